Background: an optimization exercise with open tools, aiming at small area. Do not read the settings as production practice. Only simulation tests tie the RTL to the original design; equivalence was not proved. Runs are listed by start time; runs that overlapped did not see each other's results, and the first one shown may already differ from the original design. Some runs may be left out. An edit can pass the tests and still lose a function that they never use.

<file path="flow/design.v">
`timescale 1ns/1ps
module set_time (clk, rst, button_mid, button_r, button_l, button_up, button_down,  mode, 
set_string, count, year_d, month_d, week, day_d, hour_d, min_d, sec_d);
input clk;
input rst;
input button_mid;
input button_l;
input button_r;
input button_down;
input button_up;
input [3:0]mode;
reg[15:0]year;
reg[7:0]month;
reg[7:0]day;
reg[7:0]hour;
reg[7:0]minute;
reg[7:0]sec;
output reg [3:0]week;
reg start_set;
localparam HOLD = 10;
output reg [83:0] set_string;
output reg[4:0] count;
reg[31:0] timer;
reg[31:0] timer2;
reg [3:0]year_th;
reg [3:0]year_h;
reg [3:0]year_t;
reg [3:0]year_u;
reg [3:0]month_t;
reg [3:0]month_u;
reg [3:0]day_t;
reg [3:0]day_u;
reg [3:0]hour_t;
reg [3:0]hour_u;
reg [3:0]min_t;
reg [3:0]min_u;
reg [3:0]sec_t;
reg [3:0]sec_u;
output reg [14:0]year_d;
output reg [3:0]month_d;
output reg [4:0]day_d;
output reg [5:0]hour_d;
output reg [5:0]min_d;
output reg [5:0]sec_d;
reg [14:0]year_f;
reg [3:0]month_f;
reg [8:0]week_f;
always @(*) begin
   set_string <= {year , 4'hb , month , 4'hb , day , 4'hb , week , 4'hb , hour , 4'hb , minute , 4'hb , sec};
end
always @(posedge clk) begin
if(rst)begin
    year <= 16'h2023;
    month <= 8'h01;
    day <= 8'h01;
    hour <= 8'h00;
    minute <= 8'h00;
    sec <= 8'h00;
    year_d <= 15'd2023;
    month_d <= 4'd1;
    day_d <= 5'd1;
    hour_d <= 6'd0;
    min_d <= 6'd0;
    sec_d <= 6'd0;
    year_f <= 15'd2022;
    month_f <= 4'd13;
    week = 4'd0;
    timer2 <= 32'd0;
    year_th <= 4'd2;
    year_h <= 4'd0;
    year_t <= 4'd2;
    year_u <= 4'd3;
    month_t <= 4'd0;
    month_u <= 4'd1;
    day_t <= 4'd0;
    day_u <= 4'd1;
    hour_t <= 4'd0;
    hour_u <= 4'd0;
    min_t <= 4'd0;
    min_u <= 4'd0;
    sec_t <= 4'd0;
    sec_u <= 4'd0;
end
else begin
    year <= {year_th , year_h , year_t , year_u};
    month <= {month_t , month_u};
    day <= {day_t , day_u};
    hour <= {hour_t , hour_u};
    minute <= {min_t , min_u};
    sec <= {sec_t , sec_u};
    year_d <= year_th*1000 + year_h*100 + year_t*10 + year_u;
    month_d <= month_t*10 + month_u;
    day_d <= day_t*10 + day_u;
    hour_d <= hour_t*10 + hour_u;
    min_d <= min_t*10 + min_u;
    sec_d <= sec_t*10 + sec_u;
    if(month_d == 1 || month_d == 2)begin
        month_f <= month_d + 12;
        year_f <= year_d - 1;
    end
    else begin
        month_f <= month_d ;
        year_f <= year_d ;
    end
    if(year_d > 1582)
        week = (day_d + 2*month_f + 3*(month_f + 1)/5 + year_f + year_f / 4 - year_f / 100 + year_f / 400 + 1) % 7;
    else begin
        if(year_d == 1582)begin
            if(month_d > 10)
                week = (day_d + 2*month_f + 3*(month_f + 1)/5 + year_f + year_f / 4 - year_f / 100 + year_f / 400 + 1) % 7;
            else if(month_d == 10)begin
                if(day_d >= 1 && day_d <= 4)begin  
                    week_f = year_f%100 + (year_f%100)/4 - year_f/100 + 2*month_f + (3*(month_f + 1)/5) + day_d - 1;
                    if(week_f[8] == 1)
                        week_f = ~ week_f + 1;
                    week = week_f % 7; 
                end
                else if(day_d >= 5 && day_d <= 14)begin 
                    day_t <= 1;
                    day_u <= 5;
                end 
                else begin  
                    week = (day_d + 2*month_f + 3*(month_f + 1)/5 + year_f + year_f / 4 - year_f / 100 + year_f / 400 + 1) % 7;
                end
            end
            else begin
                week_f = year_f%100 + (year_f%100)/4 - year_f/100 + 2*month_f + (3*(month_f + 1)/5) + day_d - 1;
                    if(week_f[8] == 1)
                        week_f = ~ week_f + 1;
                    week = week_f % 7; 
            end
        end
        else begin
            week_f = year_f%100 + (year_f%100)/4 - year_f/100 + 2*month_f + (3*(month_f + 1)/5) + day_d - 1;
            if(week_f[8] == 1)
                week_f = ~ week_f + 1;
            week = week_f % 7; 
        end
    end
    if(week == 0)
        week = 7;
    if(start_set == 1)begin
        if(button_up == 1 || button_down == 1)
        timer2 <= timer2 + 1;
        else
            timer2 <= 0;
    end
    else
        timer2 <= 0;
    if(timer2 == HOLD)begin  
        if(button_up == 1) begin  
            case (count)
            20: 
                begin
                    if(year_th >= 9)
                        year_th <= 0;
                    else
                        year_th <= year_th + 1; 
                end
            19:
                begin
                    if(year_h >= 9)
                        year_h <= 0;
                    else
                        year_h <= year_h + 1; 
                end
            18:
                begin
                    if(year_t >= 9)
                        year_t <= 0;
                    else
                        year_t <= year_t + 1; 
                end
            17:
                begin
                    if(year_th == 0 && year_h == 0 && year_t == 0 )begin
                        if(year_u >= 9)
                            year_u <= 1;
                        else
                            year_u <= year_u + 1; 
                    end
                    else begin
                        if(year_u >= 9)
                            year_u <= 0;
                        else
                            year_u <= year_u + 1; 
                    end
                end
            15:
                begin
                    if(month_t >= 1)
                        month_t <= 0;
                    else
                        month_t <= month_t + 1; 
                end
            14:
                begin
                    if(month_t != 1)begin
                        if(month_u >= 9)
                        month_u <= 1;
                    else
                        month_u <= month_u + 1; 
                    end
                    else begin
                        if(month_u >= 2)
                            month_u <= 0;
                        else
                            month_u <= month_u + 1; 
                    end
                end
            12:
                begin
                    if(month_d != 2)begin
                        if(day_t >= 3)
                        day_t <= 0;
                    else
                        day_t <=day_t + 1; 
                    end
                    else begin
                        if(day_t >= 2)
                            day_t <= 0;
                        else if(day_t == 3)
                            day_t <= 2;
                        else
                            day_t <=day_t + 1; 
                    end
                end
            11:
                begin
                    if(month_d == 2)begin  
                        if(day_t == 2)begin
                            if(year_d % 400 == 0 || (year_d % 4 == 0 && year_d%100!=0))begin  
                                if(day_u >= 9)
                                    day_u <= 0;  
                                else
                                    day_u <= day_u + 1;   
                            end
                            else begin
                                if(day_u >= 8)
                                    day_u <= 0;  
                                else
                                    day_u <= day_u + 1;
                            end
                        end
                        else begin
                            if(day_t == 0)begin
                                if(day_u >= 9)
                                    day_u <= 1;
                                else
                                    day_u <= day_u + 1; 
                            end
                            else begin
                                if(day_u >= 9)
                                    day_u <= 0;
                                else
                                    day_u <= day_u + 1;
                            end
                        end
                    end
                    else if(month_d == 1 || month_d == 3 || month_d == 5 || month_d == 7 || month_d == 8 || month_d == 10 || month_d == 12 )begin  
                        if(day_t == 3)begin
                            if(day_u >= 1)
                                day_u <= 0;
                            else
                                day_u <= day_u + 1;
                        end
                        else begin
                            if(day_t == 0)begin
                                if(day_u >= 9)
                                    day_u <= 1;
                                else
                                    day_u <=day_u + 1;
                            end
                            else begin
                                if(day_u >= 9)
                                    day_u <= 0;
                                else
                                    day_u <=day_u + 1;
                            end
                        end
                    end
                    else begin  
                        if(day_t == 3)begin
                            day_u <= 0;
                        end
                        else begin
                            if(day_t == 0)begin
                                if(day_u >= 9)
                                    day_u <= 1;
                                else
                                    day_u <=day_u + 1;
                            end
                            else begin
                                if(day_u >= 9)
                                    day_u <= 0;
                                else
                                    day_u <=day_u + 1; 
                            end
                        end
                    end
                end
            7:
                begin
                    if(hour_t >= 2)
                        hour_t <= 0;
                    else
                        hour_t <=hour_t + 1; 
                end
            6:
                begin
                    if(hour_t == 2)begin
                        if(hour_u >= 3)
                            hour_u <= 0;
                        else
                            hour_u <=hour_u + 1;
                    end
                    else begin
                        if(hour_u >= 9)
                            hour_u <= 0;
                        else
                            hour_u <=hour_u + 1; 
                end
                    end
            4:
                begin
                    if(min_t >= 5)
                        min_t <= 0;
                    else
                        min_t <=min_t + 1; 
                end
            3:
                begin
                    if(min_u >= 9)
                        min_u <= 0;
                    else
                        min_u <=min_u + 1; 
                end
            1:
                begin
                    if(sec_t >= 5)
                        sec_t <= 0;
                    else
                        sec_t <=sec_t + 1; 
                end
            0:
                begin
                    if(sec_u >= 9)
                        sec_u <= 0;
                    else
                        sec_u <= sec_u + 1; 
                end
            endcase
        end
        else if(button_down == 1)begin
            case (count)
            20: 
                begin
                    if(year_th <= 0)
                        year_th <= 9;
                    else
                        year_th <= year_th - 1; 
                end
            19:
                begin
                    if(year_h <= 0)
                        year_h <= 9;
                    else
                        year_h <= year_h - 1; 
                end
            18:
                begin
                    if(year_t <= 0)
                        year_t <= 9;
                    else
                        year_t <= year_t - 1; 
                end
            17:
                begin
                    if(year_th == 0 && year_h == 0 && year_t == 0)begin
                        if(year_u <= 1)
                            year_u <= 9;
                        else
                            year_u <= year_u - 1; 
                    end
                    else begin
                        if(year_u <= 0)
                            year_u <= 9;
                        else
                            year_u <= year_u - 1; 
                    end
                end
            15:
                begin
                    if(month_t <= 0)
                        month_t <= 1;
                    else
                        month_t <= month_t - 1; 
                end
            14:
                begin
                    if(month_t != 1)begin
                        if(month_u <= 1)
                        month_u <= 9;
                    else
                        month_u <= month_u - 1; 
                    end
                    else begin
                        if(month_u <= 0)
                            month_u <= 2;
                        else
                            month_u <= month_u - 1; 
                    end 
                end
            12:
                begin
                     if(month_d != 2)begin
                        if(day_t <= 0)
                        day_t <= 3;
                    else
                        day_t <=day_t - 1; 
                    end
                    else begin
                        if(day_t <= 0)
                            day_t <= 2;
                        else if(day_t == 3)
                            day_t <= 2;
                        else
                            day_t <=day_t - 1; 
                    end 
                end
            11:
                begin
                    if(month_d == 2)begin  
                        if(day_t == 2)begin
                            if(year_d % 400 == 0 || (year_d % 4 == 0 && year_d%100!=0))begin  
                                if(day_u <= 0)
                                    day_u <= 9;  
                                else
                                    day_u <= day_u - 1;   
                            end
                            else begin
                                if(day_u <= 0)
                                    day_u <= 8;  
                                else
                                    day_u <= day_u - 1;
                            end
                        end
                        else begin
                            if(day_t == 0)begin
                                if(day_u <= 1)
                                    day_u <= 9;
                                else
                                    day_u <= day_u - 1; 
                            end
                            else begin
                                if(day_u <= 0)
                                    day_u <= 9;
                                else
                                    day_u <= day_u - 1;
                            end
                        end
                    end
                    else if(month_d == 1 || month_d == 3 || month_d == 5 || month_d == 7 || month_d == 8 || month_d == 10 || month_d == 12 )begin  
                        if(day_t == 3)begin
                            if(day_u <= 0)
                                day_u <= 1;
                            else
                                day_u <= day_u - 1;
                        end
                        else begin
                            if(day_t == 0)begin
                                if(day_u <= 1)
                                    day_u <= 9;
                                else
                                    day_u <=day_u - 1;
                            end
                            else begin
                                if(day_u <= 0)
                                    day_u <= 9;
                                else
                                    day_u <=day_u - 1;
                            end
                        end
                    end
                    else begin  
                        if(day_t >= 3)begin
                            day_u <= 0;
                        end
                        else begin
                            if(day_t == 0)begin
                                if(day_u <= 1)
                                    day_u <= 9;
                                else
                                    day_u <=day_u - 1;
                            end
                            else begin
                                if(day_u <= 0)
                                    day_u <= 9;
                                else
                                    day_u <=day_u - 1;
                            end
                        end
                    end
                end
            7:
                begin
                    if(hour_t <= 0)
                        hour_t <= 2;
                    else
                        hour_t <=hour_t - 1; 
                end
            6:
                begin
                    if(hour_t == 2)begin
                        if(hour_u <= 0)
                            hour_u <= 3;
                        else
                            hour_u <=hour_u - 1;
                    end
                    else begin
                        if(hour_u <= 0)
                            hour_u <= 9;
                        else
                            hour_u <=hour_u - 1;
                    end
                end
            4:
                begin
                    if(min_t <= 0)
                        min_t <= 5;
                    else
                        min_t <=min_t - 1; 
                end
            3:
                begin
                    if(min_u <= 0)
                        min_u <= 9;
                    else
                        min_u <=min_u - 1; 
                end
            1:
                begin
                    if(sec_t <= 0)
                        sec_t <= 5;
                    else
                        sec_t <=sec_t - 1; 
                end
            0:
                begin
                    if(sec_u <= 0)
                        sec_u <= 9;
                    else
                        sec_u <= sec_u - 1; 
                end
            endcase
        end
    end
if(month_t == 1 && month_u > 2)begin
    month_t <=1;
    month_u <= 2;
end
if(month_t == 0 && month_u == 0)begin
    month_t <=0;
    month_u <= 1;
end
if(month_d == 2)begin
    if(year_d % 400 == 0 || (year_d % 4 == 0 && year_d%100!=0))begin
        if((day_t == 2 && day_u > 9) || day_t == 3)begin
            day_t <= 2;
            day_u <= 9;
        end
    end
    else begin
        if((day_t == 2 && day_u > 8) || day_t == 3)begin
            day_t <= 2;
            day_u <= 8;
        end
    end
end
else if(month_d == 1 || month_d == 3 || month_d == 5 || month_d == 7 || month_d == 8 || month_d == 10 || month_d == 12)begin
    if(day_t == 3 && day_u > 1)begin
        day_t <= 3;
        day_u <= 1; 
    end
end
else begin
    if(day_t == 3 && day_u > 0)begin
        day_t <= 3;
        day_u <= 0;
    end
end
if(day_t == 0 && day_u == 0)begin
    day_t <= 0;
    day_u <= 1;
end
if(hour_t == 2 && hour_u > 3)begin
    hour_t <= 2;
    hour_u <= 3;
end
if(year_th == 0 && year_h == 0 && year_t == 0 && year_u == 0)begin
    year_th <= 0;
    year_h <= 0;
    year_t <= 0;
    year_u <= 1;
end
if(year_d == 1582 && month_d == 10)begin
    if(day_d >4 && day_d < 15)begin
        day_t <= 1;
        day_u <= 5;
    end
end
end
end
always @(*) begin
    if(mode == 0)
        start_set <= 1;
    else
        start_set <= 0;
end
always @(posedge clk) begin
    if(rst)begin
        timer <= 32'd0;
        count <= 5'd20;
    end
    else if(start_set == 1)begin
    if(button_l == 1 || button_r == 1)
        timer <= timer + 1;
        else
            timer <= 0;
    if(timer == HOLD)begin     
        if(button_l == 1) begin
            if(count >= 20)
                count <= 0;
            else if(count == 1)
                count <= 3;
            else if(count == 4 )
                count <= 6;
            else if(count == 7)
                count <= 9;
            else if(count == 9)
                count <= 11;
            else if(count == 12)
                count <= 14;
            else if(count == 15)
                count <= 17;
            else
                count <= count + 1;
        end
        else if(button_r == 1)begin
            if(count <= 0)
                count <= 20;
            else if(count == 3)
                count <= 1;
            else if(count == 6 )
                count <= 4;
            else if(count == 9)
                count <= 7;
            else if(count == 11)
                count <= 9;
            else if(count == 14)
                count <= 12;
            else if(count == 17)
                count <= 15;
            else
                count <= count - 1;
        end
    end
    end
end
endmodule  
</file>
<file path="flow/run.sh">
#!/bin/bash
# synth_recipe.tcl (not shown) runs the flow's synth.tcl, then flattens the netlist and writes it again
# the make line also repeats each setting of config.mk as NAME=value (left out here)
make -C /OpenROAD-flow-scripts/flow DESIGN_CONFIG=/design/flow/config.mk WORK_HOME=/design/flow/orfs CLKGATE_MAP_FILE= SYNTH_SCRIPT=/design/flow/synth_recipe.tcl finish
</file>
<file path="flow/config.mk">
export PLATFORM = sky130hd
export DESIGN_NAME = set_time
export DESIGN_NICKNAME = set_time
export VERILOG_FILES = /design/flow/design.v
export SDC_FILE = /design/flow/constraint.sdc
export NUM_CORES = 4
export LEC_CHECK = 0
export CAP_MARGIN = 20
export CORE_MARGIN = 2
export CORE_UTILIZATION = 40
export PLACE_DENSITY = 0.6
export SLEW_MARGIN = 20
</file>
<file path="flow/constraint.sdc">
create_clock -name core_clock -period 40.0 [get_ports {clk}]
set_input_delay 8.0000 -clock core_clock [delete_from_list [all_inputs] [get_ports {clk}]]
set_output_delay 8.0000 -clock core_clock [all_outputs]
set_load 0.01 [all_outputs]
</file>
==> run summary, run 1 <==
* Setup TNS at 0 ns
* Layout net count at 3723
* DP Area at 27300 um^2
* Core box area at 63300 um^2
* H-tree levels at 1
* Initial antenna violation count at 0
* Ys flop type: dfxtp_1
* Setup crit end kind: register
* Startpoint Class: register
* Crit path largest cell delay at 0.70 ns
* Post-DP HPWL at 50.9 mm
* Vias/cell at 5.58
* Mapped cell area at 25700 um^2
* DR iter-0 viols at 1290
* Largest net degree at the start of global routing at 63
* Number of nets with antenna violations after routing at 0
* FF-to-FF setup slack at 19.39 ns
* Final Wtd Congestion at 0.891
* Clock skew at 0.0371 ns
* Layout area overhead at 10.2%
* Gr ovfl total at 0
* First-pass GRT wire length at 112 mm
* Fmax at 0.0485 GHz
* Largest buffer count on any clock path at 3
* Final wirelength at 67.1 mm
* MaxCap Viol Count at 0
* Avg Inst Size Synth at 7.56 um^2
* CTS tree: done
* # rows at 92
* Crit Path Class: reg -> reg
* Ports at 146
* Setup slack at placement at 19.22 ns
* Distinct cells, synth at 121
* # setup viols final at 0
* Worst Tran Pin Value at 0.996 ns
* CTS sink cnt at 240
* Cell taking the most area after synthesis: dfxtp_1
* Hold WC Path Type: reg -> reg
* Vias at 23900
* Share of async-settable or async-resettable flops after synthesis at 0%
* Fin. max-slew vios at 0
* Fill cell count at 6542
* Die Ht at 257 um
* YS warnings at 1
* Largest cells by area after synthesis: dfxtp_1 19%, ha_1 11%, fa_1 5.7%, nor2_1 5.6%, xnor2_1 4.3%
* Slack of the critical path at 19.39 ns
* Period utilisation layout at 51.5%
* Fin. Hold Viols at 0
* Post-CTS Hold Buffers at 0
* Critical Path Fanout Max at 13
* Status: complete, no violations
* Area share of the largest cell type after synthesis at 18.7%
* Clock tree root buffer cell: clkbuf_16
* Number of flops mapped to enable cells by yosys at 0
* Minimum clock period at 20.61 ns
* Finished Cell Area at 28300 um^2
* Crit-path slowest cell: a221oi_1
* Synth Instances at 3396
* 1st-pass router iterations at 6
* Gr usage total at 19.7%
* Die Area at 66300 um^2
* WL/cell at 15.7 um
* Initial Utilization at 40.6%
* RSZ-0062 raised after global routing: no
* I/O Buffers at 120
* Layout cells sized above 1 at 4.75%
* Most common cell on crit path: inv_1
* Gates resized, CTS repair at 0
* Clock slew at reported path FFs at 0.06 ns
* Total CTS buffers at 29
* # diodes at 0
* Required @ worst endpoint at 40.49 ns
* DRC Markers at 0
* Vias in the first global route at 22385
* Final core utilization at 44.7%
* Data arrival time of the worst path at 21.10 ns
* Die Span X at 257 um
* Sequential element share of the synthesized area at 18.7%
* Relative slew slack at 33.1%
* Worst skew pair latency at 0.60 ns
* Postcts setup bufs at 0
* #FFs+latches synth at 240
==> cells by family after synthesis <==
logic type	synth area share (%)
xor+xnor	7.16
compound gates	23.9
fa+ha+maj	17.3
other cells	0.0292
flops	18.7
simple gates	24.4
buf+inv	6.64
mux	1.84
==> registers in the layout (all words and copies together), names as in the netlist, 5 cells and up <==
signal	flops
sec_d	6
sec	7
day	8
year_d	14
month	8
timer	32
min_d	6
hour	7
year	16
hour_d	6
count	5
timer2	32
year_f	15
minute	7
==> synthesized netlist by cell type (all sizes together) (21+ instances only) <==
| master | count |
|---|---|
| fa | 73 |
| o31ai | 21 |
| nand4 | 41 |
| dfxtp | 240 |
| mux2i | 30 |
| and2 | 35 |
| ha | 228 |
| buf | 66 |
| o21ai | 192 |
| inv | 228 |
| xor2 | 83 |
| xnor2 | 126 |
| nor4 | 38 |
| o21a | 25 |
| nand3 | 122 |
| nand2b | 28 |
| or2 | 31 |
| a31oi | 43 |
| nor2b | 62 |
| or3 | 41 |
| and3 | 54 |
| a211oi | 62 |
| clkbuf | 109 |
| o211ai | 41 |
| nor3 | 124 |
| nor2 | 388 |
| a21oi | 209 |
| nand2 | 262 |
| a21o | 35 |
==> routing by layer <==
metal  routed length [um]  global-route usage (%)  vias to the layer above  part of all wire, %
met1                31600                    26.8                    11116                   47
met2                31100                    33.5                      520                   46
met3                 3090                    2.32                       71                  4.6
li1                     -                       -                    12193                    -
met5                    0                       0                        -                    0
met4                 1230                    4.32                        0                  1.8
==> worst max-delay path: cells and delay by family, from the launching register on <==
kind | cells | cell delay, ns
mux | 2 | 0.53
flops | 1 | 0.69
fa+ha+maj | 9 | 3.11
buf+inv | 8 | 0.84
simple gates | 19 | 4.86
compound gates | 30 | 9.84
xor+xnor | 4 | 0.66
==> final timing paths <==
check | startpoint | endpoint | cells past startpoint
setup / recovery | year_f[13] | week[1] | 72
hold / removal | timer2[0] | timer2[0] | 1
setup reg to reg | year_f[13] | week[1] | 72
hold reg to reg | timer2[0] | timer2[0] | 1
==> placed cells by master (no fill, tap or decap), drive strengths merged, types with 24 or more instances in the layout <==
cell type and n:
nor2 388, nand2 262, dfxtp 240, inv 232, ha 228, a21oi 209
o21ai 192, xnor2 126, nor3 124, nand3 122, clkdlybuf4s50 118, xor2 83
fa 73, nor2b 62, a211oi 62, and3 54, a31oi 43, nand4 41
or3 41, o211ai 41, nor4 38, a21o 35, and2 35, clkbuf 35
or2 31, mux2i 30, nand2b 28, o21a 25, conb 24
==> area by class of cell <==
cell class / instances / area (um^2) / share of cell area [%]
Multi-Input combinational cell: 2770 / 19300 / 68.1
Sequential cell: 240 / 4800 / 17.0
Timing Repair Buffer: 137 / 1320 / 4.66
Tap cell: 846 / 1060 / 3.74
Inverter: 233 / 877 / 3.10
Clock buffer: 35 / 778 / 2.75
Clock inverter: 19 / 181 / 0.641
==> metrics by stage <==
stage / hold WS [ns] / std cells
2_1_floorplan: 0.448 / 3418
3_3_place_gp: 0.477 / 4225
3_5_place_dp: 0.490 / 4225
4_1_cts: 0.503 / 4279
5_1_grt: 0.544 / 4280
6_report: 0.497 / 4280
Power of run 1 is not shown: the default activity estimate is doubtful for this run.
==> inputs of run 2 (changes only) <==
==> flow/design.v (replaced) <==
`timescale 1ns/1ps
module set_time (clk, rst, button_mid, button_r, button_l, button_up, button_down,  mode,
set_string, count, year_d, month_d, week, day_d, hour_d, min_d, sec_d);
input clk;
input rst;
input button_mid;
input button_l;
input button_r;
input button_down;
input button_up;
input [3:0]mode;
output [83:0] set_string;
output reg [4:0] count;
output [14:0] year_d;
output [3:0] month_d;
output reg [3:0] week;
output [4:0] day_d;
output [5:0] hour_d;
output [5:0] min_d;
output [5:0] sec_d;
localparam HOLD = 10;
reg [3:0] y3, y2, y1, y0;      
reg       mt;                  
reg [3:0] mu;
reg [1:0] dt;                  
reg [3:0] du;
reg [1:0] ht;                  
reg [3:0] hu;
reg [2:0] nt;                  
reg [3:0] nu;
reg [2:0] st;                  
reg [3:0] su;
reg [3:0] oy3, oy2, oy1, oy0;
reg       omt;
reg [3:0] omu;
reg [1:0] odt;
reg [3:0] odu;
reg [1:0] oht;
reg [3:0] ohu;
reg [2:0] ont;
reg [3:0] onu;
reg [2:0] ost;
reg [3:0] osu;
reg [2:0] gq;     
reg [2:0] kq;     
reg [5:0] kn;     
reg [3:0] timer;    
reg [3:0] timer2;   
assign set_string = {oy3, oy2, oy1, oy0, 4'hb, 3'b000, omt, omu, 4'hb, 2'b00, odt, odu, 4'hb,
                     week, 4'hb, 2'b00, oht, ohu, 4'hb, 1'b0, ont, onu, 4'hb, 1'b0, ost, osu};
wire [13:0] ybin = oy3 * 10'd1000 + oy2 * 7'd100 + oy1 * 4'd10 + oy0;
assign year_d  = {1'b0, ybin};
wire [4:0] mbin = omt * 4'd10 + omu;
assign month_d = mbin[3:0];
wire [5:0] dbin = odt * 4'd10 + odu;
assign day_d   = dbin[4:0];
assign hour_d  = oht * 4'd10 + ohu;
assign min_d   = ont * 4'd10 + onu;
assign sec_d   = ost * 4'd10 + osu;
wire [3:0] md = month_d;
wire [4:0] dd = day_d;
wire y_mod100 = (oy1 == 4'd0) && (oy0 == 4'd0);
wire y_mod4   = !oy0[0] && (oy0[1] == oy1[0]);
wire c_mod4   = !oy2[0] && (oy2[1] == oy3[0]);
wire leap     = (y_mod100 && c_mod4) || (y_mod4 && !y_mod100);
wire y_eq1582 = (oy3 == 4'd1) && (oy2 == 4'd5) && (oy1 == 4'd8) && (oy0 == 4'd2);
wire y_gt1582 = (oy3 > 4'd1) ||
                ((oy3 == 4'd1) && ((oy2 > 4'd5) ||
                 ((oy2 == 4'd5) && ((oy1 > 4'd8) || ((oy1 == 4'd8) && (oy0 > 4'd2))))));
wire m_feb = (md == 4'd2);
wire m_31  = (md == 4'd1) || (md == 4'd3) || (md == 4'd5) || (md == 4'd7) ||
             (md == 4'd8) || (md == 4'd10) || (md == 4'd12);
wire m_oct = (md == 4'd10);
wire d_gap = (dd > 5'd4) && (dd < 5'd15);
wire       jm = (md == 4'd1) || (md == 4'd2);
wire       fsp = jm && (oy3 == 4'd0) && (oy2 == 4'd0) && (oy1 == 4'd0) && (oy0 == 4'd0);
wire       c0 = (oy1 == 4'd0) && (oy0 == 4'd0);
wire       c4 = y_mod4;
reg [5:0] m2;
always @(*) begin
    case (md)
    4'd0: m2 = 6'd0;   4'd1: m2 = 6'd34;  4'd2: m2 = 6'd37;  4'd3: m2 = 6'd8;
    4'd4: m2 = 6'd11;  4'd5: m2 = 6'd13;  4'd6: m2 = 6'd16;  4'd7: m2 = 6'd18;
    4'd8: m2 = 6'd21;  4'd9: m2 = 6'd24;  4'd10: m2 = 6'd26; 4'd11: m2 = 6'd29;
    4'd12: m2 = 6'd31; 4'd13: m2 = 6'd34; 4'd14: m2 = 6'd37; default: m2 = 6'd39;
    endcase
end
function [2:0] mod7add;
    input [2:0] x, y;
    reg [3:0] s;
    begin
        s = x + y;
        mod7add = (s >= 4'd7) ? s - 4'd7 : s[2:0];
    end
endfunction
function [2:0] mod7;
    input [6:0] x;
    reg [3:0] s;
    begin
        s = x[6] + x[5:3] + x[2:0];
        case (s)
        4'd7, 4'd14: mod7 = 3'd0;
        4'd8, 4'd15: mod7 = 3'd1;
        4'd9:        mod7 = 3'd2;
        4'd10:       mod7 = 3'd3;
        4'd11:       mod7 = 3'd4;
        4'd12:       mod7 = 3'd5;
        4'd13:       mod7 = 3'd6;
        default:     mod7 = s[2:0];
        endcase
    end
endfunction
wire [4:0] qtu = ({oy1, 1'b0} + oy0);     
wire [4:0] qab = ({oy3, 1'b0} + oy2);     
wire [2:0] p_r  = mod7(oy1 * 7'd5 + oy0 + qtu[4:2]);
wire [2:0] m2_r = mod7({1'b0, m2});
wire [2:0] pm_r = mod7add(p_r, m2_r);
wire [2:0] g_r  = mod7(oy3 * 7'd3 + oy2 * 7'd5 + qab[4:2]);
wire [2:0] k_r  = mod7(oy3 * 7'd4 + oy2 * 7'd6);
wire [2:0] g_c = fsp ? 3'd1 : !jm ? 3'd1 : leap ? 3'd6 : 3'd0;
wire [2:0] k_c = fsp ? 3'd0 : !jm ? 3'd6 : c4 ? 3'd4 : 3'd5;
wire [2:0] gq_n = mod7add(mod7add(pm_r, g_r), g_c);
wire [2:0] kq_n = mod7add(mod7add(pm_r, k_r), k_c);
wire [6:0] cC = oy3 * 4'd10 + oy2;
wire [6:0] tT = oy1 * 4'd12 + oy0 + qtu[4:2];
wire [8:0] sS = cC + 1 + jm + (jm & c4) - tT - m2;
wire [5:0] kn_n = fsp ? 6'd32 : (jm && c0) ? 6'd0 : sS[8] ? 6'd0 : (sS[7:5] != 3'd0) ? 6'd32 : {1'b0, sS[4:0]};
wire [2:0] dd7 = mod7({2'b0, dd});
wire [2:0] greg = mod7add(dd7, gq);
wire [2:0] jr = mod7add(dd7, kq);
wire       jneg = dd < kn;
wire [2:0] jul = (jneg && jr != 3'd0) ? 3'd7 - jr : jr;
reg [3:0] wsel;
always @(*) begin
    if (y_gt1582)
        wsel = {1'b0, greg};
    else if (y_eq1582) begin
        if (md > 4'd10)
            wsel = {1'b0, greg};
        else if (m_oct) begin
            if (dd >= 5'd1 && dd <= 5'd4)
                wsel = {1'b0, jul};
            else if (d_gap)
                wsel = week;
            else
                wsel = {1'b0, greg};
        end
        else
            wsel = {1'b0, jul};
    end
    else
        wsel = {1'b0, jul};
end
wire start_set = (mode == 4'd0);
wire act_ud = (timer2 == HOLD);
wire act_lr = (timer == HOLD);
wire [3:0] timer2_inc = (timer2 == 4'd11) ? timer2 : timer2 + 4'd1;
wire [3:0] timer_inc  = (timer == 4'd11) ? timer : timer + 4'd1;
reg [3:0] sx, slo, shi;
always @(*) begin
    sx = 4'd0; slo = 4'd0; shi = 4'd9;
    case (count)
    5'd20: sx = y3;
    5'd19: sx = y2;
    5'd18: sx = y1;
    5'd17: begin sx = y0; slo = (y3 == 0 && y2 == 0 && y1 == 0) ? 4'd1 : 4'd0; end
    5'd15: begin sx = {3'd0, mt}; shi = 4'd1; end
    5'd14: begin sx = mu; slo = mt ? 4'd0 : 4'd1; shi = mt ? 4'd2 : 4'd9; end
    5'd12: begin sx = {2'd0, dt}; shi = m_feb ? 4'd2 : 4'd3; end
    5'd11: begin
        sx = du;
        slo = (dt == 2'd0) ? 4'd1 : 4'd0;
        shi = (dt == 2'd3) ? (m_feb ? 4'd9 : m_31 ? 4'd1 : 4'd0) :
              (dt == 2'd2 && m_feb) ? (leap ? 4'd9 : 4'd8) : 4'd9;
    end
    5'd7:  begin sx = {2'd0, ht}; shi = 4'd2; end
    5'd6:  begin sx = hu; shi = (ht == 2'd2) ? 4'd3 : 4'd9; end
    5'd4:  begin sx = {1'b0, nt}; shi = 4'd5; end
    5'd3:  sx = nu;
    5'd1:  begin sx = {1'b0, st}; shi = 4'd5; end
    5'd0:  sx = su;
    default: ;
    endcase
end
wire [3:0] nx = button_up ? ((sx >= shi) ? slo : sx + 4'd1)
                          : ((sx <= slo) ? shi : sx - 4'd1);
reg [3:0] n_y3, n_y2, n_y1, n_y0, n_mu, n_du, n_hu, n_nu, n_su;
reg       n_mt;
reg [1:0] n_dt, n_ht;
reg [2:0] n_nt, n_st;
always @(*) begin
    n_y3 = y3; n_y2 = y2; n_y1 = y1; n_y0 = y0;
    n_mt = mt; n_mu = mu; n_dt = dt; n_du = du;
    n_ht = ht; n_hu = hu; n_nt = nt; n_nu = nu; n_st = st; n_su = su;
    if (act_ud && (button_up || button_down)) begin
        case (count)
        5'd20: n_y3 = nx;
        5'd19: n_y2 = nx;
        5'd18: n_y1 = nx;
        5'd17: n_y0 = nx;
        5'd15: n_mt = nx[0];
        5'd14: n_mu = nx;
        5'd12: n_dt = nx[1:0];
        5'd11: n_du = nx;
        5'd7:  n_ht = nx[1:0];
        5'd6:  n_hu = nx;
        5'd4:  n_nt = nx[2:0];
        5'd3:  n_nu = nx;
        5'd1:  n_st = nx[2:0];
        5'd0:  n_su = nx;
        default: ;
        endcase
    end
    if (mt && mu > 2) begin
        n_mt = 1'b1; n_mu = 4'd2;
    end
    if (!mt && mu == 0) begin
        n_mt = 1'b0; n_mu = 4'd1;
    end
    if (m_feb) begin
        if (leap) begin
            if (dt == 3) begin
                n_dt = 2'd2; n_du = 4'd9;
            end
        end
        else begin
            if ((dt == 2 && du > 8) || dt == 3) begin
                n_dt = 2'd2; n_du = 4'd8;
            end
        end
    end
    else if (m_31) begin
        if (dt == 3 && du > 1) begin
            n_dt = 2'd3; n_du = 4'd1;
        end
    end
    else begin
        if (dt == 3 && du > 0) begin
            n_dt = 2'd3; n_du = 4'd0;
        end
    end
    if (dt == 0 && du == 0) begin
        n_dt = 2'd0; n_du = 4'd1;
    end
    if (ht == 2 && hu > 3) begin
        n_ht = 2'd2; n_hu = 4'd3;
    end
    if (y3 == 0 && y2 == 0 && y1 == 0 && y0 == 0)
        n_y0 = 4'd1;
    if (y_eq1582 && m_oct && d_gap) begin
        n_dt = 2'd1; n_du = 4'd5;
    end
end
reg [4:0] n_count;
always @(*) begin
    n_count = count;
    if (button_l) begin
        if (count >= 20)      n_count = 5'd0;
        else if (count == 1)  n_count = 5'd3;
        else if (count == 4)  n_count = 5'd6;
        else if (count == 7)  n_count = 5'd9;
        else if (count == 9)  n_count = 5'd11;
        else if (count == 12) n_count = 5'd14;
        else if (count == 15) n_count = 5'd17;
        else                  n_count = count + 5'd1;
    end
    else if (button_r) begin
        if (count == 0)       n_count = 5'd20;
        else if (count == 3)  n_count = 5'd1;
        else if (count == 6)  n_count = 5'd4;
        else if (count == 9)  n_count = 5'd7;
        else if (count == 11) n_count = 5'd9;
        else if (count == 14) n_count = 5'd12;
        else if (count == 17) n_count = 5'd15;
        else                  n_count = count - 5'd1;
    end
end
always @(posedge clk) begin
    if (rst) begin
        y3 <= 4'd2; y2 <= 4'd0; y1 <= 4'd2; y0 <= 4'd3;
        mt <= 1'b0; mu <= 4'd1; dt <= 2'd0; du <= 4'd1;
        ht <= 2'd0; hu <= 4'd0; nt <= 3'd0; nu <= 4'd0; st <= 3'd0; su <= 4'd0;
        oy3 <= 4'd2; oy2 <= 4'd0; oy1 <= 4'd2; oy0 <= 4'd3;
        omt <= 1'b0; omu <= 4'd1; odt <= 2'd0; odu <= 4'd1;
        oht <= 2'd0; ohu <= 4'd0; ont <= 3'd0; onu <= 4'd0; ost <= 3'd0; osu <= 4'd0;
        gq <= 3'd6; kq <= 3'd5; kn <= 6'd0;
        week <= 4'd0;
        timer2 <= 4'd0;
    end
    else begin
        y3 <= n_y3; y2 <= n_y2; y1 <= n_y1; y0 <= n_y0;
        mt <= n_mt; mu <= n_mu; dt <= n_dt; du <= n_du;
        ht <= n_ht; hu <= n_hu; nt <= n_nt; nu <= n_nu; st <= n_st; su <= n_su;
        oy3 <= y3; oy2 <= y2; oy1 <= y1; oy0 <= y0;
        omt <= mt; omu <= mu; odt <= dt; odu <= du;
        oht <= ht; ohu <= hu; ont <= nt; onu <= nu; ost <= st; osu <= su;
        gq <= gq_n; kq <= kq_n; kn <= kn_n;
        week <= (wsel == 4'd0) ? 4'd7 : wsel;
        timer2 <= (start_set && (button_up || button_down)) ? timer2_inc : 4'd0;
    end
end
always @(posedge clk) begin
    if (rst) begin
        timer <= 4'd0;
        count <= 5'd20;
    end
    else if (start_set) begin
        timer <= (button_l || button_r) ? timer_inc : 4'd0;
        if (act_lr)
            count <= n_count;
    end
end
endmodule
==> run summary, run 2 <==
* Status: complete, no violations
* Number of nets with antenna violations after routing at 0 (unchanged)
* Worst Tran Pin Value at 1.02 ns (+0.0237 ns)
* Area share of the largest cell type after synthesis at 19.7% (+0.96 points)
* Vias at 10741 (-55%)
* Startpoint Class: register
* Period utilisation layout at 33.7% (-18 points)
* Gr usage total at 18.7% (-1.0 points)
* Data arrival time of the worst path at 5.47 ns (-15.63 ns)
* Required @ worst endpoint at 32.00 ns (-8.49 ns)
* DRC Markers at 0 (unchanged)
* Commonest cells post-synth: 206 x ha_1, 174 x inv_1, 123 x dfxtp_1, 118 x nor2_1, 82 x a21oi_1
* Core box area at 32400 um^2 (-49%)
* Mapped cell area at 13100 um^2 (-49%)
* Share of async-settable or async-resettable flops after synthesis at 0% (unchanged)
* Avg Inst Size Synth at 8.63 um^2 (+14%)
* Gates resized, CTS repair at 0 (unchanged)
* R2R Path End: gq[1]
* Die Span X at 185 um (-28%)
* Biggest regs: kn: 6 flops, count: 5 flops
* Ports at 146 (unchanged)
* Largest buffer count on any clock path at 2 (-1)
* # setup viols final at 0 (unchanged)
* Final wirelength at 31.0 mm (-54%)
* Fin. max-slew vios at 0 (unchanged)
* Layout area overhead at 14.7%
* # rows at 66 (-28%)
* FF-to-FF setup slack at 30.67 ns (+11.28 ns)
* Sequential element share of the synthesized area at 18.8% (+0.083 points)
* Crit Path Class: reg -> out
* Final Wtd Congestion at 0.913 (+2.4%)
* Minimum clock period at 13.47 ns (-7.14 ns)
* Finished Cell Area at 15000 um^2 (-47%)
* Number of flops mapped to enable cells by yosys at 0 (unchanged)
* Largest net degree at the start of global routing at 59 (-6.3%)
* DR iter-0 viols at 591 (-54%)
* Cell taking the most area after synthesis: ha_1
* Largest cells by area after synthesis: ha_1 20%, dfxtp_1 19%, fa_1 9.5%, inv_1 5.0%, xnor2_1 3.7%
* MaxCap Viol Count at 0 (unchanged)
* Most numerous cell in the Yosys netlist: ha_1
* Worst R2R Path Depth at 35 (-51%)
* Fmax at 0.0743 GHz (+53%)
* Post-CTS Hold Buffers at 0 (unchanged)
* Layout cells sized above 1 at 6.12% (+1.4 points)
* YS warnings at 1 (unchanged)
* Setup TNS at 0 ns (unchanged)
* DP Area at 14400 um^2 (-47%)
* Hold path cells at 1 (unchanged)
* Vias/cell at 5.22 (-6.6%)
* Worst skew pair latency at 0.42 ns (-0.18 ns)
* H-tree levels at 4 (+3)
* Reg with most FFs: kn
* CTS sink cnt at 123 (-49%)
* Gr ovfl total at 0 (unchanged)
* Die Ht at 185 um (-28%)
* Clock slew at reported path FFs at 0.06 ns (about the same)
* CTS tree: done
* WL/cell at 15.1 um (-3.8%)
* Layout net count at 1883 (-49%)
* Most frequent cells in the layout: 206 x ha_1, 174 x inv_1, 123 x dfxtp_1, 118 x nor2_1, 109 x clkdlybuf4s50_1
* I/O Buffers at 110 (-8.3%)
* Postcts setup bufs at 0 (unchanged)
* # diodes at 0 (unchanged)
* Fin. Hold Viols at 0 (unchanged)
* Ys flop type: dfxtp_1
* Hold endpoint: osu[2]
* Clock skew at 0.0160 ns (-0.0211 ns)
* Initial antenna violation count at 0 (unchanged)
* Commonest non-fill, non-tap cell in the layout: ha_1
* Distinct cells, synth at 101 (-17%)
* Vias in the first global route at 10471 (-53%)
* First-pass GRT wire length at 51.8 mm (-54%)
* Synth Instances at 1519 (-55%)
* Die Area at 34200 um^2 (-48%)
* HP Start: su[2]
* #FFs+latches synth at 123 (-49%)
* Relative slew slack at 31.9% (-1.2 points)
* Total CTS buffers at 17 (-41%)
* Clock tree root buffer cell: clkbuf_16
* RSZ-0062 raised after global routing: no
* Crit Reg-Reg Startpoint: oy1[1]
* Setup crit end kind: output port
* Initial Utilization at 40.5% (-0.085 points)
* Max reg flops at 6
* Critical Path Fanout Max at 11 (-2)
* 1st-pass router iterations at 6 (unchanged)
* Hold WC Path Type: reg -> reg
* Post-DP HPWL at 24.8 mm (-51%)
-- run 2: cell count changes after synthesis, sizes merged, moves of 48 or more --
cell and delta:
a21oi -126, nand3 -96, nand2 -181, o21ai -128, xnor2 -70, dfxtp -117, clkbuf -90, nor2 -268
inv -51, xor2 -48, nor3 -98
-- run 2: cell type report --
class	instances	area [um^2]
clock inverter	12	188
tap	442	553
sequential	123	2460
fill	3150	17300
inverter	177	664
timing repair buffer	118	1160
clock buffer	20	457
multi-input combinational	1167	9540
-- run 2: worst max-delay path by stage --
stage                       from    endpoint  slack, ns
after global placement    oy3[2]  year_d[13]      26.96
after CTS                 oy3[2]  year_d[13]      26.45
final                     oy3[2]  year_d[13]      26.53
after floorplan           oy3[1]  year_d[13]      27.83
after global routing      oy3[2]  year_d[13]      26.19
after detailed placement  oy3[2]  year_d[13]      26.93
-- run 2: cells by family after synthesis --
logic type	count (synthesis)	share of synthesized area, %
and+or+nand+nor	421	17.0
DFF	123	18.8
muxes	24	1.95
buffers and inverters	261	9.31
xor gates and xnor gates	92	6.25
other	2	0.0573
AOI/OAI and AO/OA	324	17.2
adders and majority gates	272	29.4
-- run 2: worst max-delay path, stage by stage, from the launching register on --
cell and delay [ns]:
dfxtp_1 0.77, fa_1 0.61, inv_1 0.11, fa_1 0.42
inv_1 0.07, ha_1 0.25, nor2b_1 0.14, o21ai_0 0.21
and3_1 0.18, nor2_1 0.04, ha_1 0.27, ha_1 0.29
ha_1 0.35, a21o_1 0.19, a31oi_1 0.26, o21ai_0 0.18
xnor2_1 0.15, clkdlybuf4s50_1 0.55
-- run 2: routing by layer --
| layer | routed length [um] | GRT usage, % | up-vias |
|---|---|---|---|
| met5 | 0 | 0 | - |
| met4 | 796 | 5.97 | 0 |
| met3 | 1190 | 2.87 | 50 |
| met2 | 14900 | 32.1 | 241 |
| met1 | 14200 | 24.2 | 5112 |
| li1 | - | - | 5338 |
-- run 2: through the flow --
stage	worst slack (ns)	std cells	util, %	hold WS (ns)
floorplan	27.83	1551	-	0.453
global placement	26.96	2027	44.4	0.477
detailed placement	26.93	2027	44.4	0.477
CTS	26.45	2059	46.4	0.488
global route	26.19	2059	46.4	0.506
finish	26.53	2059	46.4	0.485
Power of run 2 is not shown: the default activity estimate is doubtful for this run.
==> inputs of run 3 (changes only) <==
==> flow/design.v (replaced) <==
`timescale 1ns/1ps
module set_time (clk, rst, button_mid, button_r, button_l, button_up, button_down,  mode,
set_string, count, year_d, month_d, week, day_d, hour_d, min_d, sec_d);
input clk;
input rst;
input button_mid;
input button_l;
input button_r;
input button_down;
input button_up;
input [3:0]mode;
output [83:0] set_string;
output reg [4:0] count;
output [14:0] year_d;
output [3:0] month_d;
output reg [3:0] week;
output [4:0] day_d;
output [5:0] hour_d;
output [5:0] min_d;
output [5:0] sec_d;
localparam HOLD = 10;
function [8:0] add8;    
    input [7:0] x, y;
    input ci;
    integer i;
    reg c;
    begin
        c = ci;
        for (i = 0; i < 8; i = i + 1) begin
            add8[i] = x[i] ^ y[i] ^ c;
            c = (x[i] & y[i]) | (x[i] & c) | (y[i] & c);
        end
        add8[8] = c;
    end
endfunction
function [15:0] add15;   
    input [14:0] x, y;
    integer i;
    reg c;
    begin
        c = 1'b0;
        for (i = 0; i < 15; i = i + 1) begin
            add15[i] = x[i] ^ y[i] ^ c;
            c = (x[i] & y[i]) | (x[i] & c) | (y[i] & c);
        end
        add15[15] = c;
    end
endfunction
function [3:0] inc4;
    input [3:0] x;
    inc4 = {x[3] ^ (x[2] & x[1] & x[0]), x[2] ^ (x[1] & x[0]), x[1] ^ x[0], ~x[0]};
endfunction
function [3:0] dec4;
    input [3:0] x;
    dec4 = {x[3] ^ ~(x[2] | x[1] | x[0]), x[2] ^ ~(x[1] | x[0]), x[1] ^ ~x[0], ~x[0]};
endfunction
function ge4;           
    input [3:0] x, y;
    reg [8:0] s;
    begin
        s = add8({4'd0, x}, {4'h0, ~y}, 1'b1);
        ge4 = s[4];
    end
endfunction
function [5:0] csa7;
    input [2:0] x, y, z;
    reg [2:0] s, c;
    begin
        s = x ^ y ^ z;
        c = (x & y) | (x & z) | (y & z);
        csa7 = {c[1:0], c[2], s};
    end
endfunction
function [2:0] fin7;
    input [5:0] v;
    reg [8:0] s;
    reg [8:0] r;
    begin
        s = add8({5'd0, v[2:0]}, {5'd0, v[5:3]}, 1'b0);
        r = add8({5'd0, s[2:0]}, 8'd0, s[3]);
        fin7 = (r[2:0] == 3'd7) ? 3'd0 : r[2:0];
    end
endfunction
function [15:0] tenx;
    input [14:0] x;
    input [3:0] y;
    reg [15:0] s;
    begin
        s = add15(x, {12'd0, y[3:1]});                        
        tenx = add15({x[11:0], 3'd0}, {s[13:0], y[0]});       
    end
endfunction
reg [3:0] y3, y2, y1, y0;      
reg       mt;                  
reg [3:0] mu;
reg [1:0] dt;                  
reg [3:0] du;
reg [1:0] ht;                  
reg [3:0] hu;
reg [2:0] nt;                  
reg [3:0] nu;
reg [2:0] st;                  
reg [3:0] su;
reg [3:0] oy3, oy2, oy1, oy0;
reg       omt;
reg [3:0] omu;
reg [1:0] odt;
reg [3:0] odu;
reg [1:0] oht;
reg [3:0] ohu;
reg [2:0] ont;
reg [3:0] onu;
reg [2:0] ost;
reg [3:0] osu;
reg [2:0] gq;     
reg [2:0] kq;     
reg [5:0] kn;     
reg [3:0] timer;    
reg [3:0] timer2;   
assign set_string = {oy3, oy2, oy1, oy0, 4'hb, 3'b000, omt, omu, 4'hb, 2'b00, odt, odu, 4'hb,
                     week, 4'hb, 2'b00, oht, ohu, 4'hb, 1'b0, ont, onu, 4'hb, 1'b0, ost, osu};
wire [15:0] yb1 = tenx({11'd0, oy3}, oy2);
wire [15:0] yb2 = tenx({8'd0, yb1[6:0]}, oy1);
wire [15:0] yb3 = tenx({5'd0, yb2[9:0]}, oy0);
assign year_d  = {1'b0, yb3[13:0]};
wire [15:0] mb = tenx({14'd0, omt}, omu);
assign month_d = mb[3:0];
wire [15:0] db = tenx({13'd0, odt}, odu);
assign day_d   = db[4:0];
wire [15:0] hb = tenx({13'd0, oht}, ohu);
assign hour_d  = hb[5:0];
wire [15:0] nb = tenx({12'd0, ont}, onu);
assign min_d   = nb[5:0];
wire [15:0] sb = tenx({12'd0, ost}, osu);
assign sec_d   = sb[5:0];
wire [3:0] md = month_d;
wire [4:0] dd = day_d;
wire c0   = (oy1 == 4'd0) && (oy0 == 4'd0);           
wire c4   = !oy0[0] && (oy0[1] == oy1[0]);            
wire C4   = !oy2[0] && (oy2[1] == oy3[0]);            
wire leap = (c0 && C4) || (c4 && !c0);
wire y_eq1582 = (oy3 == 4'd1) && (oy2 == 4'd5) && (oy1 == 4'd8) && (oy0 == 4'd2);
wire y_gt1582 = (|oy3[3:1]) ||
                ((oy3 == 4'd1) && ((oy2[3] | (oy2[2] & oy2[1])) ||
                 ((oy2 == 4'd5) && ((oy1[3] & (|oy1[2:0])) ||
                  ((oy1 == 4'd8) && (oy0[3] | oy0[2] | (oy0[1] & oy0[0])))))));
wire m_feb = (md == 4'd2);
wire m_31  = (md == 4'd1) || (md == 4'd3) || (md == 4'd5) || (md == 4'd7) ||
             (md == 4'd8) || (md == 4'd10) || (md == 4'd12);
wire m_oct = (md == 4'd10);
wire m_gt10 = md[3] & (md[2] | (md[1] & md[0]));
wire d_le4  = !dd[4] && !dd[3] && (!dd[2] || (!dd[1] && !dd[0]));
wire d_lt15 = !dd[4] && !(dd[3] & dd[2] & dd[1] & dd[0]);
wire d_gap  = !d_le4 && d_lt15;                       
wire d_1to4 = d_le4 && (|dd);
wire jm  = (md == 4'd1) || (md == 4'd2);
wire fsp = jm && c0 && (oy3 == 4'd0) && (oy2 == 4'd0);
wire [1:0] cm4 = {oy0[1] ^ oy1[0], oy0[0]};
wire [1:0] Cm4 = {oy2[1] ^ oy3[0], oy2[0]};
wire [3:0] nu_ = ~oy0;
wire [3:0] nb_ = ~oy2;
wire [3:0] vb_a = {cm4, Cm4};
wire [2:0] vb = {
    (vb_a == 4'd1) | (vb_a == 4'd4) | (vb_a == 4'd7) | (vb_a == 4'd10) | (vb_a == 4'd11) | (vb_a == 4'd13) | (vb_a == 4'd14),
    (vb_a == 4'd2) | (vb_a == 4'd5) | (vb_a == 4'd7) | (vb_a == 4'd8) | (vb_a == 4'd10) | (vb_a == 4'd13) | (vb_a == 4'd15),
    (vb_a == 4'd1) | (vb_a == 4'd2) | (vb_a == 4'd3) | (vb_a == 4'd4) | (vb_a == 4'd5) | (vb_a == 4'd6) | (vb_a == 4'd8) | (vb_a == 4'd9) | (vb_a == 4'd12)};
wire [1:0] vbk_a = cm4;
wire [2:0] vbk = {
    (vbk_a == 2'd1),
    (vbk_a == 2'd2),
    (vbk_a == 2'd1) | (vbk_a == 2'd2) | (vbk_a == 2'd3)};
wire [5:0] vdg_a = {md, leap, fsp};
wire [2:0] vdg = {
    (vdg_a == 6'd0) | (vdg_a == 6'd1) | (vdg_a == 6'd2) | (vdg_a == 6'd3) | (vdg_a == 6'd8) | (vdg_a == 6'd9) | (vdg_a == 6'd10) | (vdg_a == 6'd11) | (vdg_a == 6'd12) | (vdg_a == 6'd13) | (vdg_a == 6'd14) | (vdg_a == 6'd15) | (vdg_a == 6'd21) | (vdg_a == 6'd23) | (vdg_a == 6'd24) | (vdg_a == 6'd26) | (vdg_a == 6'd32) | (vdg_a == 6'd33) | (vdg_a == 6'd34) | (vdg_a == 6'd35) | (vdg_a == 6'd44) | (vdg_a == 6'd45) | (vdg_a == 6'd46) | (vdg_a == 6'd47) | (vdg_a == 6'd53) | (vdg_a == 6'd55) | (vdg_a == 6'd56) | (vdg_a == 6'd58),
    (vdg_a == 6'd4) | (vdg_a == 6'd5) | (vdg_a == 6'd7) | (vdg_a == 6'd9) | (vdg_a == 6'd11) | (vdg_a == 6'd13) | (vdg_a == 6'd15) | (vdg_a == 6'd17) | (vdg_a == 6'd19) | (vdg_a == 6'd20) | (vdg_a == 6'd22) | (vdg_a == 6'd24) | (vdg_a == 6'd26) | (vdg_a == 6'd29) | (vdg_a == 6'd31) | (vdg_a == 6'd40) | (vdg_a == 6'd41) | (vdg_a == 6'd42) | (vdg_a == 6'd43) | (vdg_a == 6'd45) | (vdg_a == 6'd47) | (vdg_a == 6'd52) | (vdg_a == 6'd54) | (vdg_a == 6'd56) | (vdg_a == 6'd58) | (vdg_a == 6'd61) | (vdg_a == 6'd63),
    (vdg_a == 6'd1) | (vdg_a == 6'd3) | (vdg_a == 6'd5) | (vdg_a == 6'd6) | (vdg_a == 6'd7) | (vdg_a == 6'd8) | (vdg_a == 6'd12) | (vdg_a == 6'd14) | (vdg_a == 6'd16) | (vdg_a == 6'd18) | (vdg_a == 6'd20) | (vdg_a == 6'd22) | (vdg_a == 6'd28) | (vdg_a == 6'd30) | (vdg_a == 6'd33) | (vdg_a == 6'd35) | (vdg_a == 6'd37) | (vdg_a == 6'd39) | (vdg_a == 6'd41) | (vdg_a == 6'd43) | (vdg_a == 6'd44) | (vdg_a == 6'd46) | (vdg_a == 6'd49) | (vdg_a == 6'd51) | (vdg_a == 6'd52) | (vdg_a == 6'd54) | (vdg_a == 6'd60) | (vdg_a == 6'd62)};
wire [5:0] vdk_a = {md, c4, fsp};
wire [2:0] vdk = {
    (vdk_a == 6'd4) | (vdk_a == 6'd6) | (vdk_a == 6'd9) | (vdk_a == 6'd11) | (vdk_a == 6'd13) | (vdk_a == 6'd15) | (vdk_a == 6'd16) | (vdk_a == 6'd18) | (vdk_a == 6'd25) | (vdk_a == 6'd27) | (vdk_a == 6'd28) | (vdk_a == 6'd30) | (vdk_a == 6'd36) | (vdk_a == 6'd37) | (vdk_a == 6'd38) | (vdk_a == 6'd39) | (vdk_a == 6'd40) | (vdk_a == 6'd42) | (vdk_a == 6'd45) | (vdk_a == 6'd47) | (vdk_a == 6'd48) | (vdk_a == 6'd49) | (vdk_a == 6'd50) | (vdk_a == 6'd51) | (vdk_a == 6'd57) | (vdk_a == 6'd59) | (vdk_a == 6'd60) | (vdk_a == 6'd62),
    (vdk_a == 6'd1) | (vdk_a == 6'd3) | (vdk_a == 6'd4) | (vdk_a == 6'd8) | (vdk_a == 6'd12) | (vdk_a == 6'd14) | (vdk_a == 6'd21) | (vdk_a == 6'd23) | (vdk_a == 6'd24) | (vdk_a == 6'd26) | (vdk_a == 6'd33) | (vdk_a == 6'd35) | (vdk_a == 6'd37) | (vdk_a == 6'd39) | (vdk_a == 6'd40) | (vdk_a == 6'd42) | (vdk_a == 6'd44) | (vdk_a == 6'd46) | (vdk_a == 6'd49) | (vdk_a == 6'd51) | (vdk_a == 6'd53) | (vdk_a == 6'd55) | (vdk_a == 6'd56) | (vdk_a == 6'd58),
    (vdk_a == 6'd0) | (vdk_a == 6'd1) | (vdk_a == 6'd2) | (vdk_a == 6'd3) | (vdk_a == 6'd5) | (vdk_a == 6'd6) | (vdk_a == 6'd7) | (vdk_a == 6'd10) | (vdk_a == 6'd16) | (vdk_a == 6'd18) | (vdk_a == 6'd24) | (vdk_a == 6'd25) | (vdk_a == 6'd26) | (vdk_a == 6'd27) | (vdk_a == 6'd28) | (vdk_a == 6'd30) | (vdk_a == 6'd32) | (vdk_a == 6'd33) | (vdk_a == 6'd34) | (vdk_a == 6'd35) | (vdk_a == 6'd41) | (vdk_a == 6'd43) | (vdk_a == 6'd56) | (vdk_a == 6'd57) | (vdk_a == 6'd58) | (vdk_a == 6'd59) | (vdk_a == 6'd60) | (vdk_a == 6'd62)};
wire [3:0] m2v_a = md;
wire [5:0] m2v = {
    (m2v_a == 4'd1) | (m2v_a == 4'd2) | (m2v_a == 4'd13) | (m2v_a == 4'd14) | (m2v_a == 4'd15),
    (m2v_a == 4'd6) | (m2v_a == 4'd7) | (m2v_a == 4'd8) | (m2v_a == 4'd9) | (m2v_a == 4'd10) | (m2v_a == 4'd11) | (m2v_a == 4'd12),
    (m2v_a == 4'd3) | (m2v_a == 4'd4) | (m2v_a == 4'd5) | (m2v_a == 4'd9) | (m2v_a == 4'd10) | (m2v_a == 4'd11) | (m2v_a == 4'd12),
    (m2v_a == 4'd2) | (m2v_a == 4'd5) | (m2v_a == 4'd8) | (m2v_a == 4'd11) | (m2v_a == 4'd12) | (m2v_a == 4'd14) | (m2v_a == 4'd15),
    (m2v_a == 4'd1) | (m2v_a == 4'd4) | (m2v_a == 4'd7) | (m2v_a == 4'd10) | (m2v_a == 4'd12) | (m2v_a == 4'd13) | (m2v_a == 4'd15),
    (m2v_a == 4'd2) | (m2v_a == 4'd4) | (m2v_a == 4'd5) | (m2v_a == 4'd8) | (m2v_a == 4'd11) | (m2v_a == 4'd12) | (m2v_a == 4'd14) | (m2v_a == 4'd15)};
wire [5:0] p1 = csa7({oy1[1], oy1[0], oy1[2]}, {nu_[3], oy1[3], 1'b0}, {nu_[0], nu_[2], nu_[1]});
wire [5:0] g1 = csa7(p1[2:0], p1[5:3], vb);
wire [5:0] g2 = csa7(g1[2:0], g1[5:3], vdg);
wire [2:0] gq_n = fin7(g2);
wire [5:0] k1 = csa7(p1[2:0], p1[5:3], vbk);
wire [5:0] k2 = csa7(k1[2:0], k1[5:3], vdk);
wire [5:0] k3 = csa7(k2[2:0], k2[5:3], {oy3[0], oy3[2], oy3[1]});
wire [5:0] k4 = csa7(k3[2:0], k3[5:3], {oy3[3], 1'b0, nb_[3]});
wire [5:0] k5 = csa7(k4[2:0], k4[5:3], {nb_[2], nb_[1], nb_[0]});
wire [2:0] kq_n = fin7(k5);
wire [15:0] cB = tenx({11'd0, oy1}, oy0);
wire [8:0] tS = add8({1'b0, cB[6:0]}, {3'd0, cB[6:2]}, 1'b0);
wire [15:0] CB = yb1;
wire [8:0] nS = add8(tS[7:0], {2'd0, m2v}, 1'b0);
wire [1:0] e = {jm, ~jm | c4};
wire [8:0] pS = add8({1'b0, CB[6:0]}, {6'd0, e}, 1'b0);
wire [8:0] sS = add8(pS[7:0], ~nS[7:0], 1'b1);         
wire spos = sS[8] && (|sS[7:0]);
wire [5:0] kn_n = fsp ? 6'd32 : (jm && c0) ? 6'd0 : !spos ? 6'd0 :
                  (|sS[7:5]) ? 6'd32 : {1'b0, sS[4:0]};
wire [5:0] gw = csa7({dd[2], dd[1], dd[0]}, {1'b0, dd[4], dd[3]}, gq);
wire [2:0] greg = fin7(gw);
wire [5:0] jw = csa7({dd[2], dd[1], dd[0]}, {1'b0, dd[4], dd[3]}, kq);
wire [2:0] jr = fin7(jw);
wire [8:0] kc = add8({3'd0, dd}, {2'b00, ~kn}, 1'b1);   
wire       jneg = !kc[6];
wire [2:0] jul = (jneg && (|jr)) ? ~jr : jr;
reg [3:0] wsel;
always @(*) begin
    if (y_gt1582)
        wsel = {1'b0, greg};
    else if (y_eq1582) begin
        if (m_gt10)
            wsel = {1'b0, greg};
        else if (m_oct) begin
            if (d_1to4)
                wsel = {1'b0, jul};
            else if (d_gap)
                wsel = week;
            else
                wsel = {1'b0, greg};
        end
        else
            wsel = {1'b0, jul};
    end
    else
        wsel = {1'b0, jul};
end
wire start_set = (mode == 4'd0);
wire act_ud = (timer2 == HOLD);
wire act_lr = (timer == HOLD);
wire [3:0] timer2_inc = (timer2 == 4'd11) ? timer2 : inc4(timer2);
wire [3:0] timer_inc  = (timer == 4'd11) ? timer : inc4(timer);
reg [3:0] sx, shi;
reg       slo;
always @(*) begin
    sx = 4'd0; slo = 1'b0; shi = 4'd9;
    case (count)
    5'd20: sx = y3;
    5'd19: sx = y2;
    5'd18: sx = y1;
    5'd17: begin sx = y0; slo = (y3 == 0 && y2 == 0 && y1 == 0); end
    5'd15: begin sx = {3'd0, mt}; shi = 4'd1; end
    5'd14: begin sx = mu; slo = !mt; shi = mt ? 4'd2 : 4'd9; end
    5'd12: begin sx = {2'd0, dt}; shi = m_feb ? 4'd2 : 4'd3; end
    5'd11: begin
        sx = du;
        slo = (dt == 2'd0);
        shi = (dt == 2'd3) ? (m_feb ? 4'd9 : m_31 ? 4'd1 : 4'd0) :
              (dt == 2'd2 && m_feb) ? (leap ? 4'd9 : 4'd8) : 4'd9;
    end
    5'd7:  begin sx = {2'd0, ht}; shi = 4'd2; end
    5'd6:  begin sx = hu; shi = (ht == 2'd2) ? 4'd3 : 4'd9; end
    5'd4:  begin sx = {1'b0, nt}; shi = 4'd5; end
    5'd3:  sx = nu;
    5'd1:  begin sx = {1'b0, st}; shi = 4'd5; end
    5'd0:  sx = su;
    default: ;
    endcase
end
wire sx_le_lo = (sx[3:1] == 3'd0) && (!sx[0] || slo);
wire [3:0] nx = button_up ? (ge4(sx, shi) ? {3'd0, slo} : inc4(sx))
                          : (sx_le_lo ? shi : dec4(sx));
wire step = act_ud && (button_up || button_down);
reg [3:0] n_y3, n_y2, n_y1, n_y0, n_mu, n_du, n_hu, n_nu, n_su;
reg       n_mt;
reg [1:0] n_dt, n_ht;
reg [2:0] n_nt, n_st;
always @(*) begin
    n_y3 = y3; n_y2 = y2; n_y1 = y1; n_y0 = y0;
    n_mt = mt; n_mu = mu; n_dt = dt; n_du = du;
    n_ht = ht; n_hu = hu; n_nt = nt; n_nu = nu; n_st = st; n_su = su;
    if (step) begin
        case (count)
        5'd20: n_y3 = nx;
        5'd19: n_y2 = nx;
        5'd18: n_y1 = nx;
        5'd17: n_y0 = nx;
        5'd15: n_mt = nx[0];
        5'd14: n_mu = nx;
        5'd12: n_dt = nx[1:0];
        5'd11: n_du = nx;
        5'd7:  n_ht = nx[1:0];
        5'd6:  n_hu = nx;
        5'd4:  n_nt = nx[2:0];
        5'd3:  n_nu = nx;
        5'd1:  n_st = nx[2:0];
        5'd0:  n_su = nx;
        default: ;
        endcase
    end
    if (mt && (mu[3] | mu[2] | (mu[1] & mu[0]))) begin    
        n_mt = 1'b1; n_mu = 4'd2;
    end
    if (!mt && mu == 4'd0) begin
        n_mt = 1'b0; n_mu = 4'd1;
    end
    if (m_feb) begin
        if (leap) begin
            if (dt == 2'd3) begin
                n_dt = 2'd2; n_du = 4'd9;
            end
        end
        else begin
            if ((dt == 2'd2 && (du[3] & (|du[2:0]))) || dt == 2'd3) begin
                n_dt = 2'd2; n_du = 4'd8;
            end
        end
    end
    else if (m_31) begin
        if (dt == 2'd3 && (|du[3:1])) begin
            n_dt = 2'd3; n_du = 4'd1;
        end
    end
    else begin
        if (dt == 2'd3 && (|du)) begin
            n_dt = 2'd3; n_du = 4'd0;
        end
    end
    if (dt == 2'd0 && du == 4'd0) begin
        n_dt = 2'd0; n_du = 4'd1;
    end
    if (ht == 2'd2 && (|hu[3:2])) begin
        n_ht = 2'd2; n_hu = 4'd3;
    end
    if (y3 == 4'd0 && y2 == 4'd0 && y1 == 4'd0 && y0 == 4'd0)
        n_y0 = 4'd1;
    if (y_eq1582 && m_oct && d_gap) begin
        n_dt = 2'd1; n_du = 4'd5;
    end
end
wire [4:0] cl_a = count;
wire [4:0] cl = {
    (cl_a == 5'd15) | (cl_a == 5'd17) | (cl_a == 5'd18) | (cl_a == 5'd19),
    (cl_a == 5'd7) | (cl_a == 5'd9) | (cl_a == 5'd11) | (cl_a == 5'd12) | (cl_a == 5'd14),
    (cl_a == 5'd3) | (cl_a == 5'd4) | (cl_a == 5'd6) | (cl_a == 5'd11) | (cl_a == 5'd12) | (cl_a == 5'd14) | (cl_a == 5'd19),
    (cl_a == 5'd1) | (cl_a == 5'd4) | (cl_a == 5'd6) | (cl_a == 5'd9) | (cl_a == 5'd12) | (cl_a == 5'd14) | (cl_a == 5'd17) | (cl_a == 5'd18),
    (cl_a == 5'd0) | (cl_a == 5'd1) | (cl_a == 5'd6) | (cl_a == 5'd7) | (cl_a == 5'd9) | (cl_a == 5'd14) | (cl_a == 5'd15) | (cl_a == 5'd18)};
wire [4:0] cr_a = count;
wire [4:0] cr = {
    (cr_a == 5'd0) | (cr_a == 5'd2) | (cr_a == 5'd5) | (cr_a == 5'd8) | (cr_a == 5'd10) | (cr_a == 5'd13) | (cr_a == 5'd16) | (cr_a == 5'd18) | (cr_a == 5'd19) | (cr_a == 5'd20) | (cr_a == 5'd21) | (cr_a == 5'd22) | (cr_a == 5'd23) | (cr_a == 5'd24) | (cr_a == 5'd25) | (cr_a == 5'd26) | (cr_a == 5'd27) | (cr_a == 5'd28) | (cr_a == 5'd29) | (cr_a == 5'd30) | (cr_a == 5'd31),
    (cr_a == 5'd11) | (cr_a == 5'd12) | (cr_a == 5'd14) | (cr_a == 5'd15) | (cr_a == 5'd17),
    (cr_a == 5'd0) | (cr_a == 5'd6) | (cr_a == 5'd7) | (cr_a == 5'd9) | (cr_a == 5'd14) | (cr_a == 5'd15) | (cr_a == 5'd17),
    (cr_a == 5'd2) | (cr_a == 5'd4) | (cr_a == 5'd5) | (cr_a == 5'd7) | (cr_a == 5'd8) | (cr_a == 5'd9) | (cr_a == 5'd10) | (cr_a == 5'd12) | (cr_a == 5'd13) | (cr_a == 5'd15) | (cr_a == 5'd16) | (cr_a == 5'd17) | (cr_a == 5'd19) | (cr_a == 5'd20) | (cr_a == 5'd21) | (cr_a == 5'd22) | (cr_a == 5'd23) | (cr_a == 5'd24) | (cr_a == 5'd25) | (cr_a == 5'd26) | (cr_a == 5'd27) | (cr_a == 5'd28) | (cr_a == 5'd29) | (cr_a == 5'd30) | (cr_a == 5'd31),
    (cr_a == 5'd2) | (cr_a == 5'd3) | (cr_a == 5'd4) | (cr_a == 5'd5) | (cr_a == 5'd8) | (cr_a == 5'd9) | (cr_a == 5'd10) | (cr_a == 5'd11) | (cr_a == 5'd12) | (cr_a == 5'd13) | (cr_a == 5'd16) | (cr_a == 5'd17) | (cr_a == 5'd18) | (cr_a == 5'd20) | (cr_a == 5'd21) | (cr_a == 5'd22) | (cr_a == 5'd23) | (cr_a == 5'd24) | (cr_a == 5'd25) | (cr_a == 5'd26) | (cr_a == 5'd27) | (cr_a == 5'd28) | (cr_a == 5'd29) | (cr_a == 5'd30) | (cr_a == 5'd31)};
wire [4:0] n_count = button_l ? cl : button_r ? cr : count;
always @(posedge clk) begin
    if (rst) begin
        y3 <= 4'd2; y2 <= 4'd0; y1 <= 4'd2; y0 <= 4'd3;
        mt <= 1'b0; mu <= 4'd1; dt <= 2'd0; du <= 4'd1;
        ht <= 2'd0; hu <= 4'd0; nt <= 3'd0; nu <= 4'd0; st <= 3'd0; su <= 4'd0;
        oy3 <= 4'd2; oy2 <= 4'd0; oy1 <= 4'd2; oy0 <= 4'd3;
        omt <= 1'b0; omu <= 4'd1; odt <= 2'd0; odu <= 4'd1;
        oht <= 2'd0; ohu <= 4'd0; ont <= 3'd0; onu <= 4'd0; ost <= 3'd0; osu <= 4'd0;
        gq <= 3'd6; kq <= 3'd5; kn <= 6'd0;
        week <= 4'd0;
        timer2 <= 4'd0;
    end
    else begin
        y3 <= n_y3; y2 <= n_y2; y1 <= n_y1; y0 <= n_y0;
        mt <= n_mt; mu <= n_mu; dt <= n_dt; du <= n_du;
        ht <= n_ht; hu <= n_hu; nt <= n_nt; nu <= n_nu; st <= n_st; su <= n_su;
        oy3 <= y3; oy2 <= y2; oy1 <= y1; oy0 <= y0;
        omt <= mt; omu <= mu; odt <= dt; odu <= du;
        oht <= ht; ohu <= hu; ont <= nt; onu <= nu; ost <= st; osu <= su;
        gq <= gq_n; kq <= kq_n; kn <= kn_n;
        week <= (wsel == 4'd0) ? 4'd7 : wsel;
        timer2 <= (start_set && (button_up || button_down)) ? timer2_inc : 4'd0;
    end
end
always @(posedge clk) begin
    if (rst) begin
        timer <= 4'd0;
        count <= 5'd20;
    end
    else if (start_set) begin
        timer <= (button_l || button_r) ? timer_inc : 4'd0;
        if (act_lr)
            count <= n_count;
    end
end
endmodule
==> run summary, run 3 <==
* Total CTS buffers at 17 (unchanged)
* Startpoint Class: register
* Biggest regs: kn: 6 flops, count: 5 flops
* Synth Instances at 1168 (-23%)
* Setup slack at placement at 25.35 ns (-1.59 ns)
* Mapped cell area at 10100 um^2 (-23%)
* Vias at 8278 (-23%)
* Largest net degree at the start of global routing at 73 (+24%)
* Area share of the largest cell type after synthesis at 24.4% (+4.8 points)
* Clock tree root buffer cell: clkbuf_16
* Vias/cell at 5.22 (about the same)
* Crit-path cells: ha_1 -> fa_1 -> inv_1 -> fa_1 -> inv_1 -> ha_1 -> inv_1 -> fa_1 -> inv_1 -> ha_1 -> inv_1 -> fa_1 -> inv_1 -> ha_1 -> fa_1 -> fa_1 -> fa_1 -> fa_1 -> fa_1 -> inv_1 -> fa_1 -> inv_1 -> clkdlybuf4s50_1
* First-pass GRT wire length at 41.5 mm (-20%)
* # rows at 58 (-12%)
* Reg with most FFs: kn
* #FFs+latches synth at 123 (unchanged)
* Die Span X at 163 um (-12%)
* Share of async-settable or async-resettable flops after synthesis at 0% (unchanged)
* Most frequent cells in the layout: 148 x inv_1, 123 x dfxtp_1, 109 x clkdlybuf4s50_1, 100 x nor2_1, 86 x fa_1
* Ports at 146 (unchanged)
* Required @ worst endpoint at 32.00 ns (about the same)
* Ys flop type: dfxtp_1
* Core box area at 25000 um^2 (-23%)
* RSZ-0062 raised after global routing: no
* CP startpoint: oy3[0]
* Largest cells by area after synthesis: dfxtp_1 24%, fa_1 17%, ha_1 8.1%, inv_1 5.5%, nor2_1 3.7%
* # setup viols final at 0 (unchanged)
* Period utilisation layout at 37.6% (+3.9 points)
* Post-DP HPWL at 19.9 mm (-19%)
* Max reg flops at 6 (unchanged)
* Layout net count at 1405 (-25%)
* Largest buffer count on any clock path at 2 (unchanged)
* DR iter-0 viols at 593 (+0.34%)
* # diodes at 0 (unchanged)
* Layout area overhead at 16.6%
* Setup TNS at 0 ns (unchanged)
* H-tree levels at 4 (unchanged)
* CTS sink cnt at 123 (unchanged)
* Worst skew pair latency at 0.42 ns (about the same)
* Clock skew at 0.0132 ns (-0.00280 ns)
* Number of flops mapped to enable cells by yosys at 0 (unchanged)
* Initial antenna violation count at 0 (unchanged)
* Crit path largest cell delay at 0.54 ns (-0.23 ns)
* Crit-path slowest cell: fa_1
* Crit Path Class: reg -> out
* Setup crit end kind: output port
* I/O Buffers at 110 (unchanged)
* 1st-pass router iterations at 5 (-1)
* Crit Reg-Reg Startpoint: omu[1]
* Data arrival time of the worst path at 7.05 ns (+1.58 ns)
* Die Ht at 163 um (-12%)
* Slack of the critical path at 24.95 ns (-1.58 ns)
* Postcts setup bufs at 0 (unchanged)
* Worst R2R Path Depth at 24 (-31%)
* Hold WC Path Type: reg -> reg
* Fin. Hold Viols at 0 (unchanged)
* Finished Cell Area at 11800 um^2 (-22%)
* Final wirelength at 25.7 mm (-17%)
* Gates resized, CTS repair at 0 (unchanged)
* MaxCap Viol Count at 0 (unchanged)
* Relative slew slack at 45.4% (+13 points)
* R2R Path End: kq[0]
* WL/cell at 16.2 um (+7.6%)
* Layout cells sized above 1 at 6.21% (+0.088 points)
* Post-CTS Hold Buffers at 0 (unchanged)
* YS warnings at 1 (unchanged)
* DP Area at 11200 um^2 (-22%)
* Cell taking the most area after synthesis: dfxtp_1
* Critical Path Fanout Max at 7 (-4)
* Die Area at 26500 um^2 (-23%)
* Distinct cells, synth at 82 (-19%)
* Worst Tran Pin Value at 0.812 ns (-0.208 ns)
* DRC Markers at 0 (unchanged)
* Minimum clock period at 15.05 ns (+1.58 ns)
* Fill cell count at 2446 (-22%)
* Commonest cells post-synth: 148 x inv_1, 123 x dfxtp_1, 100 x nor2_1, 86 x fa_1, 77 x nand2_1
* Gr ovfl total at 0 (unchanged)
* CTS tree: done
* Fin. max-slew vios at 0 (unchanged)
* Number of nets with antenna violations after routing at 0 (unchanged)
* Critical Path Sink: year_d[11]
* Vias in the first global route at 7857 (-25%)
* Initial Utilization at 40.4% (-0.11 points)
* Gr usage total at 19.9% (+1.1 points)
* Most numerous cell in the Yosys netlist: inv_1
* Commonest non-fill, non-tap cell in the layout: inv_1
* Status: complete, no violations
* Avg Inst Size Synth at 8.63 um^2 (about the same)
* Fmax at 0.0665 GHz (-10%)
* Clock slew at reported path FFs at 0.06 ns (about the same)
* Most common cell on crit path: fa_1
* Sequential element share of the synthesized area at 24.4% (+5.6 points)
* FF-to-FF setup slack at 32.64 ns (+1.97 ns)
* Final Wtd Congestion at 0.898 (-1.6%)
-- run 3: cell types whose count changed in the layout (fill, tap and decap cells not counted), sizes merged, moves of 7 or more --
cell | before | now
ha | 206 | 65
xnor2 | 56 | 16
a21o | 40 | 7
xor2 | 35 | 5
inv | 179 | 150
a21oi | 83 | 58
fa | 62 | 86
o21ai | 64 | 40
nor2 | 120 | 101
a31o | 7 | 0
nand2b | 14 | 7
-- run 3: worst min path at each step --
stage	from	end	slack, ns	cells after the start
floorplan	su[2]	su[2]	0.44	2
global placement	nt[2]	ont[2]	0.47	1
detailed placement	nt[1]	ont[1]	0.47	1
CTS	nt[2]	ont[2]	0.48	1
global route	nt[2]	ont[2]	0.50	1
finish	nt[2]	ont[2]	0.48	1
-- run 3: layout make-up --
type | count | area (um^2) | share of cell area, %
clock buffer | 19 | 453 | 3.85
clock inverter | 13 | 95.1 | 0.809
inverter | 149 | 559 | 4.76
multi-input combinational | 832 | 6600 | 56.1
sequential | 123 | 2460 | 21.0
tap | 330 | 413 | 3.51
timing repair buffer | 120 | 1170 | 9.99
-- run 3: per-stage QoR --
step / std cells / util [%] / hold slack [ns]
2_1_floorplan: 1200 / - / 0.438
3_3_place_gp: 1554 / 44.9 / 0.472
3_5_place_dp: 1554 / 44.9 / 0.474
4_1_cts: 1586 / 47.1 / 0.484
5_1_grt: 1586 / 47.1 / 0.498
6_report: 1586 / 47.1 / 0.480
-- run 3: critical path: cells and delay by family (launching register included) --
family / cells / cell delay, ns
DFF: 1 / 0.39
buffers and inverters: 9 / 1.07
adders and majority gates: 14 / 5.16
-- run 3: cell families after synthesis --
| family | after synthesis | share of synthesized area, % |
|---|---|---|
| fa+ha+maj | 155 | 25.5 |
| xor+xnor | 22 | 2.05 |
| flops | 123 | 24.4 |
| compound gates | 218 | 15.0 |
| other cells | 2 | 0.0745 |
| mux | 17 | 1.81 |
| buf+inv | 245 | 11.4 |
| simple gates | 386 | 19.7 |
-- run 3: layer usage --
| metal | global-route usage [%] | share of wire [%] | vias to the layer above | wire, um |
|---|---|---|---|---|
| met1 | 28.1 | 47 | 3988 | 12100 |
| met5 | 0 | 0 | - | 0 |
| met3 | 3.41 | 5.3 | 22 | 1350 |
| met4 | 4.83 | 1.3 | 0 | 329 |
| met2 | 31.7 | 46 | 240 | 11900 |
| li1 | - | - | 4028 | - |
Power of run 3 is not shown: the default activity estimate is doubtful for this run.
==> inputs of run 4 (changes only) <==
--- a/flow/config.mk
+++ b/flow/config.mk
@@ -10,2 +10,3 @@
 export CORE_UTILIZATION = 40
+export CTS_BUF_LIST = sky130_fd_sc_hd__clkbuf_4
 export PLACE_DENSITY = 0.6
==> run summary, run 4 <==
* Total CTS buffers at 17 (unchanged)
* Postcts setup bufs at 0 (unchanged)
* Mapped cell area at 10100 um^2 (unchanged)
* WL/cell at 16.1 um (-0.74%)
* Post-DP HPWL at 19.9 mm (unchanged)
* Fmax at 0.0658 GHz (-1.0%)
* Multi-input gate area at 6600 um^2 (unchanged)
* DR iter-0 viols at 578 (-2.5%)
* Crit path largest cell delay at 0.54 ns (about the same)
* Number of nets with antenna violations after routing at 0 (unchanged)
* Relative slew slack at 44.1% (-1.3 points)
* Biggest regs: kn: 6 flops, count: 5 flops
* Initial Utilization at 40.4% (unchanged)
* Cell taking the most area after synthesis: dfxtp_1
* Ports at 146 (unchanged)
* Share of async-settable or async-resettable flops after synthesis at 0% (unchanged)
* 1st-pass router iterations at 5 (unchanged)
* Commonest cells post-synth: 148 x inv_1, 123 x dfxtp_1, 100 x nor2_1, 86 x fa_1, 77 x nand2_1
* MaxCap Viol Count at 0 (unchanged)
* Most common cell on crit path: fa_1
* #FFs+latches synth at 123 (unchanged)
* Clock skew at 0.0197 ns (+0.00648 ns)
* Largest buffer count on any clock path at 2 (unchanged)
* Largest net degree at the start of global routing at 73 (unchanged)
* Final Wtd Congestion at 0.898 (unchanged)
* Gates resized, CTS repair at 0 (unchanged)
* DRC Markers at 0 (unchanged)
* Clock slew at reported path FFs at 0.12 ns (+0.06 ns)
* Distinct cells, synth at 82 (unchanged)
* Startpoint Class: register
* Register area at 2460 um^2 (unchanged)
* Crit Path Class: reg -> out
* RSZ-0062 raised after global routing: no
* Die Ht at 163 um (unchanged)
* Initial antenna violation count at 1 (+1)
* Sequential element share of the synthesized area at 24.4% (unchanged)
* Synth Instances at 1168 (unchanged)
* Crit-path slowest cell: fa_1
* Avg Inst Size Synth at 8.63 um^2 (unchanged)
* Data arrival time of the worst path at 7.20 ns (+0.15 ns)
* Number of flops mapped to enable cells by yosys at 0 (unchanged)
* H-tree levels at 4 (unchanged)
* Core box area at 25000 um^2 (unchanged)
* Critical Path Fanout Max at 7 (unchanged)
* Status: complete, no violations
* Ys flop type: dfxtp_1
* Setup TNS at 0 ns (unchanged)
* Fin. max-slew vios at 0 (unchanged)
* Required @ worst endpoint at 32.00 ns (about the same)
* YS warnings at 1 (unchanged)
* Setup crit end kind: output port
* Max reg flops at 6 (unchanged)
* Layout cells sized above 1 at 6.05% (-0.16 points)
* CTS sink cnt at 123 (unchanged)
* Clock tree root buffer cell: clkbuf_4
* Fill cell count at 2482 (+1.5%)
* Fin. Hold Viols at 0 (unchanged)
* Most frequent cells in the layout: 148 x inv_1, 123 x dfxtp_1, 109 x clkdlybuf4s50_1, 100 x nor2_1, 86 x fa_1
* Die Area at 26500 um^2 (unchanged)
* # rows at 58 (unchanged)
* Hold WC Path Type: reg -> reg
* Vias/cell at 5.19 (-0.56%)
* Area share of the largest cell type after synthesis at 24.4% (unchanged)
* CTS tree: done
* Most numerous cell in the Yosys netlist: inv_1
* Crit-path cells: ha_1 -> fa_1 -> inv_1 -> fa_1 -> inv_1 -> ha_1 -> inv_1 -> fa_1 -> inv_1 -> ha_1 -> inv_1 -> fa_1 -> inv_1 -> ha_1 -> fa_1 -> fa_1 -> fa_1 -> fa_1 -> fa_1 -> inv_1 -> fa_1 -> inv_1 -> clkdlybuf4s50_1
* First-pass GRT wire length at 41.2 mm (-0.81%)
* Vias at 8237 (-0.50%)
* Reg with most FFs: kn
* Commonest non-fill, non-tap cell in the layout: inv_1
* Vias in the first global route at 7791 (-0.84%)
* Gr usage total at 19.7% (-0.21 points)
* Layout net count at 1405 (unchanged)
* Gr ovfl total at 0 (unchanged)
* # setup viols final at 0 (unchanged)
* Largest cells by area after synthesis: dfxtp_1 24%, fa_1 17%, ha_1 8.1%, inv_1 5.5%, nor2_1 3.7%
* Period utilisation layout at 38.0% (+0.38 points)
* I/O Buffers at 110 (unchanged)
* Minimum clock period at 15.20 ns (+0.153 ns)
* Layout area overhead at 13.5%
* Post-CTS Hold Buffers at 0 (unchanged)
* Worst skew pair latency at 0.55 ns (+0.13 ns)
* Die Span X at 163 um (unchanged)
* Final wirelength at 25.6 mm (-0.68%)
* Worst Tran Pin Value at 0.839 ns (+0.0270 ns)
## run 4: final cells by class
class                           count  area share [%]
Clock buffer                       17            1.12
Tap cell                          330            3.61
Inverter                          149            4.89
Antenna cell                        1          0.0219
Multi-Input combinational cell    832            57.7
Clock inverter                     15           0.897
Sequential cell                   123            21.5
Timing Repair Buffer              120            10.3
## run 4: routing by layer
metal	routed length, um	part of all wire, %	global-route usage, %	vias to the layer above
met5	0	0	0	-
li1	-	-	-	4031
met4	374	1.5	4.83	0
met3	1290	5.1	3.16	28
met2	11800	46	31.1	212
met1	12100	47	28.1	3966
## run 4: final timing paths
path         startpoint          to  slack, ns  depth (start not counted)
min               nt[2]      ont[2]       0.49                          1
min reg2reg       nt[2]      ont[2]       0.49                          1
max              oy3[0]  year_d[11]      24.80                         23
max reg2reg      omu[1]       kq[0]      32.62                         24
## run 4: critical path: cells and delay by family, from the launching register on
| family | cells | cell delay [ns] |
|---|---|---|
| fa+ha+maj | 14 | 5.16 |
| flops | 1 | 0.42 |
| buf+inv | 9 | 1.08 |
## run 4: kinds of logic after synthesis
logic type | count (synthesis) | synth area share [%]
AO/OA/AOI/OAI | 218 | 15.0
XOR/XNOR | 22 | 2.05
adder cells (fa/ha/maj) | 155 | 25.5
buffers and inverters | 245 | 11.4
flip-flops | 123 | 24.4
multiplexers | 17 | 1.81
other | 2 | 0.0745
AND/OR/NAND/NOR | 386 | 19.7
## run 4: per-stage QoR
| step | cells | cell area (um^2) | hold slack (ns) | worst slack, ns | util [%] |
|---|---|---|---|---|---|
| floorplan | 1200 | 10200 | 0.438 | 26.16 | - |
| global placement | 1554 | 11200 | 0.472 | 25.42 | 44.9 |
| detailed placement | 1554 | 11200 | 0.474 | 25.35 | 44.9 |
| CTS | 1586 | 11400 | 0.491 | 24.69 | 45.8 |
| global route | 1587 | 11400 | 0.502 | 24.40 | 45.8 |
| finish | 1587 | 11400 | 0.487 | 24.80 | 45.8 |
Power of run 4 is not shown: the default activity estimate is doubtful for this run.
==> inputs of run 5 (changes only) <==
==> flow/flow/run.sh (new file) <==
#!/bin/bash
# Own layout flow: the standard synthesis, then the combinational logic of
# its netlist re-mapped for area (registers untouched, see resynth.tcl), then
# the standard layout from floorplan to finish, with buf_1 port buffers.
# Each tool's output goes to a log file of its own in the work folder.
set -euo pipefail
R=orfs/results/${FLOW_PLATFORM}/set_time/base
YOSYS=${FLOW_HOME}/../tools/install/yosys/bin/yosys
bash standard.sh synth > log_1_standard_synth.txt 2>&1
cp "$R/1_2_yosys.v" std_1_2_yosys.v
RS_LIB=${FLOW_HOME}/platforms/${FLOW_PLATFORM}/lib/sky130_fd_sc_hd__tt_025C_1v80.lib \
RS_TOP=${FLOW_TOP} RS_IN=std_1_2_yosys.v RS_OUT=resynth_1_2_yosys.v RS_ABC=flow/abc_area.script \
  "$YOSYS" -c flow/resynth.tcl > log_2_resynth.txt 2>&1
cp resynth_1_2_yosys.v "$R/1_2_yosys.v"
rm -f "$R/1_synth.odb" "$R/1_synth.sdc"
bash standard.sh BUFFER_PORTS_ARGS="-buffer_cell sky130_fd_sc_hd__buf_1" finish > log_3_standard_layout.txt 2>&1
==> flow/flow/abc_area.script (new file) <==
strash
&get -n; &deepsyn -T 60; &put
dch -f
map -a
topo
==> flow/flow/resynth.tcl (new file) <==
# Re-map the combinational logic of the standard synthesis netlist with a
# stronger ABC script. Flip-flops, tie cells and full/half adder cells are kept
# as they are (black boxes), so every register keeps its name and cell type.
yosys -import
set lib $::env(RS_LIB)
read_liberty -ignore_miss_func $lib
read_verilog $::env(RS_IN)
hierarchy -top $::env(RS_TOP)
blackbox sky130_fd_sc_hd__df* sky130_fd_sc_hd__edf* sky130_fd_sc_hd__sdf* sky130_fd_sc_hd__dl* sky130_fd_sc_hd__conb_1 sky130_fd_sc_hd__fa_* sky130_fd_sc_hd__ha_*
flatten
select $::env(RS_TOP)
opt -purge
abc -script $::env(RS_ABC) -liberty $lib -dont_use *probe* -dont_use *lpflow*
read_liberty -lib -overwrite $lib
setundef -zero
splitnets
opt_clean -purge
hilomap -singleton -hicell sky130_fd_sc_hd__conb_1 HI -locell sky130_fd_sc_hd__conb_1 LO
insbuf -buf sky130_fd_sc_hd__buf_4 A X
check -assert -mapped
tee -o resynth_stat.txt stat -liberty $lib
write_verilog -selected -noattr -nohex -nodec $::env(RS_OUT)
==> flow/standard.sh (new file) <==
#!/bin/bash
# synth_recipe.tcl (not shown) runs the flow's synth.tcl, then flattens the netlist and writes it again
# the make line also repeats each setting of config.mk as NAME=value (left out here)
make -C /OpenROAD-flow-scripts/flow DESIGN_CONFIG=/design/flow/config.mk WORK_HOME=/design/flow/orfs CLKGATE_MAP_FILE= SYNTH_SCRIPT=/design/flow/synth_recipe.tcl "${@:-finish}"
--- a/flow/config.mk
+++ b/flow/config.mk
@@ -10,3 +10,3 @@
 export CORE_UTILIZATION = 40
-export CTS_BUF_LIST = sky130_fd_sc_hd__clkbuf_4
+export CTS_BUF_LIST = sky130_fd_sc_hd__clkbuf_8
 export PLACE_DENSITY = 0.6
removed: flow/run.sh
==> run summary, run 5 <==
* FF-to-FF setup slack at 32.55 ns (-0.07 ns)
* Biggest regs: kn: 6 flops, count: 5 flops
* # rows at 56 (-3.4%)
* Setup crit end kind: output port
* Layout net count at 1410 (+0.36%)
* Mapped cell area at 9430 um^2 (-6.5%)
* Largest buffer count on any clock path at 2 (unchanged)
* Post-CTS Hold Buffers at 0 (unchanged)
* 1st-pass router iterations at 5 (unchanged)
* Die Ht at 158 um (-3.2%)
* Crit Path Class: reg -> out
* DR iter-0 viols at 487 (-16%)
* Vias at 7559 (-8.2%)
* Final wirelength at 23.2 mm (-9.2%)
* CTS tree: done
* Most frequent cells in the layout: 266 x clkinv_1, 166 x nor2_1, 123 x dfxtp_1, 119 x nand2_1, 109 x buf_1
* Die Area at 24800 um^2 (-6.3%)
* Crit Reg-Reg Startpoint: omu[1]
* Postcts setup bufs at 0 (unchanged)
* Total CTS buffers at 17 (unchanged)
* Crit-path slowest cell: fa_1
* DRC Markers at 0 (unchanged)
* Period utilisation layout at 37.4% (-0.63 points)
* Fmax at 0.0669 GHz (+1.7%)
* Worst Path Buf+Inv at 9 (unchanged)
* Layout cells sized above 1 at 3.09% (-3.0 points)
* # setup viols final at 0 (unchanged)
* Commonest non-fill, non-tap cell in the layout: clkinv_1
* Gr usage total at 19.4% (-0.25 points)
* First-pass GRT wire length at 37.2 mm (-9.8%)
* Hold slack at 0.440 ns (-0.0472 ns)
* Avg Inst Size Synth at 7.93 um^2 (-8.1%)
* Final Wtd Congestion at 0.947 (+5.5%)
* Largest net degree at the start of global routing at 67 (-8.2%)
* YS warnings at 1 (unchanged)
* H-tree levels at 4 (unchanged)
* Crit-path cells: ha_1 -> fa_1 -> clkinv_1 -> fa_1 -> clkinv_1 -> ha_1 -> clkinv_1 -> fa_1 -> clkinv_1 -> ha_1 -> clkinv_1 -> fa_1 -> fa_1 -> fa_1 -> clkinv_1 -> ha_1 -> fa_1 -> fa_1 -> fa_1 -> clkinv_1 -> fa_1 -> clkinv_1 -> ha_1 -> buf_1
* Hold path cells at 2 (+1)
* Vias/cell at 4.78 (-7.8%)
* Startpoint Class: register
* MaxCap Viol Count at 0 (unchanged)
* Gr ovfl total at 0 (unchanged)
* Minimum clock period at 14.95 ns (-0.251 ns)
* Hold WC Path Type: reg -> reg
* WL/cell at 14.7 um (-8.8%)
* Fin. Hold Viols at 0 (unchanged)
* Clock skew at 0.0108 ns (-0.00887 ns)
* Worst Tran Pin Value at 0.765 ns (-0.0737 ns)
* Setup TNS at 0 ns (unchanged)
* Hold endpoint: ost[1]
* Crit path largest cell delay at 0.54 ns (about the same)
* Data arrival time of the worst path at 6.95 ns (-0.25 ns)
* Clock tree root buffer cell: clkbuf_8
* Clock slew at reported path FFs at 0.08 ns (-0.04 ns)
* Initial Utilization at 40.4% (about the same)
* R2R Path End: kq[0]
* Initial antenna violation count at 0 (-1)
* Gates resized, CTS repair at 0 (unchanged)
* CP top delay family: adder cells
* HP Start: st[1]
* Layout area overhead at 6.20%
* CTS sink cnt at 123 (unchanged)
* # diodes at 0 (-1)
* Ports at 146 (unchanged)
* Worst skew pair latency at 0.44 ns (-0.11 ns)
* Relative slew slack at 48.5% (+4.4 points)
* Post-DP HPWL at 19.0 mm (-4.7%)
* Synth Instances at 1189 (+1.8%)
* RSZ-0062 raised after global routing: no
* Number of nets with antenna violations after routing at 0 (unchanged)
* Required @ worst endpoint at 32.00 ns (about the same)
* Vias in the first global route at 7252 (-6.9%)
* Core box area at 23300 um^2 (-6.5%)
* Most common cell on crit path: fa_1
* I/O Buffers at 110 (unchanged)
* Reg with most FFs: kn
* Critical Path Fanout Max at 6 (-1)
* Die Span X at 158 um (-3.2%)
* Worst R2R Path Depth at 31 (+29%)
* Max reg flops at 6 (unchanged)
* Status: complete, no violations
* Fin. max-slew vios at 0 (unchanged)
## run 5: per-layer routing
metal / vias up / part of all wire [%] / track usage [%]
met4: 0 / 2.4 / 6.45
met2: 246 / 45 / 31.4
met3: 37 / 5.5 / 3.08
met5: - / 0 / 0
met1: 3502 / 47 / 26.5
li1: 3774 / - / -
## run 5: cell type report
| cell class | count | area (um^2) |
|---|---|---|
| Fill cell | 2417 | 13300 |
| Multi-Input combinational cell | 729 | 5310 |
| Sequential cell | 123 | 2460 |
| Inverter | 266 | 998 |
| Timing Repair Buffer | 111 | 422 |
| Tap cell | 319 | 399 |
| Clock buffer | 19 | 262 |
| Clock inverter | 13 | 155 |
## run 5: worst min-delay path: stages (launching register included)
cell and delay [ns]:
dfxtp_1 0.31, clkinv_1 0.05, nor2_1 0.04
## run 5: worst max-delay path by stage
stage	from	end	slack (ns)	cells past startpoint
2_1_floorplan	oy3[0]	year_d[11]	25.99	23
3_3_place_gp	oy3[0]	year_d[12]	25.60	24
3_5_place_dp	oy3[0]	year_d[12]	25.57	24
4_1_cts	oy3[0]	year_d[12]	25.02	24
5_1_grt	oy3[0]	year_d[12]	24.78	24
6_report	oy3[0]	year_d[12]	25.05	24
## run 5: stage by stage
step	util [%]	instances	worst slack (ns)	instance area [um^2]
2_1_floorplan	-	1221	25.99	9550
3_3_place_gp	41.1	1548	25.60	9590
3_5_place_dp	41.1	1548	25.57	9590
4_1_cts	42.9	1580	25.02	10000
5_1_grt	42.9	1580	24.78	10000
6_report	42.9	1580	25.05	10000
Power of run 5 is not shown: the default activity estimate is doubtful for this run.
==> inputs of run 6 (changes only) <==
--- a/flow/config.mk
+++ b/flow/config.mk
@@ -11,2 +11,4 @@
 export CTS_BUF_LIST = sky130_fd_sc_hd__clkbuf_8
+export CTS_CLUSTER_DIAMETER = 100
+export CTS_CLUSTER_SIZE = 30
 export PLACE_DENSITY = 0.6
==> run summary, run 6 <==
* CTS sink cnt at 123 (unchanged)
* Final wirelength at 23.2 mm (unchanged)
* Most frequent cells in the layout: 266 x clkinv_1, 166 x nor2_1, 123 x dfxtp_1, 119 x nand2_1, 109 x buf_1
* Hold WC Path Type: reg -> reg
* Most common cell on crit path: fa_1
* Final core utilization at 42.9% (unchanged)
* # setup viols final at 0 (unchanged)
* Layout net count at 1410 (unchanged)
* Required @ worst endpoint at 32.00 ns (about the same)
* Die Ht at 158 um (unchanged)
* DR iter-0 viols at 487 (unchanged)
* Worst skew pair latency at 0.44 ns (about the same)
* WL/cell at 14.7 um (unchanged)
* Ports at 146 (unchanged)
* Avg Inst Size Synth at 7.93 um^2 (unchanged)
* Clock tree root buffer cell: clkbuf_8
* RSZ-0062 raised after global routing: no
* Relative slew slack at 48.5% (unchanged)
* Setup slack at placement at 25.57 ns (unchanged)
* Minimum clock period at 14.95 ns (unchanged)
* Gr usage total at 19.4% (unchanged)
* Critical Path Fanout Max at 6 (unchanged)
* Post-DP HPWL at 19.0 mm (unchanged)
* DRC Markers at 0 (unchanged)
* Status: complete, no violations
* Vias at 7559 (unchanged)
* Clock skew at 0.0108 ns (unchanged)
* Setup crit end kind: output port
* Post-CTS Hold Buffers at 0 (unchanged)
* Total CTS buffers at 17 (unchanged)
* Vias in the first global route at 7252 (unchanged)
* Max reg flops at 6 (unchanged)
* Crit path largest cell delay at 0.54 ns (about the same)
* Slack of the critical path at 25.05 ns (unchanged)
* # diodes at 0 (unchanged)
* Multi-input gate area at 5310 um^2 (unchanged)
* Synth Instances at 1189 (unchanged)
* # rows at 56 (unchanged)
* Vias/cell at 4.78 (unchanged)
* MaxCap Viol Count at 0 (unchanged)
* Crit-path slowest cell: fa_1
* CP top delay family: adder cells
* I/O Buffers at 110 (unchanged)
* Fill cell count at 2417 (unchanged)
* Largest net degree at the start of global routing at 67 (unchanged)
* Commonest non-fill, non-tap cell in the layout: clkinv_1
* Period utilisation layout at 37.4% (unchanged)
* Fin. Hold Viols at 0 (unchanged)
* Layout area overhead at 6.20% (unchanged)
* Final Wtd Congestion at 0.947 (unchanged)
* Reg with most FFs: kn
* Gates resized, CTS repair at 0 (unchanged)
* Initial Utilization at 40.4% (unchanged)
* Die Area at 24800 um^2 (unchanged)
* First-pass GRT wire length at 37.2 mm (unchanged)
* Worst Path Buf+Inv at 9 (unchanged)
* YS warnings at 1 (unchanged)
* Mapped cell area at 9430 um^2 (unchanged)
* Crit-path cells: ha_1 -> fa_1 -> clkinv_1 -> fa_1 -> clkinv_1 -> ha_1 -> clkinv_1 -> fa_1 -> clkinv_1 -> ha_1 -> clkinv_1 -> fa_1 -> fa_1 -> fa_1 -> clkinv_1 -> ha_1 -> fa_1 -> fa_1 -> fa_1 -> clkinv_1 -> fa_1 -> clkinv_1 -> ha_1 -> buf_1
* Largest buffer count on any clock path at 2 (unchanged)
* Fmax at 0.0669 GHz (unchanged)
* Gr ovfl total at 0 (unchanged)
* Postcts setup bufs at 0 (unchanged)
* CTS tree: done
* Initial antenna violation count at 0 (unchanged)
* H-tree levels at 4 (unchanged)
* Die Span X at 158 um (unchanged)
* Number of nets with antenna violations after routing at 0 (unchanged)
* Layout cells sized above 1 at 3.09% (unchanged)
* Crit Path Class: reg -> out
* Fin. max-slew vios at 0 (unchanged)
* Biggest regs: kn: 6 flops, count: 5 flops
* Core box area at 23300 um^2 (unchanged)
* Data arrival time of the worst path at 6.95 ns (about the same)
* Register area at 2460 um^2 (unchanged)
* 1st-pass router iterations at 5 (unchanged)
* Clock slew at reported path FFs at 0.08 ns (about the same)
* Startpoint Class: register
* Worst Tran Pin Value at 0.765 ns (unchanged)
* Setup TNS at 0 ns (unchanged)
==> run 6: final timing paths <==
check | startpoint | end | slack (ns) | cells after the start
setup / recovery | oy3[0] | year_d[12] | 25.05 | 24
hold reg to reg | st[1] | ost[1] | 0.44 | 2
hold / removal | st[1] | ost[1] | 0.44 | 2
setup reg to reg | omu[1] | kq[0] | 32.55 | 31
==> run 6: per-layer routing <==
metal / track usage, % / part of all wire [%]
met3: 3.08 / 5.5
met5: 0 / 0
met1: 26.5 / 47
met4: 6.45 / 2.4
met2: 31.4 / 45
==> run 6: layout make-up <==
cell class	instances	share of cell area, %
clock inverter	13	1.55
sequential	123	24.6
inverter	266	9.97
multi-input combinational	729	53.1
timing repair buffer	111	4.21
tap	319	3.99
clock buffer	19	2.61
==> run 6: through the flow <==
stage	area, um^2	cells	hold WS (ns)
2_1_floorplan	9550	1221	0.405
3_3_place_gp	9590	1548	0.423
3_5_place_dp	9590	1548	0.422
4_1_cts	10000	1580	0.438
5_1_grt	10000	1580	0.459
6_report	10000	1580	0.440
==> run 6: tightest hold or removal path, cell delays in order, from the launching register on <==
cell	delay, ns
dfxtp_1	0.31
clkinv_1	0.05
nor2_1	0.04
Power of run 6 is not shown: the default activity estimate is doubtful for this run.
==> inputs of run 7 (changes only) <==
--- a/flow/design.v
+++ b/flow/design.v
@@ -80,3 +80,3 @@
         r = add8({5'd0, s[2:0]}, 8'd0, s[3]);
-        fin7 = (r[2:0] == 3'd7) ? 3'd0 : r[2:0];
+        fin7 = r[2:0];
     end
@@ -166,7 +166,2 @@
     (vb_a == 4'd1) | (vb_a == 4'd2) | (vb_a == 4'd3) | (vb_a == 4'd4) | (vb_a == 4'd5) | (vb_a == 4'd6) | (vb_a == 4'd8) | (vb_a == 4'd9) | (vb_a == 4'd12)};
-wire [1:0] vbk_a = cm4;
-wire [2:0] vbk = {
-    (vbk_a == 2'd1),
-    (vbk_a == 2'd2),
-    (vbk_a == 2'd1) | (vbk_a == 2'd2) | (vbk_a == 2'd3)};
 wire [5:0] vdg_a = {md, leap, fsp};
@@ -176,7 +171,2 @@
     (vdg_a == 6'd1) | (vdg_a == 6'd3) | (vdg_a == 6'd5) | (vdg_a == 6'd6) | (vdg_a == 6'd7) | (vdg_a == 6'd8) | (vdg_a == 6'd12) | (vdg_a == 6'd14) | (vdg_a == 6'd16) | (vdg_a == 6'd18) | (vdg_a == 6'd20) | (vdg_a == 6'd22) | (vdg_a == 6'd28) | (vdg_a == 6'd30) | (vdg_a == 6'd33) | (vdg_a == 6'd35) | (vdg_a == 6'd37) | (vdg_a == 6'd39) | (vdg_a == 6'd41) | (vdg_a == 6'd43) | (vdg_a == 6'd44) | (vdg_a == 6'd46) | (vdg_a == 6'd49) | (vdg_a == 6'd51) | (vdg_a == 6'd52) | (vdg_a == 6'd54) | (vdg_a == 6'd60) | (vdg_a == 6'd62)};
-wire [5:0] vdk_a = {md, c4, fsp};
-wire [2:0] vdk = {
-    (vdk_a == 6'd4) | (vdk_a == 6'd6) | (vdk_a == 6'd9) | (vdk_a == 6'd11) | (vdk_a == 6'd13) | (vdk_a == 6'd15) | (vdk_a == 6'd16) | (vdk_a == 6'd18) | (vdk_a == 6'd25) | (vdk_a == 6'd27) | (vdk_a == 6'd28) | (vdk_a == 6'd30) | (vdk_a == 6'd36) | (vdk_a == 6'd37) | (vdk_a == 6'd38) | (vdk_a == 6'd39) | (vdk_a == 6'd40) | (vdk_a == 6'd42) | (vdk_a == 6'd45) | (vdk_a == 6'd47) | (vdk_a == 6'd48) | (vdk_a == 6'd49) | (vdk_a == 6'd50) | (vdk_a == 6'd51) | (vdk_a == 6'd57) | (vdk_a == 6'd59) | (vdk_a == 6'd60) | (vdk_a == 6'd62),
-    (vdk_a == 6'd1) | (vdk_a == 6'd3) | (vdk_a == 6'd4) | (vdk_a == 6'd8) | (vdk_a == 6'd12) | (vdk_a == 6'd14) | (vdk_a == 6'd21) | (vdk_a == 6'd23) | (vdk_a == 6'd24) | (vdk_a == 6'd26) | (vdk_a == 6'd33) | (vdk_a == 6'd35) | (vdk_a == 6'd37) | (vdk_a == 6'd39) | (vdk_a == 6'd40) | (vdk_a == 6'd42) | (vdk_a == 6'd44) | (vdk_a == 6'd46) | (vdk_a == 6'd49) | (vdk_a == 6'd51) | (vdk_a == 6'd53) | (vdk_a == 6'd55) | (vdk_a == 6'd56) | (vdk_a == 6'd58),
-    (vdk_a == 6'd0) | (vdk_a == 6'd1) | (vdk_a == 6'd2) | (vdk_a == 6'd3) | (vdk_a == 6'd5) | (vdk_a == 6'd6) | (vdk_a == 6'd7) | (vdk_a == 6'd10) | (vdk_a == 6'd16) | (vdk_a == 6'd18) | (vdk_a == 6'd24) | (vdk_a == 6'd25) | (vdk_a == 6'd26) | (vdk_a == 6'd27) | (vdk_a == 6'd28) | (vdk_a == 6'd30) | (vdk_a == 6'd32) | (vdk_a == 6'd33) | (vdk_a == 6'd34) | (vdk_a == 6'd35) | (vdk_a == 6'd41) | (vdk_a == 6'd43) | (vdk_a == 6'd56) | (vdk_a == 6'd57) | (vdk_a == 6'd58) | (vdk_a == 6'd59) | (vdk_a == 6'd60) | (vdk_a == 6'd62)};
 wire [3:0] m2v_a = md;
@@ -193,8 +183,2 @@
 wire [2:0] gq_n = fin7(g2);
-wire [5:0] k1 = csa7(p1[2:0], p1[5:3], vbk);
-wire [5:0] k2 = csa7(k1[2:0], k1[5:3], vdk);
-wire [5:0] k3 = csa7(k2[2:0], k2[5:3], {oy3[0], oy3[2], oy3[1]});
-wire [5:0] k4 = csa7(k3[2:0], k3[5:3], {oy3[3], 1'b0, nb_[3]});
-wire [5:0] k5 = csa7(k4[2:0], k4[5:3], {nb_[2], nb_[1], nb_[0]});
-wire [2:0] kq_n = fin7(k5);
 wire [15:0] cB = tenx({11'd0, oy1}, oy0);
@@ -207,2 +191,5 @@
 wire spos = sS[8] && (|sS[7:0]);
+wire [5:0] q1 = csa7({sS[2], sS[1], sS[0]}, {sS[5], sS[4], sS[3]}, {fsp, sS[7], sS[6]});
+wire [5:0] q2 = csa7(q1[2:0], q1[5:3], {1'b0, ~sS[8], ~sS[8]});
+wire [2:0] kq_n = ~fin7(q2);
 wire [5:0] kn_n = fsp ? 6'd32 : (jm && c0) ? 6'd0 : !spos ? 6'd0 :
@@ -215,3 +202,3 @@
 wire       jneg = !kc[6];
-wire [2:0] jul = (jneg && (|jr)) ? ~jr : jr;
+wire [2:0] jul = jneg ? ~jr : jr;            
 reg [3:0] wsel;
--- a/flow/config.mk
+++ b/flow/config.mk
@@ -11,4 +11,2 @@
 export CTS_BUF_LIST = sky130_fd_sc_hd__clkbuf_8
-export CTS_CLUSTER_DIAMETER = 100
-export CTS_CLUSTER_SIZE = 30
 export PLACE_DENSITY = 0.6
==> run summary, run 7 <==
* Vias in the first global route at 6953 (-4.1%)
* Required @ worst endpoint at 32.00 ns (about the same)
* Worst R2R Path Depth at 32 (+3.2%)
* Final Wtd Congestion at 0.945 (-0.23%)
* Largest net degree at the start of global routing at 65 (-3.0%)
* Setup crit end kind: output port
* R2R Path End: kq[2]
* CP top delay family: adder cells
* RSZ-0062 raised after global routing: no
* Ports at 146 (unchanged)
* Post-CTS Hold Buffers at 0 (unchanged)
* Die Ht at 154 um (-1.9%)
* H-tree levels at 4 (unchanged)
* Critical Path Fanout Max at 6 (unchanged)
* Fin. Hold Viols at 0 (unchanged)
* Crit-path slowest cell: fa_1
* Startpoint Class: register
* WP depth at 24 (unchanged)
* Crit-path cells: ha_1 -> fa_1 -> clkinv_1 -> fa_1 -> clkinv_1 -> ha_1 -> clkinv_1 -> fa_1 -> clkinv_1 -> ha_1 -> clkinv_1 -> fa_1 -> fa_1 -> clkinv_1 -> ha_1 -> fa_1 -> fa_1 -> fa_1 -> fa_1 -> clkinv_1 -> fa_1 -> clkinv_1 -> ha_1 -> buf_1
* MaxCap Viol Count at 0 (unchanged)
* DR iter-0 viols at 475 (-2.5%)
* Initial Utilization at 40.4% (about the same)
* Multi-input gate area at 5000 um^2 (-5.9%)
* Mapped cell area at 9060 um^2 (-3.9%)
* Worst Tran Pin Value at 0.982 ns (+0.217 ns)
* WL/cell at 14.5 um (-1.3%)
* Biggest regs: kn: 6 flops, count: 5 flops
* FF-to-FF setup slack at 31.22 ns (-1.33 ns)
* DRC Markers at 0 (unchanged)
* First-pass GRT wire length at 35.2 mm (-5.4%)
* Fin. max-slew vios at 0 (unchanged)
* Minimum clock period at 14.84 ns (-0.108 ns)
* Post-DP HPWL at 17.6 mm (-7.3%)
* Initial antenna violation count at 0 (unchanged)
* Hold WC Path Type: reg -> reg
* Clock tree root buffer cell: clkbuf_8
* Crit path largest cell delay at 0.55 ns (about the same)
* Worst skew pair latency at 0.45 ns (about the same)
* Non-filler instance count after layout at 1488 (-5.8%)
* Relative slew slack at 34.5% (-14 points)
* 1st-pass router iterations at 6 (+1)
* Register area at 2460 um^2 (unchanged)
* Clock skew at 0.0194 ns (+0.00856 ns)
* Critical Path Sink: year_d[12]
* Fmax at 0.0674 GHz (+0.73%)
* Vias/cell at 4.85 (+1.3%)
* DP Area at 9190 um^2 (-4.2%)
* Die Span X at 154 um (-1.9%)
* Finished Cell Area at 9590 um^2 (-4.2%)
* Max reg flops at 6 (unchanged)
* Setup TNS at 0 ns (unchanged)
* Period utilisation layout at 37.1% (-0.27 points)
* # setup viols final at 0 (unchanged)
* I/O Buffers at 110 (unchanged)
* CTS tree: done
* Avg Inst Size Synth at 8.01 um^2 (+1.1%)
* Worst Path Buf+Inv at 9 (unchanged)
* Layout cells sized above 1 at 3.57% (+0.48 points)
* Vias at 7213 (-4.6%)
* Postcts setup bufs at 0 (unchanged)
* Dpl cells at 1456 (-5.9%)
* Commonest non-fill, non-tap cell in the layout: clkinv_1
* Synth Instances at 1130 (-5.0%)
* Layout area overhead at 5.87%
* Core box area at 22400 um^2 (-3.9%)
* Crit Path Class: reg -> out
* Most frequent cells in the layout: 253 x clkinv_1, 139 x nor2_1, 123 x dfxtp_1, 114 x nand2_1, 109 x buf_1
* YS warnings at 1 (unchanged)
* Fill cell count at 2341 (-3.1%)
* Data arrival time of the worst path at 6.84 ns (-0.11 ns)
* Layout net count at 1343 (-4.8%)
* Total CTS buffers at 17 (unchanged)
* CTS sink cnt at 123 (unchanged)
* Die Area at 23900 um^2 (-3.8%)
* Final wirelength at 21.6 mm (-7.0%)
* Crit Reg-Reg Startpoint: omt
* Gr usage total at 18.7% (-0.70 points)
* Number of nets with antenna violations after routing at 0 (unchanged)
* Largest buffer count on any clock path at 2 (unchanged)
* Most common cell on crit path: fa_1
* Status: complete, no violations
* # diodes at 0 (unchanged)
* Clock slew at reported path FFs at 0.07 ns (about the same)
* # rows at 55 (-1.8%)
* Reg with most FFs: kn
* CP startpoint: oy3[0]
* Gr ovfl total at 0 (unchanged)
* Gates resized, CTS repair at 0 (unchanged)
[run 7: worst register-to-register path, delay by kind of cell (launching register included)]
family,cells,cell delay (ns)
compound gates,1,0.17
xor+xnor,2,0.26
flops,1,0.35
buf+inv,6,0.77
simple gates,6,1.07
fa+ha+maj,17,6.05
[run 7: area by class of cell]
type,count,share of cell area [%]
flip-flops and latches,123,25.7
inverters,253,9.90
repair buffers,112,4.48
multi-input cells,683,52.1
clock inverters,14,1.51
well taps,285,3.72
clock buffers,18,2.58
[run 7: stage by stage]
stage | worst slack [ns] | utilization (%) | hold WS, ns
floorplan | 26.02 | - | 0.406
global placement | 25.69 | 41.0 | 0.427
finish | 25.16 | 42.7 | 0.436
global route | 24.78 | 42.7 | 0.456
CTS | 25.09 | 42.7 | 0.436
detailed placement | 25.65 | 41.0 | 0.424
[run 7: per-layer routing]
layer | share of wire (%) | global-route usage, %
met3 | 6.2 | 4.15
met5 | 0 | 0
met4 | 1.3 | 5.11
met2 | 45 | 30.0
met1 | 48 | 25.6
[run 7: worst min path at each step]
stage,start,to,slack (ns),cells after the start
2_1_floorplan,su[2],osu[2],0.41,2
3_3_place_gp,st[0],ost[0],0.43,2
3_5_place_dp,st[1],ost[1],0.42,2
4_1_cts,st[1],ost[1],0.44,2
5_1_grt,st[0],ost[0],0.46,2
6_report,st[0],ost[0],0.44,2
Power of run 7 is not shown: the default activity estimate is doubtful for this run.
==> inputs of run 8 (changes only) <==
--- a/flow/config.mk
+++ b/flow/config.mk
@@ -9,5 +9,5 @@
 export CORE_MARGIN = 2
-export CORE_UTILIZATION = 40
+export CORE_UTILIZATION = 65
 export CTS_BUF_LIST = sky130_fd_sc_hd__clkbuf_8
-export PLACE_DENSITY = 0.6
+export PLACE_DENSITY = 0.75
 export SLEW_MARGIN = 20
==> run summary, run 8 <==
* First-pass GRT wire length at 32.9 mm (-6.5%)
* Setup slack at placement at 25.59 ns (-0.0627 ns)
* Core box area at 13700 um^2 (-39%)
* Setup TNS at 0 ns (unchanged)
* Worst skew pair latency at 0.46 ns (about the same)
* Worst Tran Pin Value at 1.03 ns (+0.0512 ns)
* Status: complete, no violations
* Gr usage total at 28.6% (+9.8 points)
* Vias/cell at 5.30 (+9.4%)
* Routing usage on met3 at 5.71% (+1.6 points)
* Die Ht at 122 um (-21%)
* Crit Path Class: reg -> out
* Hold WC Path Type: reg -> reg
* Fin. Hold Viols at 0 (unchanged)
* Period utilisation layout at 37.1% (+0.038 points)
* Biggest regs: kn: 6 flops, count: 5 flops
* Total CTS buffers at 17 (unchanged)
* Largest net degree at the start of global routing at 35 (-46%)
* Clock skew at 0.0169 ns (-0.00253 ns)
* DR iter-0 viols at 512 (+7.8%)
* Number of nets with antenna violations after routing at 0 (unchanged)
* Die Area at 14900 um^2 (-38%)
* # rows at 43 (-22%)
* Ports at 146 (unchanged)
* Postcts setup bufs at 0 (unchanged)
* Vias at 7331 (+1.6%)
* Setup crit end kind: output port
* MaxCap Viol Count at 0 (unchanged)
* Minimum clock period at 14.86 ns (+0.0152 ns)
* Met2 Use GR at 46.8% (+17 points)
* Gr ovfl total at 0 (unchanged)
* Most frequent cells in the layout: 253 x clkinv_1, 139 x nor2_1, 123 x dfxtp_1, 114 x nand2_1, 109 x buf_1
* # diodes at 0 (unchanged)
* M1 GR Usage at 35.7% (+10 points)
* CTS sink cnt at 123 (unchanged)
* Slack of the critical path at 25.14 ns (-0.0152 ns)
* # setup viols final at 0 (unchanged)
* Final wirelength at 20.2 mm (-6.4%)
* Reg with most FFs: kn
* Die Span X at 122 um (-21%)
* Final Wtd Congestion at 1.01 (+7.3%)
* CTS tree: done
* YS warnings at 1 (unchanged)
* Vias in the first global route at 6901 (-0.75%)
* Relative slew slack at 30.5% (-4.1 points)
* DRC Markers at 0 (unchanged)
* Fin. max-slew vios at 0 (unchanged)
* Mapped cell area at 9060 um^2 (unchanged)
* H-tree levels at 4 (unchanged)
* Dpl cells at 1351 (-7.2%)
* Non-filler instance count after layout at 1383 (-7.1%)
* WL/cell at 14.6 um (+0.68%)
* Required @ worst endpoint at 32.00 ns (about the same)
* I/O Buffers at 110 (unchanged)
* Post-DP HPWL at 16.1 mm (-8.6%)
* Grt peak-use layer: met2
* RSZ-0062 raised after global routing: no
* Clock slew at reported path FFs at 0.08 ns (about the same)
* Max reg flops at 6 (unchanged)
* Layout area overhead at 5.40%
* Initial Utilization at 66.0% (+26 points)
* Initial antenna violation count at 0 (unchanged)
* Avg Inst Size Synth at 8.01 um^2 (unchanged)
* Fmax at 0.0673 GHz (-0.10%)
* 1st-pass router iterations at 5 (-1)
* Layout cells sized above 1 at 3.41% (-0.17 points)
* Post-CTS Hold Buffers at 0 (unchanged)
* Largest buffer count on any clock path at 2 (unchanged)
* Gates resized, CTS repair at 0 (unchanged)
* Commonest non-fill, non-tap cell in the layout: clkinv_1
* Critical Path Fanout Max at 6 (unchanged)
* Synth Instances at 1130 (unchanged)
* Clock tree root buffer cell: clkbuf_8
* Layout net count at 1343 (unchanged)
* Startpoint Class: register
* Data arrival time of the worst path at 6.86 ns (+0.02 ns)
## run 8: critical path, stage by stage (launching register included)
cell,delay (ns)
dfxtp_1,0.38
ha_1,0.22
fa_1,0.37
clkinv_1,0.07
fa_1,0.41
clkinv_1,0.06
ha_1,0.14
clkinv_1,0.07
fa_1,0.57
clkinv_1,0.12
ha_1,0.29
clkinv_1,0.07
fa_1,0.42
fa_1,0.49
clkinv_1,0.10
ha_1,0.33
fa_1,0.43
fa_1,0.40
fa_1,0.40
fa_1,0.38
clkinv_1,0.07
fa_1,0.16
clkinv_1,0.06
ha_1,0.26
buf_1,0.14
## run 8: worst paths after layout
check,startpoint,end,slack [ns],cells after the start
setup reg to reg,omt,kq[2],31.18,32
setup / recovery,oy3[0],year_d[12],25.14,24
hold reg to reg,nu[3],onu[3],0.44,2
hold / removal,nu[3],onu[3],0.44,2
## run 8: per-layer routing
metal | vias up | wire length (um)
met2 | 285 | 9750
met5 | - | 0
met3 | 70 | 1250
met4 | 0 | 884
li1 | 3599 | -
met1 | 3377 | 8310
## run 8: per-stage QoR
step	hold WS (ns)	util (%)	cell area, um^2
finish	0.436	69.6	9550
global route	0.461	69.6	9550
CTS	0.440	69.6	9550
detailed placement	0.422	66.0	9060
global placement	0.423	66.0	9060
floorplan	0.406	-	9180
## run 8: layout make-up
cell class                 count  area [um^2]
fill                        1199         4170
clock inverter                14          240
tap                          180          225
timing repair buffer         112          429
clock buffer                  18          248
multi-input combinational    683         4990
sequential                   123         2460
inverter                     253          950
Power of run 8 is not shown: the default activity estimate is doubtful for this run.
==> inputs of run 9 (changes only) <==
--- a/flow/design.v
+++ b/flow/design.v
@@ -196,30 +196,10 @@
                   (|sS[7:5]) ? 6'd32 : {1'b0, sS[4:0]};
-wire [5:0] gw = csa7({dd[2], dd[1], dd[0]}, {1'b0, dd[4], dd[3]}, gq);
-wire [2:0] greg = fin7(gw);
-wire [5:0] jw = csa7({dd[2], dd[1], dd[0]}, {1'b0, dd[4], dd[3]}, kq);
-wire [2:0] jr = fin7(jw);
+wire w_hold = y_eq1582 && m_oct && d_gap;
+wire w_greg = y_gt1582 || (y_eq1582 && (m_gt10 || (m_oct && !d_1to4 && !d_gap)));
+wire [5:0] ww = csa7({dd[2], dd[1], dd[0]}, {1'b0, dd[4], dd[3]}, w_greg ? gq : kq);
+wire [2:0] wr = fin7(ww);                     
 wire [8:0] kc = add8({3'd0, dd}, {2'b00, ~kn}, 1'b1);   
-wire       jneg = !kc[6];
-wire [2:0] jul = jneg ? ~jr : jr;            
-reg [3:0] wsel;
-always @(*) begin
-    if (y_gt1582)
-        wsel = {1'b0, greg};
-    else if (y_eq1582) begin
-        if (m_gt10)
-            wsel = {1'b0, greg};
-        else if (m_oct) begin
-            if (d_1to4)
-                wsel = {1'b0, jul};
-            else if (d_gap)
-                wsel = week;
-            else
-                wsel = {1'b0, greg};
-        end
-        else
-            wsel = {1'b0, jul};
-    end
-    else
-        wsel = {1'b0, jul};
-end
+wire       jneg = !w_greg && !kc[6];          
+wire [2:0] wv = jneg ? ~wr : wr;              
+wire [3:0] wsel = w_hold ? week : {1'b0, wv};
 wire start_set = (mode == 4'd0);
==> flow/flow/abc_area.script (replaced) <==
strash
&get -n; &deepsyn -T 60; &put
&get -n; &dch -f; &nf -p -R 1000 -F 8 -A 8 -C 32; &put
--- a/flow/config.mk
+++ b/flow/config.mk
@@ -9,5 +9,5 @@
 export CORE_MARGIN = 2
-export CORE_UTILIZATION = 65
+export CORE_UTILIZATION = 40
 export CTS_BUF_LIST = sky130_fd_sc_hd__clkbuf_8
-export PLACE_DENSITY = 0.75
+export PLACE_DENSITY = 0.6
 export SLEW_MARGIN = 20
==> run summary, run 9 <==
* Status: complete, no violations
* Layout area overhead at 5.43% (about the same)
* FF-to-FF setup slack at 31.25 ns (+0.07 ns)
* Number of nets with antenna violations after routing at 0 (unchanged)
* Max reg flops at 6 (unchanged)
* Fmax at 0.0672 GHz (-0.20%)
* Initial Utilization at 40.5% (-25 points)
* Fin. Hold Viols at 0 (unchanged)
* Hold WC Path Type: reg -> reg
* Synth Instances at 1005 (-11%)
* Post-CTS Hold Buffers at 0 (unchanged)
* Die Ht at 152 um (+25%)
* Worst Tran Pin Value at 1.19 ns (+0.157 ns)
* Avg Inst Size Synth at 8.77 um^2 (+9.5%)
* Vias at 6763 (-7.7%)
* WL/cell at 15.1 um (+3.5%)
* Die Area at 23300 um^2 (+56%)
* Gr ovfl total at 0 (unchanged)
* Slack of the critical path at 25.11 ns (-0.0290 ns)
* Largest buffer count on any clock path at 2 (unchanged)
* Fill cell count at 2192 (+83%)
* Worst skew pair latency at 0.45 ns (about the same)
* Final wirelength at 20.5 mm (+1.7%)
* Commonest non-fill, non-tap cell in the layout: clkinv_1
* CTS sink cnt at 123 (unchanged)
* Setup crit end kind: output port
* Postcts setup bufs at 0 (unchanged)
* H-tree levels at 4 (unchanged)
* First-pass GRT wire length at 33.0 mm (+0.21%)
* Period utilisation layout at 37.2% (+0.073 points)
* Initial antenna violation count at 0 (unchanged)
* Hold path cells at 2 (unchanged)
* Clock skew at 0.00953 ns (-0.00734 ns)
* DR iter-0 viols at 544 (+6.3%)
* Required @ worst endpoint at 32.00 ns (about the same)
* DP Area at 8960 um^2 (-1.1%)
* Crit path largest cell delay at 0.54 ns (-0.03 ns)
* 1st-pass router iterations at 7 (+2)
* Setup slack at placement at 25.53 ns (-0.0529 ns)
* YS warnings at 1 (unchanged)
* Crit Path Class: reg -> out
* Final Wtd Congestion at 0.923 (-9.0%)
* Gr usage total at 17.7% (-11 points)
* Minimum clock period at 14.89 ns (+0.0290 ns)
* Data arrival time of the worst path at 6.89 ns (+0.03 ns)
* Crit-path slowest cell: fa_1
* Largest net degree at the start of global routing at 62 (+77%)
* Startpoint Class: register
* Fin. max-slew vios at 0 (unchanged)
* I/O Buffers at 110 (unchanged)
* Finished Cell Area at 9300 um^2 (-2.6%)
* Total CTS buffers at 17 (unchanged)
* Most frequent cells in the layout: 141 x clkinv_1, 123 x dfxtp_1, 111 x nor2_1, 109 x buf_1, 73 x fa_1
* MaxCap Viol Count at 0 (unchanged)
* Gates resized, CTS repair at 0 (unchanged)
* Vias in the first global route at 6383 (-7.5%)
* Clock tree root buffer cell: clkbuf_8
* Clock slew at reported path FFs at 0.07 ns (about the same)
* RSZ-0062 raised after global routing: no
* # setup viols final at 0 (unchanged)
* Core box area at 21800 um^2 (+59%)
* Die Span X at 152 um (+25%)
* Crit-path cells: ha_1 -> fa_1 -> clkinv_1 -> fa_1 -> clkinv_1 -> ha_1 -> clkinv_1 -> fa_1 -> clkinv_1 -> ha_1 -> clkinv_1 -> fa_1 -> fa_1 -> fa_1 -> clkinv_1 -> ha_1 -> fa_1 -> fa_1 -> fa_1 -> clkinv_1 -> fa_1 -> clkinv_1 -> ha_1 -> buf_1
* Biggest regs: kn: 6 flops, count: 5 flops
* Layout net count at 1212 (-9.8%)
* Setup TNS at 0 ns (unchanged)
* Layout cells sized above 1 at 3.24% (-0.16 points)
* Relative slew slack at 20.0% (-10 points)
* Critical Path Fanout Max at 6 (unchanged)
* # rows at 54 (+26%)
* # diodes at 0 (unchanged)
* DRC Markers at 0 (unchanged)
* Vias/cell at 4.98 (-6.1%)
* Post-DP HPWL at 16.1 mm (about the same)
* Most common cell on crit path: fa_1
* Worst R2R Path Depth at 28 (-13%)
* CTS tree: done
* Reg with most FFs: kn
* Mapped cell area at 8820 um^2 (-2.6%)
* Ports at 146 (unchanged)
run 9: changes by cell type in the layout (fill, tap and decap cells not counted), moves of 7 or more:
cell	before	now
clkinv_1	253	141
nand2_1	114	49
nor2b_1	0	46
nor2_1	139	111
a21oi_1	37	60
o21ai_0	64	42
nand2b_1	0	15
o22ai_1	11	1
nand3_1	21	12
a21o_1	0	8
or2_0	0	8
mux2i_1	0	7
run 9: metrics by stage:
stage / utilization, % / cells / hold WS (ns)
floorplan: - / 1037 / 0.424
global placement: 41.2 / 1328 / 0.469
detailed placement: 41.2 / 1328 / 0.469
CTS: 42.7 / 1359 / 0.481
global route: 42.7 / 1359 / 0.519
finish: 42.7 / 1359 / 0.467
run 9: cell type report:
cell class	count	area [um^2]	share of cell area [%]
multi-input cells	670	5170	55.6
flip-flops and latches	123	2460	26.5
inverters	141	529	5.69
repair buffers	114	444	4.78
well taps	280	350	3.77
clock buffers	19	262	2.81
clock inverters	12	76.3	0.821
run 9: layer usage:
metal | track usage [%] | up-vias | share of wire [%]
met5 | 0 | - | 0
met2 | 28.3 | 243 | 46
met4 | 4.98 | 0 | 1.4
met1 | 24.2 | 3165 | 46
met3 | 3.95 | 27 | 6.9
li1 | - | 3328 | -
run 9: worst paths after layout:
kind / from / end
max: oy3[0] / year_d[12]
min: y0[3] / oy0[3]
max reg2reg: oy1[0] / kq[2]
min reg2reg: y0[3] / oy0[3]
run 9: critical path: cells and delay by family, from the launching register on:
| family | cells | cell delay (ns) |
|---|---|---|
| flip-flops | 1 | 0.40 |
| adder cells (fa/ha/maj) | 15 | 5.24 |
| buffers and inverters | 9 | 0.80 |
Power of run 9 is not shown: the default activity estimate is doubtful for this run.
==> inputs of run 10 (changes only) <==
--- a/flow/design.v
+++ b/flow/design.v
@@ -122,4 +122,10 @@
 wire [15:0] yb1 = tenx({11'd0, oy3}, oy2);
-wire [15:0] yb2 = tenx({8'd0, yb1[6:0]}, oy1);
-wire [15:0] yb3 = tenx({5'd0, yb2[9:0]}, oy0);
+wire [15:0] ycB = tenx({11'd0, oy1}, oy0);
+wire [14:0] yx = {2'd0, yb1[6:0], 6'd0}, yy = {3'd0, yb1[6:0], 5'd0}, yz = {6'd0, yb1[6:0], 2'd0};
+wire [14:0] ys1 = yx ^ yy ^ yz;
+wire [14:0] yc1 = {((yx & yy) | (yx & yz) | (yy & yz)), 1'b0};
+wire [14:0] yw = {8'd0, ycB[6:0]};
+wire [14:0] ys2 = ys1 ^ yc1 ^ yw;
+wire [14:0] yc2 = {((ys1 & yc1) | (ys1 & yw) | (yc1 & yw)), 1'b0};
+wire [15:0] yb3 = add15(ys2, yc2);
 assign year_d  = {1'b0, yb3[13:0]};
@@ -171,10 +177,10 @@
     (vdg_a == 6'd1) | (vdg_a == 6'd3) | (vdg_a == 6'd5) | (vdg_a == 6'd6) | (vdg_a == 6'd7) | (vdg_a == 6'd8) | (vdg_a == 6'd12) | (vdg_a == 6'd14) | (vdg_a == 6'd16) | (vdg_a == 6'd18) | (vdg_a == 6'd20) | (vdg_a == 6'd22) | (vdg_a == 6'd28) | (vdg_a == 6'd30) | (vdg_a == 6'd33) | (vdg_a == 6'd35) | (vdg_a == 6'd37) | (vdg_a == 6'd39) | (vdg_a == 6'd41) | (vdg_a == 6'd43) | (vdg_a == 6'd44) | (vdg_a == 6'd46) | (vdg_a == 6'd49) | (vdg_a == 6'd51) | (vdg_a == 6'd52) | (vdg_a == 6'd54) | (vdg_a == 6'd60) | (vdg_a == 6'd62)};
-wire [3:0] m2v_a = md;
-wire [5:0] m2v = {
-    (m2v_a == 4'd1) | (m2v_a == 4'd2) | (m2v_a == 4'd13) | (m2v_a == 4'd14) | (m2v_a == 4'd15),
-    (m2v_a == 4'd6) | (m2v_a == 4'd7) | (m2v_a == 4'd8) | (m2v_a == 4'd9) | (m2v_a == 4'd10) | (m2v_a == 4'd11) | (m2v_a == 4'd12),
-    (m2v_a == 4'd3) | (m2v_a == 4'd4) | (m2v_a == 4'd5) | (m2v_a == 4'd9) | (m2v_a == 4'd10) | (m2v_a == 4'd11) | (m2v_a == 4'd12),
-    (m2v_a == 4'd2) | (m2v_a == 4'd5) | (m2v_a == 4'd8) | (m2v_a == 4'd11) | (m2v_a == 4'd12) | (m2v_a == 4'd14) | (m2v_a == 4'd15),
-    (m2v_a == 4'd1) | (m2v_a == 4'd4) | (m2v_a == 4'd7) | (m2v_a == 4'd10) | (m2v_a == 4'd12) | (m2v_a == 4'd13) | (m2v_a == 4'd15),
-    (m2v_a == 4'd2) | (m2v_a == 4'd4) | (m2v_a == 4'd5) | (m2v_a == 4'd8) | (m2v_a == 4'd11) | (m2v_a == 4'd12) | (m2v_a == 4'd14) | (m2v_a == 4'd15)};
+wire [4:0] tmv_a = {md, c4};
+wire [5:0] tmv = {
+    (tmv_a == 5'd2) | (tmv_a == 5'd3) | (tmv_a == 5'd4) | (tmv_a == 5'd5) | (tmv_a == 5'd26) | (tmv_a == 5'd27) | (tmv_a == 5'd28) | (tmv_a == 5'd29) | (tmv_a == 5'd30) | (tmv_a == 5'd31),
+    (tmv_a == 5'd12) | (tmv_a == 5'd13) | (tmv_a == 5'd14) | (tmv_a == 5'd15) | (tmv_a == 5'd16) | (tmv_a == 5'd17) | (tmv_a == 5'd18) | (tmv_a == 5'd19) | (tmv_a == 5'd20) | (tmv_a == 5'd21) | (tmv_a == 5'd22) | (tmv_a == 5'd23) | (tmv_a == 5'd24) | (tmv_a == 5'd25),
+    (tmv_a == 5'd6) | (tmv_a == 5'd7) | (tmv_a == 5'd8) | (tmv_a == 5'd9) | (tmv_a == 5'd10) | (tmv_a == 5'd11) | (tmv_a == 5'd18) | (tmv_a == 5'd19) | (tmv_a == 5'd20) | (tmv_a == 5'd21) | (tmv_a == 5'd22) | (tmv_a == 5'd23) | (tmv_a == 5'd24) | (tmv_a == 5'd25),
+    (tmv_a == 5'd4) | (tmv_a == 5'd10) | (tmv_a == 5'd11) | (tmv_a == 5'd16) | (tmv_a == 5'd17) | (tmv_a == 5'd22) | (tmv_a == 5'd23) | (tmv_a == 5'd24) | (tmv_a == 5'd25) | (tmv_a == 5'd28) | (tmv_a == 5'd29) | (tmv_a == 5'd30) | (tmv_a == 5'd31),
+    (tmv_a == 5'd5) | (tmv_a == 5'd8) | (tmv_a == 5'd9) | (tmv_a == 5'd14) | (tmv_a == 5'd15) | (tmv_a == 5'd20) | (tmv_a == 5'd21) | (tmv_a == 5'd24) | (tmv_a == 5'd25) | (tmv_a == 5'd26) | (tmv_a == 5'd27) | (tmv_a == 5'd30) | (tmv_a == 5'd31),
+    (tmv_a == 5'd2) | (tmv_a == 5'd5) | (tmv_a == 5'd8) | (tmv_a == 5'd9) | (tmv_a == 5'd10) | (tmv_a == 5'd11) | (tmv_a == 5'd16) | (tmv_a == 5'd17) | (tmv_a == 5'd22) | (tmv_a == 5'd23) | (tmv_a == 5'd24) | (tmv_a == 5'd25) | (tmv_a == 5'd28) | (tmv_a == 5'd29) | (tmv_a == 5'd30) | (tmv_a == 5'd31)};
 wire [5:0] p1 = csa7({oy1[1], oy1[0], oy1[2]}, {nu_[3], oy1[3], 1'b0}, {nu_[0], nu_[2], nu_[1]});
@@ -183,15 +189,11 @@
 wire [2:0] gq_n = fin7(g2);
-wire [15:0] cB = tenx({11'd0, oy1}, oy0);
+wire [15:0] cB = ycB;
 wire [8:0] tS = add8({1'b0, cB[6:0]}, {3'd0, cB[6:2]}, 1'b0);
-wire [15:0] CB = yb1;
-wire [8:0] nS = add8(tS[7:0], {2'd0, m2v}, 1'b0);
-wire [1:0] e = {jm, ~jm | c4};
-wire [8:0] pS = add8({1'b0, CB[6:0]}, {6'd0, e}, 1'b0);
-wire [8:0] sS = add8(pS[7:0], ~nS[7:0], 1'b1);         
-wire spos = sS[8] && (|sS[7:0]);
-wire [5:0] q1 = csa7({sS[2], sS[1], sS[0]}, {sS[5], sS[4], sS[3]}, {fsp, sS[7], sS[6]});
-wire [5:0] q2 = csa7(q1[2:0], q1[5:3], {1'b0, ~sS[8], ~sS[8]});
-wire [2:0] kq_n = ~fin7(q2);
-wire [5:0] kn_n = fsp ? 6'd32 : (jm && c0) ? 6'd0 : !spos ? 6'd0 :
-                  (|sS[7:5]) ? 6'd32 : {1'b0, sS[4:0]};
+wire [8:0] nS = add8(tS[7:0], {2'd0, tmv}, 1'b0);
+wire [8:0] rS = add8({1'b0, yb1[6:0]}, ~nS[7:0], 1'b1);   
+wire       rq = rS[8] | fsp;
+wire [5:0] q1 = csa7(~rS[2:0], ~rS[5:3], {1'b0, ~rS[7], ~rS[6]});
+wire [5:0] q2 = csa7(q1[2:0], q1[5:3], {1'b0, rq, rq});
+wire [2:0] kq_n = fin7(q2);
+wire [5:0] kn_n = {fsp | (rS[8] & !(jm & c0)), (fsp | (|rS[7:5])) ? 5'd31 : rS[4:0]};
 wire w_hold = y_eq1582 && m_oct && d_gap;
@@ -200,4 +202,4 @@
 wire [2:0] wr = fin7(ww);                     
-wire [8:0] kc = add8({3'd0, dd}, {2'b00, ~kn}, 1'b1);   
-wire       jneg = !w_greg && !kc[6];          
+wire [8:0] kc = add8({3'd0, kn[4:0]}, {3'd0, ~dd}, 1'b1);   
+wire       jneg = !w_greg && kn[5] && kc[5];   
 wire [2:0] wv = jneg ? ~wr : wr;              
==> run summary, run 10 <==
* Status: complete, no violations
* Minimum clock period at 15.07 ns (+0.179 ns)
* Ports at 146 (unchanged)
* Crit Path Class: reg -> out
* Fin. Hold Viols at 0 (unchanged)
* Final Wtd Congestion at 0.889 (-3.6%)
* # setup viols final at 0 (unchanged)
* YS warnings at 1 (unchanged)
* Worst skew pair latency at 0.45 ns (about the same)
* Crit-path slowest cell: fa_1
* CTS tree: done
* Data arrival time of the worst path at 7.06 ns (+0.17 ns)
* Worst Tran Pin Value at 1.03 ns (-0.160 ns)
* First-pass GRT wire length at 33.6 mm (+1.9%)
* Startpoint Class: register
* Vias/cell at 4.96 (-0.41%)
* Commonest non-fill, non-tap cell in the layout: clkinv_1
* Die Span X at 153 um (+0.16%)
* Critical Path Fanout Max at 6 (unchanged)
* Crit path largest cell delay at 0.55 ns (about the same)
* Most common cell on crit path: fa_1
* Clock slew at reported path FFs at 0.08 ns (about the same)
* 1st-pass router iterations at 8 (+1)
* Die Ht at 153 um (+0.16%)
* Vias at 6775 (+0.18%)
* Fmax at 0.0664 GHz (-1.2%)
* Layout area overhead at 5.20%
* Postcts setup bufs at 0 (unchanged)
* I/O Buffers at 110 (unchanged)
* MaxCap Viol Count at 0 (unchanged)
* Layout cells sized above 1 at 3.22% (-0.024 points)
* DR iter-0 viols at 575 (+5.7%)
* Biggest regs: kn: 6 flops, count: 5 flops
* Most frequent cells in the layout: 156 x clkinv_1, 123 x dfxtp_1, 109 x buf_1, 81 x nor2_1, 67 x nand2_1
* CP top delay family: adder cells
* Gr usage total at 17.8% (+0.071 points)
* Fin. max-slew vios at 0 (unchanged)
* Largest buffer count on any clock path at 2 (unchanged)
* Mapped cell area at 8850 um^2 (+0.33%)
* Final wirelength at 20.2 mm (-1.4%)
* Layout net count at 1212 (unchanged)
* Required @ worst endpoint at 32.00 ns (about the same)
* Hold WC Path Type: reg -> reg
* Gates resized, CTS repair at 0 (unchanged)
* Relative slew slack at 30.9% (+11 points)
* Gr ovfl total at 0 (unchanged)
* Core box area at 21800 um^2 (unchanged)
* Clock tree root buffer cell: clkbuf_8
* H-tree levels at 4 (unchanged)
* Max reg flops at 6 (unchanged)
* Worst Path Buf+Inv at 8 (-1)
* Crit-path cells: ha_1 -> fa_1 -> clkinv_1 -> fa_1 -> clkinv_1 -> ha_1 -> clkinv_1 -> fa_1 -> clkinv_1 -> fa_1 -> fa_1 -> clkinv_1 -> fa_1 -> clkinv_1 -> fa_1 -> clkinv_1 -> fa_1 -> fa_1 -> fa_1 -> fa_1 -> fa_1 -> xnor2_1 -> buf_1
* Setup TNS at 0 ns (unchanged)
* Post-DP HPWL at 15.8 mm (-1.7%)
* Setup crit end kind: output port
* DRC Markers at 0 (unchanged)
* Initial Utilization at 40.7% (+0.13 points)
* # rows at 54 (unchanged)
* Initial antenna violation count at 0 (unchanged)
* CTS sink cnt at 123 (unchanged)
* Total CTS buffers at 17 (unchanged)
* Largest net degree at the start of global routing at 71 (+15%)
* WL/cell at 14.8 um (-2.0%)
* # diodes at 0 (unchanged)
* Synth Instances at 1021 (+1.6%)
* Post-CTS Hold Buffers at 0 (unchanged)
* Vias in the first global route at 6591 (+3.3%)
* Die Area at 23300 um^2 (+0.31%)
* RSZ-0062 raised after global routing: no
* Reg with most FFs: kn
* Clock skew at 0.0142 ns (+0.00467 ns)
* Number of nets with antenna violations after routing at 0 (unchanged)
* Avg Inst Size Synth at 8.67 um^2 (-1.2%)
* Period utilisation layout at 37.7% (+0.45 points)
run 10: routing by layer:
metal / share of wire [%] / global-route usage [%] / routed length [um]
met2: 48 / 29.4 / 9630
met4: 1.5 / 4.50 / 303
met1: 45 / 23.8 / 9070
met3: 6.1 / 3.81 / 1240
met5: 0 / 0 / 0
run 10: worst register-to-register path, delay by kind of cell, from the launching register on:
kind / cells / cell delay [ns]
buf+inv: 4 / 0.28
flops: 1 / 0.34
xor+xnor: 3 / 1.05
fa+ha+maj: 17 / 5.72
compound gates: 4 / 1.01
simple gates: 4 / 0.50
run 10: final cells by class:
cell class	count	area [um^2]
clock buffers	18	248
clock inverters	14	139
fillers	2217	12400
inverters	156	586
multi-input cells	664	5090
flip-flops and latches	123	2460
well taps	280	350
repair buffers	112	429
run 10: worst paths after layout:
check | startpoint | endpoint | slack [ns] | cells after the start
setup / recovery | oy3[0] | year_d[13] | 24.94 | 23
hold / removal | hu[3] | ohu[3] | 0.47 | 2
setup reg to reg | omt | kq[2] | 31.00 | 32
hold reg to reg | hu[3] | ohu[3] | 0.47 | 2
run 10: per-stage QoR:
step / std cells / hold slack (ns) / area [um^2] / worst slack (ns) / util (%)
2_1_floorplan: 1053 / 0.422 / 8970 / 25.80 / -
3_3_place_gp: 1335 / 0.455 / 8920 / 25.45 / 41.0
3_5_place_dp: 1335 / 0.458 / 8920 / 25.40 / 41.0
4_1_cts: 1367 / 0.470 / 9310 / 24.87 / 42.8
5_1_grt: 1367 / 0.506 / 9310 / 24.59 / 42.8
6_report: 1367 / 0.468 / 9310 / 24.94 / 42.8
Power of run 10 is not shown: the default activity estimate is doubtful for this run.
==> inputs of run 11 (changes only) <==
--- a/flow/design.v
+++ b/flow/design.v
@@ -92,13 +92,9 @@
 endfunction
-reg [3:0] y3, y2, y1, y0;      
-reg       mt;                  
-reg [3:0] mu;
-reg [1:0] dt;                  
-reg [3:0] du;
-reg [1:0] ht;                  
-reg [3:0] hu;
-reg [2:0] nt;                  
-reg [3:0] nu;
-reg [2:0] st;                  
-reg [3:0] su;
+reg       e_step;              
+reg [4:0] e_pos;               
+reg [3:0] e_nv;                
+reg [1:0] e_m;                 
+reg [2:0] e_d;                 
+reg       e_h;                 
+reg       e_y;                 
 reg [3:0] oy3, oy2, oy1, oy0;
@@ -114,2 +110,35 @@
 reg [3:0] osu;
+function sel;                  
+    input       step;
+    input [4:0] pos, k;
+    sel = step && (pos == k);
+endfunction
+wire [3:0] y3 = sel(e_step, e_pos, 5'd20) ? e_nv : oy3;
+wire [3:0] y2 = sel(e_step, e_pos, 5'd19) ? e_nv : oy2;
+wire [3:0] y1 = sel(e_step, e_pos, 5'd18) ? e_nv : oy1;
+wire [3:0] y0 = e_y ? 4'd1 : sel(e_step, e_pos, 5'd17) ? e_nv : oy0;
+wire       mt = (e_m == 2'd1) ? 1'b1 : (e_m == 2'd2) ? 1'b0 : sel(e_step, e_pos, 5'd15) ? e_nv[0] : omt;
+wire [3:0] mu = (e_m == 2'd1) ? 4'd2 : (e_m == 2'd2) ? 4'd1 : sel(e_step, e_pos, 5'd14) ? e_nv : omu;
+reg  [1:0] dt;
+reg  [3:0] du;
+always @(*) begin
+    case (e_d)
+    3'd1: begin dt = 2'd2; du = 4'd9; end
+    3'd2: begin dt = 2'd2; du = 4'd8; end
+    3'd3: begin dt = 2'd3; du = 4'd1; end
+    3'd4: begin dt = 2'd3; du = 4'd0; end
+    3'd5: begin dt = 2'd0; du = 4'd1; end
+    3'd6: begin dt = 2'd1; du = 4'd5; end
+    default: begin
+        dt = sel(e_step, e_pos, 5'd12) ? e_nv[1:0] : odt;
+        du = sel(e_step, e_pos, 5'd11) ? e_nv : odu;
+    end
+    endcase
+end
+wire [1:0] ht = e_h ? 2'd2 : sel(e_step, e_pos, 5'd7) ? e_nv[1:0] : oht;
+wire [3:0] hu = e_h ? 4'd3 : sel(e_step, e_pos, 5'd6) ? e_nv : ohu;
+wire [2:0] nt = sel(e_step, e_pos, 5'd4) ? e_nv[2:0] : ont;
+wire [3:0] nu = sel(e_step, e_pos, 5'd3) ? e_nv : onu;
+wire [2:0] st = sel(e_step, e_pos, 5'd1) ? e_nv[2:0] : ost;
+wire [3:0] su = sel(e_step, e_pos, 5'd0) ? e_nv : osu;
 reg [2:0] gq;     
@@ -242,45 +271,19 @@
 wire step = act_ud && (button_up || button_down);
-reg [3:0] n_y3, n_y2, n_y1, n_y0, n_mu, n_du, n_hu, n_nu, n_su;
-reg       n_mt;
-reg [1:0] n_dt, n_ht;
-reg [2:0] n_nt, n_st;
+reg [1:0] n_m;
+reg [2:0] n_d;
 always @(*) begin
-    n_y3 = y3; n_y2 = y2; n_y1 = y1; n_y0 = y0;
-    n_mt = mt; n_mu = mu; n_dt = dt; n_du = du;
-    n_ht = ht; n_hu = hu; n_nt = nt; n_nu = nu; n_st = st; n_su = su;
-    if (step) begin
-        case (count)
-        5'd20: n_y3 = nx;
-        5'd19: n_y2 = nx;
-        5'd18: n_y1 = nx;
-        5'd17: n_y0 = nx;
-        5'd15: n_mt = nx[0];
-        5'd14: n_mu = nx;
-        5'd12: n_dt = nx[1:0];
-        5'd11: n_du = nx;
-        5'd7:  n_ht = nx[1:0];
-        5'd6:  n_hu = nx;
-        5'd4:  n_nt = nx[2:0];
-        5'd3:  n_nu = nx;
-        5'd1:  n_st = nx[2:0];
-        5'd0:  n_su = nx;
-        default: ;
-        endcase
-    end
-    if (mt && (mu[3] | mu[2] | (mu[1] & mu[0]))) begin    
-        n_mt = 1'b1; n_mu = 4'd2;
-    end
-    if (!mt && mu == 4'd0) begin
-        n_mt = 1'b0; n_mu = 4'd1;
-    end
+    n_m = 2'd0;
+    if (mt && (mu[3] | mu[2] | (mu[1] & mu[0])))         
+        n_m = 2'd1;
+    if (!mt && mu == 4'd0)
+        n_m = 2'd2;
+    n_d = 3'd0;
     if (m_feb) begin
         if (leap) begin
-            if (dt == 2'd3) begin
-                n_dt = 2'd2; n_du = 4'd9;
-            end
+            if (dt == 2'd3)
+                n_d = 3'd1;
         end
         else begin
-            if ((dt == 2'd2 && (du[3] & (|du[2:0]))) || dt == 2'd3) begin
-                n_dt = 2'd2; n_du = 4'd8;
-            end
+            if ((dt == 2'd2 && (du[3] & (|du[2:0]))) || dt == 2'd3)
+                n_d = 3'd2;
         end
@@ -288,23 +291,16 @@
     else if (m_31) begin
-        if (dt == 2'd3 && (|du[3:1])) begin
-            n_dt = 2'd3; n_du = 4'd1;
-        end
+        if (dt == 2'd3 && (|du[3:1]))
+            n_d = 3'd3;
     end
     else begin
-        if (dt == 2'd3 && (|du)) begin
-            n_dt = 2'd3; n_du = 4'd0;
-        end
-    end
-    if (dt == 2'd0 && du == 4'd0) begin
-        n_dt = 2'd0; n_du = 4'd1;
-    end
-    if (ht == 2'd2 && (|hu[3:2])) begin
-        n_ht = 2'd2; n_hu = 4'd3;
-    end
-    if (y3 == 4'd0 && y2 == 4'd0 && y1 == 4'd0 && y0 == 4'd0)
-        n_y0 = 4'd1;
-    if (y_eq1582 && m_oct && d_gap) begin
-        n_dt = 2'd1; n_du = 4'd5;
+        if (dt == 2'd3 && (|du))
+            n_d = 3'd4;
     end
+    if (dt == 2'd0 && du == 4'd0)
+        n_d = 3'd5;
+    if (y_eq1582 && m_oct && d_gap)
+        n_d = 3'd6;
 end
+wire n_h = (ht == 2'd2) && (|hu[3:2]);
+wire n_y = (y3 == 4'd0) && (y2 == 4'd0) && (y1 == 4'd0) && (y0 == 4'd0);
 wire [4:0] cl_a = count;
@@ -326,5 +322,3 @@
     if (rst) begin
-        y3 <= 4'd2; y2 <= 4'd0; y1 <= 4'd2; y0 <= 4'd3;
-        mt <= 1'b0; mu <= 4'd1; dt <= 2'd0; du <= 4'd1;
-        ht <= 2'd0; hu <= 4'd0; nt <= 3'd0; nu <= 4'd0; st <= 3'd0; su <= 4'd0;
+        e_step <= 1'b0; e_m <= 2'd0; e_d <= 3'd0; e_h <= 1'b0; e_y <= 1'b0;
         oy3 <= 4'd2; oy2 <= 4'd0; oy1 <= 4'd2; oy0 <= 4'd3;
@@ -337,5 +331,3 @@
     else begin
-        y3 <= n_y3; y2 <= n_y2; y1 <= n_y1; y0 <= n_y0;
-        mt <= n_mt; mu <= n_mu; dt <= n_dt; du <= n_du;
-        ht <= n_ht; hu <= n_hu; nt <= n_nt; nu <= n_nu; st <= n_st; su <= n_su;
+        e_step <= step; e_m <= n_m; e_d <= n_d; e_h <= n_h; e_y <= n_y;
         oy3 <= y3; oy2 <= y2; oy1 <= y1; oy0 <= y0;
@@ -348,2 +340,6 @@
 end
+always @(posedge clk) begin
+    e_pos <= count;
+    e_nv <= nx;
+end
 always @(posedge clk) begin
==> run summary, run 11 <==
* Clock tree root buffer cell: clkbuf_8
* RSZ-0062 raised after global routing: no
* Synth Instances at 1001 (-2.0%)
* Vias/cell at 5.25 (+5.9%)
* Vias in the first global route at 6420 (-2.6%)
* Postcts setup bufs at 0 (unchanged)
* Clock slew at reported path FFs at 0.11 ns (+0.03 ns)
* Avg Inst Size Synth at 8.36 um^2 (-3.5%)
* Fin. max-slew vios at 0 (unchanged)
* Setup crit end kind: output port
* DR iter-0 viols at 479 (-17%)
* Worst Tran Pin Value at 0.829 ns (-0.201 ns)
* Max reg flops at 6 (unchanged)
* # rows at 52 (-3.7%)
* Setup TNS at 0 ns (unchanged)
* 1st-pass router iterations at 6 (-2)
* Minimum clock period at 14.94 ns (-0.121 ns)
* Fin. Hold Viols at 0 (unchanged)
* Most frequent cells in the layout: 142 x clkinv_1, 109 x buf_1, 94 x nor2_1, 93 x dfxtp_1, 69 x nand2_1
* WL/cell at 15.9 um (+7.3%)
* Layout area overhead at 2.03%
* Initial antenna violation count at 0 (unchanged)
* Layout net count at 1173 (-3.2%)
* Number of nets with antenna violations after routing at 0 (unchanged)
* Fmax at 0.0669 GHz (+0.81%)
* # diodes at 0 (unchanged)
* Initial Utilization at 41.1% (+0.42 points)
* Total CTS buffers at 9 (-8)
* Layout cells sized above 1 at 2.02% (-1.2 points)
* Commonest non-fill, non-tap cell in the layout: clkinv_1
* Gates resized, CTS repair at 0 (unchanged)
* Vias at 6876 (+1.5%)
* Post-DP HPWL at 17.0 mm (+7.4%)
* # setup viols final at 0 (unchanged)
* Die Span X at 149 um (-2.7%)
* First-pass GRT wire length at 33.1 mm (-1.4%)
* Critical Path Fanout Max at 7 (+1)
* Ports at 146 (unchanged)
* Die Ht at 149 um (-2.7%)
* DRC Markers at 0 (unchanged)
* Final wirelength at 20.8 mm (+2.8%)
* H-tree levels at 3 (-1)
* Die Area at 22100 um^2 (-5.3%)
* Biggest regs: kn: 6 flops, count: 5 flops, e_pos: 5 flops
* Startpoint Class: register
* Worst skew pair latency at 0.38 ns (-0.07 ns)
* CTS tree: done
* Largest net degree at the start of global routing at 66 (-7.0%)
* Post-CTS Hold Buffers at 0 (unchanged)
* Reg with most FFs: kn
* Mapped cell area at 8370 um^2 (-5.4%)
* Data arrival time of the worst path at 6.94 ns (-0.12 ns)
* MaxCap Viol Count at 0 (unchanged)
* CTS sink cnt at 93 (-24%)
* Core box area at 20400 um^2 (-6.4%)
* Clock skew at 0.0176 ns (+0.00336 ns)
* Largest buffer count on any clock path at 2 (unchanged)
* Gr usage total at 19.0% (+1.2 points)
* YS warnings at 1 (unchanged)
* Required @ worst endpoint at 32.00 ns (about the same)
* Hold WC Path Type: reg -> reg
* Final Wtd Congestion at 0.983 (+11%)
* Relative slew slack at 44.2% (+13 points)
* Gr ovfl total at 0 (unchanged)
* Crit Path Class: reg -> out
* I/O Buffers at 110 (unchanged)
* Period utilisation layout at 37.4% (-0.30 points)
* Status: complete, no violations
## run 11: layout make-up
class / count / area, um^2
clock buffer: 10 / 138
clock inverter: 6 / 46.3
fill: 2116 / 11800
inverter: 142 / 533
multi-input combinational: 675 / 5180
sequential: 93 / 1860
tap: 270 / 338
timing repair buffer: 114 / 444
## run 11: metal layers
metal,track usage [%],part of all wire (%),vias to the layer above
met5,0,0,-
met4,5.19,2.5,0
met3,3.10,6.6,51
met2,31.8,48,282
met1,25.5,43,3249
li1,-,-,3294
## run 11: path summary, 6_finish.rpt
check	startpoint	to	slack [ns]	cells past startpoint
setup / recovery	oy3[0]	year_d[13]	25.06	23
setup reg to reg	oy1[0]	kq[1]	31.61	28
hold / removal	timer2[2]	timer2[2]	0.51	1
hold reg to reg	timer2[2]	timer2[2]	0.51	1
## run 11: worst max-delay path, stage by stage (launching register included)
cell      delay, ns
dfxtp_1        0.42
ha_1           0.24
fa_1           0.36
clkinv_1       0.06
fa_1           0.40
clkinv_1       0.06
ha_1           0.13
clkinv_1       0.07
fa_1           0.48
clkinv_1       0.21
fa_1           0.54
fa_1           0.52
clkinv_1       0.08
fa_1           0.42
clkinv_1       0.06
fa_1           0.15
clkinv_1       0.07
fa_1           0.37
fa_1           0.39
fa_1           0.42
fa_1           0.42
fa_1           0.39
xnor2_1        0.14
buf_1          0.17
## run 11: stage by stage
step,worst slack (ns),instances,hold slack [ns],instance area [um^2],util [%]
after floorplan,25.82,1033,0.464,8490,-
after global placement,25.49,1294,0.483,8350,41.0
after detailed placement,25.45,1294,0.485,8350,41.0
after CTS,25.01,1310,0.505,8530,41.9
after global routing,24.71,1310,0.535,8540,41.9
final,25.06,1310,0.506,8540,41.9
Power of run 11 is not shown: the default activity estimate is doubtful for this run.
==> inputs of run 12 (changes only) <==
==> flow/flow/run.sh (replaced) <==
#!/bin/bash
# Own layout flow: the standard synthesis, then the combinational logic of
# its netlist re-mapped for area with ABC (registers, tie cells and adder cells
# untouched, see resynth.tcl; four random seeds, the smallest result is kept),
# then the standard layout from floorplan to finish, with buf_1 cells as
# the port buffers. Each tool's output goes to a log file of its own here.
set -euo pipefail
R=orfs/results/${FLOW_PLATFORM}/set_time/base
YOSYS=${FLOW_HOME}/../tools/install/yosys/bin/yosys
LIB=${FLOW_HOME}/platforms/${FLOW_PLATFORM}/lib/sky130_fd_sc_hd__tt_025C_1v80.lib
bash standard.sh synth > log_1_standard_synth.txt 2>&1
cp "$R/1_2_yosys.v" std_1_2_yosys.v
for s in 1 2 3 4; do
  sed "s/@SEED@/$s/" flow/abc_area.script > abc_seed$s.script
  ( RS_LIB=$LIB RS_TOP=${FLOW_TOP} RS_IN=std_1_2_yosys.v RS_OUT=resynth_seed$s.v RS_ABC=abc_seed$s.script \
      "$YOSYS" -c flow/resynth.tcl > log_2_resynth_seed$s.txt 2>&1 || true ) &
done
wait
best=std_1_2_yosys.v
bestarea=1e30
for s in 1 2 3 4; do
  if [[ -s resynth_seed$s.v && -s resynth_seed$s.v.stat ]]; then
    a=$(awk '/Chip area/ {print $NF}' resynth_seed$s.v.stat)
    if awk -v a="$a" -v b="$bestarea" 'BEGIN {exit !(a < b)}'; then best=resynth_seed$s.v; bestarea=$a; fi
  fi
done
echo "using $best (area $bestarea)" > log_2_resynth_choice.txt
cp "$best" "$R/1_2_yosys.v"
rm -f "$R/1_synth.odb" "$R/1_synth.sdc"
bash standard.sh BUFFER_PORTS_ARGS="-buffer_cell sky130_fd_sc_hd__buf_1" finish > log_3_standard_layout.txt 2>&1
==> flow/flow/abc_area.script (replaced) <==
strash
&get -n; &deepsyn -T 90 -S @SEED@; &put
&get -n; &dch -f; &nf -p -R 1000 -F 8 -A 8 -C 32; &put
--- a/flow/flow/resynth.tcl
+++ b/flow/flow/resynth.tcl
@@ -20,3 +20,3 @@
 check -assert -mapped
-tee -o resynth_stat.txt stat -liberty $lib
+tee -o $::env(RS_OUT).stat stat -liberty $lib
 write_verilog -selected -noattr -nohex -nodec $::env(RS_OUT)
==> run summary, run 12 <==
* Commonest non-fill, non-tap cell in the layout: clkinv_1
* Postcts setup bufs at 0 (unchanged)
* Worst Tran Pin Value at 0.882 ns (+0.0529 ns)
* Relative slew slack at 40.6% (-3.6 points)
* Non-filler instance count after layout at 1310 (unchanged)
* WL/cell at 15.8 um (-0.37%)
* Reg with most FFs: kn
* CTS sink cnt at 93 (unchanged)
* Die Ht at 149 um (about the same)
* Total CTS buffers at 9 (unchanged)
* Gates resized, CTS repair at 0 (unchanged)
* Period utilisation layout at 37.6% (+0.23 points)
* Clock skew at 0.0123 ns (-0.00527 ns)
* Hold path cells at 2 (+1)
* Die Area at 22100 um^2 (-0.10%)
* Gr usage total at 18.7% (-0.26 points)
* Clock slew at reported path FFs at 0.09 ns (-0.02 ns)
* 1st-pass router iterations at 5 (-1)
* Vias/cell at 5.18 (-1.3%)
* Status: complete, no violations
* Startpoint Class: register
* # diodes at 0 (unchanged)
* # rows at 52 (unchanged)
* Final Wtd Congestion at 0.931 (-5.3%)
* Required @ worst endpoint at 32.00 ns (about the same)
* # setup viols final at 0 (unchanged)
* Minimum clock period at 15.04 ns (+0.0938 ns)
* Layout net count at 1173 (unchanged)
* Data arrival time of the worst path at 7.04 ns (+0.10 ns)
* Largest net degree at the start of global routing at 53 (-20%)
* Initial antenna violation count at 0 (unchanged)
* Clock tree root buffer cell: clkbuf_8
* CTS tree: done
* Worst R2R Path Depth at 29 (+3.6%)
* Hold WC Path Type: reg -> reg
* Post-DP HPWL at 16.8 mm (-1.3%)
* Crit Path Class: reg -> out
* Max reg flops at 6 (unchanged)
* Layout cells sized above 1 at 1.73% (-0.29 points)
* Vias in the first global route at 6204 (-3.4%)
* Final wirelength at 20.7 mm (-0.37%)
* Layout area overhead at 2.08% (about the same)
* Fin. Hold Viols at 0 (unchanged)
* H-tree levels at 3 (unchanged)
* Die Span X at 149 um (about the same)
* Hold slack at 0.488 ns (-0.0177 ns)
* Dpl cells at 1294 (unchanged)
* First-pass GRT wire length at 32.7 mm (-1.4%)
* Biggest regs: kn: 6 flops, count: 5 flops, e_pos: 5 flops
* Setup TNS at 0 ns (unchanged)
* DR iter-0 viols at 555 (+16%)
* Fmax at 0.0665 GHz (-0.62%)
* Gr ovfl total at 0 (unchanged)
* Mapped cell area at 8360 um^2 (-0.10%)
* Initial Utilization at 41.0% (-0.043 points)
* MaxCap Viol Count at 0 (unchanged)
* Vias at 6784 (-1.3%)
* Fin. max-slew vios at 0 (unchanged)
* Critical Path Fanout Max at 8 (+1)
* Final core utilization at 41.9% (about the same)
* Most frequent cells in the layout: 144 x clkinv_1, 109 x buf_1, 93 x dfxtp_1, 87 x nor2_1, 81 x nand2_1
* YS warnings at 1 (unchanged)
* Worst skew pair latency at 0.37 ns (about the same)
* I/O Buffers at 110 (unchanged)
* Post-CTS Hold Buffers at 0 (unchanged)
* Avg Inst Size Synth at 8.33 um^2 (-0.30%)
* Fill cell count at 2104 (-0.57%)
* Setup crit end kind: output port
* RSZ-0062 raised after global routing: no
* Number of nets with antenna violations after routing at 0 (unchanged)
* Ports at 146 (unchanged)
* Synth Instances at 1003 (+0.20%)
* Largest buffer count on any clock path at 2 (unchanged)
* DRC Markers at 0 (unchanged)
* Core box area at 20400 um^2 (unchanged)
[run 12: cell count changes in the layout (fill, tap and decap cells not counted), moves of 4 or more]
| cell | before | now |
|---|---|---|
| nand2_1 | 69 | 81 |
| nand2b_1 | 27 | 17 |
| nand3_1 | 14 | 21 |
| nor2_1 | 94 | 87 |
| o22ai_1 | 21 | 15 |
| xnor2_1 | 10 | 16 |
| a31oi_1 | 3 | 8 |
| a21oi_1 | 37 | 33 |
| a222oi_1 | 4 | 0 |
[run 12: metrics by stage]
| step | worst slack [ns] | area [um^2] |
|---|---|---|
| 2_1_floorplan | 25.82 | 8480 |
| 3_3_place_gp | 25.41 | 8320 |
| 3_5_place_dp | 25.37 | 8320 |
| 4_1_cts | 24.92 | 8530 |
| 5_1_grt | 24.61 | 8530 |
| 6_report | 24.96 | 8530 |
[run 12: cell type report]
class                   instances  area (um^2)  share of cell area, %
clock buffers                  11          151                   1.77
well taps                     270          338                   3.96
clock inverters                 5         58.8                  0.689
flip-flops and latches         93         1860                   21.8
inverters                     144          541                   6.34
multi-input cells             675         5150                   60.4
repair buffers                112          429                   5.03
[run 12: worst paths after layout]
| kind | start | to | slack, ns |
|---|---|---|---|
| hold / removal | timer2[3] | e_step | 0.49 |
| setup / recovery | oy3[0] | year_d[13] | 24.96 |
| hold reg to reg | timer2[3] | e_step | 0.49 |
| setup reg to reg | oy0[1] | kq[2] | 31.51 |
[run 12: critical path, stage by stage (launching register included)]
cell and delay [ns]:
dfxtp_1 0.43, ha_1 0.25, fa_1 0.36, clkinv_1 0.06, fa_1 0.40, clkinv_1 0.06, ha_1 0.13, clkinv_1 0.07
fa_1 0.48, clkinv_1 0.19, fa_1 0.54, fa_1 0.53, clkinv_1 0.08, fa_1 0.43, clkinv_1 0.07, fa_1 0.16
clkinv_1 0.08, fa_1 0.41, fa_1 0.41, fa_1 0.41, fa_1 0.41, fa_1 0.40, xnor2_1 0.14, buf_1 0.18
[run 12: metal layers]
layer | part of all wire (%) | routed length [um] | GRT usage [%] | vias up
met5 | 0 | 0 | 0 | -
met4 | 1.0 | 212 | 3.71 | 0
met3 | 6.0 | 1250 | 3.25 | 20
met2 | 46 | 9620 | 30.3 | 233
met1 | 47 | 9660 | 26.4 | 3253
li1 | - | - | - | 3278
Power of run 12 is not shown: the default activity estimate is doubtful for this run.
==> inputs of run 13 (changes only) <==
==> flow/flow/run.sh (replaced) <==
#!/bin/bash
# Own layout flow:
#  1. the standard synthesis;
#  2. its combinational logic re-mapped for area with ABC (registers, tie cells
#     and adder cells untouched, see resynth.tcl; four random seeds, the
#     smallest result kept);
#  3. full adders whose pins are mostly inverted flipped (faflip.py; a full
#     adder is self-dual), checked equivalent with Yosys, and steps 2-3 once more;
#  4. the standard layout from floorplan to finish, with buf_1 port buffers.
# Each tool's output goes to a log file of its own in this folder.
set -euo pipefail
R=orfs/results/${FLOW_PLATFORM}/set_time/base
YOSYS=${FLOW_HOME}/../tools/install/yosys/bin/yosys
export RS_LIB=${FLOW_HOME}/platforms/${FLOW_PLATFORM}/lib/sky130_fd_sc_hd__tt_025C_1v80.lib
export RS_TOP=${FLOW_TOP}

# resynth IN TAG: prints the smallest of four re-mapped netlists (or IN)
resynth() {
  local in=$1 tag=$2 best=$1 bestarea=1e30 s a
  for s in 1 2 3 4; do
    sed "s/@SEED@/$s/" flow/abc_area.script > abc_${tag}_$s.script
    ( RS_IN=$in RS_OUT=${tag}_$s.v RS_ABC=abc_${tag}_$s.script \
        "$YOSYS" -c flow/resynth.tcl > log_${tag}_$s.txt 2>&1 || true ) &
  done
  wait
  for s in 1 2 3 4; do
    if [[ -s ${tag}_$s.v && -s ${tag}_$s.v.stat ]]; then
      a=$(awk '/Chip area/ {print $NF}' ${tag}_$s.v.stat)
      if awk -v a="$a" -v b="$bestarea" 'BEGIN {exit !(a < b)}'; then best=${tag}_$s.v; bestarea=$a; fi
    fi
  done
  echo "$tag: $best $bestarea" >> log_choices.txt
  echo "$best"
}

# flip IN OUT: OUT is IN with full adders flipped if that is proven equivalent, else IN
flip() {
  if python3 flow/faflip.py "$1" "$2.try" > "log_$2.txt" 2>&1 &&
     RS_GOLD=$1 RS_GATE=$2.try "$YOSYS" -c flow/equiv.tcl > "log_$2_equiv.txt" 2>&1; then
    cp "$2.try" "$2"
  else
    cp "$1" "$2"
  fi
  echo "flip: $2 from $(cmp -s "$1" "$2" && echo unchanged || echo flipped)" >> log_choices.txt
}

bash standard.sh synth > log_1_standard_synth.txt 2>&1
cp "$R/1_2_yosys.v" std_1_2_yosys.v
b1=$(resynth std_1_2_yosys.v rs1)
flip "$b1" flip1.v
b2=$(resynth flip1.v rs2)
flip "$b2" flip2.v
# the netlist laid out: flip2.v if it is proven equivalent to the standard synthesis
if RS_GOLD=std_1_2_yosys.v RS_GATE=flip2.v "$YOSYS" -c flow/equiv.tcl > log_final_equiv.txt 2>&1; then
  cp flip2.v "$R/1_2_yosys.v"
else
  echo "final: standard synthesis (flip2.v not proven equivalent)" >> log_choices.txt
fi
rm -f "$R/1_synth.odb" "$R/1_synth.sdc"
bash standard.sh BUFFER_PORTS_ARGS="-buffer_cell sky130_fd_sc_hd__buf_1" finish > log_3_standard_layout.txt 2>&1
==> flow/flow/equiv.tcl (new file) <==
# Proves that two netlists of the same design (same registers) are equivalent;
# fails otherwise. RS_GOLD and RS_GATE name the netlists.
yosys -import
set lib $::env(RS_LIB)
read_liberty -ignore_miss_func $lib
read_verilog $::env(RS_GOLD)
yosys rename $::env(RS_TOP) gold
read_verilog $::env(RS_GATE)
yosys rename $::env(RS_TOP) gate
hierarchy -check
flatten gold gate
# match nets only, not the pins of flattened cells (a flipped adder's pins differ on purpose)
yosys rename -hide w:*.*
opt_clean
equiv_make gold gate equiv
hierarchy -top equiv
equiv_simple -seq 1
equiv_induct
equiv_status -assert
==> flow/flow/faflip.py (new file) <==
#!/usr/bin/env python3
"""Inverter reduction around full adders in a mapped sky130 netlist.

A full adder is self-dual: FA(~a, ~b, ~c) = (~sum, ~cout). For each fa cell this
pass counts the inverters that flipping all its pins would remove or add, and
flips it when that saves inverters. Flip-flops and all other cells are left as
they are. Usage: faflip.py in.v out.v
"""
import re
import sys

INST = re.compile(r"^  (sky130_fd_sc_hd__\w+) (\S+) \(\n((?:    \.\w+\([^\n]*\),?\n)+)  \);\n", re.M)
PIN = re.compile(r"\.(\w+)\((.*)\),?$")
OUTS = {"X", "Y", "Q", "Q_N", "SUM", "COUT", "HI", "LO"}


def main(src, dst):
    text = open(src).read()
    insts = []  # [type, name, {pin: net}, span]
    for m in INST.finditer(text):
        pins = {}
        for line in m.group(3).splitlines():
            p = PIN.search(line.strip())
            pins[p.group(1)] = p.group(2).strip()
        insts.append([m.group(1), m.group(2), pins, m.span()])

    def is_inv(t):
        return "inv_" in t

    drv, loads = {}, {}

    def index():
        drv.clear()
        loads.clear()
        for i, (t, n, pins, _) in enumerate(insts):
            if t is None:
                continue
            for p, net in pins.items():
                if p in OUTS:
                    drv[net] = (i, p)
                else:
                    loads.setdefault(net, []).append((i, p))

    ports = set()
    for m in re.finditer(r"^\s*output\s+(?:\[[^\]]*\]\s*)?(\S+);", text, re.M):
        ports.add(m.group(1))

    # nets used by assign statements are treated like ports
    for m in re.finditer(r"^\s*assign\s+(.*?)\s*=\s*(.*?);", text, re.M):
        ports.add(m.group(1).strip())
        ports.add(m.group(2).strip())

    def is_port(net):
        base = net.split("[")[0].strip()
        return base in ports or net in ports

    newnets = []
    counter = [0]
    tag = 1
    while f"_ff{tag}n" in text or f"_ff{tag}i" in text or f"_ff{tag}o" in text:
        tag += 1

    def fresh():
        counter[0] += 1
        n = f"_ff{tag}n{counter[0]}_"
        newnets.append(n)
        return n

    def inv_of(net):
        """An existing inverter output that equals ~net, or None."""
        for i, p in loads.get(net, []):
            if is_inv(insts[i][0]) and insts[i][0] is not None:
                return insts[i][2]["Y"]
        return None

    index()
    flipped = 0
    for fi in range(len(insts)):
        t, n, pins, _ = insts[fi]
        if t is None or not t.startswith("sky130_fd_sc_hd__fa_"):
            continue
        gain = 0
        plan_in = {}
        for p in ("A", "B", "CIN"):
            x = pins[p]
            d = drv.get(x)
            if d and is_inv(insts[d[0]][0]):
                w = insts[d[0]][2]["A"]
                plan_in[p] = ("use", w)
                if len(loads.get(x, [])) == 1 and not is_port(x):
                    gain += 1  # that inverter goes away
            elif inv_of(x) is not None:
                plan_in[p] = ("use", inv_of(x))
            else:
                plan_in[p] = ("new", x)
                gain -= 1
        plan_out = {}
        for p in ("SUM", "COUT"):
            o = pins[p]
            ls = loads.get(o, [])
            invs = [i for i, q in ls if is_inv(insts[i][0])]
            others = [(i, q) for i, q in ls if not is_inv(insts[i][0])]
            if ls and not others and not is_port(o) and not any(is_port(insts[i][2]["Y"]) for i in invs):
                plan_out[p] = ("absorb", invs)
                gain += len(invs)
            else:
                plan_out[p] = ("restore", invs)
                gain -= 1
        if gain <= 0:
            continue
        flipped += 1
        for p, (kind, net) in plan_in.items():
            if kind == "use":
                old = pins[p]
                pins[p] = net
            else:
                y = fresh()
                insts.append(["sky130_fd_sc_hd__inv_1", f"_ff{tag}i{counter[0]}_", {"A": net, "Y": y}, None])
                pins[p] = y
        for p, (kind, invs) in plan_out.items():
            o = pins[p]
            if kind == "absorb":
                # the fa now drives ~o: it takes the first inverter's output net,
                # the other inverters' loads move to that net
                keep = insts[invs[0]][2]["Y"]
                pins[p] = keep
                for i in invs:
                    y = insts[i][2]["Y"]
                    if y != keep:
                        for j, q in loads.get(y, []):
                            insts[j][2][q] = keep
                    insts[i][0] = None
            else:
                y = fresh()
                pins[p] = y
                insts.append(["sky130_fd_sc_hd__inv_1", f"_ff{tag}o{counter[0]}_", {"A": y, "Y": o}, None])
        index()
        # drop inverters left without loads
        for i, (ti, ni, pi, _) in enumerate(insts):
            if ti is not None and is_inv(ti) and not loads.get(pi["Y"]) and not is_port(pi["Y"]):
                insts[i][0] = None
        index()

    # write the netlist back: cells in place, new cells and wires at the end
    out = []
    pos = 0
    for t, n, pins, span in insts:
        if span is None:
            continue
        out.append(text[pos:span[0]])
        pos = span[1]
        if t is not None:
            out.append(cell(t, n, pins))
    tail = text[pos:]
    extra = "".join(cell(t, n, pins) for t, n, pins, span in insts if span is None and t is not None)
    wires = "".join(f"  wire {w};\n" for w in newnets)
    k = tail.rfind("endmodule")
    body = "".join(out)
    # declare the new wires right after the port list
    h = body.find(");\n") + 3
    body = body[:h] + wires + body[h:]
    open(dst, "w").write(body + tail[:k] + extra + tail[k:])
    print(f"flipped {flipped} full adders")


def cell(t, n, pins):
    # an escaped identifier ends at white space
    lines = [f"    .{p}({net}{' ' if net.startswith(chr(92)) else ''})" for p, net in pins.items()]
    return f"  {t} {n} (\n" + ",\n".join(lines) + "\n  );\n"


if __name__ == "__main__":
    main(sys.argv[1], sys.argv[2])
==> run summary, run 13 <==
* Core box area at 19500 um^2 (-4.4%)
* Reg with most FFs: kn
* Clock skew at 0.0109 ns (-0.00141 ns)
* Required @ worst endpoint at 32.00 ns (about the same)
* Crit-path cells: ha_1 -> fa_1 -> fa_1 -> ha_1 -> fa_1 -> fa_1 -> xor2_1 -> fa_1 -> fa_1 -> fa_1 -> fa_1 -> fa_1 -> fa_1 -> fa_1 -> fa_1 -> xor2_1 -> buf_1
* Most frequent cells in the layout: 109 x buf_1, 107 x nor2_1, 93 x dfxtp_1, 75 x nand2_1, 66 x fa_1
* Layout cells sized above 1 at 2.15% (+0.42 points)
* Hold path cells at 1 (-1)
* # diodes at 0 (unchanged)
* DRC Markers at 0 (unchanged)
* Die Ht at 145 um (-2.6%)
* Data arrival time of the worst path at 6.95 ns (-0.09 ns)
* Largest buffer count on any clock path at 2 (unchanged)
* CTS tree: done
* CTS sink cnt at 93 (unchanged)
* Worst skew pair latency at 0.39 ns (+0.02 ns)
* Fill cell count at 2059 (-2.1%)
* Minimum clock period at 14.95 ns (-0.0909 ns)
* Fmax at 0.0669 GHz (+0.61%)
* Ports at 146 (unchanged)
* Crit path largest cell delay at 0.51 ns (-0.03 ns)
* RSZ-0062 raised after global routing: no
* Total CTS buffers at 9 (unchanged)
* Initial antenna violation count at 0 (unchanged)
* Layout net count at 1064 (-9.3%)
* Postcts setup bufs at 0 (unchanged)
* Fin. max-slew vios at 0 (unchanged)
* Max reg flops at 6 (unchanged)
* # rows at 51 (-1.9%)
* DR iter-0 viols at 587 (+5.8%)
* Vias/cell at 5.31 (+2.6%)
* Mapped cell area at 7920 um^2 (-5.2%)
* YS warnings at 1 (unchanged)
* Crit Path Class: reg -> out
* I/O Buffers at 110 (unchanged)
* 1st-pass router iterations at 6 (+1)
* Crit-path slowest cell: fa_1
* Gr usage total at 19.3% (+0.57 points)
* Final Wtd Congestion at 0.924 (-0.69%)
* # setup viols final at 0 (unchanged)
* Initial Utilization at 40.7% (-0.33 points)
* Worst Tran Pin Value at 0.882 ns (-0.000540 ns)
* Crit Reg-Reg Startpoint: oy1[0]
* FF-to-FF setup slack at 31.64 ns (+0.13 ns)
* Die Span X at 145 um (-2.6%)
* WL/cell at 16.6 um (+4.8%)
* Startpoint Class: register
* Most common cell on crit path: fa_1
* Die Area at 21000 um^2 (-5.1%)
* Worst R2R Path Depth at 23 (-21%)
* MaxCap Viol Count at 0 (unchanged)
* Synth Instances at 893 (-11%)
* Vias in the first global route at 5953 (-4.0%)
* Vias at 6355 (-6.3%)
* Status: complete, no violations
* First-pass GRT wire length at 31.4 mm (-3.9%)
* Clock slew at reported path FFs at 0.10 ns (about the same)
* Final wirelength at 19.8 mm (-4.3%)
* Post-DP HPWL at 16.0 mm (-4.8%)
* Biggest regs: kn: 6 flops, count: 5 flops, e_pos: 5 flops
* Fin. Hold Viols at 0 (unchanged)
* H-tree levels at 3 (unchanged)
* Gr ovfl total at 0 (unchanged)
* Number of nets with antenna violations after routing at 0 (unchanged)
* Setup crit end kind: output port
* Setup TNS at 0 ns (unchanged)
* R2R Path End: kq[2]
* Commonest non-fill, non-tap cell in the layout: buf_1
* Relative slew slack at 41.2% (+0.58 points)
* Clock tree root buffer cell: clkbuf_8
* Critical Path Sink: year_d[13]
* Critical Path Fanout Max at 7 (-1)
* Post-CTS Hold Buffers at 0 (unchanged)
* Layout area overhead at 2.48%
* Multi-input gate area at 5100 um^2 (-1.1%)
* Register area at 1860 um^2 (unchanged)
* CP startpoint: oy1[0]
* Avg Inst Size Synth at 8.87 um^2 (+6.5%)
* Largest net degree at the start of global routing at 45 (-15%)
* Gates resized, CTS repair at 0 (unchanged)
* Period utilisation layout at 37.4% (-0.23 points)
* Hold WC Path Type: reg -> reg
[run 13: how the worst min path moves through the flow]
| stage | startpoint | endpoint | slack [ns] |
|---|---|---|---|
| after floorplan | count[0] | e_pos[0] | 0.45 |
| final | timer2[2] | timer2[2] | 0.50 |
| after global placement | timer2[2] | timer2[2] | 0.49 |
| after detailed placement | timer2[2] | timer2[2] | 0.49 |
| after global routing | week[3] | week[3] | 0.54 |
| after CTS | timer2[2] | timer2[2] | 0.51 |
[run 13: stage by stage]
stage	area, um^2	utilization [%]	instances	hold slack (ns)	setup slack [ns]
after floorplan	8040	-	925	0.446	25.77
after global placement	7890	40.5	1180	0.490	25.52
after detailed placement	7890	40.5	1180	0.493	25.43
after CTS	8120	41.7	1196	0.508	24.98
after global routing	8120	41.7	1196	0.542	24.72
final	8120	41.7	1196	0.504	25.05
[run 13: worst max-delay path: cells and delay by family (launching register included)]
| kind | cells | cell delay, ns |
|---|---|---|
| adders and majority gates | 14 | 5.40 |
| xor gates and xnor gates | 2 | 0.57 |
| buffers and inverters | 1 | 0.16 |
| DFF | 1 | 0.42 |
[run 13: layout make-up]
class	instances	area share (%)
Tap cell	265	4.08
Multi-Input combinational cell	666	62.8
Timing Repair Buffer	113	5.38
Inverter	43	1.99
Sequential cell	93	22.9
Clock buffer	10	1.69
Clock inverter	6	1.16
[run 13: per-layer routing]
layer  GRT usage, %  share of wire [%]
met3           3.82                6.9
met2           30.5                 45
met4           4.55                1.5
met1           27.2                 47
met5              0                  0
Power of run 13 is not shown: the default activity estimate is doubtful for this run.
==> inputs of run 14 (changes only) <==
--- a/flow/config.mk
+++ b/flow/config.mk
@@ -9,3 +9,3 @@
 export CORE_MARGIN = 2
-export CORE_UTILIZATION = 40
+export CORE_UTILIZATION = 55
 export CTS_BUF_LIST = sky130_fd_sc_hd__clkbuf_8
==> run summary, run 14 <==
* Status: complete, no violations
* # diodes at 0 (unchanged)
* Initial Utilization at 55.7% (+15 points)
* Crit path largest cell delay at 0.57 ns (+0.06 ns)
* Period utilisation layout at 37.5% (+0.17 points)
* WL/cell at 17.4 um (+5.2%)
* Most common cell on crit path: fa_1
* Dpl cells at 1110 (-5.9%)
* Largest net degree at the start of global routing at 61 (+36%)
* Clock skew at 0.0154 ns (+0.00448 ns)
* Final Wtd Congestion at 0.870 (-5.9%)
* Die Area at 15500 um^2 (-26%)
* Layout cells sized above 1 at 2.12% (-0.025 points)
* Core box area at 14400 um^2 (-26%)
* Die Span X at 125 um (-14%)
* DRC Markers at 0 (unchanged)
* FF-to-FF setup slack at 31.37 ns (-0.27 ns)
* Post-CTS Hold Buffers at 0 (unchanged)
* Reg with most FFs: kn
* Required @ worst endpoint at 32.00 ns (about the same)
* Biggest regs: kn: 6 flops, count: 5 flops, e_pos: 5 flops
* CTS sink cnt at 93 (unchanged)
* Worst skew pair latency at 0.39 ns (about the same)
* Setup slack at placement at 25.49 ns (+0.0606 ns)
* Crit-path cells: ha_1 -> fa_1 -> fa_1 -> ha_1 -> fa_1 -> ha_1 -> fa_1 -> fa_1 -> fa_1 -> fa_1 -> fa_1 -> fa_1 -> fa_1 -> fa_1 -> fa_1 -> xor2_1 -> buf_1
* Gates resized, CTS repair at 0 (unchanged)
* I/O Buffers at 110 (unchanged)
* Commonest non-fill, non-tap cell in the layout: buf_1
* Setup TNS at 0 ns (unchanged)
* Vias at 6482 (+2.0%)
* Crit Path Class: reg -> out
* Mapped cell area at 8000 um^2 (+0.92%)
* Fill cell count at 1359 (-34%)
* Slack of the critical path at 24.99 ns (-0.0682 ns)
* Max reg flops at 6 (unchanged)
* # rows at 44 (-14%)
* Worst Path Buf+Inv at 1 (unchanged)
* Postcts setup bufs at 0 (unchanged)
* Fin. max-slew vios at 0 (unchanged)
* CP top delay family: adder cells
* Clock tree root buffer cell: clkbuf_8
* Most frequent cells in the layout: 109 x buf_1, 93 x dfxtp_1, 76 x nor2_1, 74 x nand2_1, 66 x fa_1
* Synth Instances at 904 (+1.2%)
* Crit-path slowest cell: fa_1
* YS warnings at 1 (unchanged)
* Startpoint Class: register
* 1st-pass router iterations at 5 (-1)
* H-tree levels at 3 (unchanged)
* Relative slew slack at 36.3% (-4.9 points)
* # setup viols final at 0 (unchanged)
* CTS tree: done
* Fmax at 0.0666 GHz (-0.45%)
* Avg Inst Size Synth at 8.85 um^2 (-0.31%)
* Final core utilization at 56.2% (+15 points)
* DR iter-0 viols at 518 (-12%)
* Ports at 146 (unchanged)
* Layout net count at 1075 (+1.0%)
* First-pass GRT wire length at 32.3 mm (+2.9%)
* Layout area overhead at 1.03%
* MaxCap Viol Count at 0 (unchanged)
* Data arrival time of the worst path at 7.01 ns (+0.06 ns)
* Clock slew at reported path FFs at 0.10 ns (about the same)
* Gr usage total at 25.7% (+6.4 points)
* Final wirelength at 19.6 mm (-1.0%)
* Minimum clock period at 15.01 ns (+0.0682 ns)
* Gr ovfl total at 0 (unchanged)
* RSZ-0062 raised after global routing: no
* Vias in the first global route at 6354 (+6.7%)
* Initial antenna violation count at 0 (unchanged)
* Hold WC Path Type: reg -> reg
* Fin. Hold Viols at 0 (unchanged)
* Largest buffer count on any clock path at 2 (unchanged)
* Critical Path Fanout Max at 7 (unchanged)
* Total CTS buffers at 9 (unchanged)
* Post-DP HPWL at 15.6 mm (-2.2%)
* Number of nets with antenna violations after routing at 0 (unchanged)
* Die Ht at 125 um (-14%)
* Worst Tran Pin Value at 0.950 ns (+0.0683 ns)
* Setup crit end kind: output port
* Vias/cell at 5.76 (+8.3%)
* Non-filler instance count after layout at 1126 (-5.9%)
[run 14: path summary, 6_finish.rpt]
kind	from	endpoint	cells past startpoint
worst max-delay path	oy0[1]	year_d[13]	17
worst min-delay path	week[3]	week[3]	1
worst max register to register	omu[1]	kq[2]	28
worst min register to register	week[3]	week[3]	1
[run 14: cell type report]
type / count / area [um^2] / area share, %
Clock inverter: 4 / 53.8 / 0.666
Tap cell: 184 / 230 / 2.85
Multi-Input combinational cell: 672 / 5150 / 63.8
Inverter: 48 / 180 / 2.23
Timing Repair Buffer: 113 / 437 / 5.40
Clock buffer: 12 / 165 / 2.04
Sequential cell: 93 / 1860 / 23.0
[run 14: per-stage QoR]
step | area [um^2] | hold slack, ns
finish | 8080 | 0.510
floorplan | 8120 | 0.460
global route | 8080 | 0.560
detailed placement | 7860 | 0.497
CTS | 8080 | 0.512
global placement | 7860 | 0.493
[run 14: worst reg2reg max path: cells and delay by family, from the launching register on]
family	cells	cell delay, ns
buf+inv	3	0.57
fa+ha+maj	17	5.97
simple gates	5	0.76
xor+xnor	2	0.71
flops	1	0.37
compound gates	1	0.12
[run 14: metal layers]
metal / part of all wire, % / vias to the layer above / GRT usage (%)
met2: 50 / 216 / 44.3
li1: - / 3082 / -
met1: 44 / 3153 / 33.3
met5: 0 / - / 0
met4: 1.9 / 0 / 8.92
met3: 4.4 / 31 / 3.09
Power of run 14 is not shown: the default activity estimate is doubtful for this run.
==> inputs of run 15 (changes only) <==
--- a/flow/design.v
+++ b/flow/design.v
@@ -160,8 +160,8 @@
 assign year_d  = {1'b0, yb3[13:0]};
-wire [15:0] mb = tenx({14'd0, omt}, omu);
-assign month_d = mb[3:0];
-wire [15:0] db = tenx({13'd0, odt}, odu);
-assign day_d   = db[4:0];
-wire [15:0] hb = tenx({13'd0, oht}, ohu);
-assign hour_d  = hb[5:0];
+wire [8:0] mb = add8({5'd0, omt, 1'b0, omt}, {5'd0, omu[3:1]}, 1'b0);
+assign month_d = {mb[2:0], omu[0]};
+wire [8:0] db = add8({4'd0, odt[1], odt[0], odt[1], odt[0]}, {5'd0, odu[3:1]}, 1'b0);
+assign day_d   = {db[3:0], odu[0]};
+wire [8:0] hb = add8({4'd0, oht[1], oht[0], oht[1], oht[0]}, {5'd0, ohu[3:1]}, 1'b0);
+assign hour_d  = {hb[4:0], ohu[0]};
 wire [15:0] nb = tenx({12'd0, ont}, onu);
--- a/flow/flow/equiv.tcl
+++ b/flow/flow/equiv.tcl
@@ -12,3 +12,3 @@
 # match nets only, not the pins of flattened cells (a flipped adder's pins differ on purpose)
-yosys rename -hide w:*.*
+yosys rename -hide w:*.* w:*.Q %d w:*.D %d w:*.CLK %d
 opt_clean
--- a/flow/flow/faflip.py
+++ b/flow/flow/faflip.py
@@ -11,3 +11,3 @@
 
-INST = re.compile(r"^  (sky130_fd_sc_hd__\w+) (\S+) \(\n((?:    \.\w+\([^\n]*\),?\n)+)  \);\n", re.M)
+INST = re.compile(r"^  (sky130_fd_sc_hd__\w+) (\S+)\s+\(\n((?:    \.\w+\([^\n]*\),?\n)+)  \);\n", re.M)
 PIN = re.compile(r"\.(\w+)\((.*)\),?$")
==> run summary, run 15 <==
* Status: complete, no violations
* Largest buffer count on any clock path at 2 (unchanged)
* Fill cell count at 1341 (-1.3%)
* Mapped cell area at 7910 um^2 (-1.0%)
* Fin. Hold Viols at 0 (unchanged)
* Routing usage on met3 at 4.12% (+1.0 points)
* Worst Tran Pin Value at 0.881 ns (-0.0690 ns)
* Final wirelength at 19.9 mm (+1.1%)
* Clock skew at 0.0136 ns (-0.00178 ns)
* # setup viols final at 0 (unchanged)
* YS warnings at 1 (unchanged)
* Relative slew slack at 40.7% (+4.4 points)
* Hold path cells at 0 (-1)
* Hold WC Path Type: reg -> reg
* Final Wtd Congestion at 0.933 (+7.3%)
* Setup TNS at 0 ns (unchanged)
* Required @ worst endpoint at 32.00 ns (about the same)
* Period utilisation layout at 37.7% (+0.21 points)
* Biggest regs: kn: 6 flops, count: 5 flops, e_pos: 5 flops
* Fmax at 0.0662 GHz (-0.55%)
* Number of nets with antenna violations after routing at 0 (unchanged)
* CTS sink cnt at 93 (unchanged)
* Commonest non-fill, non-tap cell in the layout: buf_1
* Most frequent cells in the layout: 109 x buf_1, 93 x dfxtp_1, 84 x nor2_1, 67 x fa_1, 58 x ha_1
* Die Span X at 124 um (-0.51%)
* Worst skew pair latency at 0.39 ns (about the same)
* # rows at 43 (-2.3%)
* Minimum clock period at 15.10 ns (+0.0837 ns)
* Largest net degree at the start of global routing at 66 (+8.2%)
* Initial Utilization at 56.6% (+0.91 points)
* 1st-pass router iterations at 5 (unchanged)
* Initial antenna violation count at 0 (unchanged)
* Die Area at 15400 um^2 (-1.0%)
* First-pass GRT wire length at 31.3 mm (-3.0%)
* H-tree levels at 3 (unchanged)
* I/O Buffers at 110 (unchanged)
* Clock slew at reported path FFs at 0.09 ns (about the same)
* Post-CTS Hold Buffers at 0 (unchanged)
* Postcts setup bufs at 0 (unchanged)
* Vias/cell at 5.70 (-0.92%)
* Startpoint Class: register
* Max reg flops at 6 (unchanged)
* Gates resized, CTS repair at 0 (unchanged)
* Crit Path Class: reg -> out
* # diodes at 0 (unchanged)
* Vias in the first global route at 6140 (-3.4%)
* WL/cell at 18.3 um (+5.0%)
* Grt peak-use layer: met2
* Clock tree root buffer cell: clkbuf_8
* Core box area at 14000 um^2 (-2.6%)
* Vias at 6183 (-4.6%)
* M1 GR Usage at 33.8% (+0.54 points)
* Total CTS buffers at 9 (unchanged)
* CTS tree: done
* Setup crit end kind: output port
* Layout cells sized above 1 at 2.43% (+0.31 points)
* Finished Cell Area at 8000 um^2 (-1.0%)
* Worst R2R Path Depth at 29 (+3.6%)
* Die Ht at 124 um (-0.51%)
* DRC Markers at 0 (unchanged)
* Ports at 146 (unchanged)
* Met2 Use GR at 45.6% (+1.3 points)
* Synth Instances at 861 (-4.8%)
* Gr usage total at 26.7% (+0.99 points)
* Final core utilization at 57.2% (+0.94 points)
* DP Area at 7810 um^2 (-0.65%)
* MaxCap Viol Count at 0 (unchanged)
* Data arrival time of the worst path at 7.10 ns (+0.09 ns)
* Post-DP HPWL at 15.8 mm (+1.3%)
* Critical Path Fanout Max at 7 (unchanged)
* RSZ-0062 raised after global routing: no
* Fin. max-slew vios at 0 (unchanged)
* Reg with most FFs: kn
* DR iter-0 viols at 439 (-15%)
* Layout area overhead at 1.06% (about the same)
* Gr ovfl total at 0 (unchanged)
* Layout net count at 1035 (-3.7%)
* Avg Inst Size Synth at 9.19 um^2 (+3.9%)
## run 15: cell count changes in the layout (fill, tap and decap cells not counted), moves of 7 or more
cell and delta:
nand2_1 -20, mux2i_1 +10, and3_1 -8, a22o_1 +10
nand3_1 -12, o21ai_0 -40, clkinv_1 -7, nor2_1 +8
## run 15: layout make-up
cell class              instances  area [um^2]  area share (%)
clock buffers                  11          151            1.89
clock inverters                 5         36.3           0.454
inverters                      41          154            1.92
multi-input cells             638         5110            63.9
flip-flops and latches         93         1860            23.3
well taps                     180          225            2.82
repair buffers                116          459            5.74
## run 15: worst paths after layout
kind | start | slack (ns) | to
worst max-delay path | oy1[0] | 24.90 | year_d[13]
worst min-delay path | count[2] | 0.49 | e_pos[2]
worst max register to register | omt | 31.42 | kq[1]
worst min register to register | count[2] | 0.49 | e_pos[2]
## run 15: metal layers
metal  up-vias  part of all wire (%)
met4         0                   2.8
met2       203                    49
met5         -                     0
li1       2950                     -
met3        40                   5.0
met1      2990                    43
## run 15: stage by stage
stage	worst slack [ns]	instances	hold slack (ns)
2_1_floorplan	25.75	893	0.410
3_3_place_gp	25.39	1068	0.458
3_5_place_dp	25.27	1068	0.470
4_1_cts	24.84	1084	0.483
5_1_grt	24.65	1084	0.511
6_report	24.90	1084	0.489
## run 15: worst max-delay path, stage by stage, from the launching register on
cell	delay, ns
dfxtp_1	0.42
ha_1	0.24
fa_1	0.38
fa_1	0.37
ha_1	0.31
fa_1	0.41
fa_1	0.38
xor2_1	0.50
fa_1	0.53
fa_1	0.45
fa_1	0.42
fa_1	0.40
fa_1	0.39
fa_1	0.40
fa_1	0.39
fa_1	0.39
xor2_1	0.16
buf_1	0.16
Power of run 15 is not shown: the default activity estimate is doubtful for this run.
==> inputs of run 16 (changes only) <==
--- a/flow/config.mk
+++ b/flow/config.mk
@@ -9,5 +9,5 @@
 export CORE_MARGIN = 2
-export CORE_UTILIZATION = 55
+export CORE_UTILIZATION = 70
 export CTS_BUF_LIST = sky130_fd_sc_hd__clkbuf_8
-export PLACE_DENSITY = 0.6
+export PLACE_DENSITY = 0.75
 export SLEW_MARGIN = 20
==> run summary, run 16 <==
* Status: complete, no violations
* Clock slew at reported path FFs at 0.09 ns (about the same)
* CTS tree: done
* Most common cell on crit path: fa_1
* Vias at 6291 (+1.7%)
* Number of nets with antenna violations after routing at 0 (unchanged)
* 1st-pass router iterations at 6 (+1)
* Final wirelength at 19.3 mm (-2.9%)
* DRC Markers at 0 (unchanged)
* Crit Reg-Reg Startpoint: omt
* Setup TNS at 0 ns (unchanged)
* I/O Buffers at 110 (unchanged)
* Most frequent cells in the layout: 109 x buf_1, 93 x dfxtp_1, 84 x nor2_1, 67 x fa_1, 58 x ha_1
* Die Span X at 110 um (-11%)
* Clock tree root buffer cell: clkbuf_8
* # rows at 38 (-12%)
* Crit Path Class: reg -> out
* RSZ-0062 raised after global routing: no
* FF-to-FF setup slack at 31.39 ns (-0.03 ns)
* Core box area at 10900 um^2 (-22%)
* First-pass GRT wire length at 30.1 mm (-3.9%)
* CP startpoint: oy1[0]
* # setup viols final at 0 (unchanged)
* Minimum clock period at 15.09 ns (-0.0103 ns)
* # diodes at 0 (unchanged)
* Final Wtd Congestion at 0.939 (+0.59%)
* Worst R2R Path Depth at 29 (unchanged)
* Synth Instances at 861 (unchanged)
* Commonest non-fill, non-tap cell in the layout: buf_1
* Avg Inst Size Synth at 9.19 um^2 (unchanged)
* Post-CTS Hold Buffers at 0 (unchanged)
* Die Ht at 110 um (-11%)
* Hold WC Path Type: reg -> reg
* R2R Path End: kq[1]
* Period utilisation layout at 37.7% (about the same)
* Largest net degree at the start of global routing at 66 (unchanged)
* Initial antenna violation count at 0 (unchanged)
* Post-DP HPWL at 15.3 mm (-3.3%)
* Layout area overhead at -0.0158%
* Vias in the first global route at 6127 (-0.21%)
* Startpoint Class: register
* Max reg flops at 6 (unchanged)
* Worst skew pair latency at 0.39 ns (about the same)
* Crit-path slowest cell: fa_1
* Relative slew slack at 45.5% (+4.7 points)
* Postcts setup bufs at 0 (unchanged)
* Layout net count at 1035 (unchanged)
* Worst Tran Pin Value at 0.811 ns (-0.0703 ns)
* Gr usage total at 32.7% (+6.0 points)
* Mapped cell area at 7910 um^2 (unchanged)
* YS warnings at 1 (unchanged)
* Largest buffer count on any clock path at 2 (unchanged)
* Critical Path Sink: year_d[13]
* Clock skew at 0.00863 ns (-0.00495 ns)
* Ports at 146 (unchanged)
* Fmax at 0.0663 GHz (about the same)
* DR iter-0 viols at 490 (+12%)
* Biggest regs: kn: 6 flops, count: 5 flops, e_pos: 5 flops
* Reg with most FFs: kn
* Gates resized, CTS repair at 0 (unchanged)
* Fill cell count at 853 (-36%)
* Fin. max-slew vios at 0 (unchanged)
* Die Area at 12200 um^2 (-21%)
* Fin. Hold Viols at 0 (unchanged)
* H-tree levels at 3 (unchanged)
* CTS sink cnt at 93 (unchanged)
* WL/cell at 18.5 um (+0.84%)
* Layout cells sized above 1 at 1.99% (-0.44 points)
* Critical Path Fanout Max at 7 (unchanged)
* Gr ovfl total at 0 (unchanged)
* Required @ worst endpoint at 32.00 ns (about the same)
* Initial Utilization at 72.4% (+16 points)
* Setup crit end kind: output port
* Total CTS buffers at 9 (unchanged)
* MaxCap Viol Count at 0 (unchanged)
* Data arrival time of the worst path at 7.09 ns (about the same)
* Crit-path cells: ha_1 -> fa_1 -> fa_1 -> ha_1 -> fa_1 -> fa_1 -> xor2_1 -> fa_1 -> fa_1 -> fa_1 -> fa_1 -> fa_1 -> fa_1 -> fa_1 -> fa_1 -> xor2_1 -> buf_1
* Crit path largest cell delay at 0.53 ns (about the same)
* Vias/cell at 6.03 (+5.6%)
[run 16: changes by cell type in the layout (fill, tap and decap cells not counted)]
| cell | before | now |
|---|---|---|
| clkbuf_8 | 11 | 9 |
| clkinv_2 | 0 | 2 |
| clkinv_4 | 2 | 0 |
| clkinvlp_4 | 2 | 0 |
| inv_1 | 7 | 11 |
[run 16: per-layer routing]
layer | GRT usage (%) | up-vias | wire length, um
met5 | 0 | - | 0
met4 | 17.0 | 0 | 808
met3 | 6.29 | 59 | 1230
met2 | 55.3 | 287 | 9430
met1 | 39.5 | 2996 | 7820
li1 | - | 2949 | -
[run 16: final cells by class]
cell class / instances / area (um^2) / share of cell area [%]
clock buffer: 9 / 124 / 1.57
clock inverter: 7 / 28.8 / 0.364
inverter: 41 / 154 / 1.95
multi-input combinational: 638 / 5110 / 64.6
sequential: 93 / 1860 / 23.5
tap: 140 / 175 / 2.21
timing repair buffer: 116 / 459 / 5.80
[run 16: per-stage QoR]
stage	instances	instance area, um^2	hold slack [ns]	utilization, %	worst slack (ns)
after floorplan	893	8030	0.410	-	25.75
after global placement	1028	7760	0.451	70.9	25.39
after detailed placement	1028	7760	0.461	70.9	25.36
after CTS	1044	7910	0.474	72.3	24.91
after global routing	1044	7910	0.493	72.3	24.58
final	1044	7910	0.482	72.3	24.91
[run 16: worst max-delay path, delay by kind of cell (launching register included)]
family / cells / cell delay (ns)
xor+xnor: 2 / 0.65
fa+ha+maj: 14 / 5.47
buf+inv: 1 / 0.16
flops: 1 / 0.42
[run 16: worst min path at each step]
stage | start | end | slack (ns) | cells past startpoint
final | count[2] | e_pos[2] | 0.48 | 0
after global routing | count[2] | e_pos[2] | 0.49 | 0
after CTS | count[2] | e_pos[2] | 0.47 | 0
after detailed placement | count[2] | e_pos[2] | 0.46 | 0
after global placement | count[2] | e_pos[2] | 0.45 | 0
after floorplan | count[2] | e_pos[2] | 0.41 | 0
Power of run 16 is not shown: the default activity estimate is doubtful for this run.
==> inputs of run 17 (changes only) <==
--- a/flow/design.v
+++ b/flow/design.v
@@ -238,4 +238,4 @@
 wire act_lr = (timer == HOLD);
-wire [3:0] timer2_inc = (timer2 == 4'd11) ? timer2 : inc4(timer2);
-wire [3:0] timer_inc  = (timer == 4'd11) ? timer : inc4(timer);
+wire [3:0] timer2_inc = (timer2[3] & timer2[2]) ? timer2 : inc4(timer2);    
+wire [3:0] timer_inc  = (timer[3] & timer[2]) ? timer : inc4(timer);
 reg [3:0] sx, shi;
==> run summary, run 17 <==
* Status: complete, no violations
* Largest net degree at the start of global routing at 47 (-29%)
* Avg Inst Size Synth at 8.91 um^2 (-3.1%)
* RSZ-0062 raised after global routing: no
* I/O Buffers at 110 (unchanged)
* Multi-input gate area at 5080 um^2 (-0.54%)
* Initial antenna violation count at 0 (unchanged)
* Period utilisation layout at 37.6% (-0.079 points)
* YS warnings at 1 (unchanged)
* MaxCap Viol Count at 0 (unchanged)
* Most frequent cells in the layout: 109 x buf_1, 93 x dfxtp_1, 87 x nand2_1, 69 x nor2_1, 67 x fa_1
* Post-DP HPWL at 15.2 mm (-0.80%)
* Setup slack at placement at 25.38 ns (+0.0131 ns)
* Startpoint Class: register
* Critical Path Fanout Max at 8 (+1)
* Relative slew slack at 40.0% (-5.5 points)
* Mapped cell area at 7880 um^2 (-0.40%)
* Crit-path slowest cell: fa_1
* CTS sink cnt at 93 (unchanged)
* Hold slack at 0.514 ns (+0.0327 ns)
* Clock tree root buffer cell: clkbuf_8
* Non-filler instance count after layout at 1064 (+1.9%)
* Max reg flops at 6 (unchanged)
* Register area at 1860 um^2 (unchanged)
* CTS tree: done
* Vias/cell at 6.14 (+1.9%)
* Worst Tran Pin Value at 0.892 ns (+0.0812 ns)
* # rows at 38 (unchanged)
* Data arrival time of the worst path at 7.06 ns (-0.03 ns)
* Dpl cells at 1048 (+1.9%)
* Fmax at 0.0664 GHz (+0.21%)
* Fill cell count at 876 (+2.7%)
* # setup viols final at 0 (unchanged)
* Die Ht at 110 um (-0.19%)
* Layout cells sized above 1 at 1.95% (-0.043 points)
* Final wirelength at 19.2 mm (-0.46%)
* Vias in the first global route at 6110 (-0.28%)
* DR iter-0 viols at 673 (+37%)
* Final Wtd Congestion at 0.932 (-0.74%)
* Layout area overhead at 0.619%
* WL/cell at 18.0 um (-2.3%)
* Crit path largest cell delay at 0.56 ns (+0.03 ns)
* Fin. Hold Viols at 0 (unchanged)
* CP top delay family: adder cells
* Crit Path Class: reg -> out
* Largest buffer count on any clock path at 2 (unchanged)
* Most common cell on crit path: fa_1
* Core box area at 10900 um^2 (unchanged)
* Synth Instances at 885 (+2.8%)
* Worst skew pair latency at 0.39 ns (about the same)
* 1st-pass router iterations at 5 (-1)
* Die Area at 12100 um^2 (-0.38%)
* Biggest regs: kn: 6 flops, count: 5 flops, e_pos: 5 flops
* Clock slew at reported path FFs at 0.09 ns (about the same)
* Setup TNS at 0 ns (unchanged)
* # diodes at 0 (unchanged)
* Postcts setup bufs at 0 (unchanged)
* Hold WC Path Type: reg -> reg
* Die Span X at 110 um (-0.19%)
* Gates resized, CTS repair at 0 (unchanged)
* Minimum clock period at 15.06 ns (-0.0317 ns)
* Number of nets with antenna violations after routing at 0 (unchanged)
* Gr ovfl total at 0 (unchanged)
* Crit-path cells: ha_1 -> fa_1 -> fa_1 -> ha_1 -> fa_1 -> ha_1 -> fa_1 -> fa_1 -> fa_1 -> fa_1 -> fa_1 -> fa_1 -> fa_1 -> fa_1 -> fa_1 -> xor2_1 -> buf_1
* H-tree levels at 3 (unchanged)
* Slack of the critical path at 24.94 ns (+0.0317 ns)
* Vias at 6531 (+3.8%)
* Total CTS buffers at 9 (unchanged)
* Layout net count at 1055 (+1.9%)
* Fin. max-slew vios at 0 (unchanged)
* DRC Markers at 0 (unchanged)
* First-pass GRT wire length at 30.6 mm (+1.7%)
* Gr usage total at 32.7% (about the same)
* Reg with most FFs: kn
* Setup crit end kind: output port
* Post-CTS Hold Buffers at 0 (unchanged)
* Worst Path Buf+Inv at 1 (unchanged)
* Required @ worst endpoint at 32.00 ns (about the same)
* Ports at 146 (unchanged)
* Commonest non-fill, non-tap cell in the layout: buf_1
* Clock skew at 0.0112 ns (+0.00259 ns)
* Initial Utilization at 72.1% (-0.29 points)
run 17: cell types whose count changed in the layout (fill, tap and decap cells not counted), sizes merged, moves of 5 or more:
| cell | before | now |
|---|---|---|
| a22o | 12 | 1 |
| a31oi | 4 | 11 |
| clkinv | 37 | 31 |
| mux2i | 23 | 7 |
| nand2 | 54 | 87 |
| nand2b | 21 | 14 |
| nand3 | 10 | 19 |
| nor2 | 84 | 69 |
| nor3 | 22 | 17 |
| o21ai | 19 | 54 |
| o31ai | 5 | 0 |
run 17: final cells by class:
cell class,instances,share of cell area [%]
Timing Repair Buffer,112,5.41
Tap cell,140,2.21
Clock buffer,11,1.91
Multi-Input combinational cell,663,64.1
Inverter,40,1.89
Sequential cell,93,23.5
Clock inverter,5,1.03
run 17: per-stage QoR:
stage	util, %	cell area, um^2
3_3_place_gp	70.4	7700
2_1_floorplan	-	8000
5_1_grt	72.5	7930
3_5_place_dp	70.4	7700
4_1_cts	72.5	7930
6_report	72.5	7930
run 17: worst paths after layout:
kind / from / endpoint / slack, ns / cells after the start
max: oy1[0] / year_d[13] / 24.94 / 17
max reg2reg: oy1[0] / kq[2] / 31.57 / 23
min reg2reg: osu[0] / osu[0] / 0.51 / 2
min: osu[0] / osu[0] / 0.51 / 2
run 17: routing by layer:
metal | track usage [%] | up-vias | share of wire [%] | wire length, um
met5 | 0 | - | 0 | 0
met4 | 10.3 | 0 | 2.0 | 389
met3 | 6.35 | 36 | 6.6 | 1280
met2 | 57.2 | 315 | 51 | 9860
met1 | 40.8 | 3151 | 40 | 7670
li1 | - | 3029 | - | -
run 17: tightest hold or removal path, cell delays in order (launching register included):
cell	delay, ns
dfxtp_1	0.34
nand2_1	0.06
o21ai_0	0.07
Power of run 17 is not shown: the default activity estimate is doubtful for this run.
==> inputs of run 18 (changes only) <==
--- a/flow/design.v
+++ b/flow/design.v
@@ -119,20 +119,7 @@
 wire [3:0] y0 = e_y ? 4'd1 : sel(e_step, e_pos, 5'd17) ? e_nv : oy0;
-wire       mt = (e_m == 2'd1) ? 1'b1 : (e_m == 2'd2) ? 1'b0 : sel(e_step, e_pos, 5'd15) ? e_nv[0] : omt;
-wire [3:0] mu = (e_m == 2'd1) ? 4'd2 : (e_m == 2'd2) ? 4'd1 : sel(e_step, e_pos, 5'd14) ? e_nv : omu;
-reg  [1:0] dt;
-reg  [3:0] du;
-always @(*) begin
-    case (e_d)
-    3'd1: begin dt = 2'd2; du = 4'd9; end
-    3'd2: begin dt = 2'd2; du = 4'd8; end
-    3'd3: begin dt = 2'd3; du = 4'd1; end
-    3'd4: begin dt = 2'd3; du = 4'd0; end
-    3'd5: begin dt = 2'd0; du = 4'd1; end
-    3'd6: begin dt = 2'd1; du = 4'd5; end
-    default: begin
-        dt = sel(e_step, e_pos, 5'd12) ? e_nv[1:0] : odt;
-        du = sel(e_step, e_pos, 5'd11) ? e_nv : odu;
-    end
-    endcase
-end
+wire       mt = (|e_m) ? e_m[1] : sel(e_step, e_pos, 5'd15) ? e_nv[0] : omt;
+wire [3:0] mu = (|e_m) ? {2'b00, e_m} : sel(e_step, e_pos, 5'd14) ? e_nv : omu;
+wire [1:0] dt = (|e_d) ? e_d[2:1] : sel(e_step, e_pos, 5'd12) ? e_nv[1:0] : odt;
+wire [3:0] du = (|e_d) ? {e_d[2] & !e_d[1], !e_d[2] & e_d[1], 1'b0, e_d[0]} :
+                sel(e_step, e_pos, 5'd11) ? e_nv : odu;
 wire [1:0] ht = e_h ? 2'd2 : sel(e_step, e_pos, 5'd7) ? e_nv[1:0] : oht;
@@ -276,5 +263,5 @@
     if (mt && (mu[3] | mu[2] | (mu[1] & mu[0])))         
-        n_m = 2'd1;
-    if (!mt && mu == 4'd0)
         n_m = 2'd2;
+    if (!mt && mu == 4'd0)
+        n_m = 2'd1;
     n_d = 3'd0;
@@ -283,3 +270,3 @@
             if (dt == 2'd3)
-                n_d = 3'd1;
+                n_d = 3'd5;
         end
@@ -287,3 +274,3 @@
             if ((dt == 2'd2 && (du[3] & (|du[2:0]))) || dt == 2'd3)
-                n_d = 3'd2;
+                n_d = 3'd4;
         end
@@ -292,3 +279,3 @@
         if (dt == 2'd3 && (|du[3:1]))
-            n_d = 3'd3;
+            n_d = 3'd7;
     end
@@ -296,8 +283,8 @@
         if (dt == 2'd3 && (|du))
-            n_d = 3'd4;
+            n_d = 3'd6;
     end
     if (dt == 2'd0 && du == 4'd0)
-        n_d = 3'd5;
+        n_d = 3'd1;
     if (y_eq1582 && m_oct && d_gap)
-        n_d = 3'd6;
+        n_d = 3'd3;
 end
==> run summary, run 18 <==
* Fin. max-slew vios at 0 (unchanged)
* Vias/cell at 6.17 (+0.47%)
* Crit Reg-Reg Startpoint: omt
* H-tree levels at 3 (unchanged)
* 1st-pass router iterations at 7 (+2)
* # rows at 38 (unchanged)
* Gr usage total at 33.2% (+0.51 points)
* Layout cells sized above 1 at 2.33% (+0.38 points)
* Number of nets with antenna violations after routing at 0 (unchanged)
* Die Ht at 110 um (-0.32%)
* Layout area overhead at 0.272%
* Critical Path Fanout Max at 7 (-1)
* RSZ-0062 raised after global routing: no
* Relative slew slack at 28.9% (-11 points)
* # diodes at 0 (unchanged)
* MaxCap Viol Count at 0 (unchanged)
* Minimum clock period at 14.99 ns (-0.0676 ns)
* Data arrival time of the worst path at 6.99 ns (-0.07 ns)
* Die Span X at 110 um (-0.32%)
* Non-filler instance count after layout at 1043 (-2.0%)
* DRC Markers at 0 (unchanged)
* Ports at 146 (unchanged)
* Fmax at 0.0667 GHz (+0.45%)
* Mapped cell area at 7830 um^2 (-0.65%)
* I/O Buffers at 110 (unchanged)
* Crit Path Class: reg -> out
* Most frequent cells in the layout: 109 x buf_1, 93 x dfxtp_1, 88 x nor2_1, 67 x fa_1, 58 x ha_1
* Initial Utilization at 71.9% (-0.16 points)
* Post-CTS Hold Buffers at 0 (unchanged)
* Status: complete, no violations
* First-pass GRT wire length at 30.8 mm (+0.68%)
* Setup TNS at 0 ns (unchanged)
* CP startpoint: oy1[0]
* Initial antenna violation count at 0 (unchanged)
* Post-DP HPWL at 15.2 mm (about the same)
* Commonest non-fill, non-tap cell in the layout: buf_1
* CTS sink cnt at 93 (unchanged)
* Period utilisation layout at 37.5% (-0.17 points)
* Setup slack at placement at 25.41 ns (+0.0370 ns)
* Fin. Hold Viols at 0 (unchanged)
* Required @ worst endpoint at 32.00 ns (about the same)
* Startpoint Class: register
* Synth Instances at 861 (-2.7%)
* Largest buffer count on any clock path at 2 (unchanged)
* Gr ovfl total at 0 (unchanged)
* Dpl cells at 1027 (-2.0%)
* Fill cell count at 883 (+0.80%)
* Largest net degree at the start of global routing at 70 (+49%)
* Clock skew at 0.0168 ns (+0.00560 ns)
* Vias in the first global route at 6156 (+0.75%)
* Slack of the critical path at 25.01 ns (+0.0676 ns)
* Core box area at 10900 um^2 (-0.44%)
* WL/cell at 18.5 um (+2.5%)
* Max reg flops at 6 (unchanged)
* Layout net count at 1034 (-2.0%)
* CTS tree: done
* Worst Tran Pin Value at 1.05 ns (+0.163 ns)
* # setup viols final at 0 (unchanged)
* Die Area at 12000 um^2 (-0.63%)
* Clock slew at reported path FFs at 0.10 ns (about the same)
* Final core utilization at 72.1% (-0.41 points)
* Final wirelength at 19.3 mm (+0.46%)
* Reg with most FFs: kn
* Total CTS buffers at 9 (unchanged)
* YS warnings at 1 (unchanged)
* Biggest regs: kn: 6 flops, count: 5 flops, e_pos: 5 flops
* Postcts setup bufs at 0 (unchanged)
* Gates resized, CTS repair at 0 (unchanged)
* Hold WC Path Type: reg -> reg
* Avg Inst Size Synth at 9.09 um^2 (+2.1%)
* Worst skew pair latency at 0.39 ns (about the same)
* DR iter-0 viols at 672 (-0.15%)
* Final Wtd Congestion at 0.968 (+3.9%)
* Setup crit end kind: output port
* Clock tree root buffer cell: clkbuf_8
* Vias at 6432 (-1.5%)
* HP Start: timer2[3]
run 18: final cells by class:
cell class                 count  area, um^2  share of cell area, %
clock buffer                   9         124                   1.58
timing repair buffer         114         444                   5.66
multi-input combinational    639        5030                   64.1
sequential                    93        1860                   23.7
inverter                      41         154                   1.96
clock inverter                 7        58.8                  0.749
tap                          140         175                   2.23
run 18: metrics by stage:
stage / hold WS (ns) / instance area, um^2
after floorplan: 0.412 / 7950
after global placement: 0.455 / 7670
after detailed placement: 0.456 / 7670
after CTS: 0.478 / 7850
after global routing: 0.505 / 7850
final: 0.481 / 7850
run 18: worst max-delay path, cell delays in order (launching register included):
cell and delay, ns:
dfxtp_1 0.41, ha_1 0.23, fa_1 0.38, fa_1 0.37
ha_1 0.30, fa_1 0.41, fa_1 0.39, xor2_1 0.46
fa_1 0.52, fa_1 0.44, fa_1 0.38, fa_1 0.40
fa_1 0.39, fa_1 0.41, fa_1 0.40, fa_1 0.39
xor2_1 0.15, buf_1 0.16
run 18: final timing paths:
| path | endpoint | slack [ns] | cells past startpoint |
|---|---|---|---|
| worst max-delay path | year_d[13] | 25.01 | 17 |
| worst min-delay path | e_step | 0.48 | 2 |
| worst max register to register | kq[2] | 31.30 | 26 |
| worst min register to register | e_step | 0.48 | 2 |
run 18: routing by layer:
| metal | vias to the layer above | wire length (um) | track usage, % |
|---|---|---|---|
| met5 | - | 0 | 0 |
| met4 | 0 | 705 | 15.1 |
| met3 | 46 | 1320 | 5.99 |
| met2 | 320 | 9740 | 56.7 |
| met1 | 3093 | 7510 | 40.8 |
| li1 | 2973 | - | - |
Power of run 18 is not shown: the default activity estimate is doubtful for this run.

## port drivers added, routing unchanged
Ports are ideal in the flow. The routed layouts listed here were re-timed in OpenROAD.
Step 1 assumes that a clkbuf_16 drives the clock port and a buf_2 every other input.
Step 2 adds t to the input delays and takes it off the output delays; t is the mean of the earliest and latest rising clock arrival at the registers after step 1. Input paths then give back, and output paths get back, about the clock's delay inside the block.
Three values: ideal ports, drivers, drivers and shift; two values: the first two.
run	shift t [ns]	slack for setup (ns)	slew at the worst register clock pin (ns)
run 1	0.635	19.388 / 19.388 / 19.388	0.06 / 0.06
run 2	0.462	26.532 / 26.487 / 26.949	0.06 / 0.06
run 3	0.464	24.952 / 24.906 / 25.370	0.06 / 0.06
run 4	0.579	24.800 / 24.757 / 25.336	0.12 / 0.12
run 5	0.479	25.050 / 25.010 / 25.490	0.08 / 0.08
run 6	0.479	25.050 / 25.010 / 25.490	0.08 / 0.08
run 7	0.479	25.158 / 25.118 / 25.597	0.08 / 0.08
run 8	0.484	25.143 / 25.105 / 25.589	0.08 / 0.08
run 9	0.484	25.114 / 25.074 / 25.558	0.08 / 0.08
run 10	0.487	24.935 / 24.895 / 25.382	0.08 / 0.08
run 11	0.409	25.056 / 25.017 / 25.426	0.11 / 0.11
run 12	0.404	24.963 / 24.926 / 25.330	0.09 / 0.09
run 13	0.424	25.053 / 25.016 / 25.440	0.10 / 0.10
run 14	0.418	24.985 / 24.948 / 25.366	0.10 / 0.10
run 15	0.421	24.902 / 24.867 / 25.288	0.10 / 0.10
run 16	0.418	24.912 / 24.878 / 25.297	0.09 / 0.09
run 17	0.415	24.944 / 24.908 / 25.324	0.09 / 0.09
run 18	0.422	25.011 / 24.975 / 25.397	0.10 / 0.10
After both steps every run listed still meets setup and hold.
